This design comes from an exercise in tuning for small area on the open sky130 flow, not from production work.
In this exercise RTL edits were held to simulation tests only and were not proved equivalent to the original.
Runs are listed by start time; runs that overlapped did not see each other's results, and the first one shown may already differ from the original design.
The series may have gaps, and a smaller design here may also do less where the tests do not look.
Power is estimated from default activity; no workload was simulated.

==> design.v <==
module useless_boxes(input logic clk,
						   input logic reset,
						   input logic [9:0] switch, 
						   output logic [9:0] PWM);
	genvar i;
	generate
		for (i = 0; i < 10; i = i+1) begin: box_gen_loop
			useless_box box(clk, reset, switch[i], PWM[i]);
		end
	endgenerate
endmodule
module useless_box(input logic clk,
						 input logic reset,
                   input logic switch,
						 output logic PWM);
	logic switch_pulse;
	level2pulse l2p(clk, reset, switch, switch_pulse);
	logic [2:0] behavior_select;
	lfsr_rng rng(clk, reset, switch_pulse, behavior_select);
	logic behavior_clear;
	assign behavior_clear = reset | switch_pulse;
	logic [11:0] behavior_1, behavior_2, behavior_3;
	quickpush behav1(clk, behavior_clear, behavior_1);
	slowpush behav2(clk, behavior_clear, behavior_2);
	slow_then_fast_push behav3(clk, behavior_clear, behavior_3);
	logic [11:0] behavior_duty_cycle;
	always_comb
		if (switch_pulse) behavior_duty_cycle = 12'd3200;
		else
		case(behavior_select[1:0])
			2'b01: behavior_duty_cycle = behavior_1;
			2'b10: behavior_duty_cycle = behavior_2;
			2'b11: behavior_duty_cycle = behavior_3;
			default: behavior_duty_cycle = behavior_1;
		endcase
	logic [11:0] duty_cycle;
	always_comb
		if (switch) duty_cycle = behavior_duty_cycle;
		else duty_cycle = 12'd3200;   
	logic [14:0] count;
	always_ff @ (posedge clk) begin
		if (reset || count == 15'd20000) count <= 15'b0;
		else count <= count + 1'b1;
	end	
	always_ff @ (posedge clk) begin
		if (count < duty_cycle) PWM <= 1'b1;
		else PWM <= 1'b0;
	end
endmodule 
module quickpush(input logic clk,
					 input logic reset,
					 output logic [11:0] duty_cycle);
	logic [16:0] q;
	logic step;
	assign step = (q == 17'h0FFFF);   
	always_ff @(posedge clk) begin
		if (reset) q <= 17'b0;
		else q <= q + 17'b1;
	end
	always_ff @(posedge clk) begin
		if (reset) begin
			duty_cycle <= 12'd3200;
		end else if (step) begin
			if (duty_cycle > 12'd2500) duty_cycle <= duty_cycle - 12'd35;  
			else duty_cycle <= 12'd1500;
		end 
	end
endmodule
module slowpush(input logic clk,
					 input logic reset,
					 output logic [11:0] duty_cycle);
	logic [16:0] q;
	logic step;
	assign step = (q == 17'h0FFFF);   
	always_ff @(posedge clk) begin
		if (reset) q <= 17'b0;
		else q <= q + 17'b1;
	end
	always_ff @(posedge clk) begin
		if (reset) begin
			duty_cycle <= 12'd3200;
		end else if (step) begin
			if (duty_cycle > 12'd1750) duty_cycle <= duty_cycle - 12'd29;  
			else duty_cycle <= 12'd1500;
		end 
	end
endmodule
module slow_then_fast_push(input logic clk,
					            input logic reset,
					            output logic [11:0] duty_cycle);
	logic [16:0] q;
	logic step;
	assign step = (q == 17'h0FFFF);   
	always_ff @(posedge clk) begin
		if (reset) q <= 17'b0;
		else q <= q + 17'b1;
	end
	always_ff @(posedge clk) begin
		if (reset) duty_cycle <= 12'd3200;
		else if (step) begin
			if (duty_cycle > 12'd2000) duty_cycle <= duty_cycle - 12'd60;   
		   else duty_cycle <= 12'd1500;
		end
	end
endmodule
module lfsr_rng(input logic clk, 
				    input logic reset,
				    input logic en,
				    output logic [2:0] q);
	always_ff @(posedge clk) begin
    if (reset)
      q <= 3'd1;  
    else if (en)
      q <= {q[1:0], q[2] ^ q[1]};  
	 else
	   q <= q;
	end
endmodule
module level2pulse(input clk,
				       input reset,
						 input level,
						 output pulse);
	typedef enum logic [1:0] {Low, Write, High} statetype;
	statetype state, nextstate;
	always_ff @(posedge clk) 
		if (reset) state <= Low;
		else       state <= nextstate; 
   always_comb
		case(state)
			Low:if (level) nextstate=Write;
				 else nextstate=Low;
			Write:nextstate=High;
			High:if (level) nextstate=High;
				  else nextstate=Low;
			default:nextstate=Low;
		endcase 
	assign pulse=(state==Write);
endmodule 
==> run.sh <==
#!/bin/bash
# synth_recipe.tcl (not shown) runs the flow's synth.tcl, then flattens the netlist and writes it again
# the make line also repeats each setting of config.mk as NAME=value (left out here)
make -C /OpenROAD-flow-scripts/flow DESIGN_CONFIG=/design/flow/config.mk WORK_HOME=/design/flow/orfs CLKGATE_MAP_FILE= SYNTH_SCRIPT=/design/flow/synth_recipe.tcl finish
==> config.mk <==
export PLATFORM = sky130hd
export DESIGN_NAME = useless_boxes
export DESIGN_NICKNAME = useless_boxes
export VERILOG_FILES = /design/flow/design.v
export SDC_FILE = /design/flow/constraint.sdc
export NUM_CORES = 4
export LEC_CHECK = 0
export CAP_MARGIN = 20
export CORE_MARGIN = 2
export CORE_UTILIZATION = 40
export PLACE_DENSITY = 0.6
export SLEW_MARGIN = 20
==> constraint.sdc <==
create_clock -name core_clock -period 10.0 [get_ports {clk}]
set_input_delay 2.0000 -clock core_clock [delete_from_list [all_inputs] [get_ports {clk}]]
set_output_delay 2.0000 -clock core_clock [all_outputs]
set_load 0.01 [all_outputs]
==> summary.txt, run 1 <==
Detailed routing
  • WL/cell: 12.8 um
  • Post-Route WL: 97400 um
  • Vias: 39000
  • First-pass DRT Iterations: 7
  • DRC viols: 0
  • Post-route ant nets: 0
  • Initial DRC Count: 2114
  • Vias/cell: 5.11

Timing
  • Fin crit period: 3.75 ns
  • Final Setup Violations: 0
  • Final Hold Slack: 0.438 ns
  • Unrepaired setup endpoints after global routing: no
  • Tcrit/Tclk final: 37.5%
  • Final max-slew violation count: 0
  • Final Hold Fails: 0
  • Fmax: 0.267 GHz
  • Max_slew headroom: 40.5%
  • PnR worst setup slack: 6.25 ns
  • Setup TNS: 0 ns
  • Worst Max-Slew Pin Slew: 0.891 ns
  • Clk_skew: 0.0109 ns

Synthesis
  • Ys flop type: dfxtp_1
  • Library cells used by synthesis: 67
  • Top cell type's share of synthesized area: 41.8%
  • Synth warnings: 6
  • #FFs+latches synth: 1060
  • Seq/Total Area, Yosys: 41.8%
  • Mapped cell area: 50800 um2
  • Ys async rst share: 0%
  • Post-Syn Instances: 5943
  • Synth area leader: dfxtp_1
  • Syn Nets: 6205
  • Mean Syn Cell Area: 8.55 um2
  • Synth area leaders: dfxtp_1 42%, xor2_1 6.7%, nor2_1 6.5%
  • Commonest cells post-synth: 1060 x dfxtp_1, 878 x nor2_1, 437 x nand2_1, 390 x xor2_1, 354 x a21oi_1
  • Number of synthesized flops with an enable pin: 0
  • Most frequent cell after synthesis: dfxtp_1

Worst setup path
  • CP Cell Sequence: clkdlybuf4s50_1
  • CP max stage cell: clkdlybuf4s50_1
  • Worst Path Buf+Inv: 1
  • Critical Path RT: 8.00 ns
  • Worst path max stage delay: 0.59 ns
  • RR Startpoint: box_gen_loop[9].box.behav2.q[0]
  • Levels on crit path: 1
  • R2r endpoint: box_gen_loop[9].box.behav2.duty_cycle[1]
  • Flop2flop setup slack: 7.06 ns
  • CP max FO: 1
  • CP Launch Type: flop
  • Data arrival, critical path: 1.75 ns
  • Worst Reg-to-Reg Cells: 10
  • CP Class: flop to output pin
  • Crit. End Element: output pin
  • CP delay by family, top: buffers and inverters
  • Crit. Startpoint: box_gen_loop[0].box.PWM

Die
  • Die area: 130000 um2
  • Initial Util: 40.4%
  • Die Span Y: 360 um
  • Chip Width: 360 um
  • Cell Rows: 130
  • I/O pin cnt: 22
  • Core Box Area: 126000 um2

Global route
  • GRT Total Usage: 14.8%
  • First-pass GRT wire length: 170000 um
  • Initial antenna violation count: 1
  • Global route overflow: 0
  • Largest net degree at the start of global routing: 63
  • Vias in the first global route: 36600

Pwr
  • VDD IR max: 0.141 mV
  • Static Leak: 20.4 nW
  • Pwr dens: 162 nW/um2

Place
  • DP HPWL: 65400 um
  • Final GP Congestion: 0.815
  • Placed insts: 7407
  • IO buf count: 21
  • Setup WS pre-CTS: 5.56 ns

Finish
  • Fill cell count: 12300
  • Post-Layout Cell Count: 7619
  • N_diodes: 0
  • Area Overhead vs Synth: 10.9%
  • Fin nets: 6137
  • Share of layout cells above drive strength 1: 4.05%

Clock network
  • Clk root buf: clkbuf_16
  • H-tree depth reported by CTS: 3
  • Cts repair resizes: 0
  • Clock-pin slew on the worst setup and hold paths: 0.06 ns
  • CTS max path bufs: 3
  • Setup Fix Bufs, Post-CTS: 0
  • CTS sink count: 1060
  • CTS buffer count: 116
  • CTS tree: built
  • Hold buffer count at cts: 0
  • Clk latency of the worst-skew pair: 0.71 ns

Run status
  • Outcome: finished clean

Hold path
  • Worst min path class: flop to flop
  • Worst Hold Launch: box_gen_loop[6].box.behav1.q[0]
  • Hold Path Sink: box_gen_loop[6].box.behav1.q[0]
  • Worst hold stages: 1

Flow run
  • Max_cap viols: 0
-- registers in the layout, summed over array words and instances, names as in the netlist --
name,cells
box_gen_loop.box.count,150
box_gen_loop.box.PWM,10
box_gen_loop.box.l2p.state,20
box_gen_loop.box.behav3.duty_cycle,100
box_gen_loop.box.behav2.q,170
box_gen_loop.box.rng.q,30
box_gen_loop.box.behav1.duty_cycle,120
box_gen_loop.box.behav2.duty_cycle,120
box_gen_loop.box.behav1.q,170
box_gen_loop.box.behav3.q,170
-- power by group --
part           switching [mW]  total (mW)  internal (mW)
clock network            1.73        4.43           2.71
logic                   0.187       0.300          0.113
registers              0.0935        4.37           4.28
total                    2.01        9.11           7.10
-- stage by stage --
stage                     instance area [um2]  power, mW  utilization (%)
after floorplan                         50800       4.68                -
after CTS                               56300       9.27             44.7
final                                   56300       9.11             44.7
after detailed placement                52300       4.77             41.6
after global placement                  52300       4.76             41.6
after global routing                    56300       9.48             44.7
-- worst max-delay path by stage --
stage	endpoint	slack (ns)
after CTS	PWM[0]	6.14
final	PWM[0]	6.25
after floorplan	box_gen_loop[0].box.PWM	6.26
after global routing	PWM[0]	6.18
after global placement	box_gen_loop[6].box.behav2.duty_cycle[2]	5.59
after detailed placement	box_gen_loop[6].box.behav2.duty_cycle[2]	5.56
-- layout make-up --
class	instances	area (um2)	area share [%]
Timing Repair Buffer	44	378	0.671
Clock buffer	171	3450	6.13
Tap cell	1650	2060	3.66
Sequential cell	1060	21200	37.7
Clock inverter	41	551	0.977
Multi-Input combinational cell	4427	27800	49.4
Inverter	226	848	1.51
-- routing by layer --
layer / wire length (um) / share of wire, % / global-route usage (%) / vias to the layer above
li1: - / - / - / 20400
met1: 48900 / 50 / 19.9 / 18000
met2: 43100 / 44 / 24.2 / 401
met3: 3130 / 3.2 / 2.59 / 159
met4: 2260 / 2.3 / 4.32 / 2
met5: 11 / 0.011 / 0 / -
-- placed cells by master (no fill, tap or decap), types with 13 or more instances in the layout --
cell and count:
xor2_1 390, mux2i_1 127, o21bai_1 18, nor2_1 878, nand2_1 437, o41ai_1 15
nor4b_1 15, o21ai_0 206, bufinv_16 13, nand3b_1 34, dfxtp_1 1060, nor2b_1 30
o211ai_1 76, nor3_1 123, ha_1 250, nand2b_1 38, nand4b_1 15, clkdlybuf4s50_1 20
xnor2_1 325, inv_1 226, and4_1 62, o31ai_1 22, nand3_1 337, a211oi_1 13
clkbuf_1 24, a21oi_1 354, a41o_1 14, and2_1 72, or3_1 95, clkinv_2 21
buf_4 23, nor4_1 53, nand4_1 147, clkbuf_16 119, and3_1 124, clkbuf_8 28
-- cells by family after synthesis --
| group | share of synthesized area [%] |
|---|---|
| AO/OA/AOI/OAI | 9.84 |
| buffers and inverters | 3.52 |
| multiplexers | 2.50 |
| AND/OR/NAND/NOR | 23.9 |
| adder cells (fa/ha/maj) | 6.16 |
| flip-flops | 41.8 |
| XOR/XNOR | 12.3 |
==> run 2: changes to the inputs <==
==> design.v (replaced) <==
module useless_boxes(input  logic       clk,
                     input  logic       reset,
                     input  logic [9:0] switch,
                     output logic [9:0] PWM);
	logic [14:0] count;
	always_ff @(posedge clk)
		if (reset || count == 15'd20000) count <= 15'd0;
		else count <= count + 15'd1;
	logic lt3200, lt1500;
	assign lt3200 = count < 15'd3200;
	assign lt1500 = count < 15'd1500;
	logic [11:0] x;
	assign x = 12'd3199 - count[11:0];
	logic [5:0] kq, ks, kf;
	logic [5:0] dq, ds, df;
	assign dq = x / 12'd35;
	assign ds = x / 12'd29;
	assign df = x / 12'd60;
	assign kq = (dq > 6'd20) ? 6'd20 : dq;
	assign ks = (ds > 6'd50) ? 6'd50 : ds;
	assign kf = (df > 6'd20) ? 6'd20 : df;
	genvar i;
	generate
		for (i = 0; i < 10; i = i + 1) begin : box_gen_loop
			useless_box box(.clk(clk), .reset(reset), .sw(switch[i]),
			                .lt3200(lt3200), .lt1500(lt1500),
			                .kq(kq), .ks(ks), .kf(kf), .PWM(PWM[i]));
		end
	endgenerate
endmodule
module useless_box(input  logic       clk,
                   input  logic       reset,
                   input  logic       sw,
                   input  logic       lt3200,
                   input  logic       lt1500,
                   input  logic [5:0] kq, ks, kf,
                   output logic       PWM);
	logic w, h;
	always_ff @(posedge clk) begin
		w <= !reset && !w && !h && sw;
		h <= !reset && (w || (h && sw));
	end
	logic [2:0] s;
	always_ff @(posedge clk)
		if (reset) s <= 3'd1;
		else if (w) s <= {s[1:0], s[2] ^ s[1]};
	localparam logic [16:0] CLR = 17'h00204;
	localparam logic [16:0] INV = 17'h0AAAA;
	logic [16:0] r, q, qn;
	logic z, step;
	assign q = r ^ INV;
	assign z = (q[15:0] == 16'd0);
	assign step = z & !q[16];
	assign qn = {q[15:0], q[16] ^ q[13] ^ z};
	always_ff @(posedge clk)
		if (reset || w) r <= CLR ^ INV;
		else r <= qn ^ INV;
	logic [5:0] n;
	logic sat;
	assign sat = n[5] & n[4] & n[2];   
	always_ff @(posedge clk)
		if (reset || w) n <= 6'd0;
		else if (step && !sat) n <= n + 6'd1;
	logic [5:0] k;
	always_comb
		case (s[1:0])
			2'b10: k = ks;
			2'b11: k = kf;
			default: k = kq;
		endcase
	logic act;
	assign act = sw & !w;
	always_ff @(posedge clk)
		PWM <= lt3200 & (!act | lt1500 | (n <= k));
endmodule
==> run 2 against run 1 <==
Effect of this change:
- synthesized cell count shrank 65%
- still clean
- power shrank 70%
- highest routed layer is now met4
- worst hold slack lost 0.066 ns
- largest cell class unchanged
- cell count shrank 66%
- flip-flop and latch count shrank 755
- critical path depth grew 33
- via count shrank 62%
==> summary.txt, run 2 <==
Synthesis
  • Syn Nets: 2144
  • Most frequent cell after synthesis: dfxtp_1
  • Mapped cell area: 16900 um2
  • Top cell type's share of synthesized area: 36.2%
  • Mean Syn Cell Area: 8.23 um2
  • #FFs+latches synth: 305
  • Ys flop type: dfxtp_1
  • Synth warnings: 2
  • Synth area leader: dfxtp_1
  • Ys async rst share: 0%
  • Number of synthesized flops with an enable pin: 0
  • Seq/Total Area, Yosys: 36.2%
  • Library cells used by synthesis: 102
  • Post-Syn Instances: 2051
  • Synth area leaders: dfxtp_1 36%, nor2_1 6.4%, ha_1 6.0%
  • Commonest cells post-synth: 305 x dfxtp_1, 290 x nor2_1, 207 x nand2_1, 99 x o21ai_0, 91 x clkbuf_1

Timing
  • Final Hold Slack: 0.372 ns
  • Worst Max-Slew Pin Slew: 1.12 ns
  • Fmax: 0.108 GHz
  • Final max-slew violation count: 0
  • Max_slew headroom: 24.8%
  • Tcrit/Tclk final: 92.8%
  • PnR worst setup slack: 0.719 ns
  • Final Setup Violations: 0
  • Unrepaired setup endpoints after global routing: no
  • Clk_skew: 0.0174 ns
  • Final Hold Fails: 0
  • Setup TNS: 0 ns
  • Fin crit period: 9.28 ns

Clock network
  • CTS sink count: 305
  • CTS max path bufs: 3
  • Setup Fix Bufs, Post-CTS: 0
  • CTS tree: built
  • CTS buffer count: 35
  • Clock-pin slew on the worst setup and hold paths: 0.06 ns
  • Clk latency of the worst-skew pair: 0.53 ns
  • H-tree depth reported by CTS: 2
  • Clk root buf: clkbuf_16

Global route
  • Vias in the first global route: 14000
  • First-pass GRT wire length: 70800 um
  • Initial antenna violation count: 0
  • Largest net degree at the start of global routing: 62
  • GRT Total Usage: 19.2%
  • Global route overflow: 0

Pwr
  • Internal: 2.07 mW
  • Switching power total: 657 uW
  • VDD IR max: 0.103 mV
  • Static Leak: 6.91 nW
  • Sequential power share: 47.6%
  • Pwr dens: 147 nW/um2
  • Sw frac: 24.1%
  • Clock Power Share: 46.0%
  • Tot Pwr: 2.73 mW
  • Logic pwr share: 6.5%

Detailed routing
  • Initial DRC Count: 984
  • Vias/cell: 5.72
  • First-pass DRT Iterations: 5
  • Post-Route WL: 42200 um
  • Post-route ant nets: 0
  • Vias: 14700
  • DRC viols: 0
  • WL/cell: 16.4 um

Die
  • Die Span Y: 209 um
  • Die area: 43900 um2
  • Initial Util: 40.4%
  • Core Box Area: 41800 um2
  • I/O pin cnt: 22
  • Cell Rows: 75
  • Chip Width: 209 um

Place
  • Final GP Congestion: 0.925
  • DP HPWL: 29400 um
  • IO buf count: 21
  • Setup WS pre-CTS: 0.654 ns
  • Post-place instance area: 17400 um2
  • Placed insts: 2506

Finish
  • Largest registers: box_gen_loop.box.r (170), box_gen_loop.box.n (60), box_gen_loop.box.s (30)
  • Area Overhead vs Synth: 10.0%
  • Final instance area: 18600 um2
  • Max reg flops: 170
  • Share of layout cells above drive strength 1: 8.23%
  • Fin util: 44.5%
  • Fin nets: 2097
  • Post-Layout Cell Count: 2568
  • Commonest non-fill, non-tap cells in the layout: 305 x dfxtp_1, 290 x nor2_1, 207 x nand2_1, 97 x o21ai_0, 81 x xnor2_1
  • Most flop-heavy register: box_gen_loop.box.r
  • Most common cell after layout, fill and taps aside: dfxtp_1
  • N_diodes: 0

Worst setup path
  • Crit. End Element: flop
  • CP Class: flop to flop
  • CP max FO: 19
  • Worst Path Buf+Inv: 4
  • Most used cell, CP: nor2_1
  • CP max stage cell: o31ai_4
  • CP Launch Type: flop
  • Worst path max stage delay: 0.60 ns
  • Critical Path RT: 10.38 ns
  • Data arrival, critical path: 9.66 ns
  • CP delay by family, top: compound AO/OA/AOI/OAI gates

Flow run
  • Max_cap viols: 0

Hold path
  • Worst min path class: flop to flop

Run status
  • Outcome: finished clean
[run 2: layout make-up]
| cell class | instances | area, um2 |
|---|---|---|
| sequential | 305 | 6110 |
| tap | 539 | 674 |
| timing repair buffer | 43 | 370 |
| clock buffer | 45 | 975 |
| inverter | 52 | 195 |
| fill | 4128 | 23200 |
| multi-input combinational | 1567 | 10100 |
| clock inverter | 17 | 165 |
[run 2: what timing repair did]
item,4_1_cts,5_1_grt
endpoints found under the setup margin,0,10
hold buffers,0,0
gates resized for setup,0,8
[run 2: layer usage]
layer  GRT usage [%]  vias to the layer above  part of all wire, %
met5               0                        -                    0
met4            6.04                        0                  2.7
met3            2.51                       79                  5.2
met2            31.6                      390                   45
met1            26.1                     6934                   47
li1                -                     7276                    -
[run 2: logic make-up after synthesis]
family | after synthesis | share of synthesized area [%]
AOI/OAI and AO/OA | 462 | 19.4
DFF | 305 | 36.2
adders and majority gates | 85 | 6.24
xor gates and xnor gates | 122 | 6.37
muxes | 60 | 3.65
buffers and inverters | 179 | 4.41
and+or+nand+nor | 838 | 23.8
[run 2: worst paths after layout]
kind / slack, ns / depth (start not counted) / from / to
worst min-delay path: 0.37 / 1 / box_gen_loop[6].box.r[6] / box_gen_loop[6].box.r[7]
worst max register to register: 0.72 / 34 / count[7] / box_gen_loop[7].box.PWM
worst max-delay path: 0.72 / 34 / count[7] / box_gen_loop[7].box.PWM
worst min register to register: 0.37 / 1 / box_gen_loop[6].box.r[6] / box_gen_loop[6].box.r[7]
[run 2: power by group through the flow]
stage | Clock, mW | Sequential [mW] | Combinational [mW]
final | 1.26 | 1.30 | 0.177
after CTS | 1.29 | 1.30 | 0.178
after global routing | 1.34 | 1.31 | 0.200
after global placement | 0 | 1.32 | 0.172
after detailed placement | 0 | 1.32 | 0.177
after floorplan | 0 | 1.30 | 0.157
==> run 3: changes to the inputs <==
--- a/design.v
+++ b/design.v
@@ -10,14 +10,30 @@
 	assign lt3200 = count < 15'd3200;
 	assign lt1500 = count < 15'd1500;
-	logic [11:0] x;
-	assign x = 12'd3199 - count[11:0];
-	logic [5:0] kq, ks, kf;
-	logic [5:0] dq, ds, df;
-	assign dq = x / 12'd35;
-	assign ds = x / 12'd29;
-	assign df = x / 12'd60;
-	assign kq = (dq > 6'd20) ? 6'd20 : dq;
-	assign ks = (ds > 6'd50) ? 6'd50 : ds;
-	assign kf = (df > 6'd20) ? 6'd20 : df;
+	logic frame0;
+	assign frame0 = reset || count == 15'd20000;
+	logic [5:0] rq, rf;
+	logic [4:0] rs;
+	logic [4:0] kq, kf;
+	logic [5:0] ks;
+	logic goq, gos, gof;
+	assign goq = count[11:0] >= 12'd2496;   
+	assign gos = count[11:0] >= 12'd1728;   
+	assign gof = count[11:0] >= 12'd1984;   
+	always_ff @(posedge clk)
+		if (frame0) begin
+			rq <= 6'd14;   
+			rs <= 5'd9;    
+			rf <= 6'd19;   
+			kq <= 5'd20;
+			ks <= 6'd50;
+			kf <= 5'd20;
+		end else begin
+			rq <= (rq == 6'd0) ? 6'd34 : rq - 6'd1;
+			rs <= (rs == 5'd0) ? 5'd28 : rs - 5'd1;
+			rf <= (rf == 6'd0) ? 6'd59 : rf - 6'd1;
+			if (rq == 6'd0 && goq) kq <= kq - 5'd1;
+			if (rs == 5'd0 && gos) ks <= ks - 6'd1;
+			if (rf == 6'd0 && gof) kf <= kf - 5'd1;
+		end
 	genvar i;
 	generate
@@ -34,5 +50,6 @@
                    input  logic       lt3200,
                    input  logic       lt1500,
-                   input  logic [5:0] kq, ks, kf,
+                   input  logic [4:0] kq, kf,
+                   input  logic [5:0] ks,
                    output logic       PWM);
 	logic w, h;
@@ -63,13 +80,16 @@
 		else if (step && !sat) n <= n + 6'd1;
 	logic [5:0] k;
-	always_comb
-		case (s[1:0])
-			2'b10: k = ks;
-			2'b11: k = kf;
-			default: k = kq;
-		endcase
+	assign k = s[1] ? (s[0] ? {1'b0, kf} : ks) : {1'b0, kq};
+	logic [6:0] c;
+	assign c[0] = 1'b0;
+	genvar j;
+	generate
+		for (j = 0; j < 6; j = j + 1) begin : cmp
+			assign c[j+1] = (n[j] & !k[j]) | (n[j] & c[j]) | (!k[j] & c[j]);
+		end
+	endgenerate
 	logic act;
 	assign act = sw & !w;
 	always_ff @(posedge clk)
-		PWM <= lt3200 & (!act | lt1500 | (n <= k));
+		PWM <= lt3200 & (!act | lt1500 | !c[6]);
 endmodule
==> run 3 against run 2 <==
Effect of this change:
- still clean
- via count down 34%
- sequential share of layout area up 11 points
- synthesized area down 19%
- maximum frequency rose to 2.7 times the previous value
- combinational power down 12%
- global-route usage down 3.5 points
- clock power up 12%
- critical path type is now flop to output pin
- critical endpoint is now PWM[2]
==> summary.txt, run 3 <==
Run status
  • Outcome: finished clean

Worst setup path
  • Levels on crit path: 1
  • CP max stage cell: clkdlybuf4s50_1
  • CP max FO: 1
  • CP Cell Sequence: clkdlybuf4s50_1
  • Worst path max stage delay: 0.54 ns
  • Critical Path RT: 8.00 ns
  • Flop2flop setup slack: 7.67 ns
  • CP Launch Type: flop
  • Crit. End Element: output pin
  • Worst Reg-to-Reg Cells: 6
  • CP delay by family, top: buffers and inverters
  • Crit. Startpoint: box_gen_loop[2].box.PWM
  • CP Class: flop to output pin
  • Data arrival, critical path: 1.38 ns
  • RR Startpoint: kf[0]
  • Worst Path Buf+Inv: 1

Finish
  • Max reg flops: 170
  • Final instance area: 15300 um2
  • Register area: 6770 um2
  • Most common cell after layout, fill and taps aside: dfxtp_1
  • Share of layout cells above drive strength 1: 8.31%
  • Most flop-heavy register: box_gen_loop.box.r
  • Largest registers: box_gen_loop.box.r (170), box_gen_loop.box.n (60), box_gen_loop.box.s (30)
  • Area Overhead vs Synth: 11.6%
  • Fin nets: 1485
  • Commonest non-fill, non-tap cells in the layout: 338 x dfxtp_1, 268 x nor2_1, 167 x nand2_1, 68 x mux2i_1, 56 x xnor2_1
  • Multi-input logic area: 6380 um2
  • Fill cell count: 3271
  • N_diodes: 0

Global route
  • Vias in the first global route: 9557
  • Initial antenna violation count: 0
  • Largest net degree at the start of global routing: 52
  • GRT Total Usage: 15.7%
  • First-pass GRT wire length: 46900 um
  • Global route overflow: 0

Pwr
  • Pwr dens: 196 nW/um2
  • Static Leak: 5.96 nW
  • VDD IR max: 0.159 mV

Place
  • Post-place instance area: 14000 um2
  • DP HPWL: 17900 um
  • IO buf count: 21
  • Final GP Congestion: 0.760

Synthesis
  • #FFs+latches synth: 338
  • Post-Syn Instances: 1492
  • Mean Syn Cell Area: 9.22 um2
  • Synth area leader: dfxtp_1
  • Ys async rst share: 0%
  • Number of synthesized flops with an enable pin: 0
  • Syn Nets: 1523
  • Most frequent cell after synthesis: dfxtp_1
  • Synth area leaders: dfxtp_1 49%, nor2_1 7.3%, mux2i_1 5.0%
  • Top cell type's share of synthesized area: 49.2%
  • Library cells used by synthesis: 64
  • Synth warnings: 2
  • Seq/Total Area, Yosys: 49.2%
  • Ys flop type: dfxtp_1
  • Commonest cells post-synth: 338 x dfxtp_1, 268 x nor2_1, 168 x nand2_1, 68 x mux2i_1, 63 x clkbuf_1
  • Mapped cell area: 13700 um2

Timing
  • Final Hold Fails: 0
  • Unrepaired setup endpoints after global routing: no
  • Final Setup Violations: 0
  • Setup TNS: 0 ns
  • Max_slew headroom: 38.7%
  • Fmax: 0.296 GHz
  • Tcrit/Tclk final: 33.8%
  • Clk_skew: 0.0185 ns
  • Fin crit period: 3.38 ns
  • Worst Max-Slew Pin Slew: 0.905 ns
  • Final max-slew violation count: 0

Detailed routing
  • Vias: 9723
  • DRC viols: 0
  • Initial DRC Count: 401
  • Post-Route WL: 27500 um
  • WL/cell: 14.3 um
  • Post-route ant nets: 0
  • Vias/cell: 5.04
  • First-pass DRT Iterations: 5

Clock network
  • Clock-pin slew on the worst setup and hold paths: 0.06 ns
  • Setup Fix Bufs, Post-CTS: 0
  • H-tree depth reported by CTS: 2
  • Clk latency of the worst-skew pair: 0.53 ns
  • CTS buffer count: 37
  • Cts repair resizes: 0
  • CTS sink count: 338
  • CTS max path bufs: 3
  • Hold buffer count at cts: 0
  • CTS tree: built
  • Clk root buf: clkbuf_16

Die
  • Chip Width: 189 um
  • Cell Rows: 67
  • Core Box Area: 33700 um2
  • Initial Util: 40.8%
  • Die area: 35900 um2
  • I/O pin cnt: 22
  • Die Span Y: 189 um

Hold path
  • Worst Hold Launch: box_gen_loop[4].box.r[6]
  • Worst min path class: flop to flop
  • Worst hold stages: 1

Flow run
  • Max_cap viols: 0
run 3: worst paths after layout:
kind / end
worst max-delay path: PWM[2]
worst min-delay path: box_gen_loop[4].box.r[7]
worst max register to register: box_gen_loop[5].box.PWM
worst min register to register: box_gen_loop[4].box.r[7]
run 3: metal layers:
metal	track usage [%]	share of wire [%]
met5	0	0
met4	5.10	2.8
met3	2.35	3.6
met2	24.9	44
met1	21.8	50
run 3: cells by family (layout without fill, tap and decap cells):
group / after synthesis / after routing / synth area share (%)
buffers and inverters: 134 / 123 / 4.45
xor gates and xnor gates: 103 / 103 / 6.56
muxes: 74 / 74 / 5.44
AOI/OAI and AO/OA: 187 / 187 / 8.66
DFF: 338 / 338 / 49.2
and+or+nand+nor: 622 / 622 / 22.8
adders and majority gates: 34 / 34 / 2.86
run 3: per-stage QoR:
stage          utilization, %  hold slack (ns)  power, mW  setup WS [ns]  cells
2_1_floorplan               -            0.352       1.60           6.98   1492
3_3_place_gp             41.7            0.362       1.62           5.82   1863
3_5_place_dp             41.7            0.366       1.63           5.75   1863
4_1_cts                  45.5            0.376       3.04           6.31   1929
5_1_grt                  45.5            0.387       3.12           6.47   1929
6_report                 45.5            0.376       3.00           6.62   1929
run 3: layout make-up:
cell class | count | share of cell area, %
multi-input cells | 1020 | 41.6
clock inverters | 10 | 0.873
clock buffers | 56 | 7.50
flip-flops and latches | 338 | 44.1
well taps | 448 | 3.65
inverters | 34 | 0.832
repair buffers | 23 | 1.44
run 3: power by group:
part / switching, mW / internal [mW] / leakage (nW)
Combinational: 0.0827 / 0.0719 / 2.58
Sequential: 0.0489 / 1.39 / 2.75
Clock: 0.536 / 0.870 / 0.630
Total: 0.667 / 2.33 / 5.96
==> run 4: changes to the inputs <==
--- a/config.mk
+++ b/config.mk
@@ -9,4 +9,6 @@
 export CORE_MARGIN = 2
 export CORE_UTILIZATION = 40
+export CTS_BUF_LIST = sky130_fd_sc_hd__clkbuf_8
+export CTS_CLUSTER_SIZE = 30
 export PLACE_DENSITY = 0.6
 export SLEW_MARGIN = 20
==> run 4 against run 3 <==
Effect of this change:
- global-route usage grew 0.15 points
- synthesized area did not move
- sequential share of layout area rose by 0.38 points
- routed wire length grew 0.57%
- clock power decreased by 14%
- utilization down 0.39 points
- sequential power is essentially flat
- setup slack worse by 0.084 ns
- maximum frequency fell by 2.4%
- cell area down 0.85%
- register-to-register slack about the same
- synthesized cell count unchanged
- highest routed layer unchanged
==> summary.txt, run 4 <==
Worst setup path
  • CP Class: flop to output pin
  • Critical Path RT: 8.00 ns
  • CP Launch Type: flop
  • Worst path max stage delay: 0.54 ns
  • Worst Path Buf+Inv: 1
  • Flop2flop setup slack: 7.66 ns
  • Worst Reg-to-Reg Cells: 6
  • R2r endpoint: box_gen_loop[5].box.PWM
  • Data arrival, critical path: 1.46 ns
  • CP max FO: 1
  • CP max stage cell: clkdlybuf4s50_1
  • Crit. End Element: output pin
  • RR Startpoint: kf[0]
  • CP delay by family, top: buffers and inverters
  • CP Cell Sequence: clkdlybuf4s50_1

Die
  • Core Box Area: 33700 um2
  • Initial Util: 40.8%
  • Cell Rows: 67
  • Die area: 35900 um2
  • Die Span Y: 189 um
  • Chip Width: 189 um
  • I/O pin cnt: 22

Place
  • Final GP Congestion: 0.760
  • IO buf count: 21
  • Post-place instance area: 14000 um2
  • DP HPWL: 17900 um

Global route
  • First-pass GRT wire length: 47200 um
  • Initial antenna violation count: 0
  • GRT Total Usage: 15.8%
  • Vias in the first global route: 9720
  • Global route overflow: 0
  • Largest net degree at the start of global routing: 52

Timing
  • Setup TNS: 0 ns
  • Max_slew headroom: 39.0%
  • Final Hold Fails: 0
  • Tcrit/Tclk final: 34.6%
  • Fmax: 0.289 GHz
  • Fin crit period: 3.46 ns
  • Clk_skew: 0.0312 ns
  • Final max-slew violation count: 0
  • Final Setup Violations: 0
  • Worst Max-Slew Pin Slew: 0.901 ns
  • Unrepaired setup endpoints after global routing: no

Clock network
  • Clk latency of the worst-skew pair: 0.60 ns
  • Clock-pin slew on the worst setup and hold paths: 0.06 ns
  • CTS tree: built
  • Cts repair resizes: 0
  • Clk root buf: clkbuf_8
  • Hold buffer count at cts: 0
  • CTS max path bufs: 3
  • CTS buffer count: 55
  • H-tree depth reported by CTS: 2
  • Setup Fix Bufs, Post-CTS: 0
  • CTS sink count: 338

Finish
  • Commonest non-fill, non-tap cells in the layout: 338 x dfxtp_1, 268 x nor2_1, 167 x nand2_1, 71 x clkbuf_8, 68 x mux2i_1
  • Share of layout cells above drive strength 1: 10.1%
  • Most common cell after layout, fill and taps aside: dfxtp_1
  • Fill cell count: 3321
  • N_diodes: 0
  • Multi-input logic area: 6380 um2
  • Largest registers: box_gen_loop.box.r (170), box_gen_loop.box.n (60), box_gen_loop.box.s (30)
  • Most flop-heavy register: box_gen_loop.box.r
  • Fin nets: 1503
  • Area Overhead vs Synth: 10.6%
  • Register area: 6770 um2
  • Final instance area: 15200 um2
  • Max reg flops: 170

Synthesis
  • Seq/Total Area, Yosys: 49.2%
  • Synth warnings: 2
  • Number of synthesized flops with an enable pin: 0
  • Library cells used by synthesis: 64
  • #FFs+latches synth: 338
  • Top cell type's share of synthesized area: 49.2%
  • Post-Syn Instances: 1492
  • Mapped cell area: 13700 um2
  • Mean Syn Cell Area: 9.22 um2
  • Ys async rst share: 0%
  • Most frequent cell after synthesis: dfxtp_1
  • Syn Nets: 1523
  • Ys flop type: dfxtp_1
  • Synth area leader: dfxtp_1
  • Synth area leaders: dfxtp_1 49%, nor2_1 7.3%, mux2i_1 5.0%
  • Commonest cells post-synth: 338 x dfxtp_1, 268 x nor2_1, 168 x nand2_1, 68 x mux2i_1, 63 x clkbuf_1

Detailed routing
  • Top Metal Used: met4
  • Met3 routed WL: 1080 um
  • DR WL met2: 12100 um
  • Initial DRC Count: 418
  • Post-Route WL: 27700 um
  • Met1 WL: 13800 um
  • WL/cell: 14.1 um
  • Vias: 9848
  • Post-route ant nets: 0
  • DRC viols: 0
  • Vias/cell: 5.01
  • First-pass DRT Iterations: 5

Pwr
  • Pwr dens: 185 nW/um2
  • VDD IR max: 0.137 mV
  • Static Leak: 5.98 nW

Run status
  • Outcome: finished clean

Hold path
  • Worst min path class: flop to flop
  • Worst Hold Launch: box_gen_loop[2].box.r[10]
  • Hold Path Sink: box_gen_loop[2].box.r[11]
  • Worst hold stages: 1

Flow run
  • Max_cap viols: 0
## run 4: changes by cell type in the layout (fill, tap and decap cells not counted)
cell        before  now
bufinv_16        3    1
clkbuf_1         6    0
clkbuf_16       39    0
clkbuf_8        11   71
clkinv_2         4   14
clkinvlp_4       2    3
inv_1           34   46
## run 4: cell families after synthesis
family	Yosys count	share of synthesized area, %
buffers and inverters	134	4.45
AOI/OAI and AO/OA	187	8.66
adders and majority gates	34	2.86
muxes	74	5.44
and+or+nand+nor	622	22.8
xor gates and xnor gates	103	6.56
DFF	338	49.2
## run 4: stage by stage
| step | worst slack, ns | instances | total power, mW | util [%] | hold slack (ns) |
|---|---|---|---|---|---|
| 5_1_grt | 6.46 | 1965 | 2.94 | 45.1 | 0.391 |
| 3_3_place_gp | 5.82 | 1863 | 1.62 | 41.7 | 0.362 |
| 6_report | 6.54 | 1965 | 2.81 | 45.1 | 0.377 |
| 2_1_floorplan | 6.98 | 1492 | 1.60 | - | 0.352 |
| 4_1_cts | 6.42 | 1965 | 2.85 | 45.1 | 0.377 |
| 3_5_place_dp | 5.75 | 1863 | 1.63 | 41.7 | 0.366 |
## run 4: metal layers
| metal | up-vias | track usage [%] |
|---|---|---|
| li1 | 5038 | - |
| met1 | 4600 | 21.6 |
| met2 | 156 | 25.1 |
| met3 | 54 | 3.04 |
| met4 | 0 | 5.43 |
| met5 | - | 0 |
## run 4: layout make-up
cell class	count	area share (%)
Sequential cell	338	44.5
Multi-Input combinational cell	1020	41.9
Clock buffer	71	6.43
Tap cell	448	3.69
Timing Repair Buffer	23	1.45
Clock inverter	31	1.16
Inverter	34	0.839
## run 4: report_power, final
group	internal, mW	switching [mW]
Clock	0.666	0.546
Combinational	0.0719	0.0827
Sequential	1.39	0.0489
Total	2.13	0.678
## run 4: worst max-delay path by stage
stage	cells past startpoint	slack, ns	startpoint	end
floorplan	5	6.98	reset	box_gen_loop[1].box.n[3]
global placement	6	5.82	reset	rq[1]
detailed placement	5	5.75	reset	count[9]
CTS	5	6.42	reset	count[9]
global route	1	6.46	box_gen_loop[2].box.PWM	PWM[2]
finish	1	6.54	box_gen_loop[2].box.PWM	PWM[2]
==> run 5: changes to the inputs <==
==> flow/run.sh (new file) <==
#!/bin/bash
# Layout: the standard flow (standard.sh, unchanged synthesis), with
# clock tree synthesis told not to insert dummy loads, and power recovery
# (downsizing of cells off the critical paths) after global routing.
set -uo pipefail
bash standard.sh \
  "CTS_ARGS=-sink_clustering_enable -repair_clock_nets -dont_use_dummy_load" \
  RECOVER_POWER=100 \
  finish > standard.log 2>&1
==> standard.sh (new file) <==
#!/bin/bash
# synth_recipe.tcl (not shown) runs the flow's synth.tcl, then flattens the netlist and writes it again
# the make line also repeats each setting of config.mk as NAME=value (left out here)
make -C /OpenROAD-flow-scripts/flow DESIGN_CONFIG=/design/flow/config.mk WORK_HOME=/design/flow/orfs CLKGATE_MAP_FILE= SYNTH_SCRIPT=/design/flow/synth_recipe.tcl "${@:-finish}"
--- a/config.mk
+++ b/config.mk
@@ -9,6 +9,4 @@
 export CORE_MARGIN = 2
 export CORE_UTILIZATION = 40
-export CTS_BUF_LIST = sky130_fd_sc_hd__clkbuf_8
-export CTS_CLUSTER_SIZE = 30
 export PLACE_DENSITY = 0.6
 export SLEW_MARGIN = 20
removed: run.sh
==> run 5 against run 4 <==
Effect of this change:
- the layout now fails its checks (capacitance limit, slew limit)
- global-route usage decreased by 0.25 points
- critical path depth is 4 higher
- worst hold slack worse by 0.0097 ns
- critical endpoint is now count[7]
- largest power group unchanged
- highest routed layer unchanged
==> summary.txt, run 5 <==
Detailed routing
  • Post-route ant nets: 0
  • Vias: 9661
  • Post-Route WL: 27300 um
  • WL/cell: 14.3 um
  • DRC viols: 0
  • Initial DRC Count: 479
  • First-pass DRT Iterations: 4
  • Vias/cell: 5.08

Timing
  • Max_slew headroom: -70.9%
  • Worst Max-Slew Pin Slew: 2.56 ns
  • Unrepaired setup endpoints after global routing: no
  • Tcrit/Tclk final: 56.2%
  • Fin crit period: 5.62 ns
  • Final max-slew violation count: 52
  • PnR worst setup slack: 4.38 ns
  • Final Setup Violations: 0
  • Fmax: 0.178 GHz
  • Clk_skew: 0.0253 ns
  • Setup TNS: 0 ns
  • Final Hold Fails: 0

Synthesis
  • Synth area leader: dfxtp_1
  • Number of synthesized flops with an enable pin: 0
  • Most frequent cell after synthesis: dfxtp_1
  • Mapped cell area: 13700 um2
  • Top cell type's share of synthesized area: 49.2%
  • Post-Syn Instances: 1492
  • Seq/Total Area, Yosys: 49.2%
  • Synth area leaders: dfxtp_1 49%, nor2_1 7.3%, mux2i_1 5.0%
  • Commonest cells post-synth: 338 x dfxtp_1, 268 x nor2_1, 168 x nand2_1, 68 x mux2i_1, 63 x clkbuf_1
  • Library cells used by synthesis: 64
  • Synth warnings: 2
  • #FFs+latches synth: 338
  • Ys flop type: dfxtp_1
  • Ys async rst share: 0%
  • Mean Syn Cell Area: 9.22 um2
  • Syn Nets: 1523

Clock network
  • CTS buffer count: 37
  • Clock-pin slew on the worst setup and hold paths: 0.06 ns
  • CTS max path bufs: 3
  • Setup Fix Bufs, Post-CTS: 0
  • CTS tree: built
  • Clk root buf: clkbuf_16
  • Cts repair resizes: 0
  • CTS sink count: 338
  • Hold buffer count at cts: 0
  • Clk latency of the worst-skew pair: 0.51 ns
  • H-tree depth reported by CTS: 2

Flow run
  • Max_cap viols: 1

Finish
  • Fill cell count: 3312
  • Max reg flops: 170
  • Most common cell after layout, fill and taps aside: dfxtp_1
  • Most flop-heavy register: box_gen_loop.box.r
  • N_diodes: 0
  • Commonest non-fill, non-tap cells in the layout: 338 x dfxtp_1, 268 x nor2_1, 168 x nand2_1, 68 x mux2i_1, 56 x xnor2_1
  • Area Overhead vs Synth: 8.86%
  • Share of layout cells above drive strength 1: 6.06%
  • Fin nets: 1485
  • Largest registers: box_gen_loop.box.r (170), box_gen_loop.box.n (60), box_gen_loop.box.s (30)

Die
  • I/O pin cnt: 22
  • Cell Rows: 67
  • Initial Util: 40.8%
  • Die area: 35900 um2
  • Die Span Y: 189 um
  • Core Box Area: 33700 um2
  • Chip Width: 189 um

Worst setup path
  • Data arrival, critical path: 5.96 ns
  • CP Cell Sequence: buf_2, clkbuf_1, inv_1, nand2_1, nor2_1
  • CP Class: input port to flop
  • RR Startpoint: kf[0]
  • Worst path max stage delay: 1.81 ns
  • Worst Path Buf+Inv: 3
  • Crit. Startpoint: reset
  • CP Launch Type: input port
  • Crit. End Element: flop
  • CP delay by family, top: buffers and inverters
  • CP max FO: 51
  • Critical Path RT: 10.34 ns
  • CP max stage cell: clkbuf_1

Global route
  • Vias in the first global route: 9491
  • Initial antenna violation count: 0
  • Largest net degree at the start of global routing: 52
  • GRT Total Usage: 15.6%
  • Global route overflow: 0
  • First-pass GRT wire length: 46600 um

Place
  • IO buf count: 21
  • Setup WS pre-CTS: 5.75 ns
  • DP HPWL: 17900 um
  • Final GP Congestion: 0.760

Pwr
  • Internal: 2.11 mW
  • Clock Power Share: 41.5%
  • Pwr dens: 182 nW/um2
  • VDD IR max: 0.124 mV
  • Logic pwr share: 5.6%
  • Static Leak: 5.74 nW
  • Sw frac: 22.5%
  • Switching power total: 614 uW
  • Sequential power share: 52.9%

Hold path
  • Worst min path class: flop to flop
  • Worst Hold Launch: box_gen_loop[2].box.r[2]

Run status
  • Layout Check Fails: capacitance limit, slew limit
  • Outcome: finished with violations
==> run 5: cell types whose count changed in the layout (fill, tap and decap cells not counted), moves of 3 or more <==
| cell | delta |
|---|---|
| clkdlybuf4s50_1 | -20 |
| clkbuf_8 | -71 |
| clkinv_2 | -14 |
| or2_0 | +9 |
| clkbuf_16 | +37 |
| inv_1 | -12 |
| clkinvlp_4 | -3 |
| dlygate4sd3_1 | +20 |
| or2_2 | -9 |
==> run 5: kinds of logic (layout without fill, tap and decap cells) <==
kind of cell	count (synthesis)	in the layout	share of synthesized area, %
compound gates	187	187	8.66
xor+xnor	103	103	6.56
fa+ha+maj	34	34	2.86
buf+inv	134	94	4.45
flops	338	338	49.2
mux	74	74	5.44
simple gates	622	622	22.8
==> run 5: metal layers <==
layer  global-route usage, %  routed length [um]
met1                    21.8               13800
met2                    24.7               11900
met3                    2.34                 851
met4                    5.07                 751
met5                       0                   0
==> run 5: layout make-up <==
type | instances | area [um2] | share of cell area [%]
Tap cell | 448 | 561 | 3.74
Sequential cell | 338 | 6770 | 45.2
Inverter | 34 | 128 | 0.853
Timing Repair Buffer | 23 | 216 | 1.45
Clock buffer | 37 | 926 | 6.19
Multi-Input combinational cell | 1020 | 6370 | 42.6
==> run 5: power by group through the flow <==
stage                     Clock (mW)  Combinational [mW]  Sequential (mW)
final                           1.13               0.153             1.44
after global routing            1.22               0.174             1.45
after CTS                       1.16               0.157             1.44
after detailed placement           0               0.157             1.47
after global placement             0               0.154             1.47
after floorplan                    0               0.155             1.44
==> run 5: stage by stage <==
step / power [mW] / instances / cell area (um2) / hold slack, ns / util (%)
global placement: 1.62 / 1863 / 14000 / 0.362 / 41.7
global route: 2.84 / 1900 / 15000 / 0.378 / 44.4
detailed placement: 1.63 / 1863 / 14000 / 0.366 / 41.7
finish: 2.72 / 1900 / 15000 / 0.368 / 44.4
floorplan: 1.60 / 1492 / 13700 / 0.352 / -
CTS: 2.76 / 1900 / 15000 / 0.370 / 44.4
==> run 5: path summary, 6_finish.rpt <==
path	to	slack, ns	cells after the start
worst max-delay path	count[7]	4.38	5
worst min-delay path	box_gen_loop[2].box.r[3]	0.37	1
worst max register to register	box_gen_loop[5].box.PWM	7.68	6
worst min register to register	box_gen_loop[2].box.r[3]	0.37	1
==> run 6: changes to the inputs <==
==> flow/run.sh (replaced) <==
#!/bin/bash
# Layout: the standard flow (standard.sh) with two changes:
#  - synthesis maps logic with an area-oriented ABC script (area_synth.tcl);
#  - clock tree synthesis inserts no dummy loads.
set -uo pipefail
work=$(pwd)
bash standard.sh \
  "SYNTH_SCRIPT=$work/flow/area_synth.tcl" \
  "CTS_ARGS=-sink_clustering_enable -repair_clock_nets -dont_use_dummy_load" \
  finish > standard.log 2>&1
==> flow/area.abc (new file) <==
strash
&get -n
&fraig -x
&put
scorr
dc2
strash
&get -n
&dch -f
&nf -R 1000
&put
strash
dc2
&get -n
&dch -f
&nf -R 1000
&put
topo
stime -c
==> flow/area_synth.tcl (new file) <==
# The standard synthesis (synth_recipe.tcl, sourced unchanged), except
# that ABC maps the logic with the area-oriented script area.abc beside
# this file. Registers, their names and cell types are not affected: ABC
# only remaps the combinational logic between them.
set area_abc [file join [file dirname [file normalize [info script]]] area.abc]
proc abc {args} {
  global area_abc
  set i [lsearch -exact $args -script]
  if {$i >= 0} {
    set args [lreplace $args $i [expr {$i + 1}] -script $area_abc]
  }
  yosys abc {*}$args
}
source [file join [pwd] synth_recipe.tcl]
==> run 6 against run 5 <==
Effect of this change:
- the run now fails in synthesis (1_2_yosys)
==> summary.txt, run 6 <==
Run status
  • Run Error: ERROR: TCL interpreter returned an error: couldn't read file "/OpenROAD-flow-scripts/flow/synth_recipe.tcl": no such file or directory
  • Halt Stage: synthesis (1_2_yosys)
  • Outcome: did not finish

Synthesis
  • Synth warnings: 2
==> run 7: changes to the inputs <==
--- a/flow/run.sh
+++ b/flow/run.sh
@@ -7,4 +7,4 @@
 bash standard.sh \
   "SYNTH_SCRIPT=$work/flow/area_synth.tcl" \
-  "CTS_ARGS=-sink_clustering_enable -repair_clock_nets -dont_use_dummy_load" \
+  "CTS_ARGS=-sink_clustering_enable -repair_clock_nets -dont_use_dummy_load -buf_list sky130_fd_sc_hd__clkbuf_8 -sink_clustering_size 25 -sink_clustering_max_diameter 100" \
   finish > standard.log 2>&1
==> run 7 against run 6 <==
Effect of this change:
- the run again fails in synthesis (1_2_yosys)
==> summary.txt, run 7 <==
Run status
  • Halt Stage: synthesis (1_2_yosys)
  • Outcome: did not finish
  • Run Error: ERROR: TCL interpreter returned an error: couldn't read file "/OpenROAD-flow-scripts/flow/synth_recipe.tcl": no such file or directory

Synthesis
  • Synth warnings: 2
==> run 8: changes to the inputs <==
==> flow/run.sh (replaced) <==
#!/bin/bash
# Layout: the standard flow (standard.sh) with two changes:
#  - synthesis maps logic with an area-oriented ABC script (area_synth.tcl);
#  - clock tree synthesis inserts no dummy loads.
set -uo pipefail
work=$(pwd)
bash standard.sh \
  "SYNTH_SCRIPT=$work/flow/area_synth.tcl" \
  "CTS_ARGS=-sink_clustering_enable -repair_clock_nets -dont_use_dummy_load" \
  finish > standard.log 2>&1
--- a/flow/area_synth.tcl
+++ b/flow/area_synth.tcl
@@ -12,3 +12,3 @@
   yosys abc {*}$args
 }
-source [file join [pwd] synth_recipe.tcl]
+source [file join [file dirname [file dirname $area_abc]] synth_recipe.tcl]
==> run 8 against run 7 <==
Effect of this change:
- the run now finishes clean
==> summary.txt, run 8 <==
Run status
  • Outcome: finished clean

Synthesis
  • Top cell type's share of synthesized area: 54.3%
  • Ys flop type: dfxtp_1
  • Mean Syn Cell Area: 8.89 um2
  • Syn Nets: 1433
  • #FFs+latches synth: 338
  • Post-Syn Instances: 1402
  • Synth warnings: 2
  • Ys async rst share: 0%
  • Library cells used by synthesis: 44
  • Synth area leaders: dfxtp_1 54%, a21oi_1 7.7%, o21ai_0 5.5%
  • Mapped cell area: 12500 um2
  • Seq/Total Area, Yosys: 54.3%
  • Commonest cells post-synth: 338 x dfxtp_1, 191 x a21oi_1, 177 x nor2_1, 149 x nand2_1, 138 x o21ai_0
  • Number of synthesized flops with an enable pin: 0
  • Synth area leader: dfxtp_1
  • Most frequent cell after synthesis: dfxtp_1

Pwr
  • Static Leak: 5.24 nW
  • VDD IR max: 0.0945 mV
  • Tot Pwr: 2.73 mW
  • Pwr dens: 194 nW/um2

Place
  • IO buf count: 21
  • Placed insts: 1812
  • DP HPWL: 17400 um
  • Final GP Congestion: 0.776
  • Setup WS pre-CTS: 6.19 ns

Detailed routing
  • Vias: 9868
  • First-pass DRT Iterations: 5
  • DRC viols: 0
  • Initial DRC Count: 593
  • WL/cell: 14.3 um
  • Vias/cell: 5.33
  • Post-route ant nets: 0
  • Post-Route WL: 26500 um

Timing
  • Fmax: 0.295 GHz
  • Worst Max-Slew Pin Slew: 0.979 ns
  • Tcrit/Tclk final: 33.9%
  • Setup TNS: 0 ns
  • Final Hold Fails: 0
  • PnR worst setup slack: 6.61 ns
  • Final max-slew violation count: 0
  • Fin crit period: 3.39 ns
  • Final Setup Violations: 0
  • Unrepaired setup endpoints after global routing: no
  • Final Hold Slack: 0.366 ns
  • Max_slew headroom: 34.3%
  • Clk_skew: 0.0514 ns

Hold path
  • Worst min path class: flop to flop
  • Worst hold stages: 1

Clock network
  • CTS buffer count: 38
  • Clk root buf: clkbuf_16
  • Clk latency of the worst-skew pair: 0.52 ns
  • CTS sink count: 338
  • CTS max path bufs: 3
  • Clock-pin slew on the worst setup and hold paths: 0.05 ns
  • Setup Fix Bufs, Post-CTS: 0
  • Cts repair resizes: 0
  • H-tree depth reported by CTS: 2
  • CTS tree: built
  • Hold buffer count at cts: 0

Global route
  • Global routing usage on met1: 22.7%
  • Global route overflow: 0
  • Largest net degree at the start of global routing: 43
  • Top Usage Layer GRT: met2
  • GRT Total Usage: 16.4%
  • Vias in the first global route: 9374
  • Initial antenna violation count: 0
  • Global-route met3 utilization: 2.91%
  • Met2 GRT Util: 26.1%
  • First-pass GRT wire length: 45700 um

Worst setup path
  • Data arrival, critical path: 1.39 ns
  • Critical Path RT: 8.00 ns
  • Crit. End Element: output pin
  • CP Cell Sequence: clkdlybuf4s50_1
  • CP max FO: 1
  • Levels on crit path: 1
  • Worst Reg-to-Reg Cells: 9
  • CP Launch Type: flop
  • CP max stage cell: clkdlybuf4s50_1
  • Worst path max stage delay: 0.54 ns
  • CP delay by family, top: buffers and inverters
  • CP Class: flop to output pin
  • Worst Path Buf+Inv: 1

Die
  • I/O pin cnt: 22
  • Die Span Y: 181 um
  • Chip Width: 181 um
  • Cell Rows: 64
  • Die area: 32600 um2
  • Initial Util: 40.6%
  • Core Box Area: 30700 um2

Finish
  • Max reg flops: 170
  • Commonest non-fill, non-tap cells in the layout: 338 x dfxtp_1, 191 x a21oi_1, 177 x nor2_1, 149 x nand2_1, 137 x o21ai_0
  • N_diodes: 0
  • Most common cell after layout, fill and taps aside: dfxtp_1
  • Largest registers: box_gen_loop.box.r (170), box_gen_loop.box.n (60), box_gen_loop.box.s (30)
  • Fin nets: 1487
  • Area Overhead vs Synth: 12.8%
  • Post-Layout Cell Count: 1850
  • Share of layout cells above drive strength 1: 2.96%
  • Most flop-heavy register: box_gen_loop.box.r

Flow run
  • Max_cap viols: 0
## run 8: report_power, final
| part | total, mW | switching, mW | internal (mW) |
|---|---|---|---|
| Sequential | 1.44 | 0.0462 | 1.39 |
| Combinational | 0.140 | 0.0813 | 0.0586 |
| Clock | 1.15 | 0.483 | 0.665 |
## run 8: cell type report
type	count	area (um2)
timing repair buffer	24	228
inverter	43	161
multi-input combinational	1011	5460
sequential	338	6770
tap	396	495
clock buffer	38	951
fill	2946	16600
## run 8: cells by family after synthesis
logic type | count (synthesis) | synth area share [%]
compound gates | 412 | 18.5
xor+xnor | 22 | 1.55
fa+ha+maj | 32 | 2.95
buf+inv | 53 | 1.90
flops | 338 | 54.3
mux | 2 | 0.161
simple gates | 543 | 20.7
## run 8: metrics by stage
| stage | utilization [%] | area, um2 |
|---|---|---|
| finish | 45.8 | 14100 |
| global route | 45.8 | 14100 |
| CTS | 45.8 | 14100 |
| detailed placement | 42.7 | 13100 |
| global placement | 42.7 | 13100 |
| floorplan | - | 12500 |
## run 8: layer usage
layer | part of all wire [%] | up-vias
met5 | 0 | -
met3 | 4.1 | 53
li1 | - | 5103
met1 | 50 | 4566
met2 | 44 | 146
met4 | 2.2 | 0
## run 8: worst paths after layout
check,from,slack [ns],endpoint
worst max-delay path,box_gen_loop[2].box.PWM,6.61,PWM[2]
worst min-delay path,box_gen_loop[0].box.r[2],0.37,box_gen_loop[0].box.r[3]
worst max register to register,rs[0],7.26,ks[5]
worst min register to register,box_gen_loop[0].box.r[2],0.37,box_gen_loop[0].box.r[3]
==> run 9: changes to the inputs <==
--- a/flow/run.sh
+++ b/flow/run.sh
@@ -7,4 +7,4 @@
 bash standard.sh \
   "SYNTH_SCRIPT=$work/flow/area_synth.tcl" \
-  "CTS_ARGS=-sink_clustering_enable -repair_clock_nets -dont_use_dummy_load" \
+  "CTS_ARGS=-sink_clustering_enable -repair_clock_nets -dont_use_dummy_load -buf_list sky130_fd_sc_hd__clkbuf_8 -sink_clustering_size 16 -sink_clustering_max_diameter 60" \
   finish > standard.log 2>&1
==> run 9 against run 8 <==
Effect of this change:
- clock power decreased by 41%
- die area unchanged
- routed wire length decreased by 1.5%
- count of clock-buffer cells in the layout decreased by 9
- non-clock buffer count unchanged
- maximum frequency decreased by 2.0%
- flip-flop and latch count unchanged
- clock skew decreased by 0.0015 ns
- via count decreased by 1.1%
- synthesized area unchanged
- register-to-register slack about the same
- cell area decreased by 3.9%
- critical path type unchanged
- largest power group unchanged
==> summary.txt, run 9 <==
Finish
  • Fill cell count: 3000
  • Largest registers: box_gen_loop.box.r (170), box_gen_loop.box.n (60), box_gen_loop.box.s (30)
  • N_diodes: 0
  • Fin nets: 1478
  • Most common cell after layout, fill and taps aside: dfxtp_1
  • Share of layout cells above drive strength 1: 2.35%
  • Register area: 6770 um2
  • Multi-input logic area: 5460 um2
  • Most flop-heavy register: box_gen_loop.box.r
  • Area Overhead vs Synth: 8.41%
  • Commonest non-fill, non-tap cells in the layout: 338 x dfxtp_1, 191 x a21oi_1, 177 x nor2_1, 149 x nand2_1, 137 x o21ai_0
  • Max reg flops: 170

Detailed routing
  • Initial DRC Count: 621
  • Post-Route WL: 26100 um
  • Post-route ant nets: 0
  • WL/cell: 14.2 um
  • Vias/cell: 5.30
  • Vias: 9758
  • First-pass DRT Iterations: 6
  • DRC viols: 0

Global route
  • Largest net degree at the start of global routing: 43
  • Global route overflow: 0
  • GRT Total Usage: 16.0%
  • Initial antenna violation count: 0
  • Vias in the first global route: 9239
  • First-pass GRT wire length: 45000 um

Timing
  • Final max-slew violation count: 0
  • Final Setup Violations: 0
  • Max_slew headroom: 30.4%
  • Fmax: 0.289 GHz
  • Setup TNS: 0 ns
  • Fin crit period: 3.46 ns
  • PnR worst setup slack: 6.54 ns
  • Worst Max-Slew Pin Slew: 1.04 ns
  • Tcrit/Tclk final: 34.6%
  • Unrepaired setup endpoints after global routing: no
  • Clk_skew: 0.0499 ns
  • Final Hold Fails: 0

Worst setup path
  • CP Class: flop to output pin
  • Critical Path RT: 8.00 ns
  • CP Cell Sequence: clkdlybuf4s50_1
  • CP max stage cell: clkdlybuf4s50_1
  • CP delay by family, top: buffers and inverters
  • CP max FO: 1
  • Data arrival, critical path: 1.46 ns
  • Worst Path Buf+Inv: 1
  • Worst path max stage delay: 0.54 ns
  • Crit. End Element: output pin
  • CP Launch Type: flop

Synthesis
  • Number of synthesized flops with an enable pin: 0
  • Most frequent cell after synthesis: dfxtp_1
  • Library cells used by synthesis: 44
  • Ys async rst share: 0%
  • Synth warnings: 2
  • Synth area leader: dfxtp_1
  • Top cell type's share of synthesized area: 54.3%
  • Synth area leaders: dfxtp_1 54%, a21oi_1 7.7%, o21ai_0 5.5%
  • Seq/Total Area, Yosys: 54.3%
  • Mapped cell area: 12500 um2
  • Ys flop type: dfxtp_1
  • Post-Syn Instances: 1402
  • Syn Nets: 1433
  • Commonest cells post-synth: 338 x dfxtp_1, 191 x a21oi_1, 177 x nor2_1, 149 x nand2_1, 138 x o21ai_0
  • Mean Syn Cell Area: 8.89 um2
  • #FFs+latches synth: 338

Pwr
  • Clock Power Share: 29.9%
  • Static Leak: 4.98 nW
  • Sw frac: 24.1%
  • Internal: 1.71 mW
  • Logic pwr share: 6.2%
  • Switching power total: 543 uW
  • VDD IR max: 0.115 mV
  • Sequential power share: 63.8%
  • Pwr dens: 167 nW/um2

Clock network
  • Hold buffer count at cts: 0
  • Cts repair resizes: 0
  • CTS max path bufs: 3
  • Clock-pin slew on the worst setup and hold paths: 0.09 ns
  • CTS tree: built
  • CTS sink count: 338
  • Clk latency of the worst-skew pair: 0.59 ns
  • CTS buffer count: 29
  • Setup Fix Bufs, Post-CTS: 0
  • Clk root buf: clkbuf_8
  • H-tree depth reported by CTS: 1

Die
  • Die area: 32600 um2
  • Cell Rows: 64
  • I/O pin cnt: 22
  • Initial Util: 40.6%
  • Die Span Y: 181 um
  • Chip Width: 181 um
  • Core Box Area: 30700 um2

Place
  • DP HPWL: 17400 um
  • Setup WS pre-CTS: 6.19 ns
  • Final GP Congestion: 0.776
  • IO buf count: 21

Run status
  • Outcome: finished clean

Flow run
  • Max_cap viols: 0

Hold path
  • Worst min path class: flop to flop
[run 9: cell counts after synthesis]
No cell type changed its count.
[run 9: metrics by stage]
stage | total power [mW] | instance area [um2] | hold WS (ns) | utilization (%) | cells
detailed placement | 1.61 | 13100 | 0.363 | 42.7 | 1812
global placement | 1.61 | 13100 | 0.357 | 42.7 | 1812
floorplan | 1.56 | 12500 | 0.352 | - | 1402
global route | 2.36 | 13500 | 0.395 | 44.0 | 1841
CTS | 2.28 | 13500 | 0.384 | 44.0 | 1841
finish | 2.25 | 13500 | 0.379 | 44.0 | 1841
[run 9: final cells by class]
class | instances | area share, %
flip-flops and latches | 338 | 50.1
well taps | 396 | 3.67
multi-input cells | 1011 | 40.4
inverters | 43 | 1.19
repair buffers | 24 | 1.69
clock buffers | 29 | 2.95
[run 9: worst paths after layout]
| path | start | end | slack, ns | depth (start not counted) |
|---|---|---|---|---|
| max reg2reg | kq[0] | box_gen_loop[8].box.PWM | 7.25 | 9 |
| min | box_gen_loop[8].box.r[14] | box_gen_loop[8].box.r[15] | 0.38 | 1 |
| max | box_gen_loop[2].box.PWM | PWM[2] | 6.54 | 1 |
| min reg2reg | box_gen_loop[8].box.r[14] | box_gen_loop[8].box.r[15] | 0.38 | 1 |
[run 9: power by group through the flow]
| stage | logic (mW) | clock network [mW] | registers (mW) |
|---|---|---|---|
| after floorplan | 0.107 | 0 | 1.46 |
| after global placement | 0.138 | 0 | 1.47 |
| after detailed placement | 0.141 | 0 | 1.47 |
| after CTS | 0.142 | 0.706 | 1.44 |
| after global routing | 0.164 | 0.751 | 1.45 |
| final | 0.140 | 0.674 | 1.44 |
[run 9: logic make-up after synthesis]
group	synth area share, %
adder cells (fa/ha/maj)	2.95
multiplexers	0.161
XOR/XNOR	1.55
buffers and inverters	1.90
flip-flops	54.3
AND/OR/NAND/NOR	20.7
AO/OA/AOI/OAI	18.5
[run 9: routing by layer]
metal	GRT usage, %	vias up	part of all wire, %
met5	0	-	0
met4	3.61	0	2.0
met3	2.36	42	3.2
met2	25.7	115	44
met1	22.7	4527	51
li1	-	5074	-
==> run 10: changes to the inputs <==
==> flow/run.sh (replaced) <==
#!/bin/bash
# Layout: the standard flow (standard.sh) with two changes:
#  - synthesis maps logic with an area-oriented ABC script (area_synth.tcl);
#  - clock tree synthesis inserts no dummy loads.
set -uo pipefail
work=$(pwd)
bash standard.sh \
  "SYNTH_SCRIPT=$work/flow/area_synth.tcl" \
  "CTS_ARGS=-sink_clustering_enable -repair_clock_nets -dont_use_dummy_load -buf_list sky130_fd_sc_hd__clkbuf_16 -sink_clustering_size 30 -sink_clustering_max_diameter 80" \
  finish > standard.log 2>&1
==> run 10 against run 9 <==
Effect of this change:
- still clean on timing, DRC and antenna
- critical path depth unchanged
- non-clock buffer count did not move
- clock skew rose by 0.018 ns
- routed wire length decreased by 0.52%
- register-to-register slack about the same
- flip-flop and latch count unchanged
- synthesized area did not move
- power is 3.5% higher
- global-route usage fell by 0.13 points
- cell count fell by 0.54%
- critical endpoint unchanged
- largest cell class unchanged
==> summary.txt, run 10 <==
Clock network
  • CTS tree: built
  • CTS max path bufs: 3
  • Clock-pin slew on the worst setup and hold paths: 0.10 ns
  • CTS buffer count: 19
  • Setup Fix Bufs, Post-CTS: 0
  • CTS sink count: 338
  • H-tree depth reported by CTS: 1
  • Clk root buf: clkbuf_16
  • Clk latency of the worst-skew pair: 0.52 ns
  • Cts repair resizes: 0
  • Hold buffer count at cts: 0

Die
  • I/O pin cnt: 22
  • Initial Util: 40.6%
  • Core Box Area: 30700 um2
  • Chip Width: 181 um
  • Cell Rows: 64
  • Die area: 32600 um2
  • Die Span Y: 181 um

Synthesis
  • Mux contribution to synthesized area: 0.161%
  • Most frequent cell after synthesis: dfxtp_1
  • Number of synthesized flops with an enable pin: 0
  • Top cell type's share of synthesized area: 54.3%
  • Synth Area in Simple Gates: 20.7%
  • Mapped cell area: 12500 um2
  • Post-synthesis xor/xnor area fraction: 1.55%
  • Post-Syn Instances: 1402
  • Syn Nets: 1433
  • Synth Area in Adders: 2.95%
  • Synth area leaders: dfxtp_1 54%, a21oi_1 7.7%, o21ai_0 5.5%
  • Compound-Gate Fraction of Synth Area: 18.5%
  • Ys flop type: dfxtp_1
  • Seq/Total Area, Yosys: 54.3%
  • Commonest cells post-synth: 338 x dfxtp_1, 191 x a21oi_1, 177 x nor2_1, 149 x nand2_1, 138 x o21ai_0
  • Synth area leader: dfxtp_1
  • Ys async rst share: 0%
  • Library cells used by synthesis: 44
  • #FFs+latches synth: 338
  • Main combinational cell family by area after synthesis: simple AND/OR/NAND/NOR gates
  • Synth warnings: 2
  • Mean Syn Cell Area: 8.89 um2

Detailed routing
  • Vias/cell: 5.30
  • Initial DRC Count: 637
  • WL/cell: 14.2 um
  • Post-route ant nets: 0
  • Post-Route WL: 26000 um
  • First-pass DRT Iterations: 5
  • Vias: 9709
  • DRC viols: 0

Global route
  • Largest net degree at the start of global routing: 43
  • Initial antenna violation count: 0
  • GRT Total Usage: 15.9%
  • Global route overflow: 0
  • First-pass GRT wire length: 44700 um
  • Vias in the first global route: 9133

Worst setup path
  • Crit. End Element: output pin
  • CP Class: flop to output pin
  • Data arrival, critical path: 1.41 ns
  • Critical Path RT: 8.00 ns
  • CP delay by family, top: buffers and inverters
  • Worst path max stage delay: 0.54 ns
  • CP Cell Sequence: clkdlybuf4s50_1
  • CP max stage cell: clkdlybuf4s50_1
  • Worst Path Buf+Inv: 1
  • CP Launch Type: flop
  • CP max FO: 1

Pwr
  • Tot Pwr: 2.33 mW
  • VDD IR max: 0.123 mV
  • Static Leak: 5.01 nW
  • Pwr dens: 171 nW/um2

Timing
  • Tcrit/Tclk final: 34.1%
  • Clk_skew: 0.0682 ns
  • Max_slew headroom: 35.3%
  • Fin crit period: 3.41 ns
  • Fmax: 0.293 GHz
  • Setup TNS: 0 ns
  • Final max-slew violation count: 0
  • Final Hold Fails: 0
  • Final Setup Violations: 0
  • Unrepaired setup endpoints after global routing: no
  • Worst Max-Slew Pin Slew: 0.966 ns

Finish
  • Final instance area: 13600 um2
  • Fin util: 44.3%
  • Fin nets: 1468
  • Share of layout cells above drive strength 1: 1.67%
  • Area Overhead vs Synth: 9.03%
  • Commonest non-fill, non-tap cells in the layout: 338 x dfxtp_1, 191 x a21oi_1, 177 x nor2_1, 149 x nand2_1, 137 x o21ai_0
  • Largest registers: box_gen_loop.box.r (170), box_gen_loop.box.n (60), box_gen_loop.box.s (30)
  • Most common cell after layout, fill and taps aside: dfxtp_1
  • Most flop-heavy register: box_gen_loop.box.r
  • N_diodes: 0
  • Max reg flops: 170
  • Fill cell count: 2990

Hold path
  • Worst min path class: flop to flop

Place
  • DP HPWL: 17400 um
  • Final GP Congestion: 0.776
  • IO buf count: 21
  • Post-place instance area: 13100 um2

Flow run
  • Max_cap viols: 0

Run status
  • Outcome: finished clean
run 10: cell counts after synthesis:
Identical to the previous run, type by type.
run 10: where the power goes:
| group | internal [mW] | switching (mW) | leakage [nW] | total, mW |
|---|---|---|---|---|
| registers | 1.39 | 0.0462 | 2.76 | 1.44 |
| clock network | 0.340 | 0.411 | 0.234 | 0.751 |
| logic | 0.0586 | 0.0815 | 2.02 | 0.140 |
run 10: metrics by stage:
| step | setup WS (ns) | hold slack, ns | instances |
|---|---|---|---|
| floorplan | 7.07 | 0.352 | 1402 |
| CTS | 6.56 | 0.329 | 1831 |
| detailed placement | 6.19 | 0.363 | 1812 |
| global placement | 6.24 | 0.357 | 1812 |
| finish | 6.59 | 0.327 | 1831 |
| global route | 6.51 | 0.325 | 1831 |
run 10: layer usage:
layer	GRT usage, %	vias to the layer above	routed length [um]
li1	-	5069	-
met1	22.5	4519	13300
met2	25.8	94	11500
met3	2.26	27	770
met4	3.13	0	397
met5	0	-	0
run 10: logic make-up after synthesis:
| logic type | Yosys count |
|---|---|
| simple gates | 543 |
| compound gates | 412 |
| flops | 338 |
| buf+inv | 53 |
| fa+ha+maj | 32 |
| xor+xnor | 22 |
| mux | 2 |
run 10: final timing paths:
check | from | to | slack (ns) | cells after the start
setup reg to reg | rs[1] | ks[5] | 7.26 | 9
hold / removal | box_gen_loop[2].box.r[11] | box_gen_loop[2].box.r[12] | 0.33 | 1
hold reg to reg | box_gen_loop[2].box.r[11] | box_gen_loop[2].box.r[12] | 0.33 | 1
setup / recovery | box_gen_loop[2].box.PWM | PWM[2] | 6.59 | 1
run 10: cell type report:
cell class                      count  area (um2)  area share (%)
Timing Repair Buffer               24         228            1.68
Tap cell                          396         495            3.65
Clock buffer                       19         475            3.50
Inverter                           43         161            1.19
Sequential cell                   338        6770            49.8
Multi-Input combinational cell   1011        5460            40.2
run 10: worst reg2reg max path: stages, from the launching register on:
cell	delay [ns]
dfxtp_1	0.33
clkinv_1	0.04
ha_1	0.15
nand2b_1	0.10
or3_1	0.37
nor3_1	0.64
nor4b_1	0.51
nand2b_1	0.12
or3_1	0.32
nand3_1	0.08
==> run 11: changes to the inputs <==
--- a/design.v
+++ b/design.v
@@ -3,26 +3,32 @@
                      input  logic [9:0] switch,
                      output logic [9:0] PWM);
-	logic [14:0] count;
+	logic [8:0] fa;
+	logic [5:0] fb;
+	logic frame0;
+	assign frame0 = reset || (fa == 9'd333 && fb == 6'd20);   
 	always_ff @(posedge clk)
-		if (reset || count == 15'd20000) count <= 15'd0;
-		else count <= count + 15'd1;
+		if (frame0) begin
+			fa <= 9'd0;
+			fb <= 6'd0;
+		end else if (fb == 6'd59) begin
+			fa <= fa + 9'd1;
+			fb <= 6'd0;
+		end else
+			fb <= fb + 6'd1;
 	logic lt3200, lt1500;
-	assign lt3200 = count < 15'd3200;
-	assign lt1500 = count < 15'd1500;
-	logic frame0;
-	assign frame0 = reset || count == 15'd20000;
-	logic [5:0] rq, rf;
+	assign lt3200 = fa < 9'd53 || (fa == 9'd53 && fb < 6'd20);   
+	assign lt1500 = fa < 9'd25;                                  
+	logic [5:0] rq;
 	logic [4:0] rs;
 	logic [4:0] kq, kf;
 	logic [5:0] ks;
 	logic goq, gos, gof;
-	assign goq = count[11:0] >= 12'd2496;   
-	assign gos = count[11:0] >= 12'd1728;   
-	assign gof = count[11:0] >= 12'd1984;   
+	assign goq = fa > 9'd41 || (fa == 9'd41 && fb > 6'd4);   
+	assign gos = fa >= 9'd29;                               
+	assign gof = fa >= 9'd33;                               
 	always_ff @(posedge clk)
 		if (frame0) begin
 			rq <= 6'd14;   
 			rs <= 5'd9;    
-			rf <= 6'd19;   
 			kq <= 5'd20;
 			ks <= 6'd50;
@@ -31,8 +37,7 @@
 			rq <= (rq == 6'd0) ? 6'd34 : rq - 6'd1;
 			rs <= (rs == 5'd0) ? 5'd28 : rs - 5'd1;
-			rf <= (rf == 6'd0) ? 6'd59 : rf - 6'd1;
 			if (rq == 6'd0 && goq) kq <= kq - 5'd1;
 			if (rs == 5'd0 && gos) ks <= ks - 6'd1;
-			if (rf == 6'd0 && gof) kf <= kf - 5'd1;
+			if (fb == 6'd19 && gof) kf <= kf - 5'd1;   
 		end
 	genvar i;
@@ -80,5 +85,5 @@
 		else if (step && !sat) n <= n + 6'd1;
 	logic [5:0] k;
-	assign k = s[1] ? (s[0] ? {1'b0, kf} : ks) : {1'b0, kq};
+	assign k = ({6{!s[1]}} & {1'b0, kq}) | ({6{s[1] & !s[0]}} & ks) | ({6{s[1] & s[0]}} & {1'b0, kf});
 	logic [6:0] c;
 	assign c[0] = 1'b0;
==> flow/run.sh (replaced) <==
#!/bin/bash
# Layout: the standard flow (standard.sh) with two changes:
#  - synthesis maps logic with an area-oriented ABC script (area_synth.tcl);
#  - clock tree synthesis inserts no dummy loads.
set -uo pipefail
work=$(pwd)
bash standard.sh \
  "SYNTH_SCRIPT=$work/flow/area_synth.tcl" \
  "CTS_ARGS=-sink_clustering_enable -repair_clock_nets -dont_use_dummy_load -buf_list sky130_fd_sc_hd__clkbuf_8 -sink_clustering_size 16 -sink_clustering_max_diameter 60" \
  finish > standard.log 2>&1
==> run 11 against run 10 <==
Effect of this change:
- sequential share of layout area grew 0.98 points
- largest cell class unchanged
- highest routed layer unchanged
- clock skew decreased by 0.029 ns
- critical path depth did not move
- critical endpoint is now PWM[6]
==> summary.txt, run 11 <==
Finish
  • N_diodes: 0
  • Max reg flops: 170
  • Area Overhead vs Synth: 8.76%
  • Fill cell count: 2949
  • Largest registers: box_gen_loop.box.r (170), box_gen_loop.box.n (60), box_gen_loop.box.s (30)
  • Most flop-heavy register: box_gen_loop.box.r
  • Final instance area: 13100 um2
  • Most common cell after layout, fill and taps aside: dfxtp_1
  • Fin nets: 1382
  • Fin util: 44.2%
  • Register area: 6650 um2
  • Post-Layout Cell Count: 1739
  • Commonest non-fill, non-tap cells in the layout: 332 x dfxtp_1, 193 x nor2_1, 149 x nand2_1, 114 x a21oi_1, 80 x o21ai_0
  • Multi-input logic area: 5200 um2
  • Share of layout cells above drive strength 1: 2.52%

Die
  • I/O pin cnt: 22
  • Die area: 31500 um2
  • Initial Util: 40.6%
  • Die Span Y: 177 um
  • Chip Width: 177 um
  • Core Box Area: 29600 um2
  • Cell Rows: 63

Worst setup path
  • Critical Path RT: 8.00 ns
  • Worst path max stage delay: 0.54 ns
  • Data arrival, critical path: 1.46 ns
  • CP delay by family, top: buffers and inverters
  • Worst Path Buf+Inv: 1
  • Crit. End Element: output pin
  • CP max stage cell: clkdlybuf4s50_1
  • CP Class: flop to output pin
  • CP max FO: 1
  • CP Cell Sequence: clkdlybuf4s50_1
  • CP Launch Type: flop

Detailed routing
  • WL/cell: 14.9 um
  • Vias/cell: 5.52
  • Initial DRC Count: 799
  • Vias: 9592
  • Post-Route WL: 26000 um
  • DRC viols: 0
  • Post-route ant nets: 0
  • First-pass DRT Iterations: 10

Global route
  • Vias in the first global route: 8865
  • Largest net degree at the start of global routing: 46
  • Initial antenna violation count: 0
  • First-pass GRT wire length: 43300 um
  • Global route overflow: 0
  • GRT Total Usage: 16.5%

Place
  • Placed insts: 1709
  • Post-place instance area: 12700 um2
  • DP HPWL: 17000 um
  • Final GP Congestion: 0.771
  • IO buf count: 21

Timing
  • Final Setup Violations: 0
  • Clk_skew: 0.0396 ns
  • Unrepaired setup endpoints after global routing: no
  • Worst Max-Slew Pin Slew: 0.892 ns
  • Max_slew headroom: 40.6%
  • Setup TNS: 0 ns
  • Fmax: 0.289 GHz
  • Tcrit/Tclk final: 34.6%
  • Final max-slew violation count: 0
  • Fin crit period: 3.46 ns
  • Final Hold Fails: 0

Clock network
  • Clk latency of the worst-skew pair: 0.59 ns
  • Cts repair resizes: 0
  • CTS buffer count: 30
  • Setup Fix Bufs, Post-CTS: 0
  • Clk root buf: clkbuf_8
  • CTS max path bufs: 3
  • CTS tree: built
  • CTS sink count: 332
  • Clock-pin slew on the worst setup and hold paths: 0.10 ns
  • H-tree depth reported by CTS: 1
  • Hold buffer count at cts: 0

Synthesis
  • Ys async rst share: 0%
  • Most frequent cell after synthesis: dfxtp_1
  • Synth area leader: dfxtp_1
  • #FFs+latches synth: 332
  • Seq/Total Area, Yosys: 55.2%
  • Post-Syn Instances: 1306
  • Commonest cells post-synth: 332 x dfxtp_1, 193 x nor2_1, 149 x nand2_1, 114 x a21oi_1, 80 x o21ai_0
  • Syn Nets: 1337
  • Top cell type's share of synthesized area: 55.2%
  • Number of synthesized flops with an enable pin: 0
  • Ys flop type: dfxtp_1
  • Synth area leaders: dfxtp_1 55%, nor2_1 6.0%, a21oi_1 4.7%
  • Mapped cell area: 12000 um2
  • Library cells used by synthesis: 45
  • Mean Syn Cell Area: 9.21 um2
  • Synth warnings: 2

Pwr
  • VDD IR max: 0.105 mV
  • Static Leak: 4.72 nW
  • Pwr dens: 168 nW/um2

Flow run
  • Max_cap viols: 0

Hold path
  • Worst min path class: flop to flop

Run status
  • Outcome: finished clean
==> run 11: cell count changes after synthesis, moves of 7 or more <==
cell / previous run / this run
nor3_1: 43 / 52
a22oi_1: 3 / 12
o21ai_0: 138 / 80
a22o_1: 20 / 10
clkinv_1: 43 / 32
nor2b_1: 9 / 17
or4_1: 15 / 7
a21oi_1: 191 / 114
a221oi_1: 1 / 8
nor2_1: 177 / 193
a222oi_1: 0 / 41
==> run 11: per-stage QoR <==
stage | setup slack [ns] | hold WS [ns] | power, mW
after floorplan | 7.06 | 0.352 | 1.52
after global placement | 6.15 | 0.361 | 1.56
after detailed placement | 6.19 | 0.363 | 1.56
after CTS | 6.48 | 0.350 | 2.24
after global routing | 6.46 | 0.366 | 2.32
final | 6.54 | 0.350 | 2.20
==> run 11: report_power, final <==
group / switching (mW) / internal [mW]
registers: 0.0334 / 1.37
clock network: 0.408 / 0.266
logic: 0.0792 / 0.0525
total: 0.521 / 1.68
==> run 11: area by class of cell <==
class | count | share of cell area [%]
sequential | 332 | 50.8
multi-input combinational | 932 | 39.7
tap | 390 | 3.73
clock buffer | 30 | 3.16
timing repair buffer | 23 | 1.68
inverter | 32 | 0.918
==> run 11: worst paths after layout <==
kind	end	slack [ns]	depth (start not counted)	from
max	PWM[6]	6.54	1	box_gen_loop[6].box.PWM
min	box_gen_loop[7].box.r[15]	0.35	1	box_gen_loop[7].box.r[14]
max reg2reg	box_gen_loop[7].box.PWM	6.86	10	kq[0]
min reg2reg	box_gen_loop[7].box.r[15]	0.35	1	box_gen_loop[7].box.r[14]
==> run 11: logic make-up after synthesis <==
family / Yosys count / synth area share (%)
mux: 1 / 0.0832
compound gates: 309 / 16.4
fa+ha+maj: 28 / 2.72
flops: 332 / 55.2
buf+inv: 42 / 1.62
xor+xnor: 22 / 1.60
simple gates: 572 / 22.4
==> run 11: routing by layer <==
| metal | up-vias | track usage, % | share of wire [%] |
|---|---|---|---|
| li1 | 4826 | - | - |
| met1 | 4524 | 22.6 | 47 |
| met2 | 188 | 26.9 | 45 |
| met3 | 54 | 2.51 | 5.1 |
| met4 | 0 | 4.92 | 2.9 |
| met5 | - | 0 | 0 |
==> run 12: changes to the inputs <==
--- a/design.v
+++ b/design.v
@@ -3,32 +3,26 @@
                      input  logic [9:0] switch,
                      output logic [9:0] PWM);
-	logic [8:0] fa;
-	logic [5:0] fb;
+	logic [14:0] count;
+	always_ff @(posedge clk)
+		if (reset || count == 15'd20000) count <= 15'd0;
+		else count <= count + 15'd1;
+	logic lt3200, lt1500;
+	assign lt3200 = count < 15'd3200;
+	assign lt1500 = count < 15'd1500;
 	logic frame0;
-	assign frame0 = reset || (fa == 9'd333 && fb == 6'd20);   
-	always_ff @(posedge clk)
-		if (frame0) begin
-			fa <= 9'd0;
-			fb <= 6'd0;
-		end else if (fb == 6'd59) begin
-			fa <= fa + 9'd1;
-			fb <= 6'd0;
-		end else
-			fb <= fb + 6'd1;
-	logic lt3200, lt1500;
-	assign lt3200 = fa < 9'd53 || (fa == 9'd53 && fb < 6'd20);   
-	assign lt1500 = fa < 9'd25;                                  
-	logic [5:0] rq;
+	assign frame0 = reset || count == 15'd20000;
+	logic [5:0] rq, rf;
 	logic [4:0] rs;
 	logic [4:0] kq, kf;
 	logic [5:0] ks;
 	logic goq, gos, gof;
-	assign goq = fa > 9'd41 || (fa == 9'd41 && fb > 6'd4);   
-	assign gos = fa >= 9'd29;                               
-	assign gof = fa >= 9'd33;                               
+	assign goq = count[11:0] >= 12'd2496;   
+	assign gos = count[11:0] >= 12'd1728;   
+	assign gof = count[11:0] >= 12'd1984;   
 	always_ff @(posedge clk)
 		if (frame0) begin
 			rq <= 6'd14;   
 			rs <= 5'd9;    
+			rf <= 6'd19;   
 			kq <= 5'd20;
 			ks <= 6'd50;
@@ -37,7 +31,8 @@
 			rq <= (rq == 6'd0) ? 6'd34 : rq - 6'd1;
 			rs <= (rs == 5'd0) ? 5'd28 : rs - 5'd1;
+			rf <= (rf == 6'd0) ? 6'd59 : rf - 6'd1;
 			if (rq == 6'd0 && goq) kq <= kq - 5'd1;
 			if (rs == 5'd0 && gos) ks <= ks - 6'd1;
-			if (fb == 6'd19 && gof) kf <= kf - 5'd1;   
+			if (rf == 6'd0 && gof) kf <= kf - 5'd1;
 		end
 	genvar i;
@@ -85,5 +80,5 @@
 		else if (step && !sat) n <= n + 6'd1;
 	logic [5:0] k;
-	assign k = ({6{!s[1]}} & {1'b0, kq}) | ({6{s[1] & !s[0]}} & ks) | ({6{s[1] & s[0]}} & {1'b0, kf});
+	assign k = s[1] ? (s[0] ? {1'b0, kf} : ks) : {1'b0, kq};
 	logic [6:0] c;
 	assign c[0] = 1'b0;
==> flow/run.sh (replaced) <==
#!/bin/bash
# Layout: the standard flow (standard.sh) with two changes:
#  - synthesis maps logic with an area-oriented ABC script (area_synth.tcl);
#  - clock tree synthesis inserts no dummy loads.
set -uo pipefail
work=$(pwd)
bash standard.sh \
  "SYNTH_SCRIPT=$work/flow/area_synth.tcl" \
  "CTS_ARGS=-sink_clustering_enable -repair_clock_nets -dont_use_dummy_load -buf_list sky130_fd_sc_hd__clkbuf_4 -sink_clustering_size 10 -sink_clustering_max_diameter 50" \
  finish > standard.log 2>&1
==> run 12 against run 11 <==
Effect of this change:
- synthesized area grew 3.6%
- setup slack lost 0.10 ns
- critical path type unchanged
- critical path depth is the same
- first-iteration DRC count is 18% lower
- largest cell class unchanged
- die area grew 3.5%
- cell count up 6.7%
- global-route usage fell by 0.21 points
- worst hold slack better by 0.020 ns
- maximum frequency decreased by 2.8%
==> summary.txt, run 12 <==
Run status
  • Outcome: finished clean

Clock network
  • CTS max path bufs: 3
  • Clock-pin slew on the worst setup and hold paths: 0.10 ns
  • Clk latency of the worst-skew pair: 0.69 ns
  • CTS sink count: 338
  • Cts repair resizes: 0
  • Clk root buf: clkbuf_4
  • H-tree depth reported by CTS: 2
  • Setup Fix Bufs, Post-CTS: 0
  • CTS buffer count: 42
  • Hold buffer count at cts: 0
  • CTS tree: built

Die
  • Die area: 32600 um2
  • Initial Util: 40.6%
  • Core Box Area: 30700 um2
  • Die Span Y: 181 um
  • Cell Rows: 64
  • I/O pin cnt: 22
  • Chip Width: 181 um

Detailed routing
  • Vias: 9881
  • Initial DRC Count: 653
  • Vias/cell: 5.33
  • DRC viols: 0
  • Post-Route WL: 26200 um
  • First-pass DRT Iterations: 5
  • WL/cell: 14.1 um
  • Post-route ant nets: 0

Pwr
  • Static Leak: 4.97 nW
  • VDD IR max: 0.0958 mV
  • Pwr dens: 163 nW/um2

Global route
  • Vias in the first global route: 9390
  • First-pass GRT wire length: 45400 um
  • GRT Total Usage: 16.3%
  • Initial antenna violation count: 1
  • Global route overflow: 0
  • Largest net degree at the start of global routing: 43

Hold path
  • Worst hold stages: 1
  • Worst min path class: flop to flop
  • Worst Hold Launch: box_gen_loop[8].box.r[10]
  • Hold Path Sink: box_gen_loop[8].box.r[11]

Worst setup path
  • CP Cell Sequence: clkdlybuf4s50_1
  • CP max FO: 1
  • Worst path max stage delay: 0.53 ns
  • R2r endpoint: box_gen_loop[8].box.PWM
  • CP Launch Type: flop
  • CP Class: flop to output pin
  • Flop2flop setup slack: 7.25 ns
  • Data arrival, critical path: 1.56 ns
  • Critical Path RT: 8.00 ns
  • Worst Path Buf+Inv: 1
  • Worst Reg-to-Reg Cells: 9
  • RR Startpoint: ks[1]
  • CP delay by family, top: buffers and inverters
  • CP max stage cell: clkdlybuf4s50_1
  • Crit. End Element: output pin

Synthesis
  • Number of synthesized flops with an enable pin: 0
  • Mean Syn Cell Area: 8.89 um2
  • Post-Syn Instances: 1402
  • Top cell type's share of synthesized area: 54.3%
  • Mapped cell area: 12500 um2
  • Seq/Total Area, Yosys: 54.3%
  • Synth area leader: dfxtp_1
  • Ys flop type: dfxtp_1
  • Ys async rst share: 0%
  • Most frequent cell after synthesis: dfxtp_1
  • Synth warnings: 2
  • Commonest cells post-synth: 338 x dfxtp_1, 191 x a21oi_1, 177 x nor2_1, 149 x nand2_1, 138 x o21ai_0
  • Synth area leaders: dfxtp_1 54%, a21oi_1 7.7%, o21ai_0 5.5%
  • #FFs+latches synth: 338
  • Library cells used by synthesis: 44
  • Syn Nets: 1433

Timing
  • Final max-slew violation count: 0
  • Final Setup Violations: 0
  • Tcrit/Tclk final: 35.6%
  • Clk_skew: 0.0607 ns
  • Final Hold Fails: 0
  • Setup TNS: 0 ns
  • Unrepaired setup endpoints after global routing: no
  • Max_slew headroom: 33.7%
  • Worst Max-Slew Pin Slew: 0.988 ns
  • Fin crit period: 3.56 ns
  • Fmax: 0.281 GHz

Finish
  • Share of layout cells above drive strength 1: 3.22%
  • Most common cell after layout, fill and taps aside: dfxtp_1
  • Fill cell count: 3029
  • Largest registers: box_gen_loop.box.r (170), box_gen_loop.box.n (60), box_gen_loop.box.s (30)
  • Commonest non-fill, non-tap cells in the layout: 338 x dfxtp_1, 191 x a21oi_1, 177 x nor2_1, 149 x nand2_1, 137 x o21ai_0
  • Max reg flops: 170
  • Post-Layout Cell Count: 1855
  • Area Overhead vs Synth: 7.76%
  • Fin nets: 1491
  • Most flop-heavy register: box_gen_loop.box.r
  • Fin util: 43.8%

Flow run
  • Max_cap viols: 0

Place
  • DP HPWL: 17400 um
  • IO buf count: 21
  • Final GP Congestion: 0.776
  • Placed insts: 1812
-- run 12: cell types whose count changed after synthesis, sizes merged, moves of 7 or more --
cell / change
a22o: +10
a222oi: -41
clkinv: +11
a22oi: -9
o21ai: +58
nor2b: -8
a21oi: +77
a221oi: -7
nor2: -16
or4: +8
nor3: -9
-- run 12: area by class of cell --
class	instances	area, um2	share of cell area [%]
sequential	338	6770	50.4
multi-input combinational	1011	5460	40.7
tap	396	495	3.69
clock buffer	42	315	2.35
timing repair buffer	24	228	1.70
inverter	43	161	1.20
antenna	1	2.50	0.0186
-- run 12: how the worst max path moves through the flow --
stage	start	endpoint	slack [ns]	cells past startpoint
final	box_gen_loop[4].box.PWM	PWM[4]	6.44	1
after global routing	box_gen_loop[4].box.PWM	PWM[4]	6.35	1
after CTS	box_gen_loop[0].box.PWM	PWM[0]	6.38	1
after detailed placement	reset	rf[0]	6.19	5
after global placement	reset	rf[0]	6.24	5
after floorplan	reset	count[11]	7.07	3
-- run 12: cell families (layout without fill, tap and decap cells) --
logic type | Yosys count | after routing | share of synthesized area (%)
and+or+nand+nor | 543 | 543 | 20.7
AOI/OAI and AO/OA | 412 | 412 | 18.5
DFF | 338 | 338 | 54.3
buffers and inverters | 53 | 109 | 1.90
adders and majority gates | 32 | 32 | 2.95
xor gates and xnor gates | 22 | 22 | 1.55
muxes | 2 | 2 | 0.161
other | 0 | 1 | 0
-- run 12: routing by layer --
metal / up-vias / global-route usage [%] / wire (um)
li1: 5130 / - / -
met1: 4554 / 22.5 / 13200
met2: 151 / 25.9 / 11500
met3: 46 / 3.21 / 1060
met4: 0 / 4.94 / 547
met5: - / 0 / 0
-- run 12: metrics by stage --
step / hold slack, ns / instance area [um2] / setup slack, ns / power [mW]
6_report: 0.370 / 13400 / 6.44 / 2.19
5_1_grt: 0.383 / 13400 / 6.35 / 2.31
4_1_cts: 0.379 / 13400 / 6.38 / 2.22
3_5_place_dp: 0.363 / 13100 / 6.19 / 1.61
3_3_place_gp: 0.357 / 13100 / 6.24 / 1.61
2_1_floorplan: 0.352 / 12500 / 7.07 / 1.56
-- run 12: report_power, final --
| part | leakage (nW) | switching (mW) | internal, mW | total (mW) |
|---|---|---|---|---|
| sequential | 2.76 | 0.0463 | 1.39 | 1.44 |
| combinational | 2.02 | 0.0810 | 0.0586 | 0.140 |
| clock | 0.193 | 0.417 | 0.194 | 0.610 |
| total | 4.97 | 0.544 | 1.64 | 2.19 |
-- run 12: worst register-to-register path, stage by stage (launching register included) --
cell and delay [ns]:
dfxtp_1 0.54, clkinv_1 0.30, o211ai_1 0.23, o21ai_0 0.12
maj3_1 0.36, maj3_1 0.36, maj3_1 0.36, o21ai_0 0.08
nand3_1 0.10, a31oi_1 0.20
==> run 13: changes to the inputs <==
==> flow/run.sh (replaced) <==
#!/bin/bash
# Layout: the standard flow (standard.sh) with two changes:
#  - synthesis maps logic with an area-oriented ABC script (area_synth.tcl);
#  - clock tree synthesis inserts no dummy loads.
set -uo pipefail
work=$(pwd)
bash standard.sh \
  "SYNTH_SCRIPT=$work/flow/area_synth.tcl" \
  "CTS_ARGS=-sink_clustering_enable -repair_clock_nets -dont_use_dummy_load -buf_list sky130_fd_sc_hd__clkbuf_8 -sink_clustering_size 20 -sink_clustering_max_diameter 50" \
  finish > standard.log 2>&1
==> run 13 against run 12 <==
Effect of this change:
- clock skew increased by 0.019 ns
- count of clock-buffer cells in the layout decreased by 7
- via count decreased by 0.82%
- critical endpoint is now PWM[3]
- largest cell class unchanged
- largest power group unchanged
==> summary.txt, run 13 <==
Run status
  • Outcome: finished clean

Clock network
  • H-tree depth reported by CTS: 2
  • Cts repair resizes: 0
  • CTS tree: built
  • Setup Fix Bufs, Post-CTS: 0
  • CTS buffer count: 35
  • Clk latency of the worst-skew pair: 0.56 ns
  • Hold buffer count at cts: 0
  • Clock-pin slew on the worst setup and hold paths: 0.11 ns
  • CTS sink count: 338
  • Clk root buf: clkbuf_8
  • CTS max path bufs: 3

Synthesis
  • Ys flop type: dfxtp_1
  • Synth area leaders: dfxtp_1 54%, a21oi_1 7.7%, o21ai_0 5.5%
  • Mean Syn Cell Area: 8.89 um2
  • Top cell type's share of synthesized area: 54.3%
  • Library cells used by synthesis: 44
  • Mapped cell area: 12500 um2
  • #FFs+latches synth: 338
  • Most frequent cell after synthesis: dfxtp_1
  • Syn Nets: 1433
  • Main combinational cell family by area after synthesis: simple AND/OR/NAND/NOR gates
  • Commonest cells post-synth: 338 x dfxtp_1, 191 x a21oi_1, 177 x nor2_1, 149 x nand2_1, 138 x o21ai_0
  • Synth Area in Adders: 2.95%
  • Compound-Gate Fraction of Synth Area: 18.5%
  • Post-synthesis xor/xnor area fraction: 1.55%
  • Ys async rst share: 0%
  • Post-Syn Instances: 1402
  • Synth area leader: dfxtp_1
  • Synth Area in Simple Gates: 20.7%
  • Synth warnings: 2
  • Number of synthesized flops with an enable pin: 0
  • Seq/Total Area, Yosys: 54.3%
  • Mux contribution to synthesized area: 0.161%

Detailed routing
  • WL/cell: 14.1 um
  • Vias/cell: 5.31
  • Vias: 9800
  • First-pass DRT Iterations: 5
  • Post-route ant nets: 0
  • Post-Route WL: 26100 um
  • DRC viols: 0
  • Initial DRC Count: 662

Flow run
  • Max_cap viols: 0

Timing
  • Max_slew headroom: 33.8%
  • PnR worst setup slack: 6.56 ns
  • Setup TNS: 0 ns
  • Final max-slew violation count: 0
  • Final Setup Violations: 0
  • Fmax: 0.291 GHz
  • Fin crit period: 3.44 ns
  • Worst Max-Slew Pin Slew: 0.986 ns
  • Clk_skew: 0.0799 ns
  • Tcrit/Tclk final: 34.4%
  • Unrepaired setup endpoints after global routing: no
  • Final Hold Fails: 0

Place
  • Final GP Congestion: 0.776
  • IO buf count: 21
  • DP HPWL: 17400 um
  • Post-place instance area: 13100 um2
  • Setup WS pre-CTS: 6.19 ns

Die
  • Initial Util: 40.6%
  • Die Span Y: 181 um
  • Chip Width: 181 um
  • Core Box Area: 30700 um2
  • I/O pin cnt: 22
  • Cell Rows: 64
  • Die area: 32600 um2

Finish
  • Max reg flops: 170
  • Final instance area: 13600 um2
  • Share of layout cells above drive strength 1: 2.76%
  • Most flop-heavy register: box_gen_loop.box.r
  • N_diodes: 0
  • Commonest non-fill, non-tap cells in the layout: 338 x dfxtp_1, 191 x a21oi_1, 177 x nor2_1, 149 x nand2_1, 137 x o21ai_0
  • Register area: 6770 um2
  • Multi-input logic area: 5460 um2
  • Most common cell after layout, fill and taps aside: dfxtp_1
  • Area Overhead vs Synth: 9.08%
  • Fin util: 44.3%
  • Fin nets: 1484
  • Largest registers: box_gen_loop.box.r (170), box_gen_loop.box.n (60), box_gen_loop.box.s (30)
  • Fill cell count: 2995

Hold path
  • Worst min path class: flop to flop
  • Worst hold stages: 1

Worst setup path
  • CP Cell Sequence: clkdlybuf4s50_1
  • CP Launch Type: flop
  • Worst Path Buf+Inv: 1
  • Data arrival, critical path: 1.44 ns
  • CP delay by family, top: buffers and inverters
  • Worst path max stage delay: 0.53 ns
  • Levels on crit path: 1
  • Critical Path RT: 8.00 ns
  • Crit. End Element: output pin
  • CP max FO: 1
  • CP Class: flop to output pin
  • CP max stage cell: clkdlybuf4s50_1
  • Worst Reg-to-Reg Cells: 9

Pwr
  • VDD IR max: 0.0919 mV
  • Static Leak: 5.02 nW
  • Pwr dens: 170 nW/um2

Global route
  • Global route overflow: 0
  • Vias in the first global route: 9253
  • Largest net degree at the start of global routing: 43
  • Initial antenna violation count: 0
  • First-pass GRT wire length: 44900 um
  • GRT Total Usage: 16.0%
[run 13: cell counts after synthesis]
No cell type changed its count.
[run 13: final cells by class]
type	instances	area share [%]
flip-flops and latches	338	49.8
multi-input cells	1011	40.2
well taps	396	3.65
clock buffers	35	3.54
repair buffers	24	1.68
inverters	43	1.19
[run 13: worst paths after layout]
path / from / slack [ns] / endpoint
worst min register to register: box_gen_loop[7].box.r[1] / 0.36 / box_gen_loop[7].box.r[2]
worst max-delay path: box_gen_loop[3].box.PWM / 6.56 / PWM[3]
worst max register to register: rs[0] / 7.27 / ks[5]
worst min-delay path: box_gen_loop[7].box.r[1] / 0.36 / box_gen_loop[7].box.r[2]
[run 13: power breakdown]
group | leakage (nW) | internal, mW | switching, mW
Combinational | 2.02 | 0.0586 | 0.0813
Clock | 0.252 | 0.313 | 0.424
Sequential | 2.76 | 1.39 | 0.0461
Total | 5.02 | 1.76 | 0.551
[run 13: routing by layer]
layer	share of wire [%]	vias to the layer above	GRT usage [%]
li1	-	5100	-
met2	44	128	25.8
met5	0	-	0
met3	3.5	40	2.73
met4	1.7	0	4.10
met1	50	4532	22.4
[run 13: per-stage QoR]
stage                     cells  power (mW)  hold slack [ns]
final                      1847        2.31            0.361
after floorplan            1402        1.56            0.352
after detailed placement   1812        1.61            0.363
after CTS                  1847        2.35            0.363
after global routing       1847        2.43            0.376
after global placement     1812        1.61            0.357
[run 13: logic make-up after synthesis]
family,count (synthesis)
AND/OR/NAND/NOR,543
AO/OA/AOI/OAI,412
multiplexers,2
XOR/XNOR,22
flip-flops,338
adder cells (fa/ha/maj),32
buffers and inverters,53
==> run 14: changes to the inputs <==
--- a/design.v
+++ b/design.v
@@ -3,26 +3,32 @@
                      input  logic [9:0] switch,
                      output logic [9:0] PWM);
-	logic [14:0] count;
+	logic [8:0] fa;
+	logic [5:0] fb;
+	logic frame0;
+	assign frame0 = reset || (fa == 9'd333 && fb == 6'd20);   
 	always_ff @(posedge clk)
-		if (reset || count == 15'd20000) count <= 15'd0;
-		else count <= count + 15'd1;
+		if (frame0) begin
+			fa <= 9'd0;
+			fb <= 6'd0;
+		end else if (fb == 6'd59) begin
+			fa <= fa + 9'd1;
+			fb <= 6'd0;
+		end else
+			fb <= fb + 6'd1;
 	logic lt3200, lt1500;
-	assign lt3200 = count < 15'd3200;
-	assign lt1500 = count < 15'd1500;
-	logic frame0;
-	assign frame0 = reset || count == 15'd20000;
-	logic [5:0] rq, rf;
+	assign lt3200 = fa < 9'd53 || (fa == 9'd53 && fb < 6'd20);   
+	assign lt1500 = fa < 9'd25;                                  
+	logic [5:0] rq;
 	logic [4:0] rs;
 	logic [4:0] kq, kf;
 	logic [5:0] ks;
 	logic goq, gos, gof;
-	assign goq = count[11:0] >= 12'd2496;   
-	assign gos = count[11:0] >= 12'd1728;   
-	assign gof = count[11:0] >= 12'd1984;   
+	assign goq = fa > 9'd41 || (fa == 9'd41 && fb > 6'd4);   
+	assign gos = fa >= 9'd29;                               
+	assign gof = fa >= 9'd33;                               
 	always_ff @(posedge clk)
 		if (frame0) begin
 			rq <= 6'd14;   
 			rs <= 5'd9;    
-			rf <= 6'd19;   
 			kq <= 5'd20;
 			ks <= 6'd50;
@@ -31,8 +37,7 @@
 			rq <= (rq == 6'd0) ? 6'd34 : rq - 6'd1;
 			rs <= (rs == 5'd0) ? 5'd28 : rs - 5'd1;
-			rf <= (rf == 6'd0) ? 6'd59 : rf - 6'd1;
 			if (rq == 6'd0 && goq) kq <= kq - 5'd1;
 			if (rs == 5'd0 && gos) ks <= ks - 6'd1;
-			if (rf == 6'd0 && gof) kf <= kf - 5'd1;
+			if (fb == 6'd19 && gof) kf <= kf - 5'd1;   
 		end
 	genvar i;
@@ -80,5 +85,5 @@
 		else if (step && !sat) n <= n + 6'd1;
 	logic [5:0] k;
-	assign k = s[1] ? (s[0] ? {1'b0, kf} : ks) : {1'b0, kq};
+	assign k = ({6{!s[1]}} & {1'b0, kq}) | ({6{s[1] & !s[0]}} & ks) | ({6{s[1] & s[0]}} & {1'b0, kf});
 	logic [6:0] c;
 	assign c[0] = 1'b0;
==> flow/run.sh (replaced) <==
#!/bin/bash
# Layout: the standard flow (standard.sh) with two changes:
#  - synthesis maps logic with an area-oriented ABC script (area_synth.tcl);
#  - clock tree synthesis inserts no dummy loads.
set -uo pipefail
work=$(pwd)
bash standard.sh \
  "SYNTH_SCRIPT=$work/flow/area_synth.tcl" \
  "CTS_ARGS=-sink_clustering_enable -repair_clock_nets -dont_use_dummy_load -buf_list sky130_fd_sc_hd__clkbuf_4 -sink_clustering_size 12 -sink_clustering_max_diameter 40" \
  finish > standard.log 2>&1
==> flow/area.abc (replaced) <==
strash
&get -n
&fraig -x
&put
scorr
dc2
strash
balance
rewrite
refactor
balance
rewrite
rewrite -z
balance
refactor -z
rewrite -z
balance
&get -n
&dch -f
&nf -R 1000 -a
&put
strash
balance
rewrite
refactor
balance
rewrite
rewrite -z
balance
refactor -z
rewrite -z
balance
&get -n
&dch -f
&nf -R 1000 -a
&put
topo
stime -c
==> run 14 against run 13 <==
Effect of this change:
- count of clock-buffer cells in the layout up 9
- sequential share of layout area is 1.6 points higher
- still clean
- combinational power is essentially flat
- register-to-register slack gained 0.26 ns
==> summary.txt, run 14 <==
Timing
  • Unrepaired setup endpoints after global routing: no
  • Worst Max-Slew Pin Slew: 0.825 ns
  • Setup TNS: 0 ns
  • Final Setup Violations: 0
  • Final max-slew violation count: 0
  • Fmax: 0.280 GHz
  • Clk_skew: 0.101 ns
  • Fin crit period: 3.58 ns
  • Tcrit/Tclk final: 35.8%
  • Final Hold Fails: 0
  • Final Hold Slack: 0.333 ns
  • Max_slew headroom: 44.6%
  • PnR worst setup slack: 6.42 ns

Finish
  • Commonest non-fill, non-tap cells in the layout: 332 x dfxtp_1, 180 x nor2_1, 122 x nand2_1, 118 x a21oi_1, 91 x o21ai_0
  • Final instance area: 12900 um2
  • Fill cell count: 2944
  • Max reg flops: 170
  • Most flop-heavy register: box_gen_loop.box.r
  • Area Overhead vs Synth: 8.21%
  • Largest registers: box_gen_loop.box.r (170), box_gen_loop.box.n (60), box_gen_loop.box.s (30)
  • Most common cell after layout, fill and taps aside: dfxtp_1
  • Fin nets: 1367
  • Register area: 6650 um2
  • Multi-input logic area: 5050 um2
  • Share of layout cells above drive strength 1: 3.67%

Worst setup path
  • CP delay by family, top: buffers and inverters
  • Worst path max stage delay: 0.53 ns
  • Worst Path Buf+Inv: 1
  • CP Cell Sequence: clkdlybuf4s50_1
  • Crit. End Element: output pin
  • CP Launch Type: flop
  • Critical Path RT: 8.00 ns
  • CP Class: flop to output pin
  • CP max stage cell: clkdlybuf4s50_1
  • CP max FO: 1
  • Data arrival, critical path: 1.58 ns

Die
  • I/O pin cnt: 22
  • Cell Rows: 63
  • Initial Util: 40.4%
  • Chip Width: 177 um
  • Die area: 31300 um2
  • Die Span Y: 177 um
  • Core Box Area: 29600 um2

Place
  • IO buf count: 21
  • Post-place instance area: 12600 um2
  • Setup WS pre-CTS: 6.26 ns
  • DP HPWL: 16300 um
  • Final GP Congestion: 0.769

Global route
  • GRT Total Usage: 16.6%
  • Global route overflow: 0
  • First-pass GRT wire length: 43300 um
  • Vias in the first global route: 8984
  • Initial antenna violation count: 1
  • Largest net degree at the start of global routing: 63

Detailed routing
  • Met1 WL: 12300 um
  • DR WL met2: 11500 um
  • Post-route ant nets: 0
  • Vias/cell: 5.48
  • WL/cell: 14.9 um
  • Post-Route WL: 25700 um
  • Initial DRC Count: 627
  • First-pass DRT Iterations: 6
  • Vias: 9448
  • Top Metal Used: met4
  • Met3 routed WL: 1380 um
  • DRC viols: 0

Pwr
  • Internal: 1.63 mW
  • VDD IR max: 0.0761 mV
  • Pwr dens: 167 nW/um2
  • Sw frac: 24.5%
  • Sequential power share: 65.2%
  • Switching power total: 527 uW
  • Static Leak: 4.63 nW
  • Clock Power Share: 28.4%
  • Logic pwr share: 6.4%

Synthesis
  • #FFs+latches synth: 332
  • Synth area leader: dfxtp_1
  • Most frequent cell after synthesis: dfxtp_1
  • Mapped cell area: 12000 um2
  • Seq/Total Area, Yosys: 55.6%
  • Mean Syn Cell Area: 9.37 um2
  • Library cells used by synthesis: 47
  • Syn Nets: 1306
  • Post-Syn Instances: 1275
  • Commonest cells post-synth: 332 x dfxtp_1, 180 x nor2_1, 122 x nand2_1, 118 x a21oi_1, 93 x o21ai_0
  • Ys async rst share: 0%
  • Top cell type's share of synthesized area: 55.6%
  • Ys flop type: dfxtp_1
  • Number of synthesized flops with an enable pin: 0
  • Synth area leaders: dfxtp_1 56%, nor2_1 5.7%, a21oi_1 4.9%
  • Synth warnings: 2

Clock network
  • CTS max path bufs: 3
  • CTS buffer count: 44
  • Cts repair resizes: 0
  • CTS sink count: 332
  • Hold buffer count at cts: 0
  • Clk latency of the worst-skew pair: 0.69 ns
  • Setup Fix Bufs, Post-CTS: 0
  • Clk root buf: clkbuf_4
  • CTS tree: built
  • H-tree depth reported by CTS: 2
  • Clock-pin slew on the worst setup and hold paths: 0.11 ns

Flow run
  • Max_cap viols: 0

Hold path
  • Worst min path class: flop to flop

Run status
  • Outcome: finished clean
-- run 14: cell types whose count changed after synthesis, sizes merged, moves of 11 or more --
| cell | change |
|---|---|
| nand2 | -27 |
| a22o | -19 |
| a222oi | +40 |
| and3 | -12 |
| nor3 | -15 |
| or4 | -13 |
| a22oi | +15 |
| maj3 | -12 |
| a21oi | -73 |
| o21ai | -45 |
| nor4 | +11 |
-- run 14: layer usage --
layer,vias to the layer above,global-route usage [%]
met3,48,2.86
met5,-,0
met2,205,27.6
li1,4815,-
met1,4380,22.0
met4,0,5.44
-- run 14: cells by family after synthesis --
logic type | synth area share [%]
buf+inv | 2.14
simple gates | 18.1
mux | 0.837
xor+xnor | 1.61
fa+ha+maj | 2.07
flops | 55.6
compound gates | 19.6
-- run 14: per-stage QoR --
step                      instances  utilization (%)  total power [mW]
after floorplan                1275                -              1.53
after global placement         1680             42.6              1.57
after detailed placement       1680             42.6              1.57
after CTS                      1724             43.7              2.19
after global routing           1725             43.8              2.27
final                          1725             43.8              2.15
-- run 14: final timing paths --
check	from	to	cells after the start	slack (ns)
min	box_gen_loop[2].box.r[4]	box_gen_loop[2].box.r[5]	1	0.33
min reg2reg	box_gen_loop[2].box.r[4]	box_gen_loop[2].box.r[5]	1	0.33
max reg2reg	rq[1]	kq[4]	10	7.53
max	box_gen_loop[9].box.PWM	PWM[9]	1	6.42
-- run 14: area by class of cell --
type	instances	area share, %
well taps	390	3.77
multi-input cells	885	39.1
diodes	1	0.0193
inverters	48	1.39
clock buffers	44	2.55
repair buffers	25	1.82
flip-flops and latches	332	51.4
-- run 14: power groups by stage --
| stage | Combinational, mW | Clock (mW) | Sequential, mW |
|---|---|---|---|
| 5_1_grt | 0.159 | 0.699 | 1.41 |
| 4_1_cts | 0.139 | 0.647 | 1.40 |
| 2_1_floorplan | 0.105 | 0 | 1.42 |
| 3_5_place_dp | 0.139 | 0 | 1.43 |
| 6_report | 0.138 | 0.612 | 1.40 |
| 3_3_place_gp | 0.135 | 0 | 1.43 |
==> run 15: changes to the inputs <==
--- a/design.v
+++ b/design.v
@@ -3,28 +3,28 @@
                      input  logic [9:0] switch,
                      output logic [9:0] PWM);
-	logic [8:0] fa;
+	logic signed [9:0] fa;
 	logic [5:0] fb;
 	logic frame0;
-	assign frame0 = reset || (fa == 9'd333 && fb == 6'd20);   
+	assign frame0 = reset || (fa == -10'sd281 && fb == 6'd0);   
 	always_ff @(posedge clk)
 		if (frame0) begin
-			fa <= 9'd0;
-			fb <= 6'd0;
+			fa <= 10'sd53;   
+			fb <= 6'd40;
 		end else if (fb == 6'd59) begin
-			fa <= fa + 9'd1;
+			fa <= fa - 10'sd1;
 			fb <= 6'd0;
 		end else
 			fb <= fb + 6'd1;
 	logic lt3200, lt1500;
-	assign lt3200 = fa < 9'd53 || (fa == 9'd53 && fb < 6'd20);   
-	assign lt1500 = fa < 9'd25;                                  
+	assign lt3200 = !fa[9];
+	assign lt1500 = fa > 10'sd28 || (fa == 10'sd28 && fb < 6'd40);
 	logic [5:0] rq;
 	logic [4:0] rs;
 	logic [4:0] kq, kf;
 	logic [5:0] ks;
-	logic goq, gos, gof;
-	assign goq = fa > 9'd41 || (fa == 9'd41 && fb > 6'd4);   
-	assign gos = fa >= 9'd29;                               
-	assign gof = fa >= 9'd33;                               
+	logic goq, gos;
+	assign kf = (fa[4:0] > 5'd20) ? 5'd20 : fa[4:0];   
+	assign goq = fa < 10'sd12;                               
+	assign gos = fa < 10'sd24 || (fa == 10'sd24 && fb > 6'd20);   
 	always_ff @(posedge clk)
 		if (frame0) begin
@@ -33,5 +33,4 @@
 			kq <= 5'd20;
 			ks <= 6'd50;
-			kf <= 5'd20;
 		end else begin
 			rq <= (rq == 6'd0) ? 6'd34 : rq - 6'd1;
@@ -39,5 +38,4 @@
 			if (rq == 6'd0 && goq) kq <= kq - 5'd1;
 			if (rs == 5'd0 && gos) ks <= ks - 6'd1;
-			if (fb == 6'd19 && gof) kf <= kf - 5'd1;   
 		end
 	genvar i;
==> flow/run.sh (replaced) <==
#!/bin/bash
set -uo pipefail
work=$(pwd)
bash standard.sh \
  "SYNTH_SCRIPT=$work/flow/area_synth.tcl" \
  "CTS_ARGS=-sink_clustering_enable -repair_clock_nets -dont_use_dummy_load -buf_list sky130_fd_sc_hd__clkbuf_4 -sink_clustering_size 10 -sink_clustering_max_diameter 50" \
  finish > standard.log 2>&1
==> run 15 against run 14 <==
Effect of this change:
- sequential power about the same
- non-clock buffer count down 1
- synthesized area down 0.31%
- clock skew down 0.053 ns
- utilization down 0.16 points
- synthesized cell count up 3.7%
- power down 2.3%
- combinational power about the same
==> summary.txt, run 15 <==
Timing
  • Setup TNS: 0 ns
  • Final Setup Violations: 0
  • Fin crit period: 3.52 ns
  • Tcrit/Tclk final: 35.2%
  • Final max-slew violation count: 0
  • PnR worst setup slack: 6.48 ns
  • Worst Max-Slew Pin Slew: 1.13 ns
  • Max_slew headroom: 24.7%
  • Final Hold Fails: 0
  • Fmax: 0.284 GHz
  • Clk_skew: 0.0480 ns
  • Unrepaired setup endpoints after global routing: no

Finish
  • Area Overhead vs Synth: 7.85%
  • Commonest non-fill, non-tap cells in the layout: 328 x dfxtp_1, 187 x nor2_1, 149 x nand2_1, 147 x a21oi_1, 86 x o21ai_0
  • Share of layout cells above drive strength 1: 3.13%
  • Max reg flops: 170
  • Largest registers: box_gen_loop.box.r (170), box_gen_loop.box.n (60), box_gen_loop.box.s (30)
  • Register area: 6570 um2
  • Most flop-heavy register: box_gen_loop.box.r
  • Most common cell after layout, fill and taps aside: dfxtp_1
  • Multi-input logic area: 5100 um2
  • Fin nets: 1408
  • Fill cell count: 2940
  • Fin util: 43.6%

Synthesis
  • Post-Syn Instances: 1322
  • Most frequent cell after synthesis: dfxtp_1
  • Compound-Gate Fraction of Synth Area: 18.0%
  • Library cells used by synthesis: 42
  • Ys flop type: dfxtp_1
  • Seq/Total Area, Yosys: 55.1%
  • Syn Nets: 1353
  • Mean Syn Cell Area: 9.01 um2
  • Ys async rst share: 0%
  • Number of synthesized flops with an enable pin: 0
  • Synth area leader: dfxtp_1
  • Synth Area in Simple Gates: 20.2%
  • Post-synthesis xor/xnor area fraction: 1.54%
  • Synth Area in Adders: 2.16%
  • #FFs+latches synth: 328
  • Mux contribution to synthesized area: 0.840%
  • Mapped cell area: 11900 um2
  • Main combinational cell family by area after synthesis: simple AND/OR/NAND/NOR gates
  • Synth warnings: 2
  • Commonest cells post-synth: 328 x dfxtp_1, 187 x nor2_1, 149 x nand2_1, 147 x a21oi_1, 86 x o21ai_0
  • Top cell type's share of synthesized area: 55.1%
  • Synth area leaders: dfxtp_1 55%, a21oi_1 6.2%, nor2_1 5.9%

Place
  • Setup WS pre-CTS: 6.33 ns
  • DP HPWL: 16300 um
  • IO buf count: 21
  • Final GP Congestion: 0.775

Clock network
  • Cts repair resizes: 0
  • Clock-pin slew on the worst setup and hold paths: 0.10 ns
  • Clk latency of the worst-skew pair: 0.66 ns
  • CTS buffer count: 39
  • Setup Fix Bufs, Post-CTS: 0
  • Clk root buf: clkbuf_4
  • CTS tree: built
  • H-tree depth reported by CTS: 2
  • Hold buffer count at cts: 0
  • CTS max path bufs: 3
  • CTS sink count: 328

Worst setup path
  • CP delay by family, top: buffers and inverters
  • Worst Reg-to-Reg Cells: 8
  • RR Startpoint: fa[4]
  • Crit. End Element: output pin
  • Worst path max stage delay: 0.53 ns
  • CP max FO: 1
  • Data arrival, critical path: 1.52 ns
  • R2r endpoint: box_gen_loop[7].box.PWM
  • CP Launch Type: flop
  • CP Cell Sequence: clkdlybuf4s50_1
  • CP Class: flop to output pin
  • CP max stage cell: clkdlybuf4s50_1
  • Flop2flop setup slack: 6.89 ns
  • Worst Path Buf+Inv: 1
  • Critical Path RT: 8.00 ns

Global route
  • GRT Total Usage: 16.5%
  • Largest net degree at the start of global routing: 63
  • Initial antenna violation count: 1
  • First-pass GRT wire length: 42900 um
  • Vias in the first global route: 9007
  • Global route overflow: 0

Die
  • Core Box Area: 29500 um2
  • Initial Util: 40.4%
  • Cell Rows: 63
  • Die area: 31200 um2
  • Die Span Y: 177 um
  • I/O pin cnt: 22
  • Chip Width: 177 um

Detailed routing
  • WL/cell: 14.4 um
  • Post-route ant nets: 0
  • Vias/cell: 5.37
  • First-pass DRT Iterations: 7
  • Post-Route WL: 25400 um
  • DRC viols: 0
  • Vias: 9489
  • Initial DRC Count: 717

Pwr
  • Pwr dens: 164 nW/um2
  • Static Leak: 4.69 nW
  • VDD IR max: 0.0928 mV

Run status
  • Outcome: finished clean

Flow run
  • Max_cap viols: 0

Hold path
  • Worst Hold Launch: box_gen_loop[8].box.r[12]
  • Worst min path class: flop to flop
  • Worst hold stages: 1
  • Hold Path Sink: box_gen_loop[8].box.r[13]
## run 15: cell types whose count changed in the layout (fill, tap and decap cells not counted), moves of 10 or more
cell / delta
a21oi_1: +29
a222oi_1: -26
a22o_1: +10
o22ai_1: +11
nand2_1: +27
and3_1: +14
nor3_1: +19
## run 15: cell type report
cell class,count,share of cell area (%)
antenna,1,0.0195
clock buffer,39,2.28
inverter,47,1.37
multi-input combinational,937,39.7
sequential,328,51.1
tap,390,3.80
timing repair buffer,24,1.77
## run 15: metal layers
layer	global-route usage (%)	wire length [um]
met4	5.68	638
met2	26.7	11200
met1	22.2	12400
met5	0	0
met3	3.10	1160
## run 15: kinds of logic after synthesis
family,count (synthesis)
mux,10
simple gates,527
compound gates,358
fa+ha+maj,21
buf+inv,57
xor+xnor,21
flops,328
## run 15: metrics by stage
| step | total power, mW | std cells | area [um2] | hold slack [ns] |
|---|---|---|---|---|
| 2_1_floorplan | 1.51 | 1322 | 11900 | 0.358 |
| 3_3_place_gp | 1.55 | 1726 | 12600 | 0.365 |
| 3_5_place_dp | 1.56 | 1726 | 12600 | 0.365 |
| 4_1_cts | 2.14 | 1765 | 12800 | 0.389 |
| 5_1_grt | 2.22 | 1766 | 12900 | 0.400 |
| 6_report | 2.11 | 1766 | 12900 | 0.384 |
## run 15: how the worst max path moves through the flow
stage | slack (ns) | endpoint | start | cells past startpoint
6_report | 6.48 | PWM[3] | box_gen_loop[3].box.PWM | 1
4_1_cts | 6.40 | PWM[3] | box_gen_loop[3].box.PWM | 1
3_3_place_gp | 6.35 | box_gen_loop[0].box.n[0] | reset | 5
2_1_floorplan | 7.03 | fa[7] | reset | 3
5_1_grt | 6.38 | PWM[3] | box_gen_loop[3].box.PWM | 1
3_5_place_dp | 6.33 | box_gen_loop[3].box.n[0] | reset | 5
## run 15: where the power goes
group	leakage [nW]	internal, mW	switching, mW
logic	1.83	0.0554	0.0794
clock network	0.179	0.181	0.398
registers	2.68	1.35	0.0402
==> run 16: changes to the inputs <==
--- a/config.mk
+++ b/config.mk
@@ -8,5 +8,5 @@
 export CAP_MARGIN = 20
 export CORE_MARGIN = 2
-export CORE_UTILIZATION = 40
-export PLACE_DENSITY = 0.6
+export CORE_UTILIZATION = 65
+export PLACE_DENSITY = 0.8
 export SLEW_MARGIN = 20
==> run 16 against run 15 <==
Effect of this change:
- sequential power is essentially flat
- clock power is 3% lower
- synthesized cell count did not move
- power decreased by 0.69%
- critical endpoint is now PWM[0]
- largest power group unchanged
- highest routed layer unchanged
==> summary.txt, run 16 <==
Finish
  • Largest registers: box_gen_loop.box.r (170), box_gen_loop.box.n (60), box_gen_loop.box.s (30)
  • Fill cell count: 1469
  • Post-Layout Cell Count: 1603
  • Most common cell after layout, fill and taps aside: dfxtp_1
  • Most flop-heavy register: box_gen_loop.box.r
  • Fin nets: 1406
  • Commonest non-fill, non-tap cells in the layout: 328 x dfxtp_1, 187 x nor2_1, 149 x nand2_1, 147 x a21oi_1, 86 x o21ai_0
  • Max reg flops: 170
  • Area Overhead vs Synth: 6.04%
  • Share of layout cells above drive strength 1: 2.99%

Global route
  • Top Usage Layer GRT: met2
  • GRT Total Usage: 24.9%
  • First-pass GRT wire length: 41000 um
  • Global routing usage on met1: 33.5%
  • Met2 GRT Util: 39.8%
  • Largest net degree at the start of global routing: 63
  • Global-route met3 utilization: 5.16%
  • Initial antenna violation count: 1
  • Global route overflow: 0
  • Vias in the first global route: 8918

Synthesis
  • Synth area leader: dfxtp_1
  • Syn Nets: 1353
  • Number of synthesized flops with an enable pin: 0
  • Commonest cells post-synth: 328 x dfxtp_1, 187 x nor2_1, 149 x nand2_1, 147 x a21oi_1, 86 x o21ai_0
  • Mean Syn Cell Area: 9.01 um2
  • Synth area leaders: dfxtp_1 55%, a21oi_1 6.2%, nor2_1 5.9%
  • Mapped cell area: 11900 um2
  • Synth warnings: 2
  • Ys async rst share: 0%
  • Top cell type's share of synthesized area: 55.1%
  • Library cells used by synthesis: 42
  • Post-Syn Instances: 1322
  • #FFs+latches synth: 328
  • Most frequent cell after synthesis: dfxtp_1
  • Seq/Total Area, Yosys: 55.1%
  • Ys flop type: dfxtp_1

Worst setup path
  • Worst Path Buf+Inv: 1
  • CP Launch Type: flop
  • CP Class: flop to output pin
  • CP Cell Sequence: clkdlybuf4s50_1
  • Critical Path RT: 8.00 ns
  • Worst Reg-to-Reg Cells: 8
  • Levels on crit path: 1
  • RR Startpoint: fa[4]
  • CP max FO: 1
  • Data arrival, critical path: 1.52 ns
  • CP max stage cell: clkdlybuf4s50_1
  • CP delay by family, top: buffers and inverters
  • Worst path max stage delay: 0.53 ns
  • Crit. Startpoint: box_gen_loop[0].box.PWM
  • Crit. End Element: output pin

Clock network
  • Clock-pin slew on the worst setup and hold paths: 0.11 ns
  • H-tree depth reported by CTS: 2
  • Clk latency of the worst-skew pair: 0.65 ns
  • Setup Fix Bufs, Post-CTS: 0
  • Cts repair resizes: 0
  • CTS sink count: 328
  • Hold buffer count at cts: 0
  • CTS tree: built
  • Clk root buf: clkbuf_4
  • CTS max path bufs: 3
  • CTS buffer count: 38

Pwr
  • Static Leak: 4.68 nW
  • Sw frac: 24.3%
  • Sequential power share: 66.6%
  • Internal: 1.58 mW
  • Pwr dens: 165 nW/um2
  • Clock Power Share: 26.9%
  • Logic pwr share: 6.5%
  • Switching power total: 508 uW
  • VDD IR max: 0.115 mV

Timing
  • Clk_skew: 0.0539 ns
  • Fmax: 0.284 GHz
  • Setup TNS: 0 ns
  • Final Hold Fails: 0
  • Tcrit/Tclk final: 35.2%
  • Unrepaired setup endpoints after global routing: no
  • Worst Max-Slew Pin Slew: 1.19 ns
  • Final Setup Violations: 0
  • Final max-slew violation count: 0
  • Fin crit period: 3.52 ns
  • Max_slew headroom: 20.8%

Place
  • Placed insts: 1564
  • Final GP Congestion: 0.794
  • DP HPWL: 15700 um
  • IO buf count: 21

Detailed routing
  • Post-route ant nets: 0
  • DRC viols: 0
  • Vias/cell: 6.03
  • Post-Route WL: 24300 um
  • Vias: 9662
  • Initial DRC Count: 830
  • WL/cell: 15.2 um
  • First-pass DRT Iterations: 7

Flow run
  • Max_cap viols: 0

Die
  • Cell Rows: 49
  • Die area: 19400 um2
  • Core Box Area: 18000 um2
  • Die Span Y: 139 um
  • Initial Util: 66.3%
  • I/O pin cnt: 22
  • Chip Width: 139 um

Run status
  • Outcome: finished clean

Hold path
  • Worst hold stages: 1
  • Worst Hold Launch: box_gen_loop[8].box.r[0]
  • Worst min path class: flop to flop
==> run 16: changes by cell type in the layout (fill, tap and decap cells not counted), sizes merged <==
cell,before,now
clkbuf,39,38
buf,4,3
==> run 16: area by class of cell <==
class,instances,area (um2),area share [%]
Sequential cell,328,6570,52.0
Multi-Input combinational cell,937,5100,40.3
Tap cell,229,287,2.27
Clock buffer,38,285,2.26
Timing Repair Buffer,23,220,1.74
Inverter,47,176,1.40
Antenna cell,1,2.50,0.0198
==> run 16: routing by layer <==
metal	wire length, um	vias up
met1	11200	4450
met2	11100	261
met3	1380	69
met4	666	0
li1	-	4882
met5	0	-
==> run 16: power groups by stage <==
stage / Sequential (mW) / Clock, mW / Combinational, mW
4_1_cts: 1.39 / 0.582 / 0.136
3_5_place_dp: 1.42 / 0 / 0.135
3_3_place_gp: 1.42 / 0 / 0.130
6_report: 1.39 / 0.563 / 0.135
2_1_floorplan: 1.41 / 0 / 0.103
5_1_grt: 1.40 / 0.630 / 0.156
==> run 16: through the flow <==
step	area (um2)	setup slack, ns	util (%)	power, mW	hold WS (ns)
2_1_floorplan	11900	7.03	-	1.51	0.358
4_1_cts	12600	6.43	70.3	2.11	0.368
6_report	12600	6.48	70.3	2.09	0.364
3_5_place_dp	12300	6.38	68.7	1.56	0.366
5_1_grt	12600	6.42	70.3	2.19	0.400
3_3_place_gp	12300	6.40	68.7	1.55	0.360
==> run 16: worst paths after layout <==
path,endpoint,slack [ns]
min,box_gen_loop[8].box.r[1],0.36
max reg2reg,box_gen_loop[7].box.PWM,6.96
max,PWM[0],6.48
min reg2reg,box_gen_loop[8].box.r[1],0.36
==> run 16: kinds of logic after synthesis <==
group / share of synthesized area, %
mux: 0.840
buf+inv: 2.11
fa+ha+maj: 2.16
compound gates: 18.0
simple gates: 20.2
flops: 55.1
xor+xnor: 1.54
==> run 17: changes to the inputs <==
==> flow/run.sh (replaced) <==
#!/bin/bash
# Layout: the standard flow (standard.sh) with these changes:
#  - synthesis is synth_recipe.tcl unchanged except that ABC maps the
#    combinational logic with the area-oriented script area.abc
#    (area_synth.tcl); registers and their names are untouched;
#  - adders are left to ABC instead of being mapped to half/full-adder
#    cells beforehand (ADDER_MAP_FILE empty);
#  - the input and output ports are buffered with buf_1 cells;
set -uo pipefail
work=$(pwd)
bash standard.sh \
  "SYNTH_SCRIPT=$work/flow/area_synth.tcl" \
  "ADDER_MAP_FILE=" \
  "BUFFER_PORTS_ARGS=-inputs -outputs -buffer_cell sky130_fd_sc_hd__buf_1" \
  "CTS_ARGS=-sink_clustering_enable -repair_clock_nets -dont_use_dummy_load -buf_list sky130_fd_sc_hd__clkbuf_4 -sink_clustering_size 10 -sink_clustering_max_diameter 50" \
  finish > standard.log 2>&1
--- a/flow/area.abc
+++ b/flow/area.abc
@@ -18,5 +18,5 @@
 &get -n
 &dch -f
-&nf -R 1000 -a
+&nf -R 3000 -a -E 50
 &put
 strash
@@ -33,5 +33,5 @@
 &get -n
 &dch -f
-&nf -R 1000 -a
+&nf -R 3000 -a -E 50
 &put
 topo
==> run 17 against run 16 <==
Effect of this change:
- cell area decreased by 5.3%
- critical path depth unchanged
- via count decreased by 6.5%
- maximum frequency increased by 12%
- critical path type unchanged
- worst hold slack improved by 0.012 ns
- power decreased by 1.0%
- sequential power about the same
==> summary.txt, run 17 <==
Place
  • Final GP Congestion: 0.811
  • Setup WS pre-CTS: 6.32 ns
  • DP HPWL: 14800 um
  • IO buf count: 21

Clock network
  • Clk root buf: clkbuf_4
  • Hold buffer count at cts: 0
  • CTS max path bufs: 3
  • Cts repair resizes: 0
  • Clock-pin slew on the worst setup and hold paths: 0.10 ns
  • CTS buffer count: 39
  • CTS sink count: 328
  • CTS tree: built
  • Setup Fix Bufs, Post-CTS: 0
  • H-tree depth reported by CTS: 2
  • Clk latency of the worst-skew pair: 0.66 ns

Hold path
  • Worst min path class: flop to flop

Finish
  • Max reg flops: 170
  • Most flop-heavy register: box_gen_loop.box.r
  • Commonest non-fill, non-tap cells in the layout: 328 x dfxtp_1, 209 x nor2_1, 132 x nand2_1, 86 x a21oi_1, 65 x o21ai_0
  • Fin util: 69.7%
  • Share of layout cells above drive strength 1: 3.30%
  • Largest registers: box_gen_loop.box.r (170), box_gen_loop.box.n (60), box_gen_loop.box.s (30)
  • Fin nets: 1285
  • Area Overhead vs Synth: 5.25%
  • Most common cell after layout, fill and taps aside: dfxtp_1

Synthesis
  • Synth area leader: dfxtp_1
  • Commonest cells post-synth: 328 x dfxtp_1, 209 x nor2_1, 132 x nand2_1, 86 x a21oi_1, 65 x o21ai_0
  • Synth Area in Simple Gates: 21.4%
  • Syn Nets: 1231
  • #FFs+latches synth: 328
  • Post-Syn Instances: 1219
  • Synth Area in Adders: 0.616%
  • Number of synthesized flops with an enable pin: 0
  • Seq/Total Area, Yosys: 57.8%
  • Main combinational cell family by area after synthesis: simple AND/OR/NAND/NOR gates
  • Ys async rst share: 0%
  • Ys flop type: dfxtp_1
  • Post-synthesis xor/xnor area fraction: 1.62%
  • Top cell type's share of synthesized area: 57.8%
  • Compound-Gate Fraction of Synth Area: 16.3%
  • Mux contribution to synthesized area: 0.880%
  • Synth area leaders: dfxtp_1 58%, nor2_1 6.9%, nand2_1 4.4%
  • Most frequent cell after synthesis: dfxtp_1
  • Mapped cell area: 11400 um2
  • Mean Syn Cell Area: 9.33 um2
  • Synth warnings: 2
  • Library cells used by synthesis: 38

Global route
  • Initial antenna violation count: 1
  • Vias in the first global route: 8332
  • Global route overflow: 0
  • Largest net degree at the start of global routing: 64
  • First-pass GRT wire length: 38300 um
  • GRT Total Usage: 25.1%

Worst setup path
  • CP Cell Sequence: buf_1
  • Crit. End Element: output pin
  • CP max stage cell: dfxtp_1
  • CP Class: flop to output pin
  • Data arrival, critical path: 1.15 ns
  • CP Launch Type: flop
  • CP max FO: 1
  • Flop2flop setup slack: 6.93 ns
  • Worst path max stage delay: 0.34 ns
  • Critical Path RT: 8.00 ns
  • Worst Path Buf+Inv: 1
  • CP delay by family, top: flip-flops

Die
  • Die area: 18600 um2
  • Initial Util: 66.2%
  • I/O pin cnt: 22
  • Cell Rows: 48
  • Chip Width: 136 um
  • Die Span Y: 136 um
  • Core Box Area: 17200 um2

Timing
  • Final Hold Slack: 0.377 ns
  • Setup TNS: 0 ns
  • Max_slew headroom: 28.2%
  • Unrepaired setup endpoints after global routing: no
  • Final max-slew violation count: 0
  • Worst Max-Slew Pin Slew: 1.08 ns
  • Final Hold Fails: 0
  • Clk_skew: 0.0552 ns
  • Fin crit period: 3.15 ns
  • Fmax: 0.317 GHz
  • Tcrit/Tclk final: 31.5%
  • PnR worst setup slack: 6.85 ns
  • Final Setup Violations: 0

Run status
  • Outcome: finished clean

Detailed routing
  • Vias/cell: 6.04
  • Vias: 9038
  • First-pass DRT Iterations: 7
  • Post-route ant nets: 0
  • Post-Route WL: 23100 um
  • DRC viols: 0
  • Initial DRC Count: 805
  • WL/cell: 15.4 um

Pwr
  • Tot Pwr: 2.07 mW
  • Pwr dens: 173 nW/um2
  • VDD IR max: 0.136 mV
  • Static Leak: 4.36 nW

Flow run
  • Max_cap viols: 0
==> run 17: changes by cell type in the layout (fill, tap and decap cells not counted), moves of 8 or more <==
cell             delta
a22o_1             -11
clkdlybuf4s50_1    -20
clkinv_1           -25
and2_0             +11
nor2_1             +22
a222oi_1           +26
o21ai_0            -21
nand2_1            -17
a21oi_1            -61
ha_1               -19
buf_1              +20
o21a_1              +8
==> run 17: final timing paths <==
| kind | end | startpoint | depth (start not counted) |
|---|---|---|---|
| min | box_gen_loop[5].box.r[10] | box_gen_loop[5].box.r[9] | 1 |
| max | PWM[5] | box_gen_loop[5].box.PWM | 1 |
| min reg2reg | box_gen_loop[5].box.r[10] | box_gen_loop[5].box.r[9] | 1 |
| max reg2reg | box_gen_loop[8].box.PWM | fa[4] | 10 |
==> run 17: cell families (layout without fill, tap and decap cells) <==
| kind of cell | count (synthesis) | after routing |
|---|---|---|
| xor+xnor | 21 | 21 |
| simple gates | 538 | 538 |
| mux | 10 | 10 |
| flops | 328 | 328 |
| other cells | 0 | 1 |
| fa+ha+maj | 7 | 7 |
| compound gates | 283 | 283 |
| buf+inv | 32 | 84 |
==> run 17: stage by stage <==
step           cells  area, um2
4_1_cts         1496      12000
3_5_place_dp    1457      11700
6_report        1497      12000
3_3_place_gp    1457      11700
2_1_floorplan   1219      11400
5_1_grt         1497      12000
==> run 17: cell type report <==
type,instances,area (um2)
timing repair buffer,23,95.1
fill,1368,5210
sequential,328,6570
clock buffer,39,293
antenna,1,2.50
tap,225,282
inverter,22,82.6
multi-input combinational,859,4650
==> run 17: where the power goes <==
| part | total [mW] | switching [mW] | internal, mW |
|---|---|---|---|
| Combinational | 0.120 | 0.0729 | 0.0466 |
| Clock | 0.568 | 0.387 | 0.181 |
| Sequential | 1.38 | 0.0338 | 1.35 |
==> run 17: per-layer routing <==
metal  global-route usage (%)  part of all wire, %  vias up
met5                        0                    0        -
met4                     10.2                  2.6        0
met3                     4.85                  6.0       53
met2                     40.2                   46      235
met1                     33.4                   46     4210
li1                         -                    -     4540
==> run 18: changes to the inputs <==
--- a/config.mk
+++ b/config.mk
@@ -8,5 +8,5 @@
 export CAP_MARGIN = 20
 export CORE_MARGIN = 2
-export CORE_UTILIZATION = 65
-export PLACE_DENSITY = 0.8
+export CORE_UTILIZATION = 40
+export PLACE_DENSITY = 0.6
 export SLEW_MARGIN = 20
==> run 18 against run 17 <==
Effect of this change:
- utilization decreased by 26 points
- combinational power about the same
- sequential share of layout area down 0.87 points
- first-iteration DRC count down 33%
- critical path depth is the same
==> summary.txt, run 18 <==
Detailed routing
  • Post-Route WL: 24600 um
  • WL/cell: 14.9 um
  • Vias: 8913
  • Vias/cell: 5.40
  • DRC viols: 0
  • First-pass DRT Iterations: 9
  • Initial DRC Count: 540
  • Post-route ant nets: 0

Die
  • Die area: 29800 um2
  • Die Span Y: 173 um
  • Cell Rows: 61
  • I/O pin cnt: 22
  • Core Box Area: 27900 um2
  • Chip Width: 173 um
  • Initial Util: 40.8%

Synthesis
  • Library cells used by synthesis: 38
  • Synth warnings: 2
  • Post-Syn Instances: 1219
  • Synth area leader: dfxtp_1
  • Seq/Total Area, Yosys: 57.8%
  • Mean Syn Cell Area: 9.33 um2
  • Ys async rst share: 0%
  • #FFs+latches synth: 328
  • Mapped cell area: 11400 um2
  • Most frequent cell after synthesis: dfxtp_1
  • Syn Nets: 1231
  • Commonest cells post-synth: 328 x dfxtp_1, 209 x nor2_1, 132 x nand2_1, 86 x a21oi_1, 65 x o21ai_0
  • Number of synthesized flops with an enable pin: 0
  • Top cell type's share of synthesized area: 57.8%
  • Synth area leaders: dfxtp_1 58%, nor2_1 6.9%, nand2_1 4.4%
  • Ys flop type: dfxtp_1

Finish
  • Share of layout cells above drive strength 1: 3.38%
  • Register area: 6570 um2
  • Most flop-heavy register: box_gen_loop.box.r
  • Final instance area: 12200 um2
  • Multi-input logic area: 4650 um2
  • Area Overhead vs Synth: 6.95%
  • Fill cell count: 2779
  • Largest registers: box_gen_loop.box.r (170), box_gen_loop.box.n (60), box_gen_loop.box.s (30)
  • Fin nets: 1285
  • Commonest non-fill, non-tap cells in the layout: 328 x dfxtp_1, 209 x nor2_1, 132 x nand2_1, 86 x a21oi_1, 65 x o21ai_0
  • Most common cell after layout, fill and taps aside: dfxtp_1
  • Max reg flops: 170

Timing
  • Unrepaired setup endpoints after global routing: no
  • Final Setup Violations: 0
  • Max_slew headroom: 39.5%
  • Final Hold Fails: 0
  • Tcrit/Tclk final: 31.3%
  • Fin crit period: 3.13 ns
  • Setup TNS: 0 ns
  • Worst Max-Slew Pin Slew: 0.907 ns
  • Final max-slew violation count: 0
  • Clk_skew: 0.0406 ns
  • PnR worst setup slack: 6.87 ns
  • Fmax: 0.320 GHz

Pwr
  • Sw frac: 24.4%
  • VDD IR max: 0.0930 mV
  • Static Leak: 4.36 nW
  • Switching power total: 507 uW
  • Clock Power Share: 28.0%
  • Internal: 1.58 mW
  • Sequential power share: 66.3%
  • Pwr dens: 171 nW/um2
  • Logic pwr share: 5.7%

Global route
  • First-pass GRT wire length: 40900 um
  • Vias in the first global route: 8500
  • GRT Total Usage: 16.3%
  • Initial antenna violation count: 1
  • Global route overflow: 0
  • Largest net degree at the start of global routing: 64

Clock network
  • CTS tree: built
  • Clk root buf: clkbuf_4
  • Cts repair resizes: 0
  • CTS sink count: 328
  • Setup Fix Bufs, Post-CTS: 0
  • CTS max path bufs: 3
  • Clock-pin slew on the worst setup and hold paths: 0.11 ns
  • Hold buffer count at cts: 0
  • CTS buffer count: 39
  • H-tree depth reported by CTS: 2
  • Clk latency of the worst-skew pair: 0.66 ns

Worst setup path
  • Worst path max stage delay: 0.33 ns
  • Worst Path Buf+Inv: 1
  • Crit. End Element: output pin
  • Levels on crit path: 1
  • Critical Path RT: 8.00 ns
  • CP delay by family, top: flip-flops
  • CP Launch Type: flop
  • Worst Reg-to-Reg Cells: 10
  • Data arrival, critical path: 1.13 ns
  • CP Cell Sequence: buf_1
  • CP max FO: 1
  • CP Class: flop to output pin
  • CP max stage cell: dfxtp_1

Place
  • IO buf count: 21
  • Final GP Congestion: 0.791
  • Setup WS pre-CTS: 6.29 ns
  • DP HPWL: 15500 um
  • Post-place instance area: 11900 um2

Run status
  • Outcome: finished clean

Flow run
  • Max_cap viols: 0

Hold path
  • Worst min path class: flop to flop
  • Worst hold stages: 1
==> run 18: cell families after synthesis <==
family / count (synthesis) / share of synthesized area [%]
AOI/OAI and AO/OA: 283 / 16.3
xor gates and xnor gates: 21 / 1.62
adders and majority gates: 7 / 0.616
buffers and inverters: 32 / 1.39
DFF: 328 / 57.8
muxes: 10 / 0.880
and+or+nand+nor: 538 / 21.4
==> run 18: final timing paths <==
kind	from	endpoint	slack, ns
setup reg to reg	fa[4]	box_gen_loop[8].box.PWM	6.87
hold / removal	box_gen_loop[8].box.r[4]	box_gen_loop[8].box.r[5]	0.38
setup / recovery	box_gen_loop[1].box.PWM	PWM[1]	6.87
hold reg to reg	box_gen_loop[8].box.r[4]	box_gen_loop[8].box.r[5]	0.38
==> run 18: layout make-up <==
class                   instances  area share, %
clock buffers                  39           2.41
repair buffers                 23          0.782
diodes                          1         0.0206
inverters                      22          0.679
flip-flops and latches        328           54.0
well taps                     378           3.89
multi-input cells             859           38.2
==> run 18: per-stage QoR <==
stage | utilization [%] | hold WS, ns | cells | total power [mW]
floorplan | - | 0.358 | 1219 | 1.49
global placement | 42.6 | 0.362 | 1610 | 1.53
detailed placement | 42.6 | 0.366 | 1610 | 1.53
CTS | 43.6 | 0.367 | 1649 | 2.11
global route | 43.7 | 0.398 | 1650 | 2.19
finish | 43.7 | 0.377 | 1650 | 2.08
==> run 18: routing by layer <==
metal | track usage, % | up-vias | part of all wire, %
met5 | 0 | - | 0
met1 | 22.3 | 4129 | 48
li1 | - | 4535 | -
met4 | 6.05 | 0 | 2.8
met2 | 25.7 | 193 | 43
met3 | 3.14 | 56 | 5.6
==> run 18: power groups by stage <==
stage	Clock [mW]	Combinational [mW]	Sequential [mW]
3_3_place_gp	0	0.117	1.41
4_1_cts	0.611	0.120	1.38
5_1_grt	0.661	0.138	1.39
6_report	0.583	0.119	1.38
2_1_floorplan	0	0.0918	1.40
3_5_place_dp	0	0.120	1.41
==> run 19: changes to the inputs <==
--- a/design.v
+++ b/design.v
@@ -27,15 +27,18 @@
 	assign goq = fa < 10'sd12;                               
 	assign gos = fa < 10'sd24 || (fa == 10'sd24 && fb > 6'd20);   
+	logic evq, evs;
+	assign evq = &rq;
+	assign evs = &rs;
 	always_ff @(posedge clk)
 		if (frame0) begin
-			rq <= 6'd14;   
-			rs <= 5'd9;    
+			rq <= 6'b110110;   
+			rs <= 5'b10010;    
 			kq <= 5'd20;
 			ks <= 6'd50;
 		end else begin
-			rq <= (rq == 6'd0) ? 6'd34 : rq - 6'd1;
-			rs <= (rs == 5'd0) ? 5'd28 : rs - 5'd1;
-			if (rq == 6'd0 && goq) kq <= kq - 5'd1;
-			if (rs == 5'd0 && gos) ks <= ks - 6'd1;
+			rq <= evq ? 6'b101000 : {rq[4:0], rq[5] ^ rq[4]};
+			rs <= evs ? 5'b11000 : {rs[3:0], rs[4] ^ rs[2]};
+			if (evq && goq) kq <= kq - 5'd1;
+			if (evs && gos) ks <= ks - 6'd1;
 		end
 	genvar i;
==> run 19 against run 18 <==
Effect of this change:
- critical path type unchanged
- synthesized area down 0.30%
- clock skew up 0.046 ns
- via count down 0.28%
- sequential power about the same
- setup slack worse by 0.016 ns
- cell area about the same
- first-iteration DRC count up 36%
- maximum frequency down 0.51%
- synthesized cell count down 0.49%
==> summary.txt, run 19 <==
Run status
  • Outcome: finished clean

Clock network
  • Clock-pin slew on the worst setup and hold paths: 0.09 ns
  • CTS buffer count: 41
  • Setup Fix Bufs, Post-CTS: 0
  • Hold buffer count at cts: 0
  • CTS sink count: 328
  • Clk latency of the worst-skew pair: 0.65 ns
  • H-tree depth reported by CTS: 2
  • Clk root buf: clkbuf_4
  • CTS tree: built
  • CTS max path bufs: 3
  • Cts repair resizes: 0

Timing
  • Final Setup Violations: 0
  • Max_slew headroom: 38.8%
  • Worst Max-Slew Pin Slew: 0.916 ns
  • Setup TNS: 0 ns
  • Clk_skew: 0.0870 ns
  • Fin crit period: 3.15 ns
  • Unrepaired setup endpoints after global routing: no
  • Fmax: 0.318 GHz
  • Final Hold Slack: 0.347 ns
  • PnR worst setup slack: 6.85 ns
  • Final Hold Fails: 0
  • Final max-slew violation count: 0
  • Tcrit/Tclk final: 31.5%

Worst setup path
  • Worst Reg-to-Reg Cells: 10
  • Worst Path Buf+Inv: 1
  • CP max FO: 1
  • Critical Path RT: 8.00 ns
  • CP delay by family, top: flip-flops
  • CP Cell Sequence: buf_1
  • Levels on crit path: 1
  • RR Startpoint: fa[4]
  • CP Class: flop to output pin
  • Crit. Startpoint: box_gen_loop[3].box.PWM
  • CP Launch Type: flop
  • R2r endpoint: box_gen_loop[7].box.PWM
  • Crit. End Element: output pin
  • Worst path max stage delay: 0.35 ns
  • CP max stage cell: dfxtp_1
  • Flop2flop setup slack: 7.01 ns
  • Data arrival, critical path: 1.15 ns

Place
  • Setup WS pre-CTS: 6.32 ns
  • Placed insts: 1605
  • Final GP Congestion: 0.770
  • IO buf count: 21
  • DP HPWL: 15600 um

Detailed routing
  • WL/cell: 14.8 um
  • Post-route ant nets: 0
  • Initial DRC Count: 736
  • DRC viols: 0
  • First-pass DRT Iterations: 9
  • Post-Route WL: 24300 um
  • Vias/cell: 5.39
  • Vias: 8888

Global route
  • Largest net degree at the start of global routing: 64
  • GRT Total Usage: 16.4%
  • Global route overflow: 0
  • First-pass GRT wire length: 39700 um
  • Vias in the first global route: 8247
  • Initial antenna violation count: 2

Pwr
  • Logic pwr share: 5.6%
  • Clock Power Share: 28.3%
  • Sw frac: 24.2%
  • Pwr dens: 172 nW/um2
  • Switching power total: 507 uW
  • VDD IR max: 0.0547 mV
  • Static Leak: 4.36 nW
  • Sequential power share: 66.1%
  • Internal: 1.58 mW

Finish
  • Post-Layout Cell Count: 1648
  • Most flop-heavy register: box_gen_loop.box.r
  • Area Overhead vs Synth: 7.17%
  • Commonest non-fill, non-tap cells in the layout: 328 x dfxtp_1, 215 x nor2_1, 135 x nand2_1, 86 x a21oi_1, 61 x o21ai_0
  • Share of layout cells above drive strength 1: 3.55%
  • Max reg flops: 170
  • Most common cell after layout, fill and taps aside: dfxtp_1
  • Fin nets: 1282
  • Largest registers: box_gen_loop.box.r (170), box_gen_loop.box.n (60), box_gen_loop.box.s (30)

Synthesis
  • #FFs+latches synth: 328
  • Synth warnings: 2
  • Post-Syn Instances: 1213
  • Ys async rst share: 0%
  • Number of synthesized flops with an enable pin: 0
  • Ys flop type: dfxtp_1
  • Mean Syn Cell Area: 9.35 um2
  • Commonest cells post-synth: 328 x dfxtp_1, 215 x nor2_1, 135 x nand2_1, 86 x a21oi_1, 61 x o21ai_0
  • Top cell type's share of synthesized area: 57.9%
  • Seq/Total Area, Yosys: 57.9%
  • Synth area leaders: dfxtp_1 58%, nor2_1 7.1%, nand2_1 4.5%
  • Mapped cell area: 11300 um2
  • Most frequent cell after synthesis: dfxtp_1
  • Library cells used by synthesis: 40
  • Syn Nets: 1225
  • Synth area leader: dfxtp_1

Die
  • I/O pin cnt: 22
  • Chip Width: 172 um
  • Cell Rows: 61
  • Die area: 29700 um2
  • Die Span Y: 172 um
  • Initial Util: 40.7%
  • Core Box Area: 27900 um2

Hold path
  • Worst min path class: flop to flop
  • Hold Path Sink: box_gen_loop[5].box.r[11]
  • Worst hold stages: 1
  • Worst Hold Launch: box_gen_loop[5].box.r[10]

Flow run
  • Max_cap viols: 0
-- run 19: cell families after synthesis --
kind of cell,Yosys count,synth area share (%)
and+or+nand+nor,539,21.5
DFF,328,57.9
AOI/OAI and AO/OA,277,16.2
buffers and inverters,34,1.46
xor gates and xnor gates,18,1.39
muxes,10,0.883
adders and majority gates,7,0.618
-- run 19: worst max path at each step --
stage,endpoint,slack [ns]
after floorplan,fb[4],6.90
after global placement,box_gen_loop[4].box.n[1],6.34
after detailed placement,box_gen_loop[2].box.n[1],6.32
after CTS,PWM[6],6.79
after global routing,PWM[6],6.77
final,PWM[3],6.85
-- run 19: area by class of cell --
type	instances	area, um2
clock buffers	41	308
multi-input cells	851	4600
flip-flops and latches	328	6570
diodes	2	5.00
well taps	378	473
inverters	24	90.1
fillers	2747	15700
repair buffers	24	103
-- run 19: stage by stage --
stage                     total power, mW  utilization, %  area [um2]
final                                2.09            43.6       12100
after global routing                 2.20            43.6       12100
after CTS                            2.12            43.6       12100
after detailed placement             1.53            42.5       11800
after global placement               1.53            42.5       11800
after floorplan                      1.49               -       11300
-- run 19: routing by layer --
| metal | part of all wire (%) | vias up | global-route usage (%) |
|---|---|---|---|
| met3 | 5.4 | 63 | 3.27 |
| met2 | 43 | 216 | 25.8 |
| met4 | 3.0 | 0 | 6.14 |
| met5 | 0 | - | 0 |
| met1 | 48 | 4105 | 22.3 |
| li1 | - | 4504 | - |
-- run 19: power groups by stage --
stage | clock [mW] | combinational, mW | sequential (mW)
floorplan | 0 | 0.0913 | 1.40
global placement | 0 | 0.116 | 1.41
detailed placement | 0 | 0.119 | 1.41
CTS | 0.623 | 0.119 | 1.38
global route | 0.677 | 0.136 | 1.39
finish | 0.591 | 0.118 | 1.38
==> run 20: changes to the inputs <==
--- a/design.v
+++ b/design.v
@@ -6,10 +6,13 @@
 	logic [5:0] fb;
 	logic frame0;
-	assign frame0 = reset || (fa == -10'sd281 && fb == 6'd0);   
+	logic fa_last, fb_last;
+	assign fa_last = !fa[8] && fa[6] && !fa[4] && !fa[3];
+	assign fb_last = fb[5] && fb[4] && fb[3] && fb[1] && fb[0];
+	assign frame0 = reset || (fa_last && fb == 6'd0);   
 	always_ff @(posedge clk)
 		if (frame0) begin
 			fa <= 10'sd53;   
 			fb <= 6'd40;
-		end else if (fb == 6'd59) begin
+		end else if (fb_last) begin
 			fa <= fa - 10'sd1;
 			fb <= 6'd0;
--- a/flow/area.abc
+++ b/flow/area.abc
@@ -21,4 +21,5 @@
 &put
 strash
+dc2
 balance
 rewrite
==> run 20 against run 19 <==
Effect of this change:
- first-iteration DRC count down 5.4%
- via count down 0.70%
- utilization down 0.13 points
- maximum frequency down 2.6%
- power down 0.89%
- critical path depth up 7
- worst hold slack worse by 0.014 ns
- global-route usage about the same
- synthesized cell count down 0.99%
- routed wire length down 0.97%
- sequential power about the same
- largest cell class unchanged
- largest power group unchanged
==> summary.txt, run 20 <==
Timing
  • Max_slew headroom: 36.5%
  • Setup TNS: 0 ns
  • Tcrit/Tclk final: 32.3%
  • Unrepaired setup endpoints after global routing: no
  • Worst Max-Slew Pin Slew: 0.951 ns
  • Final Hold Fails: 0
  • Clk_skew: 0.0491 ns
  • Final max-slew violation count: 0
  • Fmax: 0.310 GHz
  • Final Setup Violations: 0
  • Fin crit period: 3.23 ns

Run status
  • Outcome: finished clean

Pwr
  • Static Leak: 4.36 nW
  • Pwr dens: 172 nW/um2
  • Tot Pwr: 2.07 mW
  • VDD IR max: 0.0490 mV

Finish
  • Post-Layout Cell Count: 1634
  • Share of layout cells above drive strength 1: 3.51%
  • Max reg flops: 170
  • Fin nets: 1269
  • Largest registers: box_gen_loop.box.r (170), box_gen_loop.box.n (60), box_gen_loop.box.s (30)
  • Area Overhead vs Synth: 7.15%
  • Fill cell count: 2709
  • Most flop-heavy register: box_gen_loop.box.r
  • Most common cell after layout, fill and taps aside: dfxtp_1
  • Commonest non-fill, non-tap cells in the layout: 328 x dfxtp_1, 202 x nor2_1, 142 x nand2_1, 82 x a21oi_1, 64 x o21ai_0
  • Fin util: 43.5%

Global route
  • Vias in the first global route: 8156
  • GRT Total Usage: 16.4%
  • Initial antenna violation count: 1
  • Global route overflow: 0
  • First-pass GRT wire length: 39600 um
  • Largest net degree at the start of global routing: 52

Place
  • Final GP Congestion: 0.802
  • IO buf count: 21
  • Placed insts: 1593
  • DP HPWL: 15300 um

Synthesis
  • Most frequent cell after synthesis: dfxtp_1
  • Library cells used by synthesis: 39
  • Mapped cell area: 11200 um2
  • Number of synthesized flops with an enable pin: 0
  • Commonest cells post-synth: 328 x dfxtp_1, 202 x nor2_1, 142 x nand2_1, 82 x a21oi_1, 64 x o21ai_0
  • Mean Syn Cell Area: 9.36 um2
  • Synth warnings: 2
  • Syn Nets: 1213
  • Top cell type's share of synthesized area: 58.4%
  • Ys async rst share: 0%
  • Ys flop type: dfxtp_1
  • #FFs+latches synth: 328
  • Post-Syn Instances: 1201
  • Synth area leader: dfxtp_1
  • Synth area leaders: dfxtp_1 58%, nor2_1 6.7%, nand2_1 4.7%
  • Seq/Total Area, Yosys: 58.4%

Clock network
  • CTS sink count: 328
  • CTS buffer count: 40
  • Clk latency of the worst-skew pair: 0.65 ns
  • CTS max path bufs: 3
  • H-tree depth reported by CTS: 2
  • Cts repair resizes: 0
  • Hold buffer count at cts: 0
  • Clk root buf: clkbuf_4
  • Setup Fix Bufs, Post-CTS: 0
  • CTS tree: built
  • Clock-pin slew on the worst setup and hold paths: 0.10 ns

Die
  • I/O pin cnt: 22
  • Initial Util: 40.6%
  • Chip Width: 172 um
  • Die area: 29500 um2
  • Die Span Y: 172 um
  • Cell Rows: 61
  • Core Box Area: 27700 um2

Worst setup path
  • Crit. End Element: flop
  • CP max stage cell: and2_0
  • CP Class: flop to flop
  • CP Launch Type: flop
  • Worst path max stage delay: 0.77 ns
  • Critical Path RT: 10.54 ns
  • CP delay by family, top: compound AO/OA/AOI/OAI gates
  • Data arrival, critical path: 3.77 ns
  • CP Cell Sequence: o21ai_0, and2_0, a221oi_1, maj3_1, maj3_1, a21oi_1, o21ai_0, a31oi_1
  • Worst Path Buf+Inv: 0
  • CP max FO: 19

Detailed routing
  • Vias: 8826
  • Initial DRC Count: 696
  • Post-route ant nets: 0
  • First-pass DRT Iterations: 8
  • DRC viols: 0
  • Post-Route WL: 24100 um
  • WL/cell: 14.7 um
  • Vias/cell: 5.40

Flow run
  • Max_cap viols: 0

Hold path
  • Worst min path class: flop to flop
[run 20: kinds of logic (layout without fill, tap and decap cells)]
| kind of cell | Yosys count | after routing | synth area share [%] |
|---|---|---|---|
| compound gates | 266 | 266 | 15.5 |
| buf+inv | 25 | 79 | 1.17 |
| fa+ha+maj | 12 | 12 | 1.07 |
| other cells | 0 | 1 | 0 |
| xor+xnor | 16 | 16 | 1.25 |
| mux | 4 | 4 | 0.356 |
| flops | 328 | 328 | 58.4 |
| simple gates | 550 | 550 | 22.3 |
[run 20: metal layers]
| layer | track usage (%) | vias up | routed length, um |
|---|---|---|---|
| met5 | 0 | - | 0 |
| met4 | 5.49 | 0 | 587 |
| li1 | - | 4456 | - |
| met3 | 3.64 | 59 | 1460 |
| met2 | 25.4 | 179 | 10400 |
| met1 | 22.5 | 4132 | 11600 |
[run 20: final timing paths]
check                                              start                        to  slack, ns  cells past startpoint
worst max register to register                     fa[4]   box_gen_loop[2].box.PWM       6.77                      8
worst max-delay path                               fa[4]   box_gen_loop[2].box.PWM       6.77                      8
worst min register to register  box_gen_loop[5].box.r[6]  box_gen_loop[5].box.r[7]       0.33                      1
worst min-delay path            box_gen_loop[5].box.r[6]  box_gen_loop[5].box.r[7]       0.33                      1
[run 20: power breakdown]
part | total (mW) | leakage, nW | internal, mW | switching [mW]
logic | 0.114 | 1.50 | 0.0432 | 0.0707
registers | 1.38 | 2.68 | 1.35 | 0.0304
clock network | 0.581 | 0.184 | 0.185 | 0.396
total | 2.07 | 4.36 | 1.58 | 0.497
[run 20: cell type report]
| type | instances | area, um2 | area share (%) |
|---|---|---|---|
| well taps | 378 | 473 | 3.93 |
| repair buffers | 24 | 103 | 0.852 |
| clock buffers | 40 | 300 | 2.49 |
| multi-input cells | 848 | 4540 | 37.7 |
| flip-flops and latches | 328 | 6570 | 54.5 |
| inverters | 15 | 56.3 | 0.467 |
| diodes | 1 | 2.50 | 0.0208 |
[run 20: metrics by stage]
stage / hold slack (ns) / setup WS, ns / instance area, um2
2_1_floorplan: 0.358 / 6.86 / 11200
3_3_place_gp: 0.361 / 6.35 / 11700
3_5_place_dp: 0.366 / 6.34 / 11700
4_1_cts: 0.335 / 6.80 / 12000
5_1_grt: 0.368 / 6.58 / 12000
6_report: 0.333 / 6.77 / 12000
==> run 21: changes to the inputs <==
--- a/flow/run.sh
+++ b/flow/run.sh
@@ -13,4 +13,4 @@
   "ADDER_MAP_FILE=" \
   "BUFFER_PORTS_ARGS=-inputs -outputs -buffer_cell sky130_fd_sc_hd__buf_1" \
-  "CTS_ARGS=-sink_clustering_enable -repair_clock_nets -dont_use_dummy_load -buf_list sky130_fd_sc_hd__clkbuf_4 -sink_clustering_size 10 -sink_clustering_max_diameter 50" \
+  "CTS_ARGS=-sink_clustering_enable -repair_clock_nets -dont_use_dummy_load -buf_list {sky130_fd_sc_hd__clkbuf_2 sky130_fd_sc_hd__clkbuf_4} -sink_clustering_size 10 -sink_clustering_max_diameter 50" \
   finish > standard.log 2>&1
==> run 21 against run 20 <==
Effect of this change:
- first-iteration DRC count is the same
- die area did not move
- clock power about the same
- synthesized area is the same
- flip-flop and latch count stayed put
- synthesized cell count did not move
- critical path type unchanged
- critical endpoint unchanged
==> summary.txt, run 21 <==
Die
  • Die Span Y: 172 um
  • I/O pin cnt: 22
  • Initial Util: 40.6%
  • Cell Rows: 61
  • Die area: 29500 um2
  • Core Box Area: 27700 um2
  • Chip Width: 172 um

Timing
  • Setup TNS: 0 ns
  • Worst Max-Slew Pin Slew: 0.951 ns
  • Final max-slew violation count: 0
  • Final Setup Violations: 0
  • Fin crit period: 3.23 ns
  • Unrepaired setup endpoints after global routing: no
  • PnR worst setup slack: 6.77 ns
  • Max_slew headroom: 36.5%
  • Tcrit/Tclk final: 32.3%
  • Final Hold Fails: 0
  • Clk_skew: 0.0491 ns
  • Fmax: 0.310 GHz

Global route
  • Global route overflow: 0
  • Initial antenna violation count: 1
  • Largest net degree at the start of global routing: 52
  • First-pass GRT wire length: 39600 um
  • Vias in the first global route: 8156
  • GRT Total Usage: 16.4%

Detailed routing
  • DRC viols: 0
  • First-pass DRT Iterations: 8
  • Vias/cell: 5.40
  • Post-route ant nets: 0
  • Post-Route WL: 24100 um
  • WL/cell: 14.7 um
  • Vias: 8826
  • Initial DRC Count: 696

Finish
  • Most common cell after layout, fill and taps aside: dfxtp_1
  • Post-Layout Cell Count: 1634
  • Most flop-heavy register: box_gen_loop.box.r
  • Fin util: 43.5%
  • Area Overhead vs Synth: 7.15%
  • Fin nets: 1269
  • Commonest non-fill, non-tap cells in the layout: 328 x dfxtp_1, 202 x nor2_1, 142 x nand2_1, 82 x a21oi_1, 64 x o21ai_0
  • Share of layout cells above drive strength 1: 3.51%
  • Max reg flops: 170
  • Largest registers: box_gen_loop.box.r (170), box_gen_loop.box.n (60), box_gen_loop.box.s (30)

Synthesis
  • Mapped cell area: 11200 um2
  • Ys async rst share: 0%
  • Number of synthesized flops with an enable pin: 0
  • Synth warnings: 2
  • Library cells used by synthesis: 39
  • Synth area leader: dfxtp_1
  • Syn Nets: 1213
  • #FFs+latches synth: 328
  • Synth area leaders: dfxtp_1 58%, nor2_1 6.7%, nand2_1 4.7%
  • Most frequent cell after synthesis: dfxtp_1
  • Commonest cells post-synth: 328 x dfxtp_1, 202 x nor2_1, 142 x nand2_1, 82 x a21oi_1, 64 x o21ai_0
  • Ys flop type: dfxtp_1
  • Post-Syn Instances: 1201
  • Seq/Total Area, Yosys: 58.4%
  • Top cell type's share of synthesized area: 58.4%
  • Mean Syn Cell Area: 9.36 um2

Clock network
  • Hold buffer count at cts: 0
  • CTS sink count: 328
  • H-tree depth reported by CTS: 2
  • Clock-pin slew on the worst setup and hold paths: 0.10 ns
  • CTS buffer count: 40
  • CTS max path bufs: 3
  • Cts repair resizes: 0
  • CTS tree: built
  • Clk latency of the worst-skew pair: 0.65 ns
  • Setup Fix Bufs, Post-CTS: 0
  • Clk root buf: clkbuf_4

Place
  • IO buf count: 21
  • Final GP Congestion: 0.802
  • Placed insts: 1593
  • Setup WS pre-CTS: 6.34 ns
  • DP HPWL: 15300 um

Pwr
  • Switching power total: 497 uW
  • Sequential power share: 66.5%
  • Logic pwr share: 5.5%
  • VDD IR max: 0.0490 mV
  • Sw frac: 24.0%
  • Pwr dens: 172 nW/um2
  • Clock Power Share: 28.0%
  • Static Leak: 4.36 nW
  • Internal: 1.58 mW

Worst setup path
  • CP max FO: 19
  • Critical Path RT: 10.54 ns
  • CP Class: flop to flop
  • Flop2flop setup slack: 6.77 ns
  • R2r endpoint: box_gen_loop[2].box.PWM
  • Data arrival, critical path: 3.77 ns
  • Crit. End Element: flop
  • Worst Reg-to-Reg Cells: 8
  • RR Startpoint: fa[4]
  • CP Launch Type: flop

Flow run
  • Max_cap viols: 0

Hold path
  • Worst min path class: flop to flop
  • Worst Hold Launch: box_gen_loop[5].box.r[6]
  • Hold Path Sink: box_gen_loop[5].box.r[7]
  • Worst hold stages: 1

Run status
  • Outcome: finished clean
-- run 21: cell counts after synthesis --
No cell type changed its count.
-- run 21: cell families after synthesis --
kind of cell / after synthesis / share of synthesized area (%)
muxes: 4 / 0.356
and+or+nand+nor: 550 / 22.3
adders and majority gates: 12 / 1.07
DFF: 328 / 58.4
xor gates and xnor gates: 16 / 1.25
buffers and inverters: 25 / 1.17
AOI/OAI and AO/OA: 266 / 15.5
-- run 21: critical path, stage by stage, from the launching register on --
cell      delay, ns
dfxtp_1        0.60
o21ai_0        0.22
and2_0         0.77
a221oi_1       0.23
maj3_1         0.41
maj3_1         0.36
a21oi_1        0.11
o21ai_0        0.10
a31oi_1        0.31
-- run 21: area by class of cell --
type / instances / area (um2)
Multi-Input combinational cell: 848 / 4540
Clock buffer: 40 / 300
Tap cell: 378 / 473
Timing Repair Buffer: 24 / 103
Inverter: 15 / 56.3
Antenna cell: 1 / 2.50
Fill cell: 2709 / 15700
Sequential cell: 328 / 6570
-- run 21: stage by stage --
step	area [um2]	total power, mW	hold WS, ns
finish	12000	2.07	0.333
global route	12000	2.18	0.368
CTS	12000	2.11	0.335
detailed placement	11700	1.52	0.366
global placement	11700	1.52	0.361
floorplan	11200	1.49	0.358
-- run 21: how the worst max path moves through the flow --
stage,to,start,slack [ns],cells after the start
3_3_place_gp,box_gen_loop[0].box.n[3],reset,6.35,5
4_1_cts,PWM[2],box_gen_loop[2].box.PWM,6.80,1
2_1_floorplan,fb[4],reset,6.86,3
5_1_grt,box_gen_loop[2].box.PWM,fa[4],6.58,8
6_report,box_gen_loop[2].box.PWM,fa[4],6.77,8
3_5_place_dp,box_gen_loop[6].box.n[3],reset,6.34,5
-- run 21: power groups by stage --
stage / clock network, mW / registers, mW / logic [mW]
2_1_floorplan: 0 / 1.40 / 0.0875
3_3_place_gp: 0 / 1.41 / 0.112
3_5_place_dp: 0 / 1.41 / 0.115
4_1_cts: 0.614 / 1.38 / 0.115
5_1_grt: 0.660 / 1.39 / 0.132
6_report: 0.581 / 1.38 / 0.114
-- run 21: metal layers --
metal / global-route usage, % / up-vias / part of all wire [%]
met1: 22.5 / 4132 / 48
met5: 0 / - / 0
li1: - / 4456 / -
met3: 3.64 / 59 / 6.1
met2: 25.4 / 179 / 43
met4: 5.49 / 0 / 2.4

==> what the ideal ports hide <==
In the flow no input, the clock included, has a driving cell. The finished layouts below were timed again as built, in two steps. Step 1 assumes that a clkbuf_16 drives the clock port and a buf_2 every other input. Step 2, shift: input delay + t, output delay - t, t = (earliest + latest rising clock arrival at the registers) / 2. This alone moves slack from input paths to output paths. a / b / c = no drivers / after step 1 / after step 2; a / b = the first two.
run	t, ns	setup slack, ns	worst setup path at the end	cell pins on the clock port's net
run 1	0.774	6.252 / 6.185 / 5.587	input to register	1
run 2	0.574	0.719 / 0.719 / 0.719	register to register	1
run 3	0.564	6.619 / 6.572 / 6.139	input to register	1
run 4	0.627	6.535 / 6.492 / 6.139	input to register	1
run 5	0.547	4.380 / 4.405 / 3.857	input to register	1
run 8	0.546	6.605 / 6.555 / 6.394	input to register	1
run 9	0.609	6.537 / 6.494 / 6.391	input to register	1
run 10	0.537	6.585 / 6.539 / 6.355	input to register	1
run 11	0.616	6.537 / 6.495 / 6.392	input to register	1
run 12	0.710	6.436 / 6.389 / 6.393	input to register	1
run 13	0.562	6.564 / 6.520 / 6.355	input to register	1
run 14	0.689	6.425 / 6.378 / 6.267	input to register	1
run 15	0.670	6.476 / 6.437 / 6.346	input to register	1
run 16	0.666	6.481 / 6.438 / 6.313	input to register	1
run 17	0.673	6.848 / 6.809 / 6.336	input to register	1
run 18	0.679	6.871 / 6.829 / 6.296	input to register	1
run 19	0.657	6.855 / 6.808 / 6.364	input to register	1
run 20	0.667	6.770 / 6.770 / 6.379	input to register	1
run 21	0.667	6.770 / 6.770 / 6.379	input to register	1
For run 1, which loses most, drivers alone change the setup slack by -0.067 ns; drivers and shift together by -0.665 ns.
